This design comes from an exercise in tuning for small area on the open sky130 flow, not from production work.
The RTL was checked by simulation tests, not by an equivalence proof against the original design.
The runs stand in the order in which they began. Some may have run side by side, so a run need not build on the results above it, and the first need not be the original design.
The series may have gaps, and a smaller design here may also do less where the tests do not look.
Power is estimated from default activity; no workload was simulated.

## design.v

```verilog
module fifo_sync #(
    parameter DATA_WIDTH = 8,
    parameter DEPTH      = 16
)(
    input  wire                  clk,
    input  wire                  rst,
    input  wire                  wr_en,
    input  wire [DATA_WIDTH-1:0] din,
    output wire                  full,
    input  wire                  rd_en,
    output reg  [DATA_WIDTH-1:0] dout,
    output wire                  empty
);
    localparam ADDR_WIDTH = $clog2(DEPTH);
    reg [DATA_WIDTH-1:0]   mem [0:DEPTH-1];
    reg [ADDR_WIDTH-1:0]   wr_ptr;
    reg [ADDR_WIDTH-1:0]   rd_ptr;
    reg [ADDR_WIDTH:0]     count;
    assign full  = (count == DEPTH);
    assign empty = (count == 0);
    always @(posedge clk) begin
        if (rst)
            wr_ptr <= 0;
        else if (wr_en && !full) begin
            mem[wr_ptr]                 <= din;
            wr_ptr                      <= wr_ptr + 1'b1;
        end
    end
    always @(posedge clk) begin
        if (rst) begin
            rd_ptr <= 0;
            dout   <= 0;
        end else if (rd_en && !empty) begin
            dout   <= mem[rd_ptr];
            rd_ptr <= rd_ptr + 1'b1;
        end
    end
    always @(posedge clk) begin
        if (rst) count <= 0;
        else begin
            case ({wr_en && !full, rd_en && !empty})
                2'b10: count <= count + 1'b1;    
                2'b01: count <= count - 1'b1;    
                2'b11: count <= count;           
                default: count <= count;         
            endcase
        end
    end
endmodule
module uart_rx #(
    parameter integer CLOCK_FREQ = 125_000_000,
    parameter integer BAUD_RATE  = 1_953_125  
)(
    input  wire        clk,
    input  wire        rst,
    input  wire        rx,
    output reg  [7:0]  data_out,
    output reg         data_valid
);
    localparam integer TICKS_16X = CLOCK_FREQ / (BAUD_RATE * 16);
    localparam IDLE  = 2'b00;
    localparam START = 2'b01;
    localparam DATA  = 2'b10;
    localparam STOP  = 2'b11;
    reg [1:0]  current_state, next_state;
    reg [31:0] tick_cnt;
    reg [3:0]  sample_cnt;  
    reg [2:0]  bit_cnt;
    reg [7:0]  shift_reg;
    reg [1:0]  rx_sync;
    always @(posedge clk) begin
        if (rst) rx_sync <= 2'b11;
        else     rx_sync <= {rx_sync[0], rx};
    end
    wire rx_s = rx_sync[1];
    always @(posedge clk) begin
        if (rst) current_state <= IDLE;
        else     current_state <= next_state;
    end
    wire tick_done = (tick_cnt == TICKS_16X - 1);
    always @(*) begin
        next_state = current_state;
        case (current_state)
            IDLE: begin
                if (rx_s == 1'b0)  next_state = START;                   
            end
            START: begin
                if (tick_done && sample_cnt == 7 && rx_s == 1'b1)
                    next_state = IDLE;
                else if (tick_done && sample_cnt == 15)
                    next_state = DATA;  
            end
            DATA: begin
                if (tick_done && sample_cnt == 15 && bit_cnt == 7)
                    next_state = STOP;  
            end
            STOP: begin
                if (tick_done && sample_cnt == 15)
                    next_state = IDLE;  
            end
        endcase
    end
    always @(posedge clk) begin
        if (rst) begin
            tick_cnt   <= 0;
            sample_cnt <= 0;
            bit_cnt    <= 0;
            shift_reg  <= 8'b00;
            data_valid <= 1'b0;
            data_out   <= 8'b0;
        end else begin
            data_valid <= 1'b0;
            if (tick_cnt < TICKS_16X - 1) begin
                tick_cnt <= tick_cnt + 1;
            end else begin
                tick_cnt <= 0;
                case (current_state)
                    IDLE: begin
                        sample_cnt <= 0;
                        bit_cnt    <= 0;
                    end
                    START: begin
                        if (sample_cnt == 15) sample_cnt <= 0;
                        else                  sample_cnt <= sample_cnt + 1;
                    end
                    DATA: begin
                        if (sample_cnt == 7) begin
                            shift_reg[bit_cnt] <= rx_s;
                        end
                        if (sample_cnt == 15) begin
                            sample_cnt <= 0;
                            if (bit_cnt == 7) bit_cnt <= 0;
                            else              bit_cnt <= bit_cnt + 1;
                        end else begin
                            sample_cnt <= sample_cnt + 1;
                        end
                    end
                    STOP: begin
                        if (sample_cnt == 15) begin
                            sample_cnt <= 0;
                            data_out   <= shift_reg;
                            data_valid <= 1'b1;
                        end else begin
                            sample_cnt <= sample_cnt + 1;
                        end
                    end
                endcase
            end
        end
    end
endmodule
module uart_tx #(
    parameter integer CLOCK_FREQ = 125_000_000,
    parameter integer BAUD_RATE  = 1_953_125  
)(
    input  wire       clk,
    input  wire       rst,
    input  wire [7:0] data_in,
    input  wire       data_valid,
    output reg        tx,
    output reg        tx_ready
);
    localparam integer TICKS_PER_BIT = CLOCK_FREQ / BAUD_RATE;
    localparam IDLE     = 1'b0;
    localparam ACTIVE   = 1'b1;
    reg         current_state, next_state;
    reg [31:0]  tick_cnt;
    reg [3:0]   bit_cnt;      
    reg [9:0]   tx_frame;
    wire        bit_done;
    always @(posedge clk) begin
        if (rst)    current_state <= IDLE;
        else        current_state <= next_state;
    end
    always @(*) begin
        next_state = current_state;
        case (current_state)
            IDLE:   if (data_valid) next_state = ACTIVE;
            ACTIVE: if (bit_done)   next_state = (bit_cnt == 9) ? IDLE : ACTIVE;
        endcase
    end
    always @(posedge clk) begin
        if (rst) begin
            tx         <= 1'b1;
            tx_ready   <= 1'b1;
        end else begin
            case (current_state)
                IDLE: begin
                    tx       <= 1'b1;  
                    tx_ready <= 1'b1;
                    if (data_valid) begin
                        tx_frame <= {1'b1, data_in, 1'b0};
                        tx       <= 1'b0; 
                        bit_cnt  <= 0;
                        tick_cnt <= 0;
                        tx_ready <= 1'b0;
                    end
                end
                ACTIVE: begin
                    if (bit_done) begin
                        tick_cnt <= 0;
                        if (bit_cnt == 9) begin
                            tx      <= 1'b1; 
                        end else begin
                            tx      <= tx_frame[bit_cnt + 1];
                            bit_cnt <= bit_cnt + 1;
                        end
                    end else begin
                        tick_cnt    <= tick_cnt + 1;
                    end
                end
            endcase
        end
    end
    assign bit_done = (tick_cnt == TICKS_PER_BIT - 1);
endmodule
module protocol_handler(
    input wire          clk,
    input wire          rst,
    output reg          rx_rd,
    input  wire         rx_empty,
    input  wire [7:0]   rx_data,
    output reg          tx_wr,
    input  wire         tx_full,
    output reg [7:0]    tx_data,
    input wire          card_OK,     
    input wire [31:0]   UID,         
    input wire          dispensing_active, 
    output reg [4:0]    dispenser_start,
    output reg [3:0]    count_A, count_B, count_C, count_D, count_E,
    input  wire [4:0]   input_ir,
    output reg          led1
);
    localparam CMD_MAX = 32;
    localparam IDLE       = 3'd0;
    localparam FETCH      = 3'd1;
    localparam WAIT_RX    = 3'd2;
    localparam PROCESS    = 3'd3;
    localparam RESPOND    = 3'd4;
    localparam TRANSMIT   = 3'd5;
    localparam WAIT_TX    = 3'd6;
    localparam RFID_SEND  = 3'd7;
    reg [2:0] current_state, next_state;
    reg       system_authorized;          
    reg       session_captured;           
    reg [31:0] session_uid;
    reg       disp_active_prev;
    reg [7:0] rx_buf [0:CMD_MAX-1];
    reg [7:0] tx_buf [0:CMD_MAX-1];
    reg [5:0] rx_len;
    reg [5:0] tx_len;
    reg [5:0] tx_idx;
    wire [7:0] rx_upper = (rx_data >= 8'h61 && rx_data <= 8'h7A) ? (rx_data - 8'h20) : rx_data;
    localparam LOCKOUT   = 200_000;    
    localparam BLINK_BIT = 11;         
    reg [$clog2(LOCKOUT+1)-1:0] lockout_cnt;
    reg [BLINK_BIT:0] blink_timer;
    always @(posedge clk) begin
        if (rst) begin
            current_state    <= IDLE;
            disp_active_prev <= 1'b0;
        end else begin
            current_state    <= next_state;
            disp_active_prev <= dispensing_active;
        end
    end
    always @(*) begin
        next_state = current_state;
        if (card_OK && system_authorized && !session_captured && lockout_cnt == 0 && current_state == IDLE) begin
            next_state = RFID_SEND;
        end 
        else if (disp_active_prev && !dispensing_active && current_state == IDLE) begin
            next_state = RESPOND;
        end
        else begin
            case (current_state)
                IDLE:
                    if (!rx_empty) next_state = FETCH;
                FETCH:
                    next_state = WAIT_RX;
                WAIT_RX:
                    next_state = PROCESS;
                PROCESS: begin
                    if (rx_len == 0 && (rx_upper <= 8'h20)) next_state = IDLE;
                    else if (rx_upper == 8'h0A || rx_upper == 8'h0D) begin
                        if (rx_len == 1 && rx_buf[0] == "T") next_state = RFID_SEND;
                        else next_state = RESPOND;
                    end
                    else if (rx_len >= CMD_MAX) next_state = IDLE;
                    else next_state = IDLE;
                end
                RESPOND:
                    if (tx_len > 0) next_state = TRANSMIT;
                    else            next_state = IDLE;
                RFID_SEND:
                    next_state = TRANSMIT;
                TRANSMIT: begin
                    if (tx_idx < tx_len) begin
                        if (!tx_full) next_state = WAIT_TX;
                        else          next_state = TRANSMIT;
                    end else begin
                        next_state = IDLE;
                    end
                end
                WAIT_TX:
                    next_state = TRANSMIT;
                default: next_state = IDLE;
            endcase
        end
    end
    always @(posedge clk) begin
        if (rst) begin
            rx_rd             <= 1'b0;
            tx_wr             <= 1'b0;
            rx_len            <= 6'd0;
            tx_len            <= 6'd0;
            tx_idx            <= 6'd0;
            system_authorized <= 1'b0;
            session_captured  <= 1'b0;
            led1              <= 1'b0;
            lockout_cnt       <= 0;
            blink_timer       <= 0;
            session_uid       <= 32'h0;
            dispenser_start   <= 5'b00000;
            count_A           <= 4'd0;
            count_B           <= 4'd0;
            count_C           <= 4'd0;
            count_D           <= 4'd0;
            count_E           <= 4'd0;
        end else begin
            rx_rd <= 1'b0;
            tx_wr <= 1'b0;
            if (!system_authorized) begin
                led1        <= 1'b0;
                blink_timer <= 0;
            end else begin
                blink_timer <= blink_timer + 1'b1;
                if (session_captured) begin
                    led1 <= 1'b1;            
                end else begin
                    led1 <= blink_timer[BLINK_BIT];  
                end
            end
            if (lockout_cnt > 0) lockout_cnt <= lockout_cnt - 1;
            case (next_state)
                FETCH: begin
                    rx_rd <= 1'b1;
                end
                PROCESS: begin
                    if (current_state == WAIT_RX) begin
                        if (rx_len < CMD_MAX && rx_upper > 8'h20 && rx_upper != 8'h0A && rx_upper != 8'h0D) begin
                            rx_buf[rx_len] <= rx_upper;
                            rx_len         <= rx_len + 1'b1;
                        end
                    end
                end
                RESPOND: begin
                    tx_len          <= 0;
                    tx_idx          <= 0;
                    dispenser_start <= 5'b00000;
                    if (disp_active_prev && !dispensing_active) begin
						tx_buf[0] <= "D"; 
						tx_buf[1] <= "O"; 
						tx_buf[2] <= "N"; 
						tx_buf[3] <= "E"; 
						tx_buf[4] <= 8'h0A;
						tx_len    <= 5;
                    end
                    else if (rx_len == 5 && rx_buf[0] == "S" && rx_buf[1] == "T" && rx_buf[2] == "A" && rx_buf[3] == "R" && rx_buf[4] == "T") begin
                        system_authorized <= 1'b1;
                        session_captured  <= 1'b0;
                        session_uid       <= 32'h0;
                    end
                    else if (rx_len == 3 && rx_buf[0] == "E" && rx_buf[1] == "N" && rx_buf[2] == "D") begin
						system_authorized <= 1'b0;
						session_captured  <= 1'b0;
						session_uid       <= 32'h0;
						tx_buf[0] <= "S"; 
						tx_buf[1] <= "T"; 
						tx_buf[2] <= "K"; 
						tx_buf[3] <= ":";
						tx_buf[4] <= input_ir[4] ? 8'h31 : 8'h30;
						tx_buf[5] <= input_ir[3] ? 8'h31 : 8'h30;
						tx_buf[6] <= input_ir[2] ? 8'h31 : 8'h30;
						tx_buf[7] <= input_ir[1] ? 8'h31 : 8'h30;
						tx_buf[8] <= input_ir[0] ? 8'h31 : 8'h30;
						tx_buf[9] <= 8'h0A;
						tx_len    <= 10;
                    end
                    else if (system_authorized) begin
                        if (rx_len == 4 && rx_buf[0] == "P" && rx_buf[1] == "I" && rx_buf[2] == "N" && rx_buf[3] == "G") begin
							tx_buf[0] <= "P"; 
							tx_buf[1] <= "O"; 
							tx_buf[2] <= "N"; 
							tx_buf[3] <= "G"; 
							tx_buf[4] <= 8'h0A;
							tx_len    <= 5;
                        end
                        else if (rx_len == 14 && rx_buf[0] == "M" && rx_buf[1] == "E" && rx_buf[2] == "D" && !dispensing_active) begin
							count_A <= rx_buf[5] - 8'h30; 
							count_B <= rx_buf[7] - 8'h30; 
							count_C <= rx_buf[9] - 8'h30;
							count_D <= rx_buf[11] - 8'h30; 
							count_E <= rx_buf[13] - 8'h30;
							if (rx_buf[5]  > 8'h30) dispenser_start[0] <= 1'b1;
							if (rx_buf[7]  > 8'h30) dispenser_start[1] <= 1'b1;
							if (rx_buf[9]  > 8'h30) dispenser_start[2] <= 1'b1;
							if (rx_buf[11] > 8'h30) dispenser_start[3] <= 1'b1;
							if (rx_buf[13] > 8'h30) dispenser_start[4] <= 1'b1;
							tx_buf[0] <= "D"; 
							tx_buf[1] <= "I"; 
							tx_buf[2] <= "S"; 
							tx_buf[3] <= "P"; 
							tx_buf[4] <= "E"; 
							tx_buf[5] <= "N";
							tx_buf[6] <= "S"; 
							tx_buf[7] <= "I"; 
							tx_buf[8] <= "N"; 
							tx_buf[9] <= "G"; 
							tx_buf[10]<= "."; 
							tx_buf[11]<= ".";
							tx_buf[12]<= "."; 
							tx_buf[13]<= 8'h0A;
							tx_len    <= 14;
                        end else begin
                            tx_buf[0] <= "E"; tx_buf[1] <= "R"; tx_buf[2] <= "R"; tx_buf[3] <= 8'h0A;
                            tx_len    <= 4;
                        end
                    end
                    rx_len <= 6'd0;
                end
                RFID_SEND: begin
					session_captured 	<= 1'b1;  
					session_uid      	<= UID;
					tx_buf[0] 			<= "P"; 
					tx_buf[1] 			<= "I"; 
					tx_buf[2] 			<= "D"; 
					tx_buf[3] 			<= ":";
					tx_buf[4] 			<= UID[31:24]; 
					tx_buf[5] 			<= UID[23:16]; 
					tx_buf[6] 			<= UID[15:8]; 
					tx_buf[7] 			<= UID[7:0];
					tx_buf[8] 			<= 8'h0A;
					tx_len    			<= 9;
					tx_idx    			<= 0;
					rx_len    			<= 0;
					lockout_cnt 		<= LOCKOUT;
                end
                WAIT_TX: begin
                    tx_data <= tx_buf[tx_idx];
                    tx_wr   <= 1'b1;
                    tx_idx  <= tx_idx + 1'b1;
                end 
            endcase
        end
    end
endmodule
module uart_controller (
    input  wire         clk,
    input  wire         rst,
    input  wire         rx,
    output wire         tx,
    output wire         led1,
    input  wire [31:0]  UID,
    input  wire         card_OK,
    input  wire [4:0]   ir_status,
    input  wire         dispensing_active,
    output wire [4:0]   dispenser_start,
    output wire [3:0]   count_A, count_B, count_C, count_D, count_E
);
    wire [7:0]  rx_data_raw;
    wire        rx_valid_raw;
    wire [7:0]  rx_fifo_dout;
    wire        rx_fifo_empty;
    wire        rx_fifo_rd;
    wire [7:0]  tx_fifo_din;
    wire        tx_fifo_full;
    wire        tx_wr_en;
    wire [7:0]  tx_fifo_dout;
    wire        tx_fifo_empty;   
    wire        tx_ready;
    reg [1:0] current_state, next_state;
    reg        tx_fifo_rd;     
    reg        tx_data_valid;  
    localparam IDLE       = 2'b00;
    localparam FETCH_FIFO = 2'b01;
    localparam SEND_UART  = 2'b10;
    localparam WAIT_ACK   = 2'b11; 
    always @(posedge clk) begin
        if (rst)    current_state <= IDLE;
        else        current_state <= next_state;
    end
    always @(*) begin
        next_state = current_state;
        case (current_state)
            IDLE: begin
                if (!tx_fifo_empty && tx_ready) next_state = FETCH_FIFO;
            end
            FETCH_FIFO: begin
                next_state = SEND_UART;
            end
            SEND_UART: begin
                next_state = WAIT_ACK;
            end
            WAIT_ACK: begin
                if (!tx_ready) next_state = IDLE;
            end
            default: next_state = IDLE;
        endcase
    end
    always @(posedge clk) begin
        if (rst) begin
            tx_fifo_rd     <= 1'b0;
            tx_data_valid  <= 1'b0;
        end else begin
            tx_fifo_rd     <= 1'b0;
            tx_data_valid  <= 1'b0;
            case (next_state)
                FETCH_FIFO: begin
                    tx_fifo_rd    <= 1'b1; 
                end
                SEND_UART: begin
                    tx_data_valid <= 1'b1; 
                end
            endcase
        end
    end
    uart_rx u_rx (
        .clk        (clk), 
        .rst        (rst), 
        .rx         (rx),
        .data_out   (rx_data_raw), 
        .data_valid (rx_valid_raw)
    );
    fifo_sync rx_fifo (
        .clk        (clk), 
        .rst        (rst),
        .wr_en      (rx_valid_raw), 
        .din        (rx_data_raw),
        .rd_en      (rx_fifo_rd), 
        .dout       (rx_fifo_dout), 
        .empty      (rx_fifo_empty),
        .full       () 
    );
    protocol_handler handler (
        .clk        (clk), 
        .rst        (rst),
        .rx_rd      (rx_fifo_rd), 
        .rx_empty   (rx_fifo_empty), 
        .rx_data    (rx_fifo_dout),
        .tx_wr      (tx_wr_en), 
        .tx_full    (tx_fifo_full), 
        .tx_data    (tx_fifo_din),
        .led1       (led1), 
        .card_OK    (card_OK),
        .UID        (UID),
        .input_ir   (ir_status),
        .dispensing_active      (dispensing_active),
        .dispenser_start        (dispenser_start),
        .count_A                (count_A),
        .count_B                (count_B),
        .count_C                (count_C),
        .count_D                (count_D),
        .count_E                (count_E)
    );
    fifo_sync tx_fifo (
        .clk        (clk), 
        .rst        (rst),
        .wr_en      (tx_wr_en), 
        .din        (tx_fifo_din),
        .rd_en      (tx_fifo_rd), 
        .dout       (tx_fifo_dout), 
        .empty      (tx_fifo_empty),
        .full       (tx_fifo_full)
    );
    uart_tx u_tx (
        .clk        (clk), 
        .rst        (rst),
        .data_in    (tx_fifo_dout), 
        .data_valid (tx_data_valid),
        .tx         (tx), 
        .tx_ready   (tx_ready)
    );
endmodule
module spi_master #(
    parameter DATA_WIDTH = 16,      
    parameter CLK_DIV    = 32,      
    parameter CPOL       = 0,       
    parameter CPHA       = 0,       
    parameter LSB_FIRST  = 0,        
    parameter LEAD_TICKS = 15,
    parameter LAG_TICKS  = 15
)(
    input  wire                   clk,
    input  wire                   rst,
    input  wire                   start,
    input  wire [DATA_WIDTH-1:0]  tx_data,
    output reg  [DATA_WIDTH-1:0]  rx_data,
    output reg                    busy,
    output reg                    sclk,
    output reg                    mosi,
    input  wire                   miso,
    output reg                    cs_n
);
    reg [$clog2(CLK_DIV)-1:0]   clk_cnt;
    reg [$clog2(DATA_WIDTH):0]  bit_cnt;
    reg [DATA_WIDTH-1:0]        shift_reg;
    reg [1:0]                   miso_sync; 
    localparam IDLE     = 2'b00;
    localparam LEAD_IN  = 2'b01;
    localparam TRANSFER = 2'b10;
    localparam DONE     = 2'b11;
    reg [1:0] state;
    always @(posedge clk) miso_sync <= {miso_sync[0], miso};
    wire sample_edge = (CPHA == 0); 
    always @(posedge clk) begin
        if (rst) begin
            state     <= IDLE;
            sclk      <= CPOL;
            cs_n      <= 1;
            mosi      <= 0;
            rx_data   <= 0;
            bit_cnt   <= 0;
            clk_cnt   <= 0;
            shift_reg <= 0;
            busy      <= 0;
        end else begin
            case (state)
                IDLE: begin
                    cs_n    <= 1;
                    sclk    <= CPOL;
                    busy    <= 0;
                    clk_cnt <= 0;
                    if (start) begin
                        state     <= LEAD_IN;
                        shift_reg <= tx_data;
                        busy      <= 1;
                    end
                end
                LEAD_IN: begin
                    cs_n    <= 0;
                    clk_cnt <= clk_cnt + 1;
                    mosi    <= LSB_FIRST ? shift_reg[0] : shift_reg[DATA_WIDTH-1];
                    if (clk_cnt == LEAD_TICKS) begin
                        state   <= TRANSFER;
                        bit_cnt <= DATA_WIDTH;
                        clk_cnt <= 0;
                    end
                end
                TRANSFER: begin
                    if (bit_cnt > 0) begin
                        clk_cnt <= clk_cnt + 1;
                        if (clk_cnt == CLK_DIV/2 - 1) begin
                            sclk <= ~sclk;
                            if (sample_edge) begin
                                shift_reg <= LSB_FIRST ? {miso_sync[1], shift_reg[DATA_WIDTH-1:1]} : {shift_reg[DATA_WIDTH-2:0], miso_sync[1]};
                            end else begin
                                mosi <= LSB_FIRST ? shift_reg[0] : shift_reg[DATA_WIDTH-1];
                            end
                        end 
                        else if (clk_cnt == CLK_DIV - 1) begin
                            sclk    <= ~sclk;
                            clk_cnt <= 0;
                            bit_cnt <= bit_cnt - 1;
                            if (sample_edge) begin
                                if (bit_cnt > 1) 
                                    mosi <= LSB_FIRST ? shift_reg[0] : shift_reg[DATA_WIDTH-1];
                            end else begin
                                shift_reg <= LSB_FIRST ? {miso_sync[1], shift_reg[DATA_WIDTH-1:1]} : {shift_reg[DATA_WIDTH-2:0], miso_sync[1]};
                            end
                        end
                    end else begin
                        state   <= DONE;
                        clk_cnt <= 0;
                        rx_data <= shift_reg;
                    end
                end
                DONE: begin
                    clk_cnt <= clk_cnt + 1;
                    if (clk_cnt == LAG_TICKS) begin
                        cs_n    <= 1;
                        sclk    <= CPOL;
                        state   <= IDLE;
                    end
                end
            endcase
        end
    end
endmodule
module rc522 (
    input               clk,             
    input               rst,           
    input               miso,            
    output              sclk,            
    output              mosi,            
    output              cs_n,            
    output reg          nrst_pd,             
    output reg [31:0]   UID,             
    output reg          card_OK          
);
 localparam  	CommandReg              = 8'h01 << 1,    
                ComIEnReg               = 8'h02 << 1,    
                DivIEnReg               = 8'h03 << 1,    
                ComIrqReg               = 8'h04 << 1,    
                DivIrqReg               = 8'h05 << 1,    
                ErrorReg                = 8'h06 << 1,    
                Status1Reg              = 8'h07 << 1,    
                Status2Reg              = 8'h08 << 1,    
                FIFODataReg             = 8'h09 << 1,    
                FIFOLevelReg            = 8'h0A << 1,    
                WaterLevelReg           = 8'h0B << 1,    
                ControlReg              = 8'h0C << 1,    
                BitFramingReg           = 8'h0D << 1,    
                CollReg                 = 8'h0E << 1,    
                ModeReg                 = 8'h11 << 1,    
                TxModeReg               = 8'h12 << 1,    
                RxModeReg               = 8'h13 << 1,    
                TxControlReg            = 8'h14 << 1,    
                TxASKReg                = 8'h15 << 1,    
                TxSelReg                = 8'h16 << 1,    
                RxSelReg                = 8'h17 << 1,    
                RxThresholdReg          = 8'h18 << 1,    
                DemodReg                = 8'h19 << 1,    
                MfTxReg                 = 8'h1C << 1,    
                MfRxReg                 = 8'h1D << 1,    
                SerialSpeedReg          = 8'h1F << 1,    
                CRCResultRegH           = 8'h21 << 1,    
                CRCResultRegL           = 8'h22 << 1,
                ModWidthReg             = 8'h24 << 1,    
                RFCfgReg                = 8'h26 << 1,    
                GsNReg                  = 8'h27 << 1,    
                CWGsPReg                = 8'h28 << 1,    
                ModGsPReg               = 8'h29 << 1,    
                TModeReg                = 8'h2A << 1,    
                TPrescalerReg           = 8'h2B << 1,    
                TReloadRegH             = 8'h2C << 1,    
                TReloadRegL             = 8'h2D << 1,
                TCounterValueRegH       = 8'h2E << 1,    
                TCounterValueRegL       = 8'h2F << 1,
                TestSel1Reg             = 8'h31 << 1,    
                TestSel2Reg             = 8'h32 << 1,    
                TestPinEnReg            = 8'h33 << 1,    
                TestPinValueReg         = 8'h34 << 1,    
                TestBusReg              = 8'h35 << 1,    
                AutoTestReg             = 8'h36 << 1,    
                VersionReg              = 8'h37 << 1,    
                AnalogTestReg           = 8'h38 << 1,    
                TestDAC1Reg             = 8'h39 << 1,    
                TestDAC2Reg             = 8'h3A << 1,    
                TestADCReg              = 8'h3B << 1;    
    localparam  PCD_Idle                = 8'h00,         
                PCD_Mem                 = 8'h01,         
                PCD_GenerateRandomID    = 8'h02,         
                PCD_CalcCRC             = 8'h03,         
                PCD_Transmit            = 8'h04,         
                PCD_NoCmdChange         = 8'h07,         
                PCD_Receive             = 8'h08,         
                PCD_Transceive          = 8'h0C,         
                PCD_MFAuthent           = 8'h0E,         
                PCD_SoftReset           = 8'h0F;         
    localparam  PICC_CMD_REQA           = 8'h26,         
                PICC_CMD_WUPA          = 8'h52,          
		PICC_CMD_CT            = 8'h88,          
                PICC_CMD_SEL_CL1       = 8'h93,          
                PICC_CMD_SEL_CL2       = 8'h95,          
                UltraPICC_CMD_SEL_CL3       = 8'h97,          
		PICC_CMD_HLTA          = 8'h50,          
                PICC_CMD_RATS          = 8'hE0,          
                PICC_CMD_MF_AUTH_KEY_A = 8'h60,          
                PICC_CMD_MF_AUTH_KEY_B = 8'h61,          
                PICC_CMD_MF_READ       = 8'h30,          
                PICC_CMD_MF_WRITE      = 8'hA0,          
                PICC_CMD_MF_DECREMENT  = 8'hC0,          
                PICC_CMD_MF_INCREMENT  = 8'hC1,          
                PICC_CMD_MF_RESTORE    = 8'hC2,          
                PICC_CMD_MF_TRANSFER   = 8'hB0,          
                PICC_CMD_UL_WRITE      = 8'hA2;          
    reg         spi_start;  
    reg [15:0]  data_tx;    
    wire [15:0] data_rx;    
    wire        spi_busy;	 
    reg         new_card;	 
    spi_master #(
        .DATA_WIDTH     (16),
        .CLK_DIV        (32),
        .CPOL           (0),
        .CPHA           (0),
        .LEAD_TICKS     (15),
        .LAG_TICKS      (15)
    ) spi_module (
        .clk            (clk),
        .rst            (rst),
        .start          (spi_start),
        .tx_data        (data_tx),
        .rx_data        (data_rx),
        .sclk           (sclk),
        .mosi           (mosi),
        .miso           (miso),
        .cs_n           (cs_n),
        .busy           (spi_busy)
    );
    localparam  STEP_BITS = 10;          
    reg [31:0]  cnt;					 
    reg [2:0]   cnt_2; 					 
    reg [7:0]   FIFOLevelReg_Value;	 
    reg [7:0]   BCC;					 
    reg [9:0] instr_step;  
    task spi_write;
        input [7:0] reg_addr;
        input [7:0] value;
        begin
            spi_start   <= 1;
            data_tx     <= {reg_addr, value};	 
        end										 
    endtask
    task spi_read;
        input [7:0] reg_addr;
        begin
            spi_start   <= 1;							 
            data_tx     <= {reg_addr | 8'h80, 8'h00};	 
        end
    endtask
    always @(posedge clk) begin
        if (rst) begin
            instr_step      <= 0;
            spi_start       <= 0;
            nrst_pd             <= 1;   				 
            UID             <= 32'h00000000;
            cnt             <= 0;
            cnt_2           <= 0;
            new_card        <= 0;
            card_OK         <= 0;
        end else begin													 
            if  (&cnt[4:0] && spi_start)                                     
                spi_start   <= 0;											
            if  (&cnt[STEP_BITS-1:0] && ~spi_busy) begin                              
                case (instr_step)											 
                    1:  nrst_pd <= 0;                                            
                    2:  nrst_pd <= 1;                                            
                    50: spi_write (TxModeReg,       8'h00);                  
                    51: spi_write (RxModeReg,       8'h00);                  
                    52: spi_write (ModWidthReg,     8'h26);                  
                    53: spi_write (TModeReg,        8'h80);                  
                    54: spi_write (TPrescalerReg,   8'hA9);            
                    55: spi_write (TReloadRegH,     8'h03);
                    56: spi_write (TReloadRegL,     8'hE8);
                    57: spi_write (TxASKReg,        8'h40);                  
                    58: spi_write (ModeReg,         8'h3D);                  
                    59: spi_read  (TxControlReg);							 
                    60: spi_write (TxControlReg,    8'h03 | data_rx[7:0]);        
                    62: spi_write (CommandReg,      PCD_Idle);               
                    63: spi_write (ComIrqReg,       8'h7F);                  
                    64: spi_write (FIFOLevelReg,    8'h80);                  
                    65: spi_write (FIFODataReg,     PICC_CMD_REQA);          
                    66: spi_write (BitFramingReg,   8'h07);                  
                    67: spi_write (CommandReg,      PCD_Transceive);         
                    68: spi_write (BitFramingReg,   8'h87);                  
                    70: spi_read  (ComIrqReg);                               
                    71: if (data_rx[5])                                      
                            new_card <= 1;
                    73: spi_write (FIFOLevelReg,    8'h80);                  
                    74: spi_write (FIFODataReg,     PICC_CMD_SEL_CL1);       
                    75: spi_write (FIFODataReg,     8'h20);
                    76: spi_write (BitFramingReg,   8'h00);                  
                    77: spi_write (CommandReg,      PCD_Transceive);         
                    78: spi_write (BitFramingReg,   8'h80);                  
                    83: spi_read  (FIFOLevelReg);
                    84: FIFOLevelReg_Value <= data_rx[7:0];
                    85: spi_read  (FIFODataReg);
                    86: UID[31:24] <= data_rx[7:0];
                    87: spi_read  (FIFODataReg);
                    88: UID[23:16] <= data_rx[7:0];
                    89: spi_read  (FIFODataReg);
                    90: UID[15:8] <= data_rx[7:0];
                    91: spi_read  (FIFODataReg);
                    92: UID[7:0] <= data_rx[7:0];
                    93: spi_read  (FIFODataReg);
                    94: BCC <= data_rx[7:0];                                     
                    95: new_card <= 0;
                    96: if ((FIFOLevelReg_Value == 5) && (BCC == (UID[31:24] ^ UID[23:16] ^ UID[15:8] ^ UID[7:0])))
                            card_OK <= 1;
                    97: card_OK <= 0;
                endcase
                if (instr_step == 72 && ~new_card) begin  
                    cnt_2 <= cnt_2 + 1;
                    if (cnt_2 == 5) begin
                        cnt_2 <= 0;
                        instr_step <= 62;
                    end else
                        instr_step <= 70;
                end else if (instr_step == 501)
                    instr_step <= 62;
                else
                    instr_step <= instr_step + 1;
            end
            cnt <= cnt + 1;
        end
    end
endmodule
module servo_fsm_unit (
    input  wire clk,             
    input  wire rst,             
    input  wire start_trigger,   
    input  wire [3:0] num_turns, 
    output reg  pwm_out,
    output reg  busy            
);
    localparam FRAME_COUNT = 200;        
    localparam MIN_PULSE   = 20;         
    localparam MAX_PULSE   = 101;        
    localparam STEP        = 5;          
    localparam ONE_SEC     = 2_000;      
    localparam ST_IDLE       = 3'b000;
    localparam ST_PAUSE_LOW  = 3'b001;  
    localparam ST_SWEEP_UP   = 3'b010;
    localparam ST_PAUSE_HIGH = 3'b011;  
    localparam ST_SWEEP_DOWN = 3'b100;
    localparam ST_CHECK      = 3'b101;
    reg [2:0]  state;
    reg [$clog2(FRAME_COUNT)-1:0] counter;
    reg [$clog2(FRAME_COUNT)-1:0] pulse_width;
    reg [3:0]  current_turn;
    reg [$clog2(ONE_SEC)-1:0] wait_counter; 
    reg start_reg;
    wire start_edge = (start_trigger && !start_reg);
    always @(posedge clk) begin
        if (rst) begin
            state <= ST_IDLE;
            counter <= 0;
            pulse_width <= MIN_PULSE;
            current_turn <= 0;
            pwm_out <= 0;
            busy <= 0;
            start_reg <= 0;
            wait_counter <= 0;
        end else begin
            start_reg <= start_trigger;
            if (counter >= FRAME_COUNT - 1) counter <= 0;
            else counter <= counter + 1;
            pwm_out <= (counter < pulse_width);
            case (state)
                ST_IDLE: begin
                    busy <= 0;
                    current_turn <= 0;
                    pulse_width <= MIN_PULSE;
                    if (start_edge && num_turns > 0) begin
                        state <= ST_PAUSE_LOW;
                        busy <= 1;
                        wait_counter <= 0;
                    end
                end
                ST_PAUSE_LOW: begin
                    pulse_width <= MIN_PULSE;
                    if (wait_counter >= ONE_SEC - 1) begin
                        state <= ST_SWEEP_UP;
                        wait_counter <= 0;
                    end else begin
                        wait_counter <= wait_counter + 1;
                    end
                end
                ST_SWEEP_UP: begin
                    if (counter == 0) begin 
                        if (pulse_width >= MAX_PULSE) begin
                            state <= ST_PAUSE_HIGH;
                            wait_counter <= 0;
                        end else begin
                            pulse_width <= pulse_width + STEP;
                        end
                    end
                end
                ST_PAUSE_HIGH: begin
                    pulse_width <= MAX_PULSE;
                    if (wait_counter >= ONE_SEC - 1) begin
                        state <= ST_SWEEP_DOWN;
                        wait_counter <= 0;
                    end else begin
                        wait_counter <= wait_counter + 1;
                    end
                end
                ST_SWEEP_DOWN: begin
                    if (counter == 0) begin
                        if (pulse_width <= MIN_PULSE) begin
                            state <= ST_CHECK;
                        end else begin
                            pulse_width <= pulse_width - STEP;
                        end
                    end
                end
                ST_CHECK: begin
                    if (current_turn + 1 >= num_turns) begin
                        state <= ST_IDLE;
                    end else begin
                        current_turn <= current_turn + 1;
                        state <= ST_PAUSE_LOW;
                        wait_counter <= 0;
                    end
                end
                default: state <= ST_IDLE;
            endcase
        end
    end
endmodule
module servo_fsm_unit_anticlockwise (
    input  wire clk,             
    input  wire rst,             
    input  wire start_trigger,   
    input  wire [3:0] num_turns, 
    output reg  pwm_out,
    output reg  busy            
);
    localparam FRAME_COUNT = 200;        
    localparam MIN_PULSE   = 20;         
    localparam START_PULSE = 98;         
    localparam STEP        = 5;          
    localparam ONE_SEC     = 2_000;      
    localparam ST_IDLE        = 3'b000;
    localparam ST_PAUSE_START = 3'b001;  
    localparam ST_SWEEP_DOWN  = 3'b010;  
    localparam ST_PAUSE_MIN   = 3'b011;  
    localparam ST_SWEEP_UP    = 3'b100;  
    localparam ST_CHECK       = 3'b101;
    reg [2:0]  state;
    reg [$clog2(FRAME_COUNT)-1:0] counter;
    reg [$clog2(FRAME_COUNT)-1:0] pulse_width;
    reg [3:0]  current_turn;
    reg [$clog2(ONE_SEC)-1:0] wait_counter; 
    reg start_reg;
    wire start_edge = (start_trigger && !start_reg);
    always @(posedge clk) begin
        if (rst) begin
            state <= ST_IDLE;
            counter <= 0;
            pulse_width <= START_PULSE; 
            current_turn <= 0;
            pwm_out <= 0;
            busy <= 0;
            start_reg <= 0;
            wait_counter <= 0;
        end else begin
            start_reg <= start_trigger;
            if (counter >= FRAME_COUNT - 1) counter <= 0;
            else counter <= counter + 1;
            pwm_out <= (counter < pulse_width);
            case (state)
                ST_IDLE: begin
                    busy <= 0;
                    current_turn <= 0;
                    pulse_width <= START_PULSE; 
                    if (start_edge && num_turns > 0) begin
                        state <= ST_PAUSE_START;
                        busy <= 1;
                        wait_counter <= 0;
                    end
                end
                ST_PAUSE_START: begin
                    pulse_width <= START_PULSE;
                    if (wait_counter >= ONE_SEC - 1) begin
                        state <= ST_SWEEP_DOWN;
                        wait_counter <= 0;
                    end else begin
                        wait_counter <= wait_counter + 1;
                    end
                end
                ST_SWEEP_DOWN: begin
                    if (counter == 0) begin 
                        if (pulse_width <= MIN_PULSE) begin
                            state <= ST_PAUSE_MIN;
                            wait_counter <= 0;
                        end else begin
                            pulse_width <= pulse_width - STEP;
                        end
                    end
                end
                ST_PAUSE_MIN: begin
                    pulse_width <= MIN_PULSE;
                    if (wait_counter >= ONE_SEC - 1) begin
                        state <= ST_SWEEP_UP;
                        wait_counter <= 0;
                    end else begin
                        wait_counter <= wait_counter + 1;
                    end
                end
                ST_SWEEP_UP: begin
                    if (counter == 0) begin
                        if (pulse_width >= START_PULSE) begin
                            state <= ST_CHECK;
                        end else begin
                            pulse_width <= pulse_width + STEP;
                        end
                    end
                end
                ST_CHECK: begin
                    if (current_turn + 1 >= num_turns) begin
                        state <= ST_IDLE;
                    end else begin
                        current_turn <= current_turn + 1;
                        state <= ST_PAUSE_START; 
                        wait_counter <= 0;
                    end
                end
                default: state <= ST_IDLE;
            endcase
        end
    end
endmodule
module system_top (
    input  wire         clk, 
    input  wire         rst,
    input  wire         rx,
    output wire         tx,
    input  wire         miso,
    output wire         sclk,
    output wire         mosi,
    output wire         cs_n,
    output wire         nrst_pd,
    output wire [4:0]   pwm_servos,  
    input  wire [4:0]   input_ir,
	output wire [4:0] led_busy,
	output wire         led1, led2
);
    wire [31:0] UID;
    wire        card_OK;
    wire [4:0] disp_start;
    wire [3:0] s_count [0:4];   
    wire [4:0] busy_servo;
    wire dispensing_active = |busy_servo;
    assign led2     = dispensing_active;
	assign led_busy = busy_servo;
    rc522 rfid_inst (
        .clk            (clk),
        .rst            (rst),
        .miso           (miso),
        .sclk           (sclk),
        .mosi           (mosi),
        .cs_n           (cs_n),
        .nrst_pd        (nrst_pd),
        .UID            (UID),
        .card_OK        (card_OK)
    );
    wire [3:0] count_A, count_B, count_C, count_D, count_E;
    assign s_count[0] = count_A;
    assign s_count[1] = count_B;
    assign s_count[2] = count_C;
    assign s_count[3] = count_D;
    assign s_count[4] = count_E;
    uart_controller comm_inst(
        .clk            (clk),
        .rst            (rst),
        .rx             (rx),
        .tx             (tx),
        .led1           (led1),
        .UID            (UID),
        .card_OK        (card_OK),
        .ir_status      (input_ir),
        .dispensing_active  (dispensing_active),
        .dispenser_start    (disp_start),
        .count_A        (count_A),
        .count_B        (count_B),
        .count_C        (count_C),
        .count_D        (count_D),
        .count_E        (count_E)
    );
    genvar i;
    generate
        for (i = 1; i < 5; i = i + 1) begin: servo_dispensers
            servo_fsm_unit servo_inst1(
                .clk            (clk),
                .rst            (rst),
                .start_trigger  (disp_start[i]),
                .num_turns      (s_count[i]),
                .pwm_out        (pwm_servos[i]),
                .busy           (busy_servo[i])
            );
        end
    endgenerate
	servo_fsm_unit_anticlockwise servo_inst2(
		.clk            (clk),
		.rst            (rst),
		.start_trigger  (disp_start[0]),
		.num_turns      (s_count[0]),
		.pwm_out        (pwm_servos[0]),
		.busy           (busy_servo[0])
	);
endmodule
```

## run.sh

```bash
#!/bin/bash
# synth_recipe.tcl (not shown) runs the flow's synth.tcl, then flattens the netlist and writes it again
# the make line also repeats each setting of config.mk as NAME=value (left out here)
make -C /OpenROAD-flow-scripts/flow DESIGN_CONFIG=/design/flow/config.mk WORK_HOME=/design/flow/orfs CLKGATE_MAP_FILE= SYNTH_SCRIPT=/design/flow/synth_recipe.tcl finish
```

## config.mk

```make
export PLATFORM = sky130hd
export DESIGN_NAME = system_top
export DESIGN_NICKNAME = system_top
export VERILOG_FILES = /design/flow/design.v
export SDC_FILE = /design/flow/constraint.sdc
export NUM_CORES = 4
export LEC_CHECK = 0
export CAP_MARGIN = 20
export CORE_MARGIN = 2
export CORE_UTILIZATION = 40
export SLEW_MARGIN = 20
```

## constraint.sdc

```tcl
create_clock -name core_clock -period 8.0 [get_ports {clk}]
set_input_delay 1.6000 -clock core_clock [delete_from_list [all_inputs] [get_ports {clk}]]
set_output_delay 1.6000 -clock core_clock [all_outputs]
set_load 0.01 [all_outputs]
```

==> results of run 1 <==
-- Yosys cell counts, types with 26 or more instances --
cell | number | area (um2)
a211oi_1 | 38 | 285
a21o_1 | 49 | 368
a21oi_1 | 213 | 1070
and2_1 | 51 | 319
and3_1 | 54 | 338
clkbuf_1 | 131 | 492
dfxtp_1 | 475 | 9510
edfxtp_1 | 474 | 14200
ha_1 | 166 | 2080
inv_1 | 168 | 631
mux2i_1 | 103 | 1030
mux4_2 | 82 | 1850
nand2_1 | 311 | 1170
nand2b_1 | 35 | 219
nand3_1 | 126 | 631
nand4_1 | 39 | 244
nor2_1 | 481 | 1810
nor2b_1 | 26 | 163
nor3_1 | 88 | 440
nor4_1 | 42 | 263
o21ai_0 | 99 | 495
or3_1 | 29 | 181
xnor2_1 | 119 | 1040
xor2_1 | 112 | 981
-- critical path, delay by kind of cell (launching register included) --
family	cells	cell delay [ns]
AND/OR/NAND/NOR	2	1.02
flip-flops	1	0.32
buffers and inverters	2	0.72
-- logic make-up after synthesis --
kind of cell | synth area share
XOR/XNOR | 0.0472
other | 0.0000876
multiplexers | 0.0685
adder cells (fa/ha/maj) | 0.0518
flip-flops | 0.554
AND/OR/NAND/NOR | 0.157
buffers and inverters | 0.0311
AO/OA/AOI/OAI | 0.0897
-- layer usage --
| metal | vias to the layer above | track usage | share of wire |
|---|---|---|---|
| met5 | - | 0 | 0 |
| met4 | 0 | 0.0385 | 0.020 |
| met3 | 115 | 0.0278 | 0.044 |
| met2 | 515 | 0.257 | 0.46 |
| met1 | 13500 | 0.224 | 0.48 |
| li1 | 14000 | - | - |
-- power by group through the flow --
| stage | sequential (mW) | combinational [mW] | clock [mW] |
|---|---|---|---|
| 2_1_floorplan | 5.39 | 0.506 | 0 |
| 3_3_place_gp | 5.43 | 0.617 | 0 |
| 3_5_place_dp | 5.43 | 0.625 | 0 |
| 4_1_cts | 5.32 | 0.629 | 4.83 |
| 5_1_grt | 5.34 | 0.711 | 5.01 |
| 6_report | 5.32 | 0.624 | 4.70 |
-- area by class of cell --
| cell class | count | area, um2 |
|---|---|---|
| fill | 9926 | 58700 |
| clock inverter | 46 | 509 |
| sequential | 949 | 23700 |
| timing repair buffer | 56 | 500 |
| tap | 1403 | 1760 |
| multi-input combinational | 2621 | 17900 |
| clock buffer | 136 | 2830 |
| inverter | 171 | 642 |
-- cells in the final DEF (no fill, tap or decap), drive strengths merged, types with 12 or more instances in the layout --
master	count
clkinv	24
nor3	88
edfxtp	474
nand2	311
mux4	82
a31oi	23
and3	54
clkbuf	136
dfxtp	475
a211oi	38
inv	181
o21ai	102
nor2	481
nor4	42
conb	30
nor3b	24
mux2i	103
nor4b	14
nand3	126
o211ai	12
a21oi	213
xnor2	119
buf	32
a22oi	14
nand2b	35
and2	55
ha	166
a21o	49
xor2	112
nand4	39
or3	29
or4	24
nor2b	26
clkdlybuf4s50	24
o21a	15
-- through the flow --
step	instances	utilization
3_5_place_dp	5200	0.418
2_1_floorplan	3907	-
6_report	5382	0.450
3_3_place_gp	5200	0.418
4_1_cts	5382	0.449
5_1_grt	5382	0.450
-- worst max-delay path by stage --
| stage | start | to | slack, ns |
|---|---|---|---|
| after global routing | servo_dispensers[3].servo_inst1.busy | led2 | 3.46 |
| after detailed placement | comm_inst.handler.lockout_cnt[0] | comm_inst.handler.tx_buf[7][2] | 4.04 |
| after CTS | servo_dispensers[3].servo_inst1.busy | led2 | 3.51 |
| after floorplan | comm_inst.handler.lockout_cnt[0] | comm_inst.handler.tx_buf[5][0] | 2.79 |
| final | servo_dispensers[3].servo_inst1.busy | led2 | 3.68 |
| after global placement | comm_inst.handler.lockout_cnt[0] | comm_inst.handler.tx_buf[6][2] | 4.06 |
==> summary.md, run 1 <==
| Metric | Value |
|---|---|
| Setup Viol. Count Final | `0` |
| Synth async-reset ratio | `0` |
| I/O Buffers | `25` |
| Worst r2r dst | `comm_inst.handler.tx_buf[7][4]` |
| Final wirelength | `88.9 mm` |
| P_int | `between 8 and 9 mW` |
| Hold EP | `rfid_inst.spi_module.miso_sync[1]` |
| Worst R2R Path Depth | `10` |
| VDD IR max | `~0.00016 V` |
| Max-cap violations | `0` |
| Critical-path cell list | `nor4_1 -> nor2b_1 -> inv_1 -> clkdlybuf4s50_1` |
| RSZ-0062 raised after global routing | `no` |
| DR vias/cell | `between 5 and 6` |
| Cell Rows | `120` |
| Largest net degree at the start of global routing | `148` |
| Run status | `no timing/DRC/antenna violations` |
| Clk pwr share | `0.441` |
| Total gr overflow | `0` |
| Worst slack, placed | `between 4 and 5 ns` |
| Htree depth | `3` |
| Fmax | `231 MHz` |
| Seq pwr share | `0.500` |
| Post-synth EDFFs | `approximately 470` |
| Detail-routed net length per standard cell | `16.5 um` |
| Resize count post-CTS | `0` |
| PwrDens | `around 220 nW/um2` |
| CP Launch Type | `register` |
| Post-Syn Instances | `just under 4000` |
| Post-synth cell types | `~90` |
| Combinational power share | `0.059` |
| Post-Syn Area | `~43000 um2` |
| Leakage | `around 17 nW` |
| Ys flop type | `dfxtp_1` |
| Core Area | `107000 um2` |
| CTS Buffer Depth | `3` |
| Initial Util | `0.402` |
| Residual DRC count | `0` |
| CP Data Required Time | `around 6.4 ns` |
| Slew HR | `0.250` |
| Setup WS post-layout | `about 3.7 ns` |
| CP endpoint kind | `output port` |
| Switching Share | `0.228` |
| Placed cell area | `44600 um2` |
| NetSw | `roughly 2.4 mW` |
| Postcts setup bufs | `0` |
| Min-Delay Path Depth | `0` |
| Initial antenna violation count | `1` |
| Fin. Hold Viols | `0` |
| # diodes | `0` |
| Final Power | `between 10 and 15 mW` |
| Syn Area/Cell | `~11 um2` |
| WHS | `0.341 ns` |
| Critical Path Fanout Max | `3` |
| Gpl congestion | `roughly 0.85` |
| Global-route usage over all layers | `0.160` |
| Fin area | `47900 um2` |
| Slew Viols, Final | `0` |
| Clock latency (worst-skew pair) | `0.67 ns` |
| Crit Path Category | `register to output port` |
| CTS tree | `yes` |
| Drt initial violations | `between 2000 and 2500` |
| Skew final | `approximately 0.025 ns` |
| Min-delay src | `rfid_inst.spi_module.miso_sync[0]` |
| Reg clk slew, reported paths | `0.06 ns` |
| Seq cells post-synth | `between 900 and 1000` |
| First-pass GRT wire length | `about 140 mm` |
| Routed vias | `28100` |
| Yosys warns | `roughly 160` |
| Root buf cell | `clkbuf_16` |
| Hold buffers post-CTS | `0` |
| Top Registers | `comm_inst.rx_fifo.mem x128, comm_inst.tx_fifo.mem x128, comm_inst.handler.rx_buf x80` |
| Crit path max-delay cell type | `nor4_1` |
| Die H | `approximately 330 um` |
| Share of layout cells above drive strength 1 | `0.0809` |
| Slew @ Worst Pin | `about 1.1 ns` |
| Detail Placement HPWL | `roughly 60 mm` |
| CTS buffer count | `98` |
| Reg2Reg Setup Slack | `approximately 4 ns` |
| Die width | `331 um` |
| Register area share after synthesis | `0.554` |
| Initial DRT Pass Iterations | `7` |
| Minimum clock period | `roughly 4.3 ns` |
| Final net count | `between 4000 and 5000` |
| Final cycle utilization of the critical path | `0.540` |
| Hold/Removal Path Class | `register to register` |
| Antenna-violating nets left | `0` |
| Worst endpoint data arrival time | `2.72 ns` |
| Vias in the first global route | `about 27000` |
| Die ar. | `110000 um2` |
| Clock sink count | `about 950` |
| I/O pin count | `26` |
| Area growth syn-to-layout | `11.9%` |
| FF-to-FF Start | `comm_inst.handler.lockout_cnt[0]` |
| Max incr delay on CP | `approximately 0.67 ns` |
| Setup TNS Final | `0 ns` |
==> run 2: changes to the inputs <==
==> design.v (replaced) <==
module fifo_sync #(
    parameter W = 8
)(
    input  wire         clk,
    input  wire         rst,
    input  wire         wr_en,
    input  wire [W-1:0] din,
    input  wire         rd_en,
    input  wire [3:0]   ridx,
    output wire [W-1:0] q,
    output reg  [4:0]   count
);
    reg [16*W-1:0] mem;
    wire wr_ok = wr_en && !count[4];
    always @(posedge clk) begin
        if (wr_ok) mem <= {mem[15*W-1:0], din};
    end
    always @(posedge clk) begin
        if (rst)                  count <= 5'd0;
        else if (wr_ok && !rd_en) count <= count + 5'd1;
        else if (!wr_ok && rd_en) count <= count - 5'd1;
    end
    assign q = mem[ridx*W +: W];
endmodule
module uart_rx (
    input  wire       clk,
    input  wire       rst,
    input  wire       rx,
    input  wire       tick,
    output reg        valid,
    output reg  [4:0] sym
);
    localparam IDLE = 2'b00, START = 2'b01, DATA = 2'b10, STOP = 2'b11;
    reg [1:0] state, next_state;
    reg [3:0] sample_cnt;
    reg [2:0] bit_cnt;
    reg [7:0] shift_reg;
    reg [1:0] rx_sync;
    always @(posedge clk) begin
        if (rst) rx_sync <= 2'b11;
        else     rx_sync <= {rx_sync[0], rx};
    end
    wire rx_s = rx_sync[1];
    always @(*) begin
        next_state = state;
        case (state)
            IDLE:  if (!rx_s) next_state = START;
            START: if (tick && sample_cnt == 4'd7 && rx_s) next_state = IDLE;
                   else if (tick && sample_cnt == 4'd15)   next_state = DATA;
            DATA:  if (tick && sample_cnt == 4'd15 && bit_cnt == 3'd7) next_state = STOP;
            STOP:  if (tick && sample_cnt == 4'd15) next_state = IDLE;
        endcase
    end
    always @(posedge clk) begin
        if (rst) begin
            state      <= IDLE;
            sample_cnt <= 4'd0;
            bit_cnt    <= 3'd0;
            valid      <= 1'b0;
        end else begin
            state <= next_state;
            valid <= 1'b0;
            if (tick) begin
                case (state)
                    IDLE:  sample_cnt <= 4'd0;
                    START: sample_cnt <= sample_cnt + 4'd1;
                    DATA: begin
                        if (sample_cnt == 4'd7) shift_reg <= {rx_s, shift_reg[7:1]};
                        if (sample_cnt == 4'd15) bit_cnt <= bit_cnt + 3'd1;
                        sample_cnt <= sample_cnt + 4'd1;
                    end
                    STOP: begin
                        if (sample_cnt == 4'd15) valid <= 1'b1;
                        sample_cnt <= sample_cnt + 4'd1;
                    end
                endcase
            end
        end
    end
    wire [7:0] u = (shift_reg >= 8'h61 && shift_reg <= 8'h7A) ? shift_reg - 8'h20 : shift_reg;
    always @(*) begin
        case (u)
            8'h0A, 8'h0D: sym = 5'd10;
            "P": sym = 5'd0;
            "A": sym = 5'd1;
            "R": sym = 5'd2;
            "S": sym = 5'd3;
            "T": sym = 5'd4;
            "E": sym = 5'd5;
            "D": sym = 5'd6;
            "G": sym = 5'd7;
            "I": sym = 5'd9;
            "M": sym = 5'd13;
            "N": sym = 5'd14;
            default:
                if (u <= 8'h20)      sym = 5'd8;
                else if (u <= 8'h30) sym = 5'd11;
                else                 sym = {1'b1, u[3:0]};
        endcase
    end
endmodule
module protocol_handler (
    input  wire         clk,
    input  wire         rst,
    output wire         rx_rd,
    input  wire         rx_empty,
    input  wire [4:0]   rx_sym,       
    output wire         tx_wr,
    input  wire         tx_full,
    output reg  [7:0]   tx_data,
    input  wire         card_OK,
    input  wire [31:0]  UID,
    input  wire [4:0]   busy,
    output wire [4:0]   go,           
    output wire [19:0]  turns,
    input  wire [4:0]   input_ir,
    output reg          led1
);
    localparam [2:0] IDLE = 3'd0, FETCH = 3'd1, WAIT_RX = 3'd2, PROCESS = 3'd3,
                     RESPOND = 3'd4, TRANSMIT = 3'd5, WAIT_TX = 3'd6, RFID_SEND = 3'd7;
    localparam [2:0] W_NONE = 3'd0, W_START = 3'd1, W_END = 3'd2, W_PING = 3'd3,
                     W_MED = 3'd4, W_T = 3'd5;
    localparam [2:0] M_NONE = 3'd0, M_DONE = 3'd1, M_STK = 3'd2, M_PONG = 3'd3,
                     M_DISP = 3'd4, M_ERR = 3'd5, M_PID = 3'd6;
    localparam LOCKOUT   = 200_000;
    localparam BLINK_BIT = 11;
    reg [2:0]  state, next_state;
    reg        eol;
    reg [3:0]  idx;         
    reg [2:0]  kind;        
    reg [31:0] data;        
    reg        system_authorized;
    reg        session_captured;
    reg        disp_active_prev;
    reg [4:0]  dispenser_start;
    reg [$clog2(LOCKOUT+1)-1:0] lockout_cnt;
    reg [BLINK_BIT:0] blink_timer;
    wire dispensing_active = |busy;
    wire done_evt = disp_active_prev && !dispensing_active;
    wire       s_h   = rx_sym[4];
    wire [3:0] s_x   = rx_sym[3:0];
    wire       s_eol = (rx_sym == 5'd10);
    wire       s_prt = !(rx_sym == 5'd10 || rx_sym == 5'd8);
    wire       s_gt  = s_h || !(s_x == 4'd8 || s_x == 4'd10 || s_x == 4'd11 || s_x == 4'd12 || s_x == 4'd15);
    wire [3:0] s_nib = (rx_sym == 5'd6) ? 4'd4 : s_x;
    wire c_P = rx_sym == 5'd0, c_A = rx_sym == 5'd1, c_R = rx_sym == 5'd2, c_S = rx_sym == 5'd3,
         c_T = rx_sym == 5'd4, c_E = rx_sym == 5'd5, c_D = rx_sym == 5'd6, c_G = rx_sym == 5'd7,
         c_I = rx_sym == 5'd9, c_M = rx_sym == 5'd13, c_N = rx_sym == 5'd14;
    reg [3:0] tx_len;
    always @(*) begin
        case (kind)
            M_DONE, M_PONG: tx_len = 4'd5;
            M_STK:          tx_len = 4'd10;
            M_DISP:         tx_len = 4'd14;
            M_ERR:          tx_len = 4'd4;
            M_PID:          tx_len = 4'd9;
            default:        tx_len = 4'd0;
        endcase
    end
    always @(*) begin
        tx_data = 8'h0A;
        case (kind)
            M_DONE: case (idx)
                4'd0: tx_data = "D"; 4'd1: tx_data = "O"; 4'd2: tx_data = "N"; 4'd3: tx_data = "E";
                default: ;
            endcase
            M_STK: case (idx)
                4'd0: tx_data = "S"; 4'd1: tx_data = "T"; 4'd2: tx_data = "K"; 4'd3: tx_data = ":";
                4'd4: tx_data = {7'h18, data[4]};
                4'd5: tx_data = {7'h18, data[3]};
                4'd6: tx_data = {7'h18, data[2]};
                4'd7: tx_data = {7'h18, data[1]};
                4'd8: tx_data = {7'h18, data[0]};
                default: ;
            endcase
            M_PONG: case (idx)
                4'd0: tx_data = "P"; 4'd1: tx_data = "O"; 4'd2: tx_data = "N"; 4'd3: tx_data = "G";
                default: ;
            endcase
            M_DISP: case (idx)
                4'd0: tx_data = "D"; 4'd1: tx_data = "I"; 4'd2: tx_data = "S"; 4'd3: tx_data = "P";
                4'd4: tx_data = "E"; 4'd5: tx_data = "N"; 4'd6: tx_data = "S"; 4'd7: tx_data = "I";
                4'd8: tx_data = "N"; 4'd9: tx_data = "G"; 4'd10: tx_data = "."; 4'd11: tx_data = ".";
                4'd12: tx_data = ".";
                default: ;
            endcase
            M_ERR: case (idx)
                4'd0: tx_data = "E"; 4'd1: tx_data = "R"; 4'd2: tx_data = "R";
                default: ;
            endcase
            M_PID: case (idx)
                4'd0: tx_data = "P"; 4'd1: tx_data = "I"; 4'd2: tx_data = "D"; 4'd3: tx_data = ":";
                4'd4: tx_data = data[31:24];
                4'd5: tx_data = data[23:16];
                4'd6: tx_data = data[15:8];
                4'd7: tx_data = data[7:0];
                default: ;
            endcase
            default: ;
        endcase
    end
    assign rx_rd = (state == FETCH);
    assign tx_wr = (state == WAIT_TX);
    always @(*) begin
        next_state = state;
        if (card_OK && system_authorized && !session_captured && lockout_cnt == 0 && state == IDLE)
            next_state = RFID_SEND;
        else if (done_evt && state == IDLE)
            next_state = RESPOND;
        else begin
            case (state)
                IDLE:      if (!rx_empty) next_state = FETCH;
                FETCH:     next_state = WAIT_RX;
                WAIT_RX:   next_state = PROCESS;
                PROCESS: begin
                    if (!eol || idx == 4'd0)            next_state = IDLE;
                    else if (idx == 4'd1 && kind == W_T) next_state = RFID_SEND;
                    else                                next_state = RESPOND;
                end
                RESPOND:   next_state = (tx_len != 4'd0) ? TRANSMIT : IDLE;
                RFID_SEND: next_state = TRANSMIT;
                TRANSMIT: begin
                    if (idx < tx_len) begin
                        if (!tx_full) next_state = WAIT_TX;
                    end else
                        next_state = IDLE;
                end
                WAIT_TX:   next_state = TRANSMIT;
            endcase
        end
    end
    wire med_ok = (next_state == RESPOND) && !disp_active_prev && !dispensing_active &&
                  system_authorized && idx == 4'd14 && kind == W_MED;
    genvar g;
    generate
        for (g = 0; g < 5; g = g + 1) begin : cnts
            assign turns[4*g+3:4*g] = data[5*g+3:5*g];
            assign go[g] = med_ok && data[5*g+4] && !dispenser_start[g] && (data[5*g+3:5*g] != 4'd0);
        end
    endgenerate
    always @(posedge clk) begin
        if (rst) begin
            state             <= IDLE;
            disp_active_prev  <= 1'b0;
            idx               <= 4'd0;
            system_authorized <= 1'b0;
            session_captured  <= 1'b0;
            led1              <= 1'b0;
            lockout_cnt       <= 0;
            blink_timer       <= 0;
            dispenser_start   <= 5'b00000;
        end else begin
            state            <= next_state;
            disp_active_prev <= dispensing_active;
            if (!system_authorized) begin
                led1        <= 1'b0;
                blink_timer <= 0;
            end else begin
                blink_timer <= blink_timer + 1'b1;
                led1        <= session_captured ? 1'b1 : blink_timer[BLINK_BIT];
            end
            if (lockout_cnt != 0) lockout_cnt <= lockout_cnt - 1'b1;
            case (next_state)
                PROCESS: begin
                    eol <= s_eol;
                    if (s_prt) begin
                        if (idx != 4'd15) idx <= idx + 4'd1;
                        case (idx)
                            4'd0: kind <= c_S ? W_START : c_E ? W_END : c_P ? W_PING :
                                          c_M ? W_MED : c_T ? W_T : W_NONE;
                            4'd1: if ((kind == W_START && !c_T) || (kind == W_END && !c_N) ||
                                      (kind == W_PING && !c_I) || (kind == W_MED && !c_E)) kind <= W_NONE;
                            4'd2: if ((kind == W_START && !c_A) || (kind == W_END && !c_D) ||
                                      (kind == W_PING && !c_N) || (kind == W_MED && !c_D)) kind <= W_NONE;
                            4'd3: if ((kind == W_START && !c_R) || (kind == W_PING && !c_G)) kind <= W_NONE;
                            4'd4: if (kind == W_START && !c_T) kind <= W_NONE;
                            4'd5:  data[4:0]   <= {s_gt, s_nib};
                            4'd7:  data[9:5]   <= {s_gt, s_nib};
                            4'd9:  data[14:10] <= {s_gt, s_nib};
                            4'd11: data[19:15] <= {s_gt, s_nib};
                            4'd13: data[24:20] <= {s_gt, s_nib};
                            default: ;
                        endcase
                    end
                end
                RESPOND: begin
                    idx             <= 4'd0;
                    dispenser_start <= 5'b00000;
                    kind            <= M_NONE;
                    if (done_evt)
                        kind <= M_DONE;
                    else if (idx == 4'd5 && kind == W_START) begin
                        system_authorized <= 1'b1;
                        session_captured  <= 1'b0;
                    end
                    else if (idx == 4'd3 && kind == W_END) begin
                        system_authorized <= 1'b0;
                        session_captured  <= 1'b0;
                        data[4:0]         <= input_ir;
                        kind              <= M_STK;
                    end
                    else if (system_authorized) begin
                        if (idx == 4'd4 && kind == W_PING)
                            kind <= M_PONG;
                        else if (idx == 4'd14 && kind == W_MED && !dispensing_active) begin
                            dispenser_start <= {data[24], data[19], data[14], data[9], data[4]};
                            kind            <= M_DISP;
                        end
                        else
                            kind <= M_ERR;
                    end
                end
                RFID_SEND: begin
                    session_captured <= 1'b1;
                    data             <= UID;
                    kind             <= M_PID;
                    idx              <= 4'd0;
                    lockout_cnt      <= LOCKOUT;
                end
                TRANSMIT: begin
                    if (state == WAIT_TX) idx <= idx + 4'd1;
                end
                IDLE: begin
                    if (state == TRANSMIT) idx <= 4'd0;
                end
                default: ;
            endcase
        end
    end
endmodule
module uart_controller (
    input  wire         clk,
    input  wire         rst,
    input  wire         rx,
    output wire         tx,
    output wire         led1,
    input  wire         tick,
    input  wire [31:0]  UID,
    input  wire         card_OK,
    input  wire [4:0]   ir_status,
    input  wire [4:0]   busy,
    output wire [4:0]   go,
    output wire [19:0]  turns
);
    wire       rx_valid;
    wire [4:0] rx_sym_in;
    wire [4:0] rx_sym;
    wire [4:0] rx_count;
    wire       rx_rd;
    uart_rx u_rx (
        .clk(clk), .rst(rst), .rx(rx), .tick(tick),
        .valid(rx_valid), .sym(rx_sym_in)
    );
    fifo_sync #(.W(5)) rx_fifo (
        .clk(clk), .rst(rst), .wr_en(rx_valid), .din(rx_sym_in),
        .rd_en(rx_rd), .ridx(rx_count[3:0]), .q(rx_sym), .count(rx_count)
    );
    wire       tx_wr;
    wire [7:0] tx_din;
    wire [4:0] tx_count;
    protocol_handler handler (
        .clk(clk), .rst(rst),
        .rx_rd(rx_rd), .rx_empty(rx_count == 5'd0), .rx_sym(rx_sym),
        .tx_wr(tx_wr), .tx_full(tx_count[4]), .tx_data(tx_din),
        .card_OK(card_OK), .UID(UID),
        .busy(busy), .go(go), .turns(turns),
        .input_ir(ir_status), .led1(led1)
    );
    reg  [9:0] p;
    reg  [7:0] tx_byte;
    wire [7:0] tx_q;
    wire [3:0] k = p[9:6];
    fifo_sync #(.W(8)) tx_fifo (
        .clk(clk), .rst(rst), .wr_en(tx_wr), .din(tx_din),
        .rd_en(p == 10'd62), .ridx(tx_count[3:0]), .q(tx_q), .count(tx_count)
    );
    always @(posedge clk) begin
        if (rst)               p <= 10'd0;
        else if (p == 10'd0)   begin if (tx_count != 5'd0) p <= 10'd62; end
        else if (p == 10'd704) p <= 10'd0;
        else                   p <= p + 10'd1;
    end
    always @(posedge clk) begin
        if (p == 10'd63) tx_byte <= tx_q;
    end
    assign tx = (k == 4'd1) ? 1'b0 :
                (k >= 4'd2 && k <= 4'd9) ? tx_byte[k - 4'd2] : 1'b1;
endmodule
module rc522 (
    input  wire        clk,
    input  wire        rst,
    input  wire        miso,
    output wire        sclk,
    output reg         mosi,
    output wire        cs_n,
    output wire        nrst_pd,
    output reg  [31:0] UID,
    output wire        card_OK,
    output wire [1:0]  tick_ph
);
    localparam [7:0] CommandReg    = 8'h01 << 1,
                     ComIrqReg     = 8'h04 << 1,
                     FIFODataReg   = 8'h09 << 1,
                     FIFOLevelReg  = 8'h0A << 1,
                     BitFramingReg = 8'h0D << 1,
                     ModeReg       = 8'h11 << 1,
                     TxModeReg     = 8'h12 << 1,
                     RxModeReg     = 8'h13 << 1,
                     TxControlReg  = 8'h14 << 1,
                     TxASKReg      = 8'h15 << 1,
                     ModWidthReg   = 8'h24 << 1,
                     TModeReg      = 8'h2A << 1,
                     TPrescalerReg = 8'h2B << 1,
                     TReloadRegH   = 8'h2C << 1,
                     TReloadRegL   = 8'h2D << 1;
    localparam [7:0] PCD_Idle = 8'h00, PCD_Transceive = 8'h0C;
    localparam [7:0] PICC_CMD_REQA = 8'h26, PICC_CMD_SEL_CL1 = 8'h93;
    localparam [7:0] RD = 8'h80;
    reg [9:0]  cnt;         
    reg [8:0]  step;        
    reg [2:0]  cnt_2;
    reg        ok;          
    reg        xfer;        
    reg [15:0] sr;          
    reg [1:0]  miso_sync;
    assign tick_ph = cnt[1:0];
    assign nrst_pd = (step != 9'd2);
    assign card_OK = (step == 9'd97) && ok;
    wire stp = &cnt;
    reg        w;
    reg [15:0] d;
    always @(*) begin
        w = 1'b1;
        d = 16'h0000;
        case (step)
            9'd50: d = {TxModeReg,     8'h00};
            9'd51: d = {RxModeReg,     8'h00};
            9'd52: d = {ModWidthReg,   8'h26};
            9'd53: d = {TModeReg,      8'h80};
            9'd54: d = {TPrescalerReg, 8'hA9};
            9'd55: d = {TReloadRegH,   8'h03};
            9'd56: d = {TReloadRegL,   8'hE8};
            9'd57: d = {TxASKReg,      8'h40};
            9'd58: d = {ModeReg,       8'h3D};
            9'd59: d = {TxControlReg | RD, 8'h00};
            9'd60: d = {TxControlReg,  8'h03 | sr[7:0]};
            9'd62: d = {CommandReg,    PCD_Idle};
            9'd63: d = {ComIrqReg,     8'h7F};
            9'd64: d = {FIFOLevelReg,  8'h80};
            9'd65: d = {FIFODataReg,   PICC_CMD_REQA};
            9'd66: d = {BitFramingReg, 8'h07};
            9'd67: d = {CommandReg,    PCD_Transceive};
            9'd68: d = {BitFramingReg, 8'h87};
            9'd70: d = {ComIrqReg | RD, 8'h00};
            9'd73: d = {FIFOLevelReg,  8'h80};
            9'd74: d = {FIFODataReg,   PICC_CMD_SEL_CL1};
            9'd75: d = {FIFODataReg,   8'h20};
            9'd76: d = {BitFramingReg, 8'h00};
            9'd77: d = {CommandReg,    PCD_Transceive};
            9'd78: d = {BitFramingReg, 8'h80};
            9'd83: d = {FIFOLevelReg | RD, 8'h00};
            9'd85, 9'd87, 9'd89, 9'd91, 9'd93:
                   d = {FIFODataReg | RD, 8'h00};
            default: w = 1'b0;
        endcase
    end
    assign cs_n = !(xfer && cnt >= 10'd2 && cnt <= 10'd545);
    assign sclk = xfer && cnt >= 10'd33 && cnt <= 10'd528 && (cnt[4:0] != 5'd0) && (!cnt[4] || cnt[3:0] == 4'd0);
    wire sample = xfer && cnt[4:0] == 5'd0 && cnt >= 10'd32 && cnt <= 10'd512;
    wire shift_out = xfer && ((cnt == 10'd1) || (cnt[4:0] == 5'd16 && cnt >= 10'd48 && cnt <= 10'd496));
    always @(posedge clk) miso_sync <= {miso_sync[0], miso};
    always @(posedge clk) begin
        if (stp) begin
            case (step)
                9'd84: ok <= (sr[7:0] == 8'd5);
                9'd94: ok <= ok && (sr[7:0] == (UID[31:24] ^ UID[23:16] ^ UID[15:8] ^ UID[7:0]));
                default: ;
            endcase
        end
    end
    always @(posedge clk) begin
        if (rst) begin
            cnt   <= 10'd0;
            step  <= 9'd0;
            cnt_2 <= 3'd0;
            UID   <= 32'h0;
            xfer  <= 1'b0;
            sr    <= 16'h0;
            mosi  <= 1'b0;
        end else begin
            cnt <= cnt + 10'd1;
            if (stp) begin
                xfer <= w;
                if (w) sr <= d;
                case (step)
                    9'd86: UID[31:24] <= sr[7:0];
                    9'd88: UID[23:16] <= sr[7:0];
                    9'd90: UID[15:8]  <= sr[7:0];
                    9'd92: UID[7:0]   <= sr[7:0];
                    default: ;
                endcase
                if (step == 9'd72 && !sr[5]) begin
                    if (cnt_2 == 3'd5) begin
                        cnt_2 <= 3'd0;
                        step  <= 9'd62;
                    end else begin
                        cnt_2 <= cnt_2 + 3'd1;
                        step  <= 9'd70;
                    end
                end else if (step == 9'd501)
                    step <= 9'd62;
                else
                    step <= step + 9'd1;
            end else begin
                if (sample)    sr   <= {sr[14:0], miso_sync[1]};
                if (shift_out) mosi <= sr[15];
            end
        end
    end
endmodule
module servo_fsm_unit #(parameter ACW = 0) (
    input  wire       clk,
    input  wire       rst,
    input  wire [7:0] counter,
    input  wire       go,
    input  wire [3:0] turns,
    output reg        pwm_out,
    output wire       busy
);
    localparam [6:0] P1 = ACW ? 7'd98 : 7'd20;
    localparam [6:0] P2 = ACW ? 7'd20 : 7'd101;
    localparam [2:0] ST_IDLE  = 3'd0,
                     ST_IDLEB = 3'd1,    
                     ST_START = 3'd2,    
                     ST_PA1   = 3'd3,
                     ST_SW1   = 3'd4,
                     ST_PA2   = 3'd5,
                     ST_SW2   = 3'd6,
                     ST_CHK   = 3'd7;
    reg [2:0] state;
    reg [6:0] pw;
    reg [3:0] zc;
    reg [3:0] rem;
    wire z = (counter == 8'd0);
    assign busy = (state != ST_IDLE) && (state != ST_START);
    wire sw1_end = ACW ? (pw <= 7'd20) : (pw >= 7'd101);
    wire sw2_end = ACW ? (pw >= 7'd98) : (pw <= 7'd20);
    wire [6:0] pw_sw1 = ACW ? pw - 7'd5 : pw + 7'd5;
    wire [6:0] pw_sw2 = ACW ? pw + 7'd5 : pw - 7'd5;
    always @(posedge clk) begin
        if (rst) begin
            state   <= ST_IDLE;
            pw      <= P1;
            pwm_out <= 1'b0;
        end else begin
            pwm_out <= (counter < {1'b0, pw});
            case (state)
                ST_IDLE, ST_IDLEB: begin
                    pw    <= P1;
                    state <= ST_IDLE;
                    if (go) begin
                        state <= ST_START;
                        rem   <= turns;
                    end
                end
                ST_START: begin
                    pw    <= P1;
                    zc    <= 4'd0;
                    state <= ST_PA1;
                end
                ST_PA1: begin
                    pw <= P1;
                    if (z) begin
                        zc <= (zc == 4'd9) ? 4'd0 : zc + 4'd1;
                        if (zc == 4'd9) state <= ST_SW1;
                    end
                end
                ST_SW1: begin
                    if (z) begin
                        if (sw1_end) state <= ST_PA2;
                        else         pw    <= pw_sw1;
                    end
                end
                ST_PA2: begin
                    pw <= P2;
                    if (z) begin
                        zc <= (zc == 4'd9) ? 4'd0 : zc + 4'd1;
                        if (zc == 4'd9) state <= ST_SW2;
                    end
                end
                ST_SW2: begin
                    if (z) begin
                        if (sw2_end) state <= ST_CHK;
                        else         pw    <= pw_sw2;
                    end
                end
                ST_CHK: begin
                    if (rem <= 4'd1) state <= ST_IDLEB;
                    else begin
                        rem   <= rem - 4'd1;
                        state <= ST_PA1;
                    end
                end
            endcase
        end
    end
endmodule
module servo_bank (
    input  wire        clk,
    input  wire        rst,
    input  wire [4:0]  go,
    input  wire [19:0] turns,
    output wire [4:0]  pwm,
    output wire [4:0]  busy
);
    reg [7:0] counter;    
    always @(posedge clk) begin
        if (rst)                   counter <= 8'd0;
        else if (counter >= 8'd199) counter <= 8'd0;
        else                       counter <= counter + 8'd1;
    end
    genvar i;
    generate
        for (i = 0; i < 5; i = i + 1) begin : servo
            servo_fsm_unit #(.ACW(i == 0)) u (
                .clk(clk), .rst(rst), .counter(counter),
                .go(go[i]), .turns(turns[4*i+3:4*i]),
                .pwm_out(pwm[i]), .busy(busy[i])
            );
        end
    endgenerate
endmodule
module system_top (
    input  wire         clk,
    input  wire         rst,
    input  wire         rx,
    output wire         tx,
    input  wire         miso,
    output wire         sclk,
    output wire         mosi,
    output wire         cs_n,
    output wire         nrst_pd,
    output wire [4:0]   pwm_servos,
    input  wire [4:0]   input_ir,
    output wire [4:0]   led_busy,
    output wire         led1, led2
);
    wire [31:0] UID;
    wire        card_OK;
    wire [1:0]  tick_ph;       
    wire [4:0]  busy_servo;
    wire [4:0]  go;
    wire [19:0] turns;
    assign led_busy = busy_servo;
    assign led2     = |busy_servo;
    rc522 rfid_inst (
        .clk(clk), .rst(rst), .miso(miso), .sclk(sclk), .mosi(mosi), .cs_n(cs_n),
        .nrst_pd(nrst_pd), .UID(UID), .card_OK(card_OK), .tick_ph(tick_ph)
    );
    uart_controller comm_inst (
        .clk(clk), .rst(rst), .rx(rx), .tx(tx), .led1(led1),
        .tick(&tick_ph), .UID(UID), .card_OK(card_OK), .ir_status(input_ir),
        .busy(busy_servo), .go(go), .turns(turns)
    );
    servo_bank servos (
        .clk(clk), .rst(rst), .go(go), .turns(turns),
        .pwm(pwm_servos), .busy(busy_servo)
    );
endmodule
==> summary.md, run 2 <==
| Metric | Value |
|---|---|
| Most frequent cell after synthesis | `edfxtp_1` |
| Yosys top cell area share | `0.332` |
| First-pass GRT wire length | `between 100 and 150 mm` |
| Min-delay src | `rfid_inst.miso_sync[0]` |
| CP Launch Type | `register` |
| Slew @ Worst Pin | `a little over 1 ns` |
| Skew final | `0.0137 ns` |
| Postcts setup bufs | `0` |
| Most common cell after layout, fill and taps aside | `edfxtp_1` |
| RSZ-0062 raised after global routing | `no` |
| Final net count | `about 2700` |
| Post-synth EDFFs | `301` |
| Synth async-reset ratio | `0` |
| PwrDens | `between 200 and 250 nW/um2` |
| DR vias/cell | `5.57` |
| Syn Area/Cell | `10.4 um2` |
| Largest net degree at the start of global routing | `87` |
| I/O Buffers | `25` |
| Clock latency (worst-skew pair) | `0.61 ns` |
| Share of layout cells above drive strength 1 | `0.0784` |
| CTS buffer count | `56` |
| Run status | `no timing/DRC/antenna violations` |
| Minimum clock period | `about 5.4 ns` |
| VDD IR max | `between 0.00015 and 0.0002 V` |
| FF-to-FF Start | `comm_inst.handler.kind[1]` |
| Cell Rows | `between 90 and 100` |
| Placed cell area | `28000 um2` |
| Slew Viols, Final | `0` |
| Top delay family on crit path | `simple AND/OR/NAND/NOR gates` |
| Register area share after synthesis | `0.496` |
| Top Registers | `comm_inst.tx_fifo.mem x128, comm_inst.rx_fifo.mem x80, servos.servo.u.pw x35` |
| CP endpoint kind | `register` |
| Compound-cell area share of the yosys netlist | `0.141` |
| Crit Path Category | `register to register` |
| Initial DRT Pass Iterations | `5` |
| Gpl congestion | `about 0.86` |
| Initial Util | `0.404` |
| Largest register by flop count | `comm_inst.tx_fifo.mem` |
| Post-synth top area cell | `edfxtp_1` |
| Root buf cell | `clkbuf_16` |
| Fill cells | `roughly 6300` |
| Routed vias | `19400` |
| Reg clk slew, reported paths | `about 0.070 ns` |
| WHS | `about 0.34 ns` |
| Clock sink count | `between 500 and 600` |
| Vias in the first global route | `between 15000 and 20000` |
| Post-synthesis mux area share | `0.0685` |
| Htree depth | `2` |
| Leakage | `10.8 nW` |
| Max reg flops | `~130` |
| Setup Viol. Count Final | `0` |
| Final cycle utilization of the critical path | `0.676` |
| Total gr overflow | `0` |
| Post-Synth XOR/XNOR Area | `0.0448` |
| # diodes | `0` |
| Detail Placement HPWL | `approximately 42 mm` |
| CP Data Required Time | `around 8.5 ns` |
| Synth area leaders | `edfxtp_1 (33%), dfxtp_1 (16%), ha_1 (5.2%)` |
| Yosys warns | `9` |
| Max incr delay on CP | `~0.74 ns` |
| Crit. Startpoint | `comm_inst.handler.kind[1]` |
| Hold/Removal Path Class | `register to register` |
| Fin. Hold Viols | `0` |
| Adder-cell share of the synthesized area | `0.0572` |
| Worst slack, placed | `about 2.7 ns` |
| Setup WS post-layout | `~2.6 ns` |
| Die width | `265 um` |
| Final wirelength | `around 62 mm` |
| Commonest cells after routing, fill and taps aside | `edfxtp_1 (301), nor2_1 (271), dfxtp_1 (221)` |
| Fmax | `~180 MHz` |
| Slew HR | `0.303` |
| Die H | `approximately 260 um` |
| Hold buffers post-CTS | `0` |
| Final Power | `between 6 and 7 mW` |
| I/O pin count | `26` |
| Crit path max-delay cell type | `or3_1` |
| Resize count post-CTS | `0` |
| Initial antenna violation count | `2` |
| Post-synth cell types | `between 90 and 100` |
| Worst endpoint data arrival time | `5.95 ns` |
| Setup TNS Final | `0 ns` |
| Post-Syn Area | `27200 um2` |
| Largest family of logic cells by synthesized area | `simple AND/OR/NAND/NOR gates` |
| Drt initial violations | `about 1500` |
| Antenna-violating nets left | `0` |
| Post-Syn Instances | `roughly 2600` |
| Max-cap violations | `0` |
| Core Area | `67300 um2` |
| Buffers & Inverters on Critical Path | `3` |
| Ys flop type | `edfxtp_1` |
| Critical Path Fanout Max | `26` |
| Global-route usage over all layers | `0.174` |
| CTS Buffer Depth | `3` |
| Post-Synth Simple-Gate Area | `0.154` |
| Seq cells post-synth | `roughly 520` |
| Critical-path cell list | `inv_1 -> nand2_1 -> nor2_1 -> nor2_1 -> ha_1 -> nand3_1 -> a211oi_1 -> nor4_1 -> nor4bb_1 -> buf_4 -> or3_1 -> nand4_1 -> o21ai_1 -> inv_1 -> ha_1 -> or4_1 -> o211ai_2` |
| Die ar. | `70100 um2` |
| CTS tree | `yes` |
| Commonest cells in the netlist | `edfxtp_1 (301), nor2_1 (271), dfxtp_1 (222)` |
| Area growth syn-to-layout | `9.89%` |
| Detail-routed net length per standard cell | `17.7 um` |
| Fin area | `around 30000 um2` |
| Residual DRC count | `0` |
[run 2: changes by cell type after synthesis, sizes merged, moves of 34 or more]
cell,previous run,this run
xor2,112,59
dfxtp,475,222
and2,55,16
xnor2,119,80
mux2i,103,69
nor2,481,271
edfxtp,474,301
nand2,311,202
nand3,126,80
nor3,88,53
inv,171,110
ha,166,113
a21oi,213,178
[run 2: final cells by class]
class / instances / area [um2] / area share
Multi-Input combinational cell: 1829 / 12600 / 0.423
Tap cell: 873 / 1090 / 0.0366
Clock inverter: 26 / 250 / 0.00838
Sequential cell: 523 / 13500 / 0.451
Inverter: 112 / 420 / 0.0141
Timing Repair Buffer: 46 / 409 / 0.0137
Clock buffer: 78 / 1580 / 0.0527
[run 2: through the flow]
step,util,instances
6_report,0.444,3487
5_1_grt,0.444,3487
4_1_cts,0.444,3486
3_5_place_dp,0.417,3382
3_3_place_gp,0.417,3382
2_1_floorplan,-,2618
[run 2: kinds of logic (layout without fill, tap and decap cells)]
logic type,Yosys count,in the layout
simple gates,851,851
fa+ha+maj,120,120
xor+xnor,139,139
compound gates,598,598
flops,523,523
mux,121,121
buf+inv,266,262
[run 2: final timing paths]
| path | endpoint | cells past startpoint | slack, ns |
|---|---|---|---|
| hold reg to reg | rfid_inst.miso_sync[1] | 0 | 0.34 |
| hold / removal | rfid_inst.miso_sync[1] | 0 | 0.34 |
| setup / recovery | register | 17 | 2.59 |
| setup reg to reg | register | 17 | 2.59 |
[run 2: where the power goes]
| part | switching (mW) | leakage (nW) | internal (mW) | total [mW] |
|---|---|---|---|---|
| clock | 1.07 | 0.897 | 1.50 | 2.57 |
| combinational | 0.763 | 5.37 | 0.563 | 1.33 |
| sequential | 0.129 | 4.51 | 2.95 | 3.08 |
[run 2: metal layers]
| metal | GRT usage | wire length [um] | up-vias |
|---|---|---|---|
| met3 | 0.0301 | 2830 | 115 |
| met1 | 0.238 | 28900 | 9382 |
| met4 | 0.0600 | 1830 | 4 |
| met5 | 0 | 27 | - |
| met2 | 0.279 | 28300 | 419 |
| li1 | - | - | 9492 |
[run 2: worst register-to-register path, delay by kind of cell, from the launching register on]
family | cells | cell delay, ns
AND/OR/NAND/NOR | 9 | 2.66
AO/OA/AOI/OAI | 3 | 0.93
buffers and inverters | 3 | 0.62
flip-flops | 1 | 0.60
adder cells (fa/ha/maj) | 2 | 0.52
==> run 3: changes to the inputs <==
--- a/design.v
+++ b/design.v
@@ -523,3 +523,7 @@
     input  wire       rst,
-    input  wire [7:0] counter,
+    input  wire       z,           
+    input  wire [5:0] q,
+    input  wire       lt_p1,       
+    input  wire       lt_p2,       
+    input  wire [6:0] dn,          
     input  wire       go,
@@ -529,4 +533,2 @@
 );
-    localparam [6:0] P1 = ACW ? 7'd98 : 7'd20;
-    localparam [6:0] P2 = ACW ? 7'd20 : 7'd101;
     localparam [2:0] ST_IDLE  = 3'd0,
@@ -539,12 +541,20 @@
                      ST_CHK   = 3'd7;
+    localparam [4:0] SW_LAST = ACW ? 5'd16 : 5'd17;
     reg [2:0] state;
-    reg [6:0] pw;
-    reg [3:0] zc;
+    reg [4:0] k;
     reg [3:0] rem;
-    wire z = (counter == 8'd0);
     assign busy = (state != ST_IDLE) && (state != ST_START);
-    wire sw1_end = ACW ? (pw <= 7'd20) : (pw >= 7'd101);
-    wire sw2_end = ACW ? (pw >= 7'd98) : (pw <= 7'd20);
-    wire [6:0] pw_sw1 = ACW ? pw - 7'd5 : pw + 7'd5;
-    wire [6:0] pw_sw2 = ACW ? pw + 7'd5 : pw - 7'd5;
+    wire up_lt = ({1'b0, q} < {2'b00, k} + 7'd4);           
+    wire dn_lt = !dn[6] && ({2'b00, k} <= dn);               
+    reg pwm_next;
+    always @(*) begin
+        case (state)
+            ST_SW1:  pwm_next = ACW ? dn_lt : up_lt;
+            ST_SW2:  pwm_next = ACW ? up_lt : dn_lt;
+            ST_PA2:  pwm_next = lt_p2;
+            default: pwm_next = lt_p1;
+        endcase
+    end
+    wire pa_last = (k == 5'd9);
+    wire sw_last = (k == SW_LAST);
     always @(posedge clk) begin
@@ -552,9 +562,7 @@
             state   <= ST_IDLE;
-            pw      <= P1;
             pwm_out <= 1'b0;
         end else begin
-            pwm_out <= (counter < {1'b0, pw});
+            pwm_out <= pwm_next;
             case (state)
                 ST_IDLE, ST_IDLEB: begin
-                    pw    <= P1;
                     state <= ST_IDLE;
@@ -566,30 +574,15 @@
                 ST_START: begin
-                    pw    <= P1;
-                    zc    <= 4'd0;
+                    k     <= 5'd0;
                     state <= ST_PA1;
                 end
-                ST_PA1: begin
-                    pw <= P1;
-                    if (z) begin
-                        zc <= (zc == 4'd9) ? 4'd0 : zc + 4'd1;
-                        if (zc == 4'd9) state <= ST_SW1;
-                    end
-                end
-                ST_SW1: begin
+                ST_PA1, ST_PA2: begin
                     if (z) begin
-                        if (sw1_end) state <= ST_PA2;
-                        else         pw    <= pw_sw1;
+                        k <= pa_last ? 5'd0 : k + 5'd1;
+                        if (pa_last) state <= state + 3'd1;
                     end
                 end
-                ST_PA2: begin
-                    pw <= P2;
+                ST_SW1, ST_SW2: begin
                     if (z) begin
-                        zc <= (zc == 4'd9) ? 4'd0 : zc + 4'd1;
-                        if (zc == 4'd9) state <= ST_SW2;
-                    end
-                end
-                ST_SW2: begin
-                    if (z) begin
-                        if (sw2_end) state <= ST_CHK;
-                        else         pw    <= pw_sw2;
+                        k <= sw_last ? 5'd0 : k + 5'd1;
+                        if (sw_last) state <= state + 3'd1;
                     end
@@ -615,8 +608,20 @@
 );
-    reg [7:0] counter;    
+    reg [5:0] q;
+    reg [2:0] r;
     always @(posedge clk) begin
-        if (rst)                   counter <= 8'd0;
-        else if (counter >= 8'd199) counter <= 8'd0;
-        else                       counter <= counter + 8'd1;
+        if (rst) begin
+            q <= 6'd0;
+            r <= 3'd0;
+        end else if (r == 3'd4) begin
+            r <= 3'd0;
+            q <= (q == 6'd39) ? 6'd0 : q + 6'd1;
+        end else
+            r <= r + 3'd1;
     end
+    wire z     = (q == 6'd0) && (r == 3'd0);
+    wire lt20  = (q < 6'd4);                                    
+    wire lt101 = (q < 6'd20) || (q == 6'd20 && r == 3'd0);      
+    wire lt98  = (q < 6'd19) || (q == 6'd19 && r < 3'd3);       
+    wire [6:0] dn_cw  = 7'd20 - {1'b0, q} - {6'd0, r != 3'd0};
+    wire [6:0] dn_acw = 7'd19 - {1'b0, q} - {6'd0, r >= 3'd3};
     genvar i;
@@ -625,3 +630,6 @@
             servo_fsm_unit #(.ACW(i == 0)) u (
-                .clk(clk), .rst(rst), .counter(counter),
+                .clk(clk), .rst(rst), .z(z), .q(q),
+                .lt_p1(i == 0 ? lt98 : lt20),
+                .lt_p2(i == 0 ? lt20 : lt101),
+                .dn(i == 0 ? dn_acw : dn_cw),
                 .go(go[i]), .turns(turns[4*i+3:4*i]),
==> summary.md, run 3 <==
| Metric | Value |
|---|---|
| Synth area leaders | `edfxtp_1 (35%), dfxtp_1 (14%), ha_1 (7.8%)` |
| Area growth syn-to-layout | `10.2%` |
| Largest net degree at the start of global routing | `just under 100` |
| RSZ-0062 raised after global routing | `no` |
| CTS tree | `yes` |
| Final net count | `approximately 2600` |
| CP endpoint kind | `register` |
| Core Area | `about 65000 um2` |
| Leakage | `around 10 nW` |
| Critical Path Fanout Max | `27` |
| Post-Syn Area | `26300 um2` |
| Slew Viols, Final | `0` |
| Cell Rows | `between 90 and 100` |
| Critical-path cell list | `nand2b_1 -> a21o_1 -> ha_1 -> a21o_1 -> a2111oi_0 -> a22o_1 -> nor2_2 -> o211a_2 -> or2_0 -> or3_1 -> a21oi_1 -> inv_1 -> ha_1 -> mux2i_1 -> o21ai_0` |
| Max-cap violations | `0` |
| Fmax | `about 210 MHz` |
| Seq cells post-synth | `roughly 500` |
| Vias in the first global route | `between 15000 and 20000` |
| Final wirelength | `around 60 mm` |
| Fin. Hold Viols | `0` |
| Worst slack, placed | `approximately 3.4 ns` |
| Initial Util | `0.402` |
| Antenna-violating nets left | `0` |
| Root buf cell | `clkbuf_16` |
| Skew final | `roughly 0.022 ns` |
| Setup WS post-layout | `3.32 ns` |
| Final cycle utilization of the critical path | `0.586` |
| Adder-cell share of the synthesized area | `0.0798` |
| Drt initial violations | `1571` |
| Commonest cells in the netlist | `nor2_1 (311), edfxtp_1 (306), dfxtp_1 (188)` |
| Post-synth top area cell | `edfxtp_1` |
| Clk pwr share | `0.333` |
| Largest family of logic cells by synthesized area | `simple AND/OR/NAND/NOR gates` |
| Crit path max-delay cell type | `edfxtp_1` |
| Post-synth EDFFs | `between 300 and 400` |
| Post-Syn Instances | `between 2000 and 2500` |
| Switching Share | `0.313` |
| Worst R2R Path Depth | `15` |
| P_int | `slightly above 5 mW` |
| I/O Buffers | `25` |
| Postcts setup bufs | `0` |
| Largest register by flop count | `comm_inst.tx_fifo.mem` |
| Reg2Reg Setup Slack | `3.32 ns` |
| Post-Synth XOR/XNOR Area | `0.0406` |
| Post-synth cell types | `84` |
| CP Data Required Time | `around 8.4 ns` |
| Hold/Removal Path Class | `register to register` |
| Resize count post-CTS | `0` |
| Ys flop type | `edfxtp_1` |
| Final Power | `about 7.3 mW` |
| Initial antenna violation count | `0` |
| I/O pin count | `26` |
| Slew @ Worst Pin | `approximately 1.1 ns` |
| Die ar. | `around 68000 um2` |
| Global-route usage over all layers | `0.178` |
| Post-Synth Simple-Gate Area | `0.154` |
| Residual DRC count | `0` |
| Crit. Startpoint | `comm_inst.handler.kind[1]` |
| Detail Placement HPWL | `between 40 and 50 mm` |
| VDD IR max | `0.000186 V` |
| Crit Path Category | `register to register` |
| Hold buffers post-CTS | `0` |
| Detail-routed net length per standard cell | `about 18 um` |
| Setup TNS Final | `0 ns` |
| Gpl congestion | `between 0.8 and 0.9` |
| Minimum clock period | `approximately 4.7 ns` |
| Syn Area/Cell | `~11 um2` |
| Top Registers | `comm_inst.tx_fifo.mem x128, comm_inst.rx_fifo.mem x80` |
| Register area share after synthesis | `0.493` |
| CP Launch Type | `register` |
| Reg clk slew, reported paths | `0.07 ns` |
| Htree depth | `2` |
| Fin util | `0.443` |
| CTS Buffer Depth | `3` |
| Most common cell after layout, fill and taps aside | `nor2_1` |
| Clock latency (worst-skew pair) | `~0.60 ns` |
| First-pass GRT wire length | `98.2 mm` |
| Share of layout cells above drive strength 1 | `0.0780` |
| Setup Viol. Count Final | `0` |
| Compound-cell area share of the yosys netlist | `0.121` |
| PwrDens | `about 250 nW/um2` |
| Initial DRT Pass Iterations | `7` |
| DR vias/cell | `around 5.6` |
| Combinational power share | `0.242` |
| Die H | `260 um` |
| Slew HR | `0.271` |
| CTS buffer count | `52` |
| Max incr delay on CP | `~0.74 ns` |
| Run status | `no timing/DRC/antenna violations` |
| Synth async-reset ratio | `0` |
| Commonest cells after routing, fill and taps aside | `nor2_1 (309), edfxtp_1 (306), nand2_1 (187), dfxtp_1 (187), ha_1 (163)` |
| Post-synthesis mux area share | `0.0752` |
| Clock sink count | `~500` |
| FF-to-FF Start | `comm_inst.handler.kind[1]` |
| Total gr overflow | `0` |
| Max reg flops | `128` |
| NetSw | `2.30 mW` |
| Worst endpoint data arrival time | `~5 ns` |
| Seq pwr share | `0.425` |
| Die width | `approximately 260 um` |
| Yosys top cell area share | `0.349` |
| # diodes | `0` |
| Routed vias | `~19000` |
| Most frequent cell after synthesis | `nor2_1` |
| Yosys warns | `9` |
| Placed cell area | `27300 um2` |
| Fin area | `approximately 29000 um2` |
[run 3: power groups by stage]
stage | registers [mW] | logic (mW) | clock network [mW]
floorplan | 3.05 | 1.42 | 0
global placement | 3.17 | 1.75 | 0
detailed placement | 3.17 | 1.77 | 0
CTS | 3.12 | 1.78 | 2.51
global route | 3.15 | 1.98 | 2.61
finish | 3.13 | 1.78 | 2.44
[run 3: through the flow]
step | hold slack (ns) | instances
CTS | 0.330 | 3363
detailed placement | 0.316 | 3266
finish | 0.327 | 3363
global route | 0.345 | 3363
floorplan | 0.310 | 2494
global placement | 0.315 | 3265
[run 3: layout make-up]
cell class	instances	area, um2
fillers	6119	36400
flip-flops and latches	494	13000
multi-input cells	1754	12400
clock buffers	72	1490
well taps	864	1080
inverters	112	420
repair buffers	42	383
clock inverters	25	246
[run 3: critical path, delay by kind of cell (launching register included)]
kind	cells	cell delay, ns
buf+inv	1	0.11
simple gates	4	1.22
compound gates	7	1.83
flops	1	0.74
mux	1	0.12
fa+ha+maj	2	0.50
[run 3: per-layer routing]
layer	track usage	vias to the layer above	routed length (um)
met5	0	-	0
met4	0.0510	0	1370
met1	0.253	9081	28500
met3	0.0241	89	2800
met2	0.285	470	28300
li1	-	9052	-
[run 3: cell families (layout without fill, tap and decap cells)]
| family | count (synthesis) | in the layout |
|---|---|---|
| xor gates and xnor gates | 122 | 122 |
| buffers and inverters | 246 | 251 |
| DFF | 494 | 494 |
| and+or+nand+nor | 851 | 851 |
| AOI/OAI and AO/OA | 493 | 493 |
| adders and majority gates | 166 | 166 |
| muxes | 122 | 122 |
[run 3: worst min path at each step]
| stage | slack [ns] | depth (start not counted) | endpoint | from |
|---|---|---|---|---|
| 2_1_floorplan | 0.31 | 0 | rfid_inst.miso_sync[1] | rfid_inst.miso_sync[0] |
| 3_3_place_gp | 0.31 | 0 | rfid_inst.miso_sync[1] | rfid_inst.miso_sync[0] |
| 3_5_place_dp | 0.32 | 0 | rfid_inst.miso_sync[1] | rfid_inst.miso_sync[0] |
| 4_1_cts | 0.33 | 0 | rfid_inst.miso_sync[1] | rfid_inst.miso_sync[0] |
| 5_1_grt | 0.35 | 0 | rfid_inst.miso_sync[1] | rfid_inst.miso_sync[0] |
| 6_report | 0.33 | 0 | rfid_inst.miso_sync[1] | rfid_inst.miso_sync[0] |
==> run 4: changes to the inputs <==
--- a/design.v
+++ b/design.v
@@ -135,4 +135,7 @@
     reg [4:0]  dispenser_start;
-    reg [$clog2(LOCKOUT+1)-1:0] lockout_cnt;
-    reg [BLINK_BIT:0] blink_timer;
+    localparam [17:0] LK_LOAD = 18'h00001, LK_TERM = 18'h3324b;
+    reg [17:0] lockout;
+    wire       lockout_done = (lockout == LK_TERM);
+    reg [10:0] blink_lo;
+    reg        blink_hi;
     wire dispensing_active = |busy;
@@ -205,3 +208,3 @@
         next_state = state;
-        if (card_OK && system_authorized && !session_captured && lockout_cnt == 0 && state == IDLE)
+        if (card_OK && system_authorized && !session_captured && lockout_done && state == IDLE)
             next_state = RFID_SEND;
@@ -248,4 +251,5 @@
             led1              <= 1'b0;
-            lockout_cnt       <= 0;
-            blink_timer       <= 0;
+            lockout           <= LK_TERM;
+            blink_lo          <= 11'd0;
+            blink_hi          <= 1'b0;
             dispenser_start   <= 5'b00000;
@@ -255,9 +259,11 @@
             if (!system_authorized) begin
-                led1        <= 1'b0;
-                blink_timer <= 0;
+                led1     <= 1'b0;
+                blink_lo <= 11'd0;
+                blink_hi <= 1'b0;
             end else begin
-                blink_timer <= blink_timer + 1'b1;
-                led1        <= session_captured ? 1'b1 : blink_timer[BLINK_BIT];
+                blink_lo <= {blink_lo[9:0], blink_lo[10] ^ blink_lo[8] ^ (blink_lo[9:0] == 10'd0)};
+                if (blink_lo == 11'h400) blink_hi <= !blink_hi;
+                led1     <= session_captured ? 1'b1 : blink_hi;
             end
-            if (lockout_cnt != 0) lockout_cnt <= lockout_cnt - 1'b1;
+            if (!lockout_done) lockout <= {lockout[16:0], lockout[17] ^ lockout[10]};
             case (next_state)
@@ -317,3 +323,3 @@
                     idx              <= 4'd0;
-                    lockout_cnt      <= LOCKOUT;
+                    lockout          <= LK_LOAD;
                 end
@@ -524,6 +530,6 @@
     input  wire       z,           
-    input  wire [5:0] q,
+    input  wire [2:0] r,
+    input  wire [5:0] x,           
     input  wire       lt_p1,       
     input  wire       lt_p2,       
-    input  wire [6:0] dn,          
     input  wire       go,
@@ -541,3 +547,3 @@
                      ST_CHK   = 3'd7;
-    localparam [4:0] SW_LAST = ACW ? 5'd16 : 5'd17;
+    localparam [4:0] SWK = ACW ? 5'd16 : 5'd17;
     reg [2:0] state;
@@ -546,4 +552,5 @@
     assign busy = (state != ST_IDLE) && (state != ST_START);
-    wire up_lt = ({1'b0, q} < {2'b00, k} + 7'd4);           
-    wire dn_lt = !dn[6] && ({2'b00, k} <= dn);               
+    wire r_ok = (state == ST_SW1) ? (ACW ? (r == 3'd3) : (r == 3'd0))
+                                  : (ACW ? (r == 3'd0) : (r == 3'd1));
+    wire fall = r_ok && (x == {1'b0, k});
     reg pwm_next;
@@ -551,10 +558,8 @@
         case (state)
-            ST_SW1:  pwm_next = ACW ? dn_lt : up_lt;
-            ST_SW2:  pwm_next = ACW ? up_lt : dn_lt;
-            ST_PA2:  pwm_next = lt_p2;
-            default: pwm_next = lt_p1;
+            ST_SW1, ST_SW2: pwm_next = z || (pwm_out && !fall);
+            ST_PA2:         pwm_next = lt_p2;
+            default:        pwm_next = lt_p1;
         endcase
     end
-    wire pa_last = (k == 5'd9);
-    wire sw_last = (k == SW_LAST);
+    wire k0 = (k == 5'd0);
     always @(posedge clk) begin
@@ -574,15 +579,12 @@
                 ST_START: begin
-                    k     <= 5'd0;
+                    k     <= 5'd9;
                     state <= ST_PA1;
                 end
-                ST_PA1, ST_PA2: begin
+                ST_PA1, ST_SW1, ST_PA2, ST_SW2: begin
                     if (z) begin
-                        k <= pa_last ? 5'd0 : k + 5'd1;
-                        if (pa_last) state <= state + 3'd1;
-                    end
-                end
-                ST_SW1, ST_SW2: begin
-                    if (z) begin
-                        k <= sw_last ? 5'd0 : k + 5'd1;
-                        if (sw_last) state <= state + 3'd1;
+                        if (k0) begin
+                            state <= state + 3'd1;
+                            k     <= state[0] ? SWK : 5'd9;
+                        end else
+                            k <= k - 5'd1;
                     end
@@ -590,2 +592,3 @@
                 ST_CHK: begin
+                    k <= 5'd9;
                     if (rem <= 4'd1) state <= ST_IDLEB;
@@ -624,4 +627,4 @@
     wire lt98  = (q < 6'd19) || (q == 6'd19 && r < 3'd3);       
-    wire [6:0] dn_cw  = 7'd20 - {1'b0, q} - {6'd0, r != 3'd0};
-    wire [6:0] dn_acw = 7'd19 - {1'b0, q} - {6'd0, r >= 3'd3};
+    wire [5:0] x_cw  = r[0] ? q - 6'd3 : 6'd21 - q;
+    wire [5:0] x_acw = r[0] ? q - 6'd3 : 6'd20 - q;
     genvar i;
@@ -630,6 +633,6 @@
             servo_fsm_unit #(.ACW(i == 0)) u (
-                .clk(clk), .rst(rst), .z(z), .q(q),
+                .clk(clk), .rst(rst), .z(z), .r(r),
+                .x(i == 0 ? x_acw : x_cw),
                 .lt_p1(i == 0 ? lt98 : lt20),
                 .lt_p2(i == 0 ? lt20 : lt101),
-                .dn(i == 0 ? dn_acw : dn_cw),
                 .go(go[i]), .turns(turns[4*i+3:4*i]),
==> summary.md, run 4 <==
| Metric | Value |
|---|---|
| Run status | `no timing/DRC/antenna violations` |
| DR vias/cell | `approximately 5.6` |
| Die ar. | `between 60000 and 70000 um2` |
| Initial antenna violation count | `2` |
| Seq cells post-synth | `494` |
| Routed vias | `17700` |
| Fin. Hold Viols | `0` |
| VDD IR max | `around 0.00014 V` |
| Hold buffers post-CTS | `0` |
| Initial Util | `0.405` |
| Commonest cells in the netlist | `edfxtp_1 (306), nor2_1 (260), nand2_1 (204)` |
| Reg clk slew, reported paths | `0.06 ns` |
| Crit Path Category | `register to register` |
| Vias in the first global route | `17000` |
| WHS | `around 0.34 ns` |
| Synth async-reset ratio | `0` |
| Register area | `about 13000 um2` |
| Residual DRC count | `0` |
| Synth area leaders | `edfxtp_1 (37%), dfxtp_1 (15%), mux4_2 (5.3%)` |
| Critical-path cell list | `nand2b_1 -> a21oi_1 -> inv_1 -> ha_1 -> and3_1 -> o211ai_1 -> a41oi_1 -> nor2_1 -> or2_2 -> nor3_2 -> nand4b_1 -> nor4b_1 -> nor2_1 -> a2111oi_1` |
| I/O pin count | `26` |
| Post-synth cell types | `86` |
| Slew Viols, Final | `0` |
| Final cycle utilization of the critical path | `0.683` |
| Post-Syn Area | `approximately 25000 um2` |
| Share of layout cells above drive strength 1 | `0.0873` |
| Register area share after synthesis | `0.519` |
| Antenna-violating nets left | `0` |
| Final wirelength | `just under 60 mm` |
| RSZ-0062 raised after global routing | `no` |
| Yosys top cell area share | `0.368` |
| Area of the multi-input gates | `between 10000 and 15000 um2` |
| Largest net degree at the start of global routing | `90` |
| Initial DRT Pass Iterations | `8` |
| Post-synth EDFFs | `about 310` |
| Slew HR | `0.262` |
| Top Registers | `comm_inst.tx_fifo.mem x128, comm_inst.rx_fifo.mem x80` |
| Hold/Removal Path Class | `register to register` |
| Worst endpoint data arrival time | `approximately 5.7 ns` |
| Commonest cells after routing, fill and taps aside | `edfxtp_1 (306), nor2_1 (260), nand2_1 (204)` |
| Most frequent cell after synthesis | `edfxtp_1` |
| Minimum clock period | `5.46 ns` |
| Post-synth top area cell | `edfxtp_1` |
| Detail-routed net length per standard cell | `between 15 and 20 um` |
| Yosys warns | `9` |
| Root buf cell | `clkbuf_16` |
| Leakage | `between 9 and 10 nW` |
| Skew final | `approximately 0.022 ns` |
| Die H | `254 um` |
| Setup TNS Final | `0 ns` |
| Drt initial violations | `approximately 1500` |
| Fill cells | `just under 6000` |
| Top delay family on crit path | `simple AND/OR/NAND/NOR gates` |
| Max reg flops | `128` |
| CP Data Required Time | `between 8 and 9 ns` |
| CTS tree | `yes` |
| Ys flop type | `edfxtp_1` |
| Gpl congestion | `just over 0.9` |
| Postcts setup bufs | `0` |
| CTS buffer count | `54` |
| Core Area | `61700 um2` |
| Final net count | `between 2000 and 2500` |
| Clock sink count | `slightly below 500` |
| Buffers & Inverters on Critical Path | `1` |
| Most common cell after layout, fill and taps aside | `edfxtp_1` |
| Max-cap violations | `0` |
| Critical Path Fanout Max | `17` |
| CP endpoint kind | `register` |
| First-pass GRT wire length | `approximately 93 mm` |
| Die width | `around 250 um` |
| CP Launch Type | `register` |
| Most frequent CP cell | `nor2_1` |
| Detail Placement HPWL | `40.2 mm` |
| Resize count post-CTS | `0` |
| Post-Syn Instances | `about 2300` |
| PwrDens | `263 nW/um2` |
| Global-route usage over all layers | `0.180` |
| Cell Rows | `a little over 90` |
| Setup Viol. Count Final | `0` |
| Largest register by flop count | `comm_inst.tx_fifo.mem` |
| Fmax | `183 MHz` |
| Syn Area/Cell | `roughly 11 um2` |
| Area growth syn-to-layout | `10.8%` |
| Htree depth | `2` |
| # diodes | `0` |
| Slew @ Worst Pin | `1.10 ns` |
| I/O Buffers | `25` |
| CTS Buffer Depth | `3` |
| Max incr delay on CP | `0.82 ns` |
| Clock latency (worst-skew pair) | `0.61 ns` |
| Total gr overflow | `0` |
| Crit path max-delay cell type | `a2111oi_1` |
## run 4: changes by cell type after synthesis, sizes merged, moves of 9 or more
cell	previous run	this run
ha	163	88
nor2	312	260
a21oi	135	169
nand2b	40	14
nand3	71	45
inv	110	85
nor3	47	65
nand2	187	204
nand4	20	32
o211ai	20	8
and2	12	23
o21ai	109	100
## run 4: cell type report
class / count / area share
inverters: 88 / 0.0119
clock buffers: 71 / 0.0552
well taps: 837 / 0.0378
repair buffers: 42 / 0.0136
clock inverters: 31 / 0.0100
multi-input cells: 1622 / 0.403
flip-flops and latches: 494 / 0.468
## run 4: per-stage QoR
step / util / worst slack, ns / cell area, um2 / std cells / power (mW)
2_1_floorplan: - / 0.210 / 25000 / 2336 / 4.32
5_1_grt: 0.448 / 1.98 / 27700 / 3185 / 7.66
6_report: 0.448 / 2.54 / 27700 / 3185 / 7.29
3_5_place_dp: 0.419 / 2.17 / 25900 / 3082 / 4.82
4_1_cts: 0.448 / 2.16 / 27700 / 3184 / 7.35
3_3_place_gp: 0.419 / 2.42 / 25900 / 3082 / 4.80
## run 4: worst reg2reg max path, cell delays in order (launching register included)
cell and delay [ns]:
edfxtp_1 0.60, nand2b_1 0.39, a21oi_1 0.32, inv_1 0.08, ha_1 0.27, and3_1 0.14
o211ai_1 0.13, a41oi_1 0.24, nor2_1 0.15, or2_2 0.33, nor3_2 0.58, nand4b_1 0.43
nor4b_1 0.52, nor2_1 0.09, a2111oi_1 0.82
## run 4: cell families (layout without fill, tap and decap cells)
logic type / Yosys count / in the layout / share of synthesized area
DFF: 494 / 494 / 0.519
adders and majority gates: 90 / 90 / 0.0457
and+or+nand+nor: 805 / 805 / 0.156
xor gates and xnor gates: 127 / 127 / 0.0446
buffers and inverters: 220 / 232 / 0.0351
muxes: 115 / 115 / 0.0759
AOI/OAI and AO/OA: 485 / 485 / 0.124
## run 4: power breakdown
part | total [mW] | internal, mW | switching [mW]
Clock | 2.50 | 1.47 | 1.03
Combinational | 1.71 | 0.666 | 1.05
Sequential | 3.07 | 2.89 | 0.183
## run 4: path summary, 6_finish.rpt
| check | start | endpoint | slack (ns) | cells after the start |
|---|---|---|---|---|
| max | comm_inst.handler.kind[1] | servos.servo[1].u.rem[1] | 2.54 | 14 |
| min | rfid_inst.miso_sync[0] | rfid_inst.miso_sync[1] | 0.34 | 0 |
| min reg2reg | rfid_inst.miso_sync[0] | rfid_inst.miso_sync[1] | 0.34 | 0 |
| max reg2reg | comm_inst.handler.kind[1] | servos.servo[1].u.rem[1] | 2.54 | 14 |
## run 4: per-layer routing
metal	track usage	vias to the layer above	routed length [um]
li1	-	8520	-
met1	0.255	8628	27200
met2	0.283	468	26600
met3	0.0309	97	3130
met4	0.0514	2	1320
met5	0	-	11
==> run 5: changes to the inputs <==
--- a/design.v
+++ b/design.v
@@ -148,2 +148,13 @@
     wire [3:0] s_nib = (rx_sym == 5'd6) ? 4'd4 : s_x;
+    reg [3:0] s_turns;
+    always @(*) begin
+        case (s_nib)
+            4'd1: s_turns = 4'b1000;  4'd2: s_turns = 4'b1100;  4'd3: s_turns = 4'b1110;
+            4'd4: s_turns = 4'b1111;  4'd5: s_turns = 4'b0111;  4'd6: s_turns = 4'b1011;
+            4'd7: s_turns = 4'b0101;  4'd8: s_turns = 4'b1010;  4'd9: s_turns = 4'b1101;
+            4'd10: s_turns = 4'b0110; 4'd11: s_turns = 4'b0011; 4'd12: s_turns = 4'b1001;
+            4'd13: s_turns = 4'b0100; 4'd14: s_turns = 4'b0010; 4'd15: s_turns = 4'b0001;
+            default: s_turns = 4'b0000;
+        endcase
+    end
     wire c_P = rx_sym == 5'd0, c_A = rx_sym == 5'd1, c_R = rx_sym == 5'd2, c_S = rx_sym == 5'd3,
@@ -282,7 +293,7 @@
                             4'd4: if (kind == W_START && !c_T) kind <= W_NONE;
-                            4'd5:  data[4:0]   <= {s_gt, s_nib};
-                            4'd7:  data[9:5]   <= {s_gt, s_nib};
-                            4'd9:  data[14:10] <= {s_gt, s_nib};
-                            4'd11: data[19:15] <= {s_gt, s_nib};
-                            4'd13: data[24:20] <= {s_gt, s_nib};
+                            4'd5:  data[4:0]   <= {s_gt, s_turns};
+                            4'd7:  data[9:5]   <= {s_gt, s_turns};
+                            4'd9:  data[14:10] <= {s_gt, s_turns};
+                            4'd11: data[19:15] <= {s_gt, s_turns};
+                            4'd13: data[24:20] <= {s_gt, s_turns};
                             default: ;
@@ -550,3 +561,4 @@
     reg [4:0] k;
-    reg [3:0] rem;
+    reg [3:0] rem;          
+    localparam [3:0] TURN1 = 4'b1000;
     assign busy = (state != ST_IDLE) && (state != ST_START);
@@ -593,5 +605,5 @@
                     k <= 5'd9;
-                    if (rem <= 4'd1) state <= ST_IDLEB;
+                    if (rem == TURN1) state <= ST_IDLEB;
                     else begin
-                        rem   <= rem - 4'd1;
+                        rem   <= {rem[2:0], rem[3] ^ rem[2]};
                         state <= ST_PA1;
--- a/config.mk
+++ b/config.mk
@@ -9,3 +9,5 @@
 export CORE_MARGIN = 2
-export CORE_UTILIZATION = 40
+export CORE_UTILIZATION = 65
+export CTS_CLUSTER_DIAMETER = 100
+export CTS_CLUSTER_SIZE = 28
 export SLEW_MARGIN = 20
==> summary.md, run 5 <==
| Metric | Value |
|---|---|
| Most frequent cell after synthesis | `edfxtp_1` |
| Hold/Removal Path Class | `register to register` |
| Leakage | `~9.2 nW` |
| Post-Syn Area | `approximately 25000 um2` |
| Die ar. | `approximately 40000 um2` |
| M1 GR Usage | `0.381` |
| Gpl congestion | `0.945` |
| Initial antenna violation count | `0` |
| I/O pin count | `26` |
| Detail Placement HPWL | `about 37 mm` |
| Post-synth cell types | `96` |
| Max reg flops | `about 130` |
| Fin. Hold Viols | `0` |
| Fin util | `0.690` |
| Slew @ Worst Pin | `approximately 1.1 ns` |
| CTS Buffer Depth | `3` |
| Post-synth EDFFs | `306` |
| Postcts setup bufs | `0` |
| Crit Path Category | `register to register` |
| Resize count post-CTS | `0` |
| Detail-routed net length per standard cell | `a little under 20 um` |
| Fin cells | `2777` |
| First-pass GRT wire length | `roughly 90 mm` |
| Total gr overflow | `0` |
| Largest net degree at the start of global routing | `slightly above 80` |
| Slew Viols, Final | `0` |
| Clock latency (worst-skew pair) | `~0.58 ns` |
| Most used routing layer in global routing | `met2` |
| Setup Viol. Count Final | `0` |
| Synth area leaders | `edfxtp_1 (37%), dfxtp_1 (15%), ha_1 (4.5%)` |
| Placed cell area | `roughly 26000 um2` |
| # diodes | `0` |
| Hold buffers post-CTS | `0` |
| CP Launch Type | `register` |
| Root buf cell | `clkbuf_16` |
| Setup TNS Final | `0 ns` |
| CP Data Required Time | `between 8 and 9 ns` |
| Minimum clock period | `about 5 ns` |
| RSZ-0062 raised after global routing | `no` |
| Htree depth | `1` |
| Fmax | `204 MHz` |
| Skew final | `roughly 0.022 ns` |
| Core Area | `37800 um2` |
| Commonest cells in the netlist | `edfxtp_1 (306), nor2_1 (265), dfxtp_1 (188)` |
| VDD IR max | `between 0.0001 and 0.00015 V` |
| I/O Buffers | `25` |
| Ys flop type | `edfxtp_1` |
| CTS tree | `yes` |
| Worst endpoint data arrival time | `between 5 and 6 ns` |
| Final net count | `roughly 2400` |
| Initial DRT Pass Iterations | `5` |
| Vias in the first global route | `between 15000 and 20000` |
| Seq cells post-synth | `between 400 and 500` |
| Drt initial violations | `roughly 1600` |
| Top Registers | `comm_inst.tx_fifo.mem x128, comm_inst.rx_fifo.mem x80` |
| DR vias/cell | `between 6 and 7` |
| Residual DRC count | `0` |
| Share of layout cells above drive strength 1 | `0.0675` |
| Post-synth top area cell | `edfxtp_1` |
| Largest register by flop count | `comm_inst.tx_fifo.mem` |
| PwrDens | `approximately 240 nW/um2` |
| Placed cells | `2739` |
| Slew HR | `0.290` |
| Die H | `between 200 and 250 um` |
| Post-Syn Instances | `2329` |
| Final cycle utilization of the critical path | `0.612` |
| Die width | `200 um` |
| Area growth syn-to-layout | `4.31%` |
| Reg clk slew, reported paths | `about 0.11 ns` |
| Commonest cells after routing, fill and taps aside | `edfxtp_1 (306), nor2_1 (265), dfxtp_1 (187)` |
| CP endpoint kind | `register` |
| CTS buffer count | `21` |
| Most common cell after layout, fill and taps aside | `edfxtp_1` |
| Antenna-violating nets left | `0` |
| Clock sink count | `494` |
| Yosys top cell area share | `0.367` |
| Synth async-reset ratio | `0` |
| Met3 GRT Util | `0.0295` |
| Routed vias | `17500` |
| Cell Rows | `71` |
| Met2 Usage GRT | `0.427` |
| Run status | `no timing/DRC/antenna violations` |
| Initial Util | `0.662` |
| Final wirelength | `53.9 mm` |
| WHS | `0.357 ns` |
| Syn Area/Cell | `about 11 um2` |
| Critical Path Fanout Max | `19` |
| Global-route usage over all layers | `0.265` |
| Register area share after synthesis | `0.517` |
| Yosys warns | `9` |
| Max-cap violations | `0` |
| Fin area | `between 20000 and 30000 um2` |
==> run 5: cell count changes in the layout (fill, tap and decap cells not counted), moves of 12 or more <==
cell / change
inv_1: -13
a221oi_1: -13
clkinv_2: -12
mux2_2: +13
clkbuf_16: -33
a21oi_1: -22
nand2_1: -30
mux2i_1: +37
nand3_1: +16
==> run 5: cell type report <==
cell class / count / area [um2]
fillers: 2917 / 11700
clock buffers: 36 / 603
well taps: 511 / 639
inverters: 75 / 282
repair buffers: 43 / 383
multi-input cells: 1616 / 11300
clock inverters: 2 / 17.5
flip-flops and latches: 494 / 13000
==> run 5: routing by layer <==
metal  wire length (um)  vias up
li1                   -     8343
met1              24400     8555
met2              25200      530
met3               2840       90
met4               1420        0
met5                  0        -
==> run 5: cell families after synthesis <==
kind of cell	share of synthesized area
AOI/OAI and AO/OA	0.122
muxes	0.0882
adders and majority gates	0.0465
buffers and inverters	0.0352
xor gates and xnor gates	0.0392
and+or+nand+nor	0.152
DFF	0.517
==> run 5: path summary, 6_finish.rpt <==
kind	cells past startpoint	to	startpoint	slack [ns]
max reg2reg	11	comm_inst.handler.data[0]	comm_inst.handler.kind[2]	3.10
min reg2reg	0	rfid_inst.miso_sync[1]	rfid_inst.miso_sync[0]	0.36
min	0	rfid_inst.miso_sync[1]	rfid_inst.miso_sync[0]	0.36
max	11	comm_inst.handler.data[0]	comm_inst.handler.kind[2]	3.10
==> run 5: metrics by stage <==
stage               setup slack (ns)  total power [mW]
finish                          3.10              6.40
detailed placement              3.11              5.12
global placement                3.27              5.06
global route                    2.72              6.73
CTS                             3.08              6.40
floorplan                     0.0907              4.61
==> run 5: worst max-delay path, cell delays in order, from the launching register on <==
cell and delay [ns]:
edfxtp_1 0.73, nor2b_1 0.50, o21ai_0 0.25, ha_1 0.33, and3_1 0.16, o211ai_1 0.19, a211o_1 0.34, nor2_1 0.12
and2_1 0.39, nor2b_1 0.62, o21ai_0 0.26, a211oi_1 0.64
==> run 5: where the power goes <==
group | internal [mW] | switching, mW | total (mW)
Sequential | 2.93 | 0.209 | 3.14
Clock | 0.527 | 0.766 | 1.29
Combinational | 0.780 | 1.18 | 1.96
Total | 4.24 | 2.16 | 6.40
==> run 6: changes to the inputs <==
==> flow/run.sh (new file) <==
#!/bin/bash
# Own layout flow: the standard synthesis; then its combinational logic
# is mapped again by ABC with an area-oriented script (flow/remap.abc), the
# registers kept as the standard synthesis made them; then the standard
# layout steps on that netlist. Each tool's output goes to a log file here.
set -euo pipefail
R=orfs/results/$FLOW_PLATFORM/system_top/base
YOSYS=yosys
if [[ -x $FLOW_HOME/../tools/install/yosys/bin/yosys ]]; then YOSYS=$FLOW_HOME/../tools/install/yosys/bin/yosys; fi
export REMAP_LIB=$FLOW_HOME/platforms/$FLOW_PLATFORM/lib/sky130_fd_sc_hd__tt_025C_1v80.lib

bash standard.sh synth > std_synth.log 2>&1
cp $R/1_2_yosys.v std_1_2_yosys.v
$YOSYS -c flow/remap1.tcl > remap1.log 2>&1
$YOSYS -c flow/remap2.tcl > remap2.log 2>&1
cp remapped.v $R/1_2_yosys.v
bash standard.sh > std_layout.log 2>&1
==> flow/abc.constr (new file) <==
set_driving_cell sky130_fd_sc_hd__buf_1
set_load 5
==> flow/remap.abc (new file) <==
&get -n
&st
&dc2
&dch -f
&nf -a
&put
mfs2
&get -n
&st
&dc2
&dch -f
&nf -a
&put
topo
stime -c
dnsize -c
==> flow/remap1.tcl (new file) <==
# Map the standard synthesis's combinational cells back to gates (registers
# stay as they are) and map them again with flow/remap.abc.
yosys read_liberty -ignore_miss_func $::env(REMAP_LIB)
yosys blackbox sky130_fd_sc_hd__dfbbn_1 sky130_fd_sc_hd__dfbbn_2 sky130_fd_sc_hd__dfbbp_1 sky130_fd_sc_hd__dfrbp_1 sky130_fd_sc_hd__dfrbp_2 sky130_fd_sc_hd__dfrtn_1 sky130_fd_sc_hd__dfrtp_1 sky130_fd_sc_hd__dfrtp_2 sky130_fd_sc_hd__dfrtp_4 sky130_fd_sc_hd__dfsbp_1 sky130_fd_sc_hd__dfsbp_2 sky130_fd_sc_hd__dfstp_1 sky130_fd_sc_hd__dfstp_2 sky130_fd_sc_hd__dfstp_4 sky130_fd_sc_hd__dfxbp_1 sky130_fd_sc_hd__dfxbp_2 sky130_fd_sc_hd__dfxtp_1 sky130_fd_sc_hd__dfxtp_2 sky130_fd_sc_hd__dfxtp_4 sky130_fd_sc_hd__dlclkp_1 sky130_fd_sc_hd__dlclkp_2 sky130_fd_sc_hd__dlclkp_4 sky130_fd_sc_hd__dlrbn_1 sky130_fd_sc_hd__dlrbn_2 sky130_fd_sc_hd__dlrbp_1 sky130_fd_sc_hd__dlrbp_2 sky130_fd_sc_hd__dlrtn_1 sky130_fd_sc_hd__dlrtn_2 sky130_fd_sc_hd__dlrtn_4 sky130_fd_sc_hd__dlrtp_1 sky130_fd_sc_hd__dlrtp_2 sky130_fd_sc_hd__dlrtp_4 sky130_fd_sc_hd__dlxbn_1 sky130_fd_sc_hd__dlxbn_2 sky130_fd_sc_hd__dlxbp_1 sky130_fd_sc_hd__dlxtn_1 sky130_fd_sc_hd__dlxtn_2 sky130_fd_sc_hd__dlxtn_4 sky130_fd_sc_hd__dlxtp_1 sky130_fd_sc_hd__edfxbp_1 sky130_fd_sc_hd__edfxtp_1 sky130_fd_sc_hd__lpflow_inputisolatch_1 sky130_fd_sc_hd__sdfbbn_1 sky130_fd_sc_hd__sdfbbn_2 sky130_fd_sc_hd__sdfbbp_1 sky130_fd_sc_hd__sdfrbp_1 sky130_fd_sc_hd__sdfrbp_2 sky130_fd_sc_hd__sdfrtn_1 sky130_fd_sc_hd__sdfrtp_1 sky130_fd_sc_hd__sdfrtp_2 sky130_fd_sc_hd__sdfrtp_4 sky130_fd_sc_hd__sdfsbp_1 sky130_fd_sc_hd__sdfsbp_2 sky130_fd_sc_hd__sdfstp_1 sky130_fd_sc_hd__sdfstp_2 sky130_fd_sc_hd__sdfstp_4 sky130_fd_sc_hd__sdfxbp_1 sky130_fd_sc_hd__sdfxbp_2 sky130_fd_sc_hd__sdfxtp_1 sky130_fd_sc_hd__sdfxtp_2 sky130_fd_sc_hd__sdfxtp_4 sky130_fd_sc_hd__sdlclkp_1 sky130_fd_sc_hd__sdlclkp_2 sky130_fd_sc_hd__sdlclkp_4 sky130_fd_sc_hd__sedfxbp_1 sky130_fd_sc_hd__sedfxbp_2 sky130_fd_sc_hd__sedfxtp_1 sky130_fd_sc_hd__sedfxtp_2 sky130_fd_sc_hd__sedfxtp_4
yosys read_verilog std_1_2_yosys.v
yosys hierarchy -top $::env(FLOW_TOP)
yosys flatten
yosys delete {t:$scopeinfo}
yosys opt_clean -purge
yosys abc -script flow/remap.abc -liberty $::env(REMAP_LIB) -dont_use sky130_fd_sc_hd__probe_p_8 -dont_use sky130_fd_sc_hd__probec_p_8 -dont_use sky130_fd_sc_hd__lpflow_bleeder_1 -dont_use sky130_fd_sc_hd__lpflow_clkbufkapwr_1 -dont_use sky130_fd_sc_hd__lpflow_clkbufkapwr_16 -dont_use sky130_fd_sc_hd__lpflow_clkbufkapwr_2 -dont_use sky130_fd_sc_hd__lpflow_clkbufkapwr_4 -dont_use sky130_fd_sc_hd__lpflow_clkbufkapwr_8 -dont_use sky130_fd_sc_hd__lpflow_clkinvkapwr_1 -dont_use sky130_fd_sc_hd__lpflow_clkinvkapwr_16 -dont_use sky130_fd_sc_hd__lpflow_clkinvkapwr_2 -dont_use sky130_fd_sc_hd__lpflow_clkinvkapwr_4 -dont_use sky130_fd_sc_hd__lpflow_clkinvkapwr_8 -dont_use sky130_fd_sc_hd__lpflow_decapkapwr_12 -dont_use sky130_fd_sc_hd__lpflow_decapkapwr_3 -dont_use sky130_fd_sc_hd__lpflow_decapkapwr_4 -dont_use sky130_fd_sc_hd__lpflow_decapkapwr_6 -dont_use sky130_fd_sc_hd__lpflow_decapkapwr_8 -dont_use sky130_fd_sc_hd__lpflow_inputiso0n_1 -dont_use sky130_fd_sc_hd__lpflow_inputiso0p_1 -dont_use sky130_fd_sc_hd__lpflow_inputiso1n_1 -dont_use sky130_fd_sc_hd__lpflow_inputiso1p_1 -dont_use sky130_fd_sc_hd__lpflow_inputisolatch_1 -dont_use sky130_fd_sc_hd__lpflow_isobufsrc_1 -dont_use sky130_fd_sc_hd__lpflow_isobufsrc_16 -dont_use sky130_fd_sc_hd__lpflow_isobufsrc_2 -dont_use sky130_fd_sc_hd__lpflow_isobufsrc_4 -dont_use sky130_fd_sc_hd__lpflow_isobufsrc_8 -dont_use sky130_fd_sc_hd__lpflow_isobufsrckapwr_16 -dont_use sky130_fd_sc_hd__lpflow_lsbuf_lh_hl_isowell_tap_1 -dont_use sky130_fd_sc_hd__lpflow_lsbuf_lh_hl_isowell_tap_2 -dont_use sky130_fd_sc_hd__lpflow_lsbuf_lh_hl_isowell_tap_4 -dont_use sky130_fd_sc_hd__lpflow_lsbuf_lh_isowell_4 -dont_use sky130_fd_sc_hd__lpflow_lsbuf_lh_isowell_tap_1 -dont_use sky130_fd_sc_hd__lpflow_lsbuf_lh_isowell_tap_2 -dont_use sky130_fd_sc_hd__lpflow_lsbuf_lh_isowell_tap_4 -dont_use sky130_fd_sc_hd__fill_1 -dont_use sky130_fd_sc_hd__fill_2 -dont_use sky130_fd_sc_hd__fill_4 -dont_use sky130_fd_sc_hd__fill_8  -constr flow/abc.constr
yosys opt_clean -purge
yosys write_verilog -noattr -nohex -nodec remap_tmp.v
==> flow/remap2.tcl (new file) <==
# Tie cells and pass-through buffers as the standard synthesis adds them.
yosys read_liberty -lib $::env(REMAP_LIB)
yosys read_verilog remap_tmp.v
yosys hierarchy -top $::env(FLOW_TOP)
yosys opt_clean -purge
yosys hilomap -singleton -hicell sky130_fd_sc_hd__conb_1 HI -locell sky130_fd_sc_hd__conb_1 LO
yosys insbuf -buf sky130_fd_sc_hd__buf_4 A X
yosys check -assert -mapped
yosys tee -o remap_stat.txt stat -liberty $::env(REMAP_LIB)
yosys write_verilog -nohex -nodec remapped.v
==> standard.sh (new file) <==
#!/bin/bash
# synth_recipe.tcl (not shown) runs the flow's synth.tcl, then flattens the netlist and writes it again
# the make line also repeats each setting of config.mk as NAME=value (left out here)
make -C /OpenROAD-flow-scripts/flow DESIGN_CONFIG=/design/flow/config.mk WORK_HOME=/design/flow/orfs CLKGATE_MAP_FILE= SYNTH_SCRIPT=/design/flow/synth_recipe.tcl "${@:-finish}"
removed: run.sh
==> summary.md, run 6 <==
| Metric | Value |
|---|---|
| Run status | `no timing/DRC/antenna violations` |
| Final net count | `2140` |
| Critical-path cell list | `nor2_1 -> nor4b_1 -> nand4_1 -> or4b_1 -> nand3_1 -> nor4_1 -> a311oi_1 -> nor3_1` |
| Routed vias | `17200` |
| First-pass GRT wire length | `between 80 and 90 mm` |
| Most used routing layer in global routing | `met2` |
| M1 GR Usage | `0.429` |
| Slew @ Worst Pin | `between 1 and 1.5 ns` |
| Final Power | `between 5 and 6 mW` |
| Reg clk slew, reported paths | `~0.11 ns` |
| Die width | `between 150 and 200 um` |
| Root buf cell | `clkbuf_16` |
| Fin cells | `2594` |
| CP endpoint kind | `register` |
| CTS tree | `yes` |
| Hold/Removal Path Class | `register to register` |
| Global-route usage over all layers | `0.297` |
| Antenna-violating nets left | `0` |
| Largest register by flop count | `comm_inst.tx_fifo.mem` |
| PwrDens | `between 200 and 250 nW/um2` |
| Final cycle utilization of the critical path | `0.605` |
| Setup Viol. Count Final | `0` |
| Detail-routed net length per standard cell | `~21 um` |
| Die H | `~190 um` |
| Max reg flops | `approximately 130` |
| Fin. Hold Viols | `0` |
| RSZ-0062 raised after global routing | `no` |
| Die ar. | `35500 um2` |
| Worst endpoint data arrival time | `roughly 5 ns` |
| Largest net degree at the start of global routing | `90` |
| Post-Syn Area | `approximately 22000 um2` |
| Most common cell after layout, fill and taps aside | `edfxtp_1` |
| Hold buffers post-CTS | `0` |
| CTS Buffer Depth | `3` |
| Fmax | `between 200 and 250 MHz` |
| CP Data Required Time | `8.20 ns` |
| Max-cap violations | `0` |
| Slew Viols, Final | `0` |
| VDD IR max | `roughly 0.00019 V` |
| Total gr overflow | `0` |
| I/O pin count | `26` |
| Initial antenna violation count | `0` |
| Crit path max-delay cell type | `nor4_1` |
| Resize count post-CTS | `0` |
| Met2 Usage GRT | `0.473` |
| Postcts setup bufs | `0` |
| Commonest cells after routing, fill and taps aside | `edfxtp_1 (306), nand2_1 (273), nor2_1 (224)` |
| Htree depth | `1` |
| Leakage | `just under 8 nW` |
| I/O Buffers | `25` |
| Max incr delay on CP | `1.00 ns` |
| Cell Rows | `67` |
| Final wirelength | `around 54 mm` |
| Top Registers | `comm_inst.tx_fifo.mem x128, comm_inst.rx_fifo.mem x80` |
| Critical Path Fanout Max | `20` |
| Post-Syn Instances | `2075` |
| Clock latency (worst-skew pair) | `0.56 ns` |
| Syn Area/Cell | `10.7 um2` |
| Met3 GRT Util | `0.0332` |
| Share of layout cells above drive strength 1 | `0.0247` |
| Setup TNS Final | `0 ns` |
| Drt initial violations | `around 1900` |
| Detail Placement HPWL | `around 37 mm` |
| Residual DRC count | `0` |
| Placed cells | `2556` |
| Crit Path Category | `register to register` |
| Initial Util | `0.659` |
| Yosys warns | `9` |
| DR vias/cell | `about 6.6` |
| Slew HR | `0.283` |
| Core Area | `~34000 um2` |
| Area growth syn-to-layout | `6.80%` |
| Minimum clock period | `just under 5 ns` |
| Clock sink count | `494` |
| Gpl congestion | `a little under 1` |
| # diodes | `0` |
| CTS buffer count | `21` |
| Initial DRT Pass Iterations | `7` |
| CP Launch Type | `register` |
| Vias in the first global route | `16200` |
| Skew final | `about 0.018 ns` |
## run 6: worst max-delay path, delay by kind of cell (launching register included)
family,cells,cell delay (ns)
DFF,1,0.50
and+or+nand+nor,7,3.71
AOI/OAI and AO/OA,1,0.28
## run 6: final timing paths
check	from	to	slack (ns)	depth (start not counted)
setup / recovery	rfid_inst.step[2]	servos.servo[3].u.rem[3]	3.16	8
hold / removal	rfid_inst.miso_sync[0]	rfid_inst.miso_sync[1]	0.35	0
setup reg to reg	rfid_inst.step[2]	servos.servo[3].u.rem[3]	3.16	8
hold reg to reg	rfid_inst.miso_sync[0]	rfid_inst.miso_sync[1]	0.35	0
## run 6: layer usage
layer / part of all wire / wire [um]
met5: 0 / 0
met4: 0.035 / 1860
met3: 0.066 / 3530
met2: 0.46 / 24800
met1: 0.44 / 23600
## run 6: final cells by class
class	instances	area, um2
flip-flops and latches	494	13000
fillers	2443	9920
multi-input cells	1541	9020
clock buffers	35	588
well taps	448	561
repair buffers	38	345
inverters	35	131
clock inverters	3	21.3
## run 6: metrics by stage
step	hold slack [ns]	util	cell area, um2	worst slack, ns
detailed placement	0.334	0.686	23000	3.37
finish	0.351	0.704	23600	3.16
global route	0.360	0.704	23600	2.92
global placement	0.312	0.686	23000	3.62
floorplan	0.310	-	22100	0.502
CTS	0.356	0.704	23600	3.34
## run 6: power by group
group | switching [mW] | internal (mW) | total [mW]
Sequential | 0.117 | 2.80 | 2.92
Clock | 0.758 | 0.515 | 1.27
Combinational | 0.702 | 0.422 | 1.12
Total | 1.58 | 3.74 | 5.32
==> run 7: changes to the inputs <==
==> flow/remap.abc (replaced) <==
&get -n
&st
&deepsyn -T 60
&dch -f
&nf -a
&put
mfs2
&get -n
&st
&dc2
&dch -f
&nf -a
&put
mfs2
&get -n
&st
&dch -f
&nf -a
&put
topo
stime -c
dnsize -c
==> summary.md, run 7 <==
| Metric | Value |
|---|---|
| Post-Syn Instances | `1925` |
| Leakage | `between 7 and 8 nW` |
| Initial DRT Pass Iterations | `8` |
| Detail Placement HPWL | `around 35 mm` |
| Hold buffers post-CTS | `0` |
| Max-cap violations | `0` |
| PwrDens | `approximately 240 nW/um2` |
| Share of layout cells above drive strength 1 | `0.0225` |
| CP Data Required Time | `roughly 8.5 ns` |
| Cell Rows | `66` |
| Root buf cell | `clkbuf_16` |
| Hold/Removal Path Class | `register to register` |
| P_int | `approximately 3.8 mW` |
| Crit path max-delay cell type | `a2111oi_0` |
| Critical Path Fanout Max | `19` |
| Commonest cells after routing, fill and taps aside | `edfxtp_1 (306), dfxtp_1 (188), nor2_1 (186)` |
| Slew HR | `0.242` |
| Fin. Hold Viols | `0` |
| Slew Viols, Final | `0` |
| Routed vias | `between 15000 and 20000` |
| Antenna-violating nets left | `0` |
| Syn Area/Cell | `roughly 11 um2` |
| NetSw | `between 1.5 and 2 mW` |
| Skew final | `0.0166 ns` |
| Crit Path Category | `register to register` |
| Top Registers | `comm_inst.tx_fifo.mem x128, comm_inst.rx_fifo.mem x80` |
| Die H | `approximately 190 um` |
| Initial antenna violation count | `0` |
| Run status | `no timing/DRC/antenna violations` |
| Final net count | `about 2000` |
| Final cycle utilization of the critical path | `0.599` |
| Htree depth | `1` |
| VDD IR max | `slightly below 0.0002 V` |
| CTS tree | `yes` |
| Max incr delay on CP | `1.00 ns` |
| Clock latency (worst-skew pair) | `~0.56 ns` |
| Detail-routed net length per standard cell | `20.7 um` |
| Reg clk slew, reported paths | `0.11 ns` |
| Resize count post-CTS | `0` |
| I/O pin count | `26` |
| Gpl congestion | `0.995` |
| CTS Buffer Depth | `3` |
| RSZ-0062 raised after global routing | `no` |
| Clk pwr share | `0.232` |
| Seq pwr share | `0.529` |
| Clock sink count | `a little under 500` |
| Die width | `185 um` |
| Vias in the first global route | `14800` |
| Setup TNS Final | `0 ns` |
| # diodes | `0` |
| Total gr overflow | `0` |
| Largest net degree at the start of global routing | `a little over 80` |
| CP endpoint kind | `register` |
| Initial Util | `0.659` |
| Setup Viol. Count Final | `0` |
| Die ar. | `34300 um2` |
| Global-route usage over all layers | `0.290` |
| Max reg flops | `~130` |
| First-pass GRT wire length | `79.6 mm` |
| Buffers & Inverters on Critical Path | `1` |
| Postcts setup bufs | `0` |
| DR vias/cell | `roughly 6.6` |
| Combinational power share | `0.238` |
| Fmax | `209 MHz` |
| Area growth syn-to-layout | `7.12%` |
| Minimum clock period | `approximately 4.8 ns` |
| Drt initial violations | `about 1900` |
| Slew @ Worst Pin | `around 1.1 ns` |
| Core Area | `32500 um2` |
| I/O Buffers | `25` |
| Yosys warns | `9` |
| WHS | `approximately 0.35 ns` |
| Critical-path cell list | `clkinv_1 -> a2111oi_0 -> o2111ai_1 -> nand2_1 -> nor3_1 -> o211ai_1 -> a32oi_1 -> o32ai_1 -> and2_0 -> o21ai_0 -> a21o_1` |
| Top delay family on crit path | `compound AO/OA/AOI/OAI gates` |
| Most common cell after layout, fill and taps aside | `edfxtp_1` |
| Worst endpoint data arrival time | `5.26 ns` |
| Residual DRC count | `0` |
| Switching Share | `0.312` |
| Fill cells | `~2400` |
| Post-Syn Area | `~21000 um2` |
| CTS buffer count | `21` |
| Final wirelength | `about 50 mm` |
| Largest register by flop count | `comm_inst.tx_fifo.mem` |
| CP Launch Type | `register` |
-- run 7: final timing paths --
| check | slack [ns] | from | end | cells after the start |
|---|---|---|---|---|
| max | 3.21 | rfid_inst.step[3] | register | 11 |
| min | 0.35 | rfid_inst.miso_sync[0] | rfid_inst.miso_sync[1] | 0 |
| max reg2reg | 3.21 | rfid_inst.step[3] | register | 11 |
| min reg2reg | 0.35 | rfid_inst.miso_sync[0] | rfid_inst.miso_sync[1] | 0 |
-- run 7: final cells by class --
type | count | area (um2) | area share
clock inverters | 2 | 17.5 | 0.000765
repair buffers | 40 | 360 | 0.0157
clock buffers | 35 | 599 | 0.0262
multi-input cells | 1392 | 8290 | 0.362
flip-flops and latches | 494 | 13000 | 0.566
well taps | 442 | 553 | 0.0242
inverters | 34 | 128 | 0.00557
-- run 7: layer usage --
layer | share of wire | vias to the layer above | GRT usage
met5 | 0 | - | 0
met2 | 0.47 | 704 | 0.464
met4 | 0.027 | 0 | 0.0797
met1 | 0.44 | 7791 | 0.423
met3 | 0.072 | 102 | 0.0305
li1 | - | 7533 | -
-- run 7: power groups by stage --
stage | clock network (mW) | registers [mW] | logic (mW)
after floorplan | 0 | 2.95 | 0.899
final | 1.29 | 2.93 | 1.32
after global routing | 1.38 | 2.94 | 1.44
after global placement | 0 | 2.98 | 1.26
after detailed placement | 0 | 2.98 | 1.27
after CTS | 1.30 | 2.93 | 1.28
-- run 7: worst register-to-register path, stage by stage, from the launching register on --
cell and delay [ns]:
dfxtp_1 0.74, clkinv_1 0.36, a2111oi_0 1.00, o2111ai_1 0.48, nand2_1 0.28, nor3_1 0.10, o211ai_1 0.16, a32oi_1 0.15
o32ai_1 0.72, and2_0 0.35, o21ai_0 0.17, a21o_1 0.19
-- run 7: metrics by stage --
step                setup WS, ns  total power, mW  area, um2   util  std cells
floorplan                   1.08             3.85      21400      -       1925
global placement            3.65             4.24      22300  0.686       2402
detailed placement          3.41             4.25      22300  0.686       2402
CTS                         3.38             5.50      22900  0.705       2439
global route                2.94             5.76      22900  0.705       2439
finish                      3.21             5.53      22900  0.705       2439
==> run 8: changes to the inputs <==
--- a/flow/remap.abc
+++ b/flow/remap.abc
@@ -9,3 +9,3 @@
 &st
-&dc2
+&deepsyn -T 60
 &dch -f
--- a/config.mk
+++ b/config.mk
@@ -9,5 +9,5 @@
 export CORE_MARGIN = 2
-export CORE_UTILIZATION = 65
+export CORE_UTILIZATION = 75
 export CTS_CLUSTER_DIAMETER = 100
-export CTS_CLUSTER_SIZE = 28
+export CTS_CLUSTER_SIZE = 30
 export SLEW_MARGIN = 20
==> summary.md, run 8 <==
| Metric | Value |
|---|---|
| Run status | `no timing/DRC/antenna violations` |
| Slew Viols, Final | `0` |
| Drt initial violations | `2816` |
| CTS Buffer Depth | `3` |
| Total gr overflow | `0` |
| WHS | `between 0.3 and 0.4 ns` |
| First-pass GRT wire length | `roughly 83 mm` |
| Met2 Usage GRT | `0.566` |
| Detail Placement HPWL | `around 36 mm` |
| Commonest cells after routing, fill and taps aside | `edfxtp_1 (306), nand2_1 (205), nor2_1 (191)` |
| Slew @ Worst Pin | `just over 1 ns` |
| CTS tree | `yes` |
| Vias in the first global route | `~16000` |
| Setup TNS Final | `0 ns` |
| Largest net degree at the start of global routing | `84` |
| Hold buffers post-CTS | `0` |
| Critical-path cell list | `clkinv_1 -> o21ai_0 -> o22a_1 -> or3b_1 -> nand4_1 -> o32ai_2 -> buf_4 -> and4_1 -> nand2_1 -> o41ai_1` |
| Residual DRC count | `0` |
| Fin. Hold Viols | `0` |
| CP Launch Type | `register` |
| Crit. Startpoint | `rfid_inst.step[0]` |
| VDD IR max | `between 0.0002 and 0.00025 V` |
| Seq pwr share | `0.534` |
| M1 GR Usage | `0.481` |
| Most used routing layer in global routing | `met2` |
| Buffers & Inverters on Critical Path | `2` |
| Met3 GRT Util | `0.0385` |
| Min-delay src | `rfid_inst.miso_sync[0]` |
| Cell Rows | `about 60` |
| # diodes | `0` |
| Yosys warns | `9` |
| Initial Util | `0.765` |
| Clock latency (worst-skew pair) | `approximately 0.57 ns` |
| CP endpoint kind | `register` |
| Hold/Removal Path Class | `register to register` |
| Htree depth | `1` |
| NetSw | `around 1.7 mW` |
| Max reg flops | `between 100 and 150` |
| Die width | `approximately 170 um` |
| Critical Path Fanout Max | `20` |
| Max incr delay on CP | `0.89 ns` |
| Setup Viol. Count Final | `0` |
| Post-Syn Area | `between 20000 and 25000 um2` |
| RSZ-0062 raised after global routing | `no` |
| Placed cell area | `around 22000 um2` |
| Antenna-violating nets left | `0` |
| Reg clk slew, reported paths | `0.11 ns` |
| Fill cells | `~1700` |
| Global-route usage over all layers | `0.342` |
| Fin util | `0.816` |
| Top Registers | `comm_inst.tx_fifo.mem x128, comm_inst.rx_fifo.mem x80` |
| Resize count post-CTS | `0` |
| Core Area | `roughly 28000 um2` |
| Fmax | `around 230 MHz` |
| Most common cell after layout, fill and taps aside | `edfxtp_1` |
| Final cycle utilization of the critical path | `0.551` |
| Post-Syn Instances | `1947` |
| Switching Share | `0.310` |
| Minimum clock period | `between 4 and 5 ns` |
| Die ar. | `~30000 um2` |
| Worst endpoint data arrival time | `between 4 and 5 ns` |
| Gpl congestion | `1.05` |
| Clock sink count | `just under 500` |
| Slew HR | `0.310` |
| I/O Buffers | `25` |
| I/O pin count | `26` |
| PwrDens | `about 240 nW/um2` |
| Crit Path Category | `register to register` |
| Final wirelength | `between 50 and 60 mm` |
| Initial antenna violation count | `0` |
| CTS buffer count | `20` |
| Area of the multi-input gates | `~8300 um2` |
| Combinational power share | `0.237` |
| Postcts setup bufs | `0` |
| Area growth syn-to-layout | `6.65%` |
| Fin area | `22800 um2` |
| DR vias/cell | `roughly 7` |
| P_int | `between 3 and 4 mW` |
| Crit path max-delay cell type | `o41ai_1` |
| Leakage | `just under 8 nW` |
| CP Data Required Time | `8.19 ns` |
| Syn Area/Cell | `about 11 um2` |
| Initial DRT Pass Iterations | `10` |
| Detail-routed net length per standard cell | `roughly 22 um` |
| Largest register by flop count | `comm_inst.tx_fifo.mem` |
| FF-to-FF Start | `rfid_inst.step[0]` |
| Skew final | `0.0274 ns` |
| Register area | `~13000 um2` |
| Clk pwr share | `0.228` |
| Max-cap violations | `0` |
| Routed vias | `between 15000 and 20000` |
| Final net count | `2013` |
| Die H | `between 150 and 200 um` |
| Share of layout cells above drive strength 1 | `0.0218` |
| Root buf cell | `clkbuf_16` |
| Top delay family on crit path | `compound AO/OA/AOI/OAI gates` |
==> run 8: power groups by stage <==
| stage | Clock (mW) | Combinational, mW | Sequential [mW] |
|---|---|---|---|
| after floorplan | 0 | 0.858 | 2.93 |
| after global placement | 0 | 1.19 | 2.96 |
| after detailed placement | 0 | 1.22 | 2.97 |
| after CTS | 1.24 | 1.24 | 2.91 |
| after global routing | 1.32 | 1.38 | 2.92 |
| final | 1.24 | 1.29 | 2.91 |
==> run 8: final timing paths <==
kind / endpoint / slack [ns] / cells after the start
worst max register to register: servos.servo[1].u.rem[3] / 3.59 / 10
worst min-delay path: rfid_inst.miso_sync[1] / 0.34 / 0
worst max-delay path: servos.servo[1].u.rem[3] / 3.59 / 10
worst min register to register: rfid_inst.miso_sync[1] / 0.34 / 0
==> run 8: metal layers <==
metal,vias to the layer above,wire length [um]
li1,7594,-
met1,8077,20800
met2,1099,25100
met3,142,4970
met4,0,1590
met5,-,0
==> run 8: layout make-up <==
cell class | instances | area share
sequential | 494 | 0.568
clock buffer | 34 | 0.0243
timing repair buffer | 40 | 0.0158
inverter | 34 | 0.00560
tap | 378 | 0.0208
clock inverter | 2 | 0.00143
multi-input combinational | 1414 | 0.364
==> run 8: stage by stage <==
step | cells | setup WS (ns) | total power [mW]
after detailed placement | 2360 | 3.42 | 4.19
after CTS | 2396 | 3.66 | 5.39
after global placement | 2360 | 3.65 | 4.15
after floorplan | 1947 | 1.18 | 3.79
final | 2396 | 3.59 | 5.45
after global routing | 2396 | 3.41 | 5.62
==> run 8: worst register-to-register path, delay by kind of cell (launching register included) <==
kind	cells	cell delay, ns
buf+inv	2	0.66
simple gates	4	1.00
flops	1	0.68
compound gates	4	1.70
==> run 9: changes to the inputs <==
--- a/config.mk
+++ b/config.mk
@@ -9,5 +9,5 @@
 export CORE_MARGIN = 2
-export CORE_UTILIZATION = 75
+export CORE_UTILIZATION = 82
 export CTS_CLUSTER_DIAMETER = 100
-export CTS_CLUSTER_SIZE = 30
+export CTS_CLUSTER_SIZE = 28
 export SLEW_MARGIN = 20
==> summary.md, run 9 <==
| Metric | Value |
|---|---|
| CTS buffer count | `21` |
| Commonest cells after routing, fill and taps aside | `edfxtp_1 (306), nand2_1 (205), nor2_1 (191)` |
| Area growth syn-to-layout | `6.56%` |
| Final wirelength | `56.9 mm` |
| Fin area | `~23000 um2` |
| Critical Path Fanout Max | `13` |
| CTS tree | `yes` |
| Leakage | `about 7.7 nW` |
| Fmax | `about 230 MHz` |
| Critical-path cell list | `nand2_1 -> o22ai_1 -> nor2_1 -> nor4_1 -> nand2_1 -> o21ai_0 -> a211oi_1 -> and2_0 -> a21oi_1 -> clkinv_1 -> a32o_1 -> a211oi_1` |
| First-pass GRT wire length | `86.8 mm` |
| Run status | `no timing/DRC/antenna violations` |
| Top delay family on crit path | `compound AO/OA/AOI/OAI gates` |
| Antenna-violating nets left | `0` |
| Placed cell area | `between 20000 and 25000 um2` |
| Initial antenna violation count | `0` |
| Clock latency (worst-skew pair) | `between 0.5 and 0.6 ns` |
| CP Launch Type | `register` |
| Total gr overflow | `0` |
| Slew @ Worst Pin | `~1 ns` |
| Slew HR | `0.318` |
| Post-Syn Area | `around 21000 um2` |
| Max reg flops | `approximately 130` |
| Resize count post-CTS | `0` |
| Die H | `between 150 and 200 um` |
| Final cycle utilization of the critical path | `0.534` |
| Largest register by flop count | `comm_inst.tx_fifo.mem` |
| Max-cap violations | `0` |
| CP endpoint kind | `register` |
| Detail Placement HPWL | `38.2 mm` |
| Most common cell after layout, fill and taps aside | `edfxtp_1` |
| Drt initial violations | `approximately 3200` |
| Cell Rows | `59` |
| Buffers & Inverters on Critical Path | `1` |
| Clock sink count | `around 500` |
| Placed cells | `2319` |
| Crit. path cell count | `12` |
| Top Registers | `comm_inst.tx_fifo.mem x128, comm_inst.rx_fifo.mem x80` |
| Fin util | `0.881` |
| Gpl congestion | `about 1.0` |
| PwrDens | `between 200 and 250 nW/um2` |
| Die width | `around 170 um` |
| CTS Buffer Depth | `3` |
| Share of layout cells above drive strength 1 | `0.0232` |
| Slew Viols, Final | `0` |
| Fin cells | `2357` |
| Worst endpoint data arrival time | `4.75 ns` |
| Htree depth | `1` |
| Setup Viol. Count Final | `0` |
| DR vias/cell | `7.51` |
| Core Area | `25800 um2` |
| Vias in the first global route | `about 16000` |
| I/O pin count | `26` |
| Residual DRC count | `0` |
| Largest net degree at the start of global routing | `between 90 and 100` |
| Routed vias | `around 18000` |
| Hold/Removal Path Class | `register to register` |
| Post-Syn Instances | `just under 2000` |
| Initial Util | `0.827` |
| Setup TNS Final | `0 ns` |
| Hold buffers post-CTS | `0` |
| Syn Area/Cell | `between 10 and 15 um2` |
| VDD IR max | `0.000252 V` |
| Yosys warns | `9` |
| Worst R2R Path Depth | `12` |
| Fin. Hold Viols | `0` |
| RSZ-0062 raised after global routing | `no` |
| Min-Delay Path Depth | `0` |
| Global-route usage over all layers | `0.407` |
| Postcts setup bufs | `0` |
| Reg clk slew, reported paths | `0.11 ns` |
| Skew final | `between 0.02 and 0.03 ns` |
| Crit path max-delay cell type | `nor4_1` |
| CP Data Required Time | `between 8 and 9 ns` |
| Root buf cell | `clkbuf_16` |
| # diodes | `0` |
| I/O Buffers | `25` |
| Max incr delay on CP | `between 0.8 and 0.9 ns` |
| Minimum clock period | `about 4.3 ns` |
| Initial DRT Pass Iterations | `10` |
| Final net count | `just over 2000` |
| Detail-routed net length per standard cell | `about 24 um` |
| Die ar. | `~27000 um2` |
| Crit Path Category | `register to register` |
-- run 9: path summary, 6_finish.rpt --
kind | from | end | slack [ns]
worst min-delay path | rfid_inst.miso_sync[0] | rfid_inst.miso_sync[1] | 0.35
worst max-delay path | comm_inst.rx_fifo.count[2] | register | 3.73
worst max register to register | comm_inst.rx_fifo.count[2] | register | 3.73
worst min register to register | rfid_inst.miso_sync[0] | rfid_inst.miso_sync[1] | 0.35
-- run 9: metal layers --
| layer | vias to the layer above | global-route usage | routed length (um) | part of all wire |
|---|---|---|---|---|
| met5 | - | 0 | 0 | 0 |
| met2 | 1515 | 0.681 | 27200 | 0.48 |
| met1 | 8264 | 0.521 | 19800 | 0.35 |
| met4 | 0 | 0.192 | 3270 | 0.057 |
| met3 | 334 | 0.0729 | 6610 | 0.12 |
| li1 | 7594 | - | - | - |
-- run 9: layout make-up --
type | count | area, um2
sequential | 494 | 13000
multi-input combinational | 1414 | 8280
fill | 1239 | 3070
clock buffer | 36 | 592
tap | 335 | 419
timing repair buffer | 42 | 379
inverter | 34 | 128
clock inverter | 2 | 17.5
-- run 9: metrics by stage --
stage                     hold WS [ns]  worst slack, ns  total power [mW]
after floorplan                  0.310             1.18              3.79
after global placement           0.311             3.69              4.14
after detailed placement         0.319             3.56              4.19
after CTS                        0.349             3.82              5.43
after global routing             0.359             3.47              5.65
final                            0.349             3.73              5.52
-- run 9: report_power, final --
group | total, mW | internal [mW] | switching, mW | leakage [nW]
Sequential | 2.91 | 2.81 | 0.103 | 4.28
Clock | 1.29 | 0.518 | 0.774 | 0.292
Combinational | 1.32 | 0.458 | 0.858 | 3.16
Total | 5.52 | 3.79 | 1.74 | 7.74
==> run 10: changes to the inputs <==
--- a/flow/run.sh
+++ b/flow/run.sh
@@ -16,2 +16,4 @@
 cp remapped.v $R/1_2_yosys.v
-bash standard.sh > std_layout.log 2>&1
+# The port buffers are the smallest buffer rather than the one buffer_ports
+# picks by default.
+bash standard.sh "BUFFER_PORTS_ARGS=-buffer_cell sky130_fd_sc_hd__buf_1" finish > std_layout.log 2>&1
--- a/config.mk
+++ b/config.mk
@@ -9,3 +9,3 @@
 export CORE_MARGIN = 2
-export CORE_UTILIZATION = 82
+export CORE_UTILIZATION = 65
 export CTS_CLUSTER_DIAMETER = 100
==> summary.md, run 10 <==
| Metric | Value |
|---|---|
| Residual DRC count | `0` |
| Top Registers | `comm_inst.tx_fifo.mem x128, comm_inst.rx_fifo.mem x80` |
| Initial antenna violation count | `0` |
| Post-Syn Instances | `1947` |
| Share of layout cells above drive strength 1 | `0.0227` |
| Worst slack, placed | `3.48 ns` |
| Fin. Hold Viols | `0` |
| Fmax | `~230 MHz` |
| FF-to-FF Start | `rfid_inst.step[0]` |
| Setup WS post-layout | `approximately 3.7 ns` |
| Minimum clock period | `approximately 4.3 ns` |
| I/O Buffers | `25` |
| Crit. Startpoint | `rfid_inst.step[0]` |
| Routed vias | `approximately 16000` |
| CTS buffer count | `21` |
| Placed cell area | `~22000 um2` |
| First-pass GRT wire length | `78.4 mm` |
| Critical Path Fanout Max | `20` |
| Resize count post-CTS | `0` |
| Most common cell after layout, fill and taps aside | `edfxtp_1` |
| Drt initial violations | `around 1900` |
| Largest register by flop count | `comm_inst.tx_fifo.mem` |
| Slew @ Worst Pin | `1.02 ns` |
| Setup TNS Final | `0 ns` |
| VDD IR max | `0.000222 V` |
| Area growth syn-to-layout | `6.45%` |
| Reg2Reg Setup Slack | `about 3.7 ns` |
| Commonest cells after routing, fill and taps aside | `edfxtp_1 (306), nand2_1 (205), nor2_1 (191)` |
| RSZ-0062 raised after global routing | `no` |
| Max reg flops | `between 100 and 150` |
| Final wirelength | `about 50 mm` |
| CTS tree | `yes` |
| CP Data Required Time | `around 8.2 ns` |
| Global-route usage over all layers | `0.285` |
| Reg clk slew, reported paths | `approximately 0.11 ns` |
| Core Area | `around 32000 um2` |
| Crit Path Category | `register to register` |
| Initial DRT Pass Iterations | `6` |
| Largest net degree at the start of global routing | `84` |
| Clock sink count | `between 400 and 500` |
| Root buf cell | `clkbuf_16` |
| CP endpoint kind | `register` |
| Total gr overflow | `0` |
| Fin area | `around 23000 um2` |
| Detail Placement HPWL | `around 35 mm` |
| Slew Viols, Final | `0` |
| Hold/Removal Path Class | `register to register` |
| Cell Rows | `66` |
| Syn Area/Cell | `11.0 um2` |
| Post-Syn Area | `around 21000 um2` |
| PwrDens | `approximately 240 nW/um2` |
| Slew HR | `0.320` |
| Antenna-violating nets left | `0` |
| Die ar. | `~34000 um2` |
| Initial Util | `0.658` |
| Worst R2R Path Depth | `10` |
| CP Launch Type | `register` |
| I/O pin count | `26` |
| Skew final | `approximately 0.021 ns` |
| Final net count | `2016` |
| Detail-routed net length per standard cell | `between 20 and 25 um` |
| Hold buffers post-CTS | `0` |
| Max-cap violations | `0` |
| Die width | `about 190 um` |
| Yosys warns | `9` |
| Fin cells | `2464` |
| Final cycle utilization of the critical path | `0.541` |
| DR vias/cell | `~6.6` |
| Clock latency (worst-skew pair) | `~0.56 ns` |
| Worst endpoint data arrival time | `roughly 4.5 ns` |
| Worst Setup EP | `servos.servo[1].u.rem[2]` |
| Die H | `roughly 190 um` |
| Vias in the first global route | `between 10000 and 15000` |
| Placed cells | `between 2000 and 2500` |
| Htree depth | `1` |
| Leakage | `about 7.7 nW` |
| Setup Viol. Count Final | `0` |
| Fill cells | `2395` |
| Postcts setup bufs | `0` |
| CTS Buffer Depth | `3` |
| # diodes | `0` |
| WHS | `0.358 ns` |
| Gpl congestion | `a little under 1` |
| Worst r2r dst | `servos.servo[1].u.rem[2]` |
| Run status | `no timing/DRC/antenna violations` |
run 10: changes by cell type in the layout (fill, tap and decap cells not counted), sizes merged:
| cell | previous run | this run |
|---|---|---|
| buf | 18 | 41 |
| clkdlybuf4s50 | 24 | 0 |
| clkbuf | 36 | 37 |
run 10: power by group:
group	internal, mW	total (mW)	switching, mW
registers	2.81	2.91	0.0973
logic	0.454	1.28	0.822
clock network	0.509	1.26	0.746
total	3.77	5.44	1.67
run 10: through the flow:
step                      utilization  power (mW)
after global placement          0.682        4.18
after floorplan                     -        3.79
after global routing            0.701        5.66
after CTS                       0.701        5.43
after detailed placement        0.682        4.19
final                           0.701        5.44
run 10: worst max-delay path, cell delays in order, from the launching register on:
cell and delay, ns:
dfxtp_1 0.67, clkinv_1 0.38, o21ai_0 0.35, o22a_1 0.22
or3b_1 0.27, nand4_1 0.20, o32ai_2 0.27, buf_4 0.29
and4_1 0.35, nand2_1 0.12, o41ai_1 0.85
run 10: how the worst min path moves through the flow:
stage | from | to | slack, ns | cells after the start
2_1_floorplan | rfid_inst.miso_sync[0] | rfid_inst.miso_sync[1] | 0.31 | 0
3_3_place_gp | rfid_inst.miso_sync[0] | rfid_inst.miso_sync[1] | 0.31 | 0
3_5_place_dp | rfid_inst.miso_sync[0] | rfid_inst.miso_sync[1] | 0.32 | 0
4_1_cts | rfid_inst.miso_sync[0] | rfid_inst.miso_sync[1] | 0.36 | 0
5_1_grt | rfid_inst.miso_sync[0] | rfid_inst.miso_sync[1] | 0.37 | 0
6_report | rfid_inst.miso_sync[0] | rfid_inst.miso_sync[1] | 0.36 | 0
run 10: final cells by class:
| cell class | count | area, um2 | share of cell area |
|---|---|---|---|
| Sequential cell | 494 | 13000 | 0.569 |
| Multi-Input combinational cell | 1414 | 8290 | 0.364 |
| Clock buffer | 36 | 582 | 0.0256 |
| Tap cell | 442 | 553 | 0.0243 |
| Timing Repair Buffer | 42 | 225 | 0.00990 |
| Inverter | 34 | 128 | 0.00561 |
| Clock inverter | 2 | 20.0 | 0.000880 |
run 10: per-layer routing:
metal	share of wire	up-vias	GRT usage	routed length (um)
met5	0	-	0	0
met4	0.025	0	0.0756	1260
met3	0.076	96	0.0346	3740
met2	0.46	726	0.464	23000
met1	0.43	7738	0.408	21500
li1	-	7602	-	-
==> run 11: changes to the inputs <==
--- a/design.v
+++ b/design.v
@@ -443,4 +443,4 @@
     assign tick_ph = cnt[1:0];
-    assign nrst_pd = (step != 9'd2);
-    assign card_OK = (step == 9'd97) && ok;
+    assign nrst_pd = (step != 9'd464);
+    assign card_OK = (step == 9'd47) && ok;
     wire stp = &cnt;
@@ -452,29 +452,29 @@
         case (step)
-            9'd50: d = {TxModeReg,     8'h00};
-            9'd51: d = {RxModeReg,     8'h00};
-            9'd52: d = {ModWidthReg,   8'h26};
-            9'd53: d = {TModeReg,      8'h80};
-            9'd54: d = {TPrescalerReg, 8'hA9};
-            9'd55: d = {TReloadRegH,   8'h03};
-            9'd56: d = {TReloadRegL,   8'hE8};
-            9'd57: d = {TxASKReg,      8'h40};
-            9'd58: d = {ModeReg,       8'h3D};
-            9'd59: d = {TxControlReg | RD, 8'h00};
-            9'd60: d = {TxControlReg,  8'h03 | sr[7:0]};
-            9'd62: d = {CommandReg,    PCD_Idle};
-            9'd63: d = {ComIrqReg,     8'h7F};
-            9'd64: d = {FIFOLevelReg,  8'h80};
-            9'd65: d = {FIFODataReg,   PICC_CMD_REQA};
-            9'd66: d = {BitFramingReg, 8'h07};
-            9'd67: d = {CommandReg,    PCD_Transceive};
-            9'd68: d = {BitFramingReg, 8'h87};
-            9'd70: d = {ComIrqReg | RD, 8'h00};
-            9'd73: d = {FIFOLevelReg,  8'h80};
-            9'd74: d = {FIFODataReg,   PICC_CMD_SEL_CL1};
-            9'd75: d = {FIFODataReg,   8'h20};
-            9'd76: d = {BitFramingReg, 8'h00};
-            9'd77: d = {CommandReg,    PCD_Transceive};
-            9'd78: d = {BitFramingReg, 8'h80};
-            9'd83: d = {FIFOLevelReg | RD, 8'h00};
-            9'd85, 9'd87, 9'd89, 9'd91, 9'd93:
+            9'd0: d = {TxModeReg,     8'h00};
+            9'd1: d = {RxModeReg,     8'h00};
+            9'd2: d = {ModWidthReg,   8'h26};
+            9'd3: d = {TModeReg,      8'h80};
+            9'd4: d = {TPrescalerReg, 8'hA9};
+            9'd5: d = {TReloadRegH,   8'h03};
+            9'd6: d = {TReloadRegL,   8'hE8};
+            9'd7: d = {TxASKReg,      8'h40};
+            9'd8: d = {ModeReg,       8'h3D};
+            9'd9: d = {TxControlReg | RD, 8'h00};
+            9'd10: d = {TxControlReg,  8'h03 | sr[7:0]};
+            9'd12: d = {CommandReg,    PCD_Idle};
+            9'd13: d = {ComIrqReg,     8'h7F};
+            9'd14: d = {FIFOLevelReg,  8'h80};
+            9'd15: d = {FIFODataReg,   PICC_CMD_REQA};
+            9'd16: d = {BitFramingReg, 8'h07};
+            9'd17: d = {CommandReg,    PCD_Transceive};
+            9'd18: d = {BitFramingReg, 8'h87};
+            9'd20: d = {ComIrqReg | RD, 8'h00};
+            9'd23: d = {FIFOLevelReg,  8'h80};
+            9'd24: d = {FIFODataReg,   PICC_CMD_SEL_CL1};
+            9'd25: d = {FIFODataReg,   8'h20};
+            9'd26: d = {BitFramingReg, 8'h00};
+            9'd27: d = {CommandReg,    PCD_Transceive};
+            9'd28: d = {BitFramingReg, 8'h80};
+            9'd33: d = {FIFOLevelReg | RD, 8'h00};
+            9'd35, 9'd37, 9'd39, 9'd41, 9'd43:
                    d = {FIFODataReg | RD, 8'h00};
@@ -491,4 +491,4 @@
             case (step)
-                9'd84: ok <= (sr[7:0] == 8'd5);
-                9'd94: ok <= ok && (sr[7:0] == (UID[31:24] ^ UID[23:16] ^ UID[15:8] ^ UID[7:0]));
+                9'd34: ok <= (sr[7:0] == 8'd5);
+                9'd44: ok <= ok && (sr[7:0] == (UID[31:24] ^ UID[23:16] ^ UID[15:8] ^ UID[7:0]));
                 default: ;
@@ -500,3 +500,3 @@
             cnt   <= 10'd0;
-            step  <= 9'd0;
+            step  <= 9'd462;
             cnt_2 <= 3'd0;
@@ -512,18 +512,18 @@
                 case (step)
-                    9'd86: UID[31:24] <= sr[7:0];
-                    9'd88: UID[23:16] <= sr[7:0];
-                    9'd90: UID[15:8]  <= sr[7:0];
-                    9'd92: UID[7:0]   <= sr[7:0];
+                    9'd36: UID[31:24] <= sr[7:0];
+                    9'd38: UID[23:16] <= sr[7:0];
+                    9'd40: UID[15:8]  <= sr[7:0];
+                    9'd42: UID[7:0]   <= sr[7:0];
                     default: ;
                 endcase
-                if (step == 9'd72 && !sr[5]) begin
+                if (step == 9'd22 && !sr[5]) begin
                     if (cnt_2 == 3'd5) begin
                         cnt_2 <= 3'd0;
-                        step  <= 9'd62;
+                        step  <= 9'd12;
                     end else begin
                         cnt_2 <= cnt_2 + 3'd1;
-                        step  <= 9'd70;
+                        step  <= 9'd20;
                     end
-                end else if (step == 9'd501)
-                    step <= 9'd62;
+                end else if (step == 9'd451)
+                    step <= 9'd12;
                 else
==> summary.md, run 11 <==
| Metric | Value |
|---|---|
| Run status | `no timing/DRC/antenna violations` |
| Antenna-violating nets left | `0` |
| Total gr overflow | `0` |
| Clock sink count | `~490` |
| Crit Path Category | `register to register` |
| Post-Syn Instances | `roughly 1900` |
| Clk pwr share | `0.235` |
| Fin cells | `~2500` |
| Htree depth | `1` |
| PwrDens | `238 nW/um2` |
| Die width | `about 190 um` |
| Detail Placement HPWL | `approximately 34 mm` |
| Critical Path Fanout Max | `31` |
| Final Power | `5.40 mW` |
| Commonest cells after routing, fill and taps aside | `edfxtp_1 (306), nor2_1 (209), nand2_1 (202)` |
| Switching Share | `0.307` |
| Core Area | `32500 um2` |
| VDD IR max | `~0.00017 V` |
| Fmax | `roughly 190 MHz` |
| Share of layout cells above drive strength 1 | `0.0224` |
| Final wirelength | `slightly below 50 mm` |
| Resize count post-CTS | `0` |
| Seq pwr share | `0.543` |
| CTS tree | `yes` |
| Vias in the first global route | `about 15000` |
| Skew final | `roughly 0.018 ns` |
| Max reg flops | `128` |
| Crit. Startpoint | `comm_inst.handler.idx[2]` |
| Die ar. | `approximately 34000 um2` |
| Fin util | `0.700` |
| CP Data Required Time | `8.50 ns` |
| Postcts setup bufs | `0` |
| Top Registers | `comm_inst.tx_fifo.mem x128, comm_inst.rx_fifo.mem x80` |
| Syn Area/Cell | `approximately 11 um2` |
| Minimum clock period | `approximately 5.3 ns` |
| Initial Util | `0.659` |
| RSZ-0062 raised after global routing | `no` |
| Post-Syn Area | `21400 um2` |
| Max-cap violations | `0` |
| Cell Rows | `between 60 and 70` |
| Fill cells | `2420` |
| CP endpoint kind | `register` |
| Largest register by flop count | `comm_inst.tx_fifo.mem` |
| Worst endpoint data arrival time | `approximately 5.8 ns` |
| Residual DRC count | `0` |
| Routed vias | `16100` |
| Slew Viols, Final | `0` |
| NetSw | `approximately 1.7 mW` |
| DR vias/cell | `6.55` |
| P_int | `between 3 and 4 mW` |
| I/O pin count | `26` |
| Most common cell after layout, fill and taps aside | `edfxtp_1` |
| Drt initial violations | `1689` |
| Gpl congestion | `around 0.95` |
| Final cycle utilization of the critical path | `0.656` |
| Slew @ Worst Pin | `between 1 and 1.5 ns` |
| Initial DRT Pass Iterations | `7` |
| Leakage | `slightly below 8 nW` |
| Combinational power share | `0.222` |
| Setup Viol. Count Final | `0` |
| Worst R2R Path Depth | `10` |
| Hold/Removal Path Class | `register to register` |
| Largest net degree at the start of global routing | `83` |
| Root buf cell | `clkbuf_16` |
| Detail-routed net length per standard cell | `20.2 um` |
| Global-route usage over all layers | `0.285` |
| Setup TNS Final | `0 ns` |
| Reg clk slew, reported paths | `about 0.11 ns` |
| Placed cells | `about 2400` |
| # diodes | `0` |
| CP Launch Type | `register` |
| FF-to-FF Start | `comm_inst.handler.idx[2]` |
| Yosys warns | `9` |
| Reg2Reg Setup Slack | `2.75 ns` |
| Hold buffers post-CTS | `0` |
| Fin. Hold Viols | `0` |
| CTS Buffer Depth | `3` |
| Final net count | `around 2000` |
| First-pass GRT wire length | `slightly below 80 mm` |
| Clock latency (worst-skew pair) | `between 0.5 and 0.6 ns` |
| Area growth syn-to-layout | `6.25%` |
| Slew HR | `0.262` |
| CTS buffer count | `21` |
| Initial antenna violation count | `0` |
| I/O Buffers | `25` |
| Die H | `between 150 and 200 um` |
## run 11: stage by stage
stage / hold slack (ns) / area, um2 / setup WS, ns
4_1_cts: 0.358 / 22700 / 2.76
5_1_grt: 0.358 / 22700 / 2.37
2_1_floorplan: 0.310 / 21400 / 0.859
3_3_place_gp: 0.309 / 22100 / 3.15
3_5_place_dp: 0.334 / 22100 / 2.84
6_report: 0.354 / 22700 / 2.75
## run 11: area by class of cell
type	instances	area, um2	area share
flip-flops and latches	494	13000	0.570
multi-input cells	1413	8320	0.366
clock buffers	35	578	0.0254
well taps	442	553	0.0243
repair buffers	36	180	0.00793
inverters	30	113	0.00496
clock inverters	2	20.0	0.000881
## run 11: worst max-delay path, stage by stage, from the launching register on
cell and delay (ns):
dfxtp_1 0.58, nor2_1 0.45, nand3_1 0.24, nor4_1 0.81, nand2b_1 0.94, nor2_1 0.26, nand2_1 0.22, o22ai_1 0.16
mux2_1 0.43, o311ai_0 0.83, mux2i_1 0.26
## run 11: layer usage
layer / GRT usage / routed length [um] / share of wire
met5: 0 / 0 / 0
met4: 0.0949 / 1440 / 0.029
met3: 0.0326 / 3150 / 0.064
met2: 0.464 / 23200 / 0.47
met1: 0.402 / 21700 / 0.44
## run 11: power by group through the flow
stage                     Sequential, mW  Combinational, mW  Clock [mW]
after floorplan                     2.95              0.815           0
after global placement              2.99               1.14           0
after detailed placement            2.99               1.15           0
after CTS                           2.93               1.16        1.29
after global routing                2.95               1.30        1.37
final                               2.93               1.20        1.27
## run 11: how the worst min path moves through the flow
stage | startpoint | to | slack (ns) | depth (start not counted)
3_5_place_dp | rfid_inst.miso_sync[0] | rfid_inst.miso_sync[1] | 0.33 | 0
6_report | rfid_inst.miso_sync[0] | rfid_inst.miso_sync[1] | 0.35 | 0
5_1_grt | rfid_inst.miso_sync[0] | rfid_inst.miso_sync[1] | 0.36 | 0
4_1_cts | rfid_inst.miso_sync[0] | rfid_inst.miso_sync[1] | 0.36 | 0
3_3_place_gp | rfid_inst.miso_sync[0] | rfid_inst.miso_sync[1] | 0.31 | 0
2_1_floorplan | rfid_inst.miso_sync[0] | rfid_inst.miso_sync[1] | 0.31 | 0
==> run 12: changes to the inputs <==
--- a/flow/run.sh
+++ b/flow/run.sh
@@ -2,3 +2,3 @@
 # Own layout flow: the standard synthesis; then its combinational logic
-# is mapped again by ABC with an area-oriented script (flow/remap.abc), the
+# is mapped again by ABC with area-oriented scripts (flow/remap_*.abc), the
 # registers kept as the standard synthesis made them; then the standard
@@ -13,4 +13,21 @@
 cp $R/1_2_yosys.v std_1_2_yosys.v
-$YOSYS -c flow/remap1.tcl > remap1.log 2>&1
-$YOSYS -c flow/remap2.tcl > remap2.log 2>&1
+# Four mappings (ABC scripts flow/remap_[abc].abc, with a seed for ABC's
+# deepsyn); the smallest is kept.
+CANDS=("a 0" "a 1" "b 0" "c 0")
+for S in 0 1 2 3; do
+  set -- ${CANDS[$S]}
+  sed "s/@SEED@/$2/" flow/remap_$1.abc > remap_s$S.abc
+  ( export REMAP_SCRIPT=remap_s$S.abc REMAP_OUT=remap_tmp_s$S.v REMAP_FINAL=remapped_s$S.v REMAP_STAT=remap_stat_s$S.txt
+    $YOSYS -c flow/remap1.tcl > remap1_s$S.log 2>&1 && $YOSYS -c flow/remap2.tcl > remap2_s$S.log 2>&1 ) &
+done
+wait
+best=""; best_area=""
+for S in 0 1 2 3; do
+  [[ -s remapped_s$S.v && -s remap_stat_s$S.txt ]] || continue
+  a=$(grep "Chip area" remap_stat_s$S.txt | head -1 | awk '{print $NF}')
+  echo "candidate $S (${CANDS[$S]}): area $a" >> remap_choice.log
+  if [[ -z $best_area ]] || awk -v a="$a" -v b="$best_area" 'BEGIN {exit !(a < b)}'; then best=$S; best_area=$a; fi
+done
+echo "kept candidate $best ($best_area)" >> remap_choice.log
+cp remapped_s$best.v remapped.v
 cp remapped.v $R/1_2_yosys.v
==> flow/remap1.tcl (replaced) <==
# Map the standard synthesis's combinational cells back to gates (registers
# stay as they are) and map them again with the ABC script REMAP_SCRIPT.
yosys read_liberty -ignore_miss_func $::env(REMAP_LIB)
yosys blackbox sky130_fd_sc_hd__dfbbn_1 sky130_fd_sc_hd__dfbbn_2 sky130_fd_sc_hd__dfbbp_1 sky130_fd_sc_hd__dfrbp_1 sky130_fd_sc_hd__dfrbp_2 sky130_fd_sc_hd__dfrtn_1 sky130_fd_sc_hd__dfrtp_1 sky130_fd_sc_hd__dfrtp_2 sky130_fd_sc_hd__dfrtp_4 sky130_fd_sc_hd__dfsbp_1 sky130_fd_sc_hd__dfsbp_2 sky130_fd_sc_hd__dfstp_1 sky130_fd_sc_hd__dfstp_2 sky130_fd_sc_hd__dfstp_4 sky130_fd_sc_hd__dfxbp_1 sky130_fd_sc_hd__dfxbp_2 sky130_fd_sc_hd__dfxtp_1 sky130_fd_sc_hd__dfxtp_2 sky130_fd_sc_hd__dfxtp_4 sky130_fd_sc_hd__dlclkp_1 sky130_fd_sc_hd__dlclkp_2 sky130_fd_sc_hd__dlclkp_4 sky130_fd_sc_hd__dlrbn_1 sky130_fd_sc_hd__dlrbn_2 sky130_fd_sc_hd__dlrbp_1 sky130_fd_sc_hd__dlrbp_2 sky130_fd_sc_hd__dlrtn_1 sky130_fd_sc_hd__dlrtn_2 sky130_fd_sc_hd__dlrtn_4 sky130_fd_sc_hd__dlrtp_1 sky130_fd_sc_hd__dlrtp_2 sky130_fd_sc_hd__dlrtp_4 sky130_fd_sc_hd__dlxbn_1 sky130_fd_sc_hd__dlxbn_2 sky130_fd_sc_hd__dlxbp_1 sky130_fd_sc_hd__dlxtn_1 sky130_fd_sc_hd__dlxtn_2 sky130_fd_sc_hd__dlxtn_4 sky130_fd_sc_hd__dlxtp_1 sky130_fd_sc_hd__edfxbp_1 sky130_fd_sc_hd__edfxtp_1 sky130_fd_sc_hd__lpflow_inputisolatch_1 sky130_fd_sc_hd__sdfbbn_1 sky130_fd_sc_hd__sdfbbn_2 sky130_fd_sc_hd__sdfbbp_1 sky130_fd_sc_hd__sdfrbp_1 sky130_fd_sc_hd__sdfrbp_2 sky130_fd_sc_hd__sdfrtn_1 sky130_fd_sc_hd__sdfrtp_1 sky130_fd_sc_hd__sdfrtp_2 sky130_fd_sc_hd__sdfrtp_4 sky130_fd_sc_hd__sdfsbp_1 sky130_fd_sc_hd__sdfsbp_2 sky130_fd_sc_hd__sdfstp_1 sky130_fd_sc_hd__sdfstp_2 sky130_fd_sc_hd__sdfstp_4 sky130_fd_sc_hd__sdfxbp_1 sky130_fd_sc_hd__sdfxbp_2 sky130_fd_sc_hd__sdfxtp_1 sky130_fd_sc_hd__sdfxtp_2 sky130_fd_sc_hd__sdfxtp_4 sky130_fd_sc_hd__sdlclkp_1 sky130_fd_sc_hd__sdlclkp_2 sky130_fd_sc_hd__sdlclkp_4 sky130_fd_sc_hd__sedfxbp_1 sky130_fd_sc_hd__sedfxbp_2 sky130_fd_sc_hd__sedfxtp_1 sky130_fd_sc_hd__sedfxtp_2 sky130_fd_sc_hd__sedfxtp_4
yosys read_verilog std_1_2_yosys.v
yosys hierarchy -top $::env(FLOW_TOP)
yosys flatten
yosys delete {t:$scopeinfo}
yosys opt_clean -purge
yosys abc -script $::env(REMAP_SCRIPT) -liberty $::env(REMAP_LIB) -dont_use sky130_fd_sc_hd__probe_p_8 -dont_use sky130_fd_sc_hd__probec_p_8 -dont_use sky130_fd_sc_hd__lpflow_bleeder_1 -dont_use sky130_fd_sc_hd__lpflow_clkbufkapwr_1 -dont_use sky130_fd_sc_hd__lpflow_clkbufkapwr_16 -dont_use sky130_fd_sc_hd__lpflow_clkbufkapwr_2 -dont_use sky130_fd_sc_hd__lpflow_clkbufkapwr_4 -dont_use sky130_fd_sc_hd__lpflow_clkbufkapwr_8 -dont_use sky130_fd_sc_hd__lpflow_clkinvkapwr_1 -dont_use sky130_fd_sc_hd__lpflow_clkinvkapwr_16 -dont_use sky130_fd_sc_hd__lpflow_clkinvkapwr_2 -dont_use sky130_fd_sc_hd__lpflow_clkinvkapwr_4 -dont_use sky130_fd_sc_hd__lpflow_clkinvkapwr_8 -dont_use sky130_fd_sc_hd__lpflow_decapkapwr_12 -dont_use sky130_fd_sc_hd__lpflow_decapkapwr_3 -dont_use sky130_fd_sc_hd__lpflow_decapkapwr_4 -dont_use sky130_fd_sc_hd__lpflow_decapkapwr_6 -dont_use sky130_fd_sc_hd__lpflow_decapkapwr_8 -dont_use sky130_fd_sc_hd__lpflow_inputiso0n_1 -dont_use sky130_fd_sc_hd__lpflow_inputiso0p_1 -dont_use sky130_fd_sc_hd__lpflow_inputiso1n_1 -dont_use sky130_fd_sc_hd__lpflow_inputiso1p_1 -dont_use sky130_fd_sc_hd__lpflow_inputisolatch_1 -dont_use sky130_fd_sc_hd__lpflow_isobufsrc_1 -dont_use sky130_fd_sc_hd__lpflow_isobufsrc_16 -dont_use sky130_fd_sc_hd__lpflow_isobufsrc_2 -dont_use sky130_fd_sc_hd__lpflow_isobufsrc_4 -dont_use sky130_fd_sc_hd__lpflow_isobufsrc_8 -dont_use sky130_fd_sc_hd__lpflow_isobufsrckapwr_16 -dont_use sky130_fd_sc_hd__lpflow_lsbuf_lh_hl_isowell_tap_1 -dont_use sky130_fd_sc_hd__lpflow_lsbuf_lh_hl_isowell_tap_2 -dont_use sky130_fd_sc_hd__lpflow_lsbuf_lh_hl_isowell_tap_4 -dont_use sky130_fd_sc_hd__lpflow_lsbuf_lh_isowell_4 -dont_use sky130_fd_sc_hd__lpflow_lsbuf_lh_isowell_tap_1 -dont_use sky130_fd_sc_hd__lpflow_lsbuf_lh_isowell_tap_2 -dont_use sky130_fd_sc_hd__lpflow_lsbuf_lh_isowell_tap_4 -dont_use sky130_fd_sc_hd__fill_1 -dont_use sky130_fd_sc_hd__fill_2 -dont_use sky130_fd_sc_hd__fill_4 -dont_use sky130_fd_sc_hd__fill_8  -constr flow/abc.constr
yosys opt_clean -purge
yosys write_verilog -noattr -nohex -nodec $::env(REMAP_OUT)
--- a/flow/remap2.tcl
+++ b/flow/remap2.tcl
@@ -2,3 +2,3 @@
 yosys read_liberty -lib $::env(REMAP_LIB)
-yosys read_verilog remap_tmp.v
+yosys read_verilog $::env(REMAP_OUT)
 yosys hierarchy -top $::env(FLOW_TOP)
@@ -8,3 +8,3 @@
 yosys check -assert -mapped
-yosys tee -o remap_stat.txt stat -liberty $::env(REMAP_LIB)
-yosys write_verilog -nohex -nodec remapped.v
+yosys tee -o $::env(REMAP_STAT) stat -liberty $::env(REMAP_LIB)
+yosys write_verilog -nohex -nodec $::env(REMAP_FINAL)
==> flow/remap_a.abc (new file) <==
&get -n
&st
&deepsyn -T 60 -S @SEED@
&dch -f
&nf -a -p -R 1000 -F 8 -A 4
&put
mfs2
&get -n
&st
&deepsyn -T 60 -S @SEED@
&dch -f
&nf -a -p -R 1000 -F 8 -A 4
&put
mfs2
&get -n
&st
&dch -f
&nf -a -p -R 1000 -F 8 -A 4
&put
topo
stime -c
dnsize -c
==> flow/remap_b.abc (new file) <==
&get -n
&st
&deepsyn -T 60 -S @SEED@
&dch -f
&nf -a -p -R 1000 -F 8 -A 4 -C 32
&put
mfs2
&get -n
&st
&deepsyn -T 60 -S @SEED@
&dch -f
&nf -a -p -R 1000 -F 8 -A 4 -C 32
&put
mfs2
&get -n
&st
&dch -f
&nf -a -p -R 1000 -F 8 -A 4 -C 32
&put
topo
stime -c
dnsize -c
==> flow/remap_c.abc (new file) <==
&get -n
&st
&deepsyn -T 60 -S @SEED@
&dch -f
&nf -a -p -R 1000 -F 16 -A 8
&put
mfs2
&get -n
&st
&deepsyn -T 60 -S @SEED@
&dch -f
&nf -a -p -R 1000 -F 16 -A 8
&put
mfs2
&get -n
&st
&dch -f
&nf -a -p -R 1000 -F 16 -A 8
&put
topo
stime -c
dnsize -c
removed: flow/remap.abc
==> summary.md, run 12 <==
| Metric | Value |
|---|---|
| Run status | `no timing/DRC/antenna violations` |
| DR WL met2 | `22.5 mm` |
| Initial Util | `0.664` |
| Vias in the first global route | `about 14000` |
| Drt initial violations | `between 1500 and 2000` |
| PwrDens | `between 200 and 250 nW/um2` |
| Largest register by flop count | `comm_inst.tx_fifo.mem` |
| Reg2Reg Setup Slack | `about 2.7 ns` |
| I/O Buffers | `25` |
| Final net count | `approximately 2000` |
| Top Registers | `comm_inst.tx_fifo.mem x128, comm_inst.rx_fifo.mem x80` |
| Most common cell after layout, fill and taps aside | `edfxtp_1` |
| Final cycle utilization of the critical path | `0.661` |
| Total gr overflow | `0` |
| Fin. Hold Viols | `0` |
| # diodes | `0` |
| Critical Path Fanout Max | `18` |
| DR vias/cell | `around 6.5` |
| Top Layer Used | `met4` |
| Reg clk slew, reported paths | `about 0.11 ns` |
| CTS Buffer Depth | `3` |
| Leakage | `about 7.5 nW` |
| Htree depth | `1` |
| Resize count post-CTS | `0` |
| Die width | `184 um` |
| DRT met1 WL | `~21 mm` |
| Cell Rows | `65` |
| Slew HR | `0.259` |
| Post-Syn Instances | `about 1900` |
| Global-route usage over all layers | `0.281` |
| VDD IR max | `0.000202 V` |
| Final wirelength | `between 40 and 50 mm` |
| Minimum clock period | `about 5.3 ns` |
| Root buf cell | `clkbuf_16` |
| Initial DRT Pass Iterations | `7` |
| First-pass GRT wire length | `76.7 mm` |
| CTS buffer count | `21` |
| Slew Viols, Final | `0` |
| Worst endpoint data arrival time | `around 5.5 ns` |
| Fill cells | `2321` |
| Yosys warns | `9` |
| Post-Syn Area | `21100 um2` |
| Seq pwr share | `0.548` |
| Residual DRC count | `0` |
| Fin area | `about 22000 um2` |
| CP endpoint kind | `register` |
| Initial antenna violation count | `0` |
| Slew @ Worst Pin | `about 1.1 ns` |
| Area growth syn-to-layout | `6.25%` |
| Fmax | `189 MHz` |
| NetSw | `1.57 mW` |
| Max-cap violations | `0` |
| Clock sink count | `~490` |
| Max reg flops | `128` |
| Combinational power share | `0.216` |
| Detail Placement HPWL | `about 33 mm` |
| Detail-routed net length per standard cell | `approximately 20 um` |
| Setup Viol. Count Final | `0` |
| CP Launch Type | `register` |
| Antenna-violating nets left | `0` |
| Clock latency (worst-skew pair) | `about 0.55 ns` |
| Die ar. | `about 34000 um2` |
| Syn Area/Cell | `around 11 um2` |
| RSZ-0062 raised after global routing | `no` |
| CP Data Required Time | `8.23 ns` |
| Skew final | `roughly 0.017 ns` |
| Switching Share | `0.296` |
| Placed cell area | `approximately 22000 um2` |
| Commonest cells after routing, fill and taps aside | `edfxtp_1 (306), dfxtp_1 (188), nor2_1 (188)` |
| Met3 Wirelength | `2.99 mm` |
| Setup TNS Final | `0 ns` |
| Gpl congestion | `0.964` |
| Routed vias | `15800` |
| Die H | `~180 um` |
| Share of layout cells above drive strength 1 | `0.0222` |
| Core Area | `around 32000 um2` |
| Largest net degree at the start of global routing | `82` |
| I/O pin count | `26` |
| Hold/Removal Path Class | `register to register` |
| Crit Path Category | `register to register` |
| CTS tree | `yes` |
| Hold buffers post-CTS | `0` |
| P_int | `3.75 mW` |
| Clk pwr share | `0.236` |
| Postcts setup bufs | `0` |
[run 12: critical path, stage by stage (launching register included)]
cell and delay, ns:
dfxtp_1 0.70, or2_0 0.54, a21oi_1 0.13, or4_1 0.56, nand4_1 0.16, o21ai_0 0.15, nand2_1 0.10, o21ai_0 0.11
a21oi_1 0.54, and2_0 0.62, nand2_1 0.16, nor2_1 0.38, nand2_1 0.14, o31ai_1 0.23, o31ai_1 0.13, nor2_1 0.31
[run 12: power groups by stage]
stage          sequential [mW]  clock (mW)  combinational [mW]
2_1_floorplan             2.94           0               0.791
3_3_place_gp              2.97           0                1.11
3_5_place_dp              2.97           0                1.11
4_1_cts                   2.91        1.28                1.12
5_1_grt                   2.93        1.35                1.25
6_report                  2.92        1.26                1.15
[run 12: routing by layer]
| layer | track usage | up-vias |
|---|---|---|
| li1 | - | 7435 |
| met1 | 0.413 | 7602 |
| met2 | 0.457 | 636 |
| met3 | 0.0233 | 81 |
| met4 | 0.0707 | 0 |
| met5 | 0 | - |
[run 12: worst paths after layout]
kind | start | to | cells after the start
hold / removal | rfid_inst.miso_sync[0] | rfid_inst.miso_sync[1] | 0
hold reg to reg | rfid_inst.miso_sync[0] | rfid_inst.miso_sync[1] | 0
setup reg to reg | comm_inst.handler.idx[1] | servos.servo[2].u.rem[1] | 15
setup / recovery | comm_inst.handler.idx[1] | servos.servo[2].u.rem[1] | 15
[run 12: cell type report]
| type | count | area, um2 | area share |
|---|---|---|---|
| Clock buffer | 36 | 582 | 0.0259 |
| Clock inverter | 1 | 11.3 | 0.000502 |
| Inverter | 30 | 113 | 0.00502 |
| Multi-Input combinational cell | 1381 | 8030 | 0.358 |
| Sequential cell | 494 | 13000 | 0.577 |
| Tap cell | 435 | 544 | 0.0243 |
| Timing Repair Buffer | 38 | 200 | 0.00893 |
[run 12: stage by stage]
step / hold slack (ns) / setup slack (ns) / total power, mW / util / std cells
2_1_floorplan: 0.310 / 0.528 / 3.73 / - / 1910
3_3_place_gp: 0.310 / 2.54 / 4.08 / 0.686 / 2377
3_5_place_dp: 0.314 / 2.31 / 4.08 / 0.686 / 2377
4_1_cts: 0.341 / 2.26 / 5.31 / 0.705 / 2414
5_1_grt: 0.343 / 2.23 / 5.53 / 0.705 / 2415
6_report: 0.339 / 2.72 / 5.32 / 0.705 / 2415

## re-timing with driven ports
No port has a modelled driver above. Below, the same layouts with a new extraction and two added sets of constraints. Step 1 (the two cells are an assumption about what drives the block):
set clk [get_ports {clk}]
set_driving_cell -lib_cell sky130_fd_sc_hd__clkbuf_16 $clk
set_driving_cell -lib_cell sky130_fd_sc_hd__buf_2 [delete_from_list [all_inputs] $clk]
Step 2 times the ports against the registers' clock, not the clock port: input delays grow and output delays shrink by t, the midpoint of the rising clock arrivals with the driver on. a / b / c = no drivers / after step 1 / after step 2; a / b = the first two.
run | shift t [ns] | slack for setup (ns) | hold WS [ns]
run 1 | 0.721 | 3.678 / 3.614 / 4.015 | 0.341 / 0.341 / 0.341
run 2 | 0.663 | 2.594 / 2.594 / 2.594 | 0.336 / 0.336 / 0.336
run 3 | 0.647 | 3.315 / 3.315 / 3.315 | 0.327 / 0.327 / 0.327
run 4 | 0.659 | 2.540 / 2.540 / 2.540 | 0.341 / 0.341 / 0.341
run 5 | 0.630 | 3.103 / 3.103 / 3.103 | 0.357 / 0.357 / 0.357
run 6 | 0.607 | 3.156 / 3.156 / 3.156 | 0.351 / 0.351 / 0.351
run 7 | 0.605 | 3.206 / 3.206 / 3.206 | 0.351 / 0.351 / 0.351
run 8 | 0.611 | 3.588 / 3.588 / 3.368 | 0.338 / 0.338 / 0.338
run 9 | 0.606 | 3.732 / 3.732 / 3.537 | 0.349 / 0.349 / 0.349
run 10 | 0.601 | 3.670 / 3.670 / 3.477 | 0.358 / 0.358 / 0.358
run 11 | 0.608 | 2.750 / 2.750 / 2.750 | 0.354 / 0.354 / 0.354
run 12 | 0.601 | 2.716 / 2.716 / 2.716 | 0.339 / 0.339 / 0.339
After both steps every run listed still meets setup and hold. For run 8, which loses most, drivers alone change the setup slack by 0.000 ns; drivers and shift together by -0.220 ns.
